This design comes from an exercise in tuning for small area, a short achievable clock period and few clock cycles per item on the open sky130 flow, not from production work. At most, simulation tests tie the RTL to the original design; equivalence was not proved. Runs are listed by start time; runs that overlapped did not see each other's results, and the first one shown may already differ from the original design. Some runs may be left out. An edit can pass the tests and still lose a function that they never use. No functional check of the RTL was part of runs 2 to 5, 8 and 9. Power and IR drop assume default switching activity.

### flow/design.v
module CompDiv(
	input [31:0] Divisor_input,
	input [31:0] Dividend_input,
	input run,
	input rst,
	input clk,
	output ready,
	output [31:0] Quotient_output,
	output [31:0] Remainder_output
	);
	localparam IDLE = 2'd0, ALIGN = 2'd1, ITER = 2'd2, DONE = 2'd3;
	reg [1:0] state;
	reg rdy;
	reg [4:0] cnt;
	reg [31:0] R, Q, D;
	assign ready = rdy;
	assign Quotient_output = Q;
	assign Remainder_output = R;
	wire [5:0] za, zb;
	Clz32 clza(.x(R), .z(za));
	Clz32 clzb(.x(D), .z(zb));
	wire [6:0] dd = {1'b0, zb} - {1'b0, za};
	wire dneg = dd[6];
	wire bzero = zb[5];
	wire [4:0] sh = dd[4:0];
	wire [31:0] s0 = sh[0] ? {D[30:0], 1'b0} : D;
	wire [31:0] s1 = sh[1] ? {s0[29:0], 2'b0} : s0;
	wire [31:0] s2 = sh[2] ? {s1[27:0], 4'b0} : s1;
	wire [31:0] s3 = sh[3] ? {s2[23:0], 8'b0} : s2;
	wire [31:0] s4 = sh[4] ? {s3[15:0], 16'b0} : s3;
	wire [32:0] diff = {1'b0, R} - {1'b0, D};
	wire ge = ~diff[32];
	always @(posedge clk or posedge rst) begin
		if (rst) begin
			state <= IDLE;
			rdy <= 1'b0;
		end else begin
			case (state)
				IDLE: if (run) state <= ALIGN;
				ALIGN: if (bzero | dneg) begin
						state <= DONE;
						rdy <= 1'b1;
					end else state <= ITER;
				ITER: if (cnt == 5'd0) begin
						state <= DONE;
						rdy <= 1'b1;
					end
				default: ;
			endcase
		end
	end
	always @(posedge clk) begin
		case (state)
			IDLE: begin
				R <= Dividend_input;
				D <= Divisor_input;
			end
			ALIGN: begin
				D <= s4;
				cnt <= sh;
				Q <= {32{bzero}};
			end
			ITER: begin
				if (ge) R <= diff[31:0];
				Q <= {Q[30:0], ge};
				D <= {1'b0, D[31:1]};
				cnt <= cnt - 5'd1;
			end
			default: ;
		endcase
	end
endmodule
module Clz32(input [31:0] x, output [5:0] z);
	wire [4:0] zh, zl;
	Clz16 h(.x(x[31:16]), .z(zh));
	Clz16 l(.x(x[15:0]), .z(zl));
	assign z = zh[4] ? (zl[4] ? 6'd32 : {2'b01, zl[3:0]}) : {2'b00, zh[3:0]};
endmodule
module Clz16(input [15:0] x, output [4:0] z);
	wire [3:0] zh, zl;
	Clz8 h(.x(x[15:8]), .z(zh));
	Clz8 l(.x(x[7:0]), .z(zl));
	assign z = zh[3] ? (zl[3] ? 5'd16 : {2'b01, zl[2:0]}) : {2'b00, zh[2:0]};
endmodule
module Clz8(input [7:0] x, output [3:0] z);
	wire [2:0] zh, zl;
	Clz4 h(.x(x[7:4]), .z(zh));
	Clz4 l(.x(x[3:0]), .z(zl));
	assign z = zh[2] ? (zl[2] ? 4'd8 : {2'b01, zl[1:0]}) : {2'b00, zh[1:0]};
endmodule
module Clz4(input [3:0] x, output [2:0] z);
	assign z[2] = ~|x;
	assign z[1] = ~|x[3:2] & |x[1:0];
	assign z[0] = (~x[3] & x[2]) | (~x[3] & ~x[2] & ~x[1] & x[0]);
endmodule
### flow/run.sh
#!/bin/bash
# synth_recipe.tcl (not shown) runs the flow's synth.tcl, then flattens the netlist and writes it again
# the make line also repeats each setting of config.mk as NAME=value (left out here)
make -C /OpenROAD-flow-scripts/flow DESIGN_CONFIG=/design/flow/config.mk WORK_HOME=/design/flow/orfs CLKGATE_MAP_FILE= SYNTH_SCRIPT=/design/flow/synth_recipe.tcl finish
### flow/config.mk
export PLATFORM = sky130hd
export DESIGN_NAME = CompDiv
export DESIGN_NICKNAME = CompDiv
export VERILOG_FILES = /design/flow/design.v
export SDC_FILE = /design/flow/constraint.sdc
export NUM_CORES = 4
export LEC_CHECK = 0
export CAP_MARGIN = 20
export CORE_MARGIN = 2
export CORE_UTILIZATION = 40
export SLEW_MARGIN = 20
### flow/constraint.sdc
create_clock -name core_clock -period 10.0 [get_ports {clk}]
set_input_delay 2.0000 -clock core_clock [delete_from_list [all_inputs] [get_ports {clk}]]
set_output_delay 2.0000 -clock core_clock [all_outputs]
set_load 0.01 [all_outputs]
==> metrics.md, run 1 <==
| Metric | Value |
|---|---|
| Area Overhead vs Synth | 21.4% |
| Hold_sp | rdy |
| Drt wl/cell | 20.2 um |
| GR Overflow Total | 0 |
| Distinct cells, synth | 81 |
| Gr usage total | 0.234 |
| Status | no timing/DRC/antenna violations |
| Syn_nets | 1,083 |
| Setup TNS | 0 ns |
| Critical path class | flop to flop |
| Initial Util | 0.406 |
| Worst Path Required | 10.21 ns |
| Clock latency (worst-skew pair) | 0.36 ns |
| Hold path depth | 1 |
| Core ar. | 21,700 um2 |
| Final setup vio count | 0 |
| Mean Syn Cell Area | 9.08 um2 |
| Actual slew at the worst max-slew pin | 0.995 ns |
| Synth top cells by count | edfxtp_1, a21oi_1, nand2_1 |
| CP Launch Type | flop |
| Nets@finish | 1,191 |
| Syn Std Cell Area | 8810 um2 |
| Vias | 8,099 |
| Number of global-route vias before repair | 7,730 |
| Die width | 152 um |
| Critical path's largest stage delay | 0.72 ns |
| Asr flop ratio synth | 0.0288 |
| Setup WS pre-CTS | 5.06 ns |
| Synth top area cells | edfxtp_1, ha_1, a21oi_1 |
| Initial DRC Count | 667 |
| RePlAce Congestion | 0.938 |
| CP arrival | 5.31 ns |
| Post-synthesis compound-gate area fraction | 0.236 |
| Hold endpoint | rdy |
| Area leader, netlist | edfxtp_1 |
| Top cell by count, worst path | nor2_1 |
| Largest net degree at the start of global routing | 70 |
| # IOs | 132 |
| # port buffers | 131 |
| Ant. Diodes | 0 |
| Post-CTS Resized | 0 |
| Reg2reg path depth | 17 |
| Crit Path Max Fanout | 15 |
| Remaining DRCs | 0 |
| Total of max-cap violations | 0 |
| Met2 Routed Length | 13.3 mm |
| Antenna Nets Post-Route | 0 |
| Maximum clock path buffer count | 2 |
| Drt first pass iters | 7 |
| Post-synth top area share | 0.344 |
| Crit share post-route | 0.510 |
| Post-DP HPWL | 20.8 mm |
| Adder-cell share of the synthesized area | 0.0670 |
| Top Metal Used | met4 |
| F_max | 196 MHz |
| Global-route wire length before repair | 43.4 mm |
| Die Area | 23,200 um2 |
| Syn Inst Count | 970 |
| Die Span Y | 152 um |
| CP cell instances | nor4_1 > nand4_1 > nand2b_1 > o32a_1 > nor2_1 > a311oi_1 > ha_1 > inv_1 > fa_1 > a21o_1 > a21oi_1 > xnor2_1 > buf_4 > nor2_1 > nand2_1 > o22a_1 > a31oi_1 |
| FF+latch count, synth | 104 |
| Number of synthesized flops with an enable pin | 101 |
| CTS Buf Count | 9 |
| Wl on met1 | 12.2 mm |
| Clock sink count | 104 |
| Util after Layout | 0.493 |
| Ys flop type | edfxtp_1 |
| Worst path slowest cell | nor2_1 |
| Cts hold-fix bufs | 0 |
| Share of layout cells above drive strength 1 | 0.0794 |
| Initial antenna violation count | 0 |
| Slew headroom | 0.331 |
| Xor/xnor share of the synthesized area | 0.0330 |
| Final WL | 27.6 mm |
| Multiplexer area fraction after synthesis | 0.108 |
| Met3 WL | 1.65 mm |
| Hold Path Class | flop to flop |
| Worst setup slack after layout | 4.90 ns |
| Final hold vios | 0 |
| Yosys warns | 1 |
| Setup Skew | 0.0102 ns |
| Multi-input logic area | 5310 um2 |
| Row count | 54 |
| Non-filler cells, final | 1,363 |
| Worst r2r dst | D[21] |
| R2r startpoint | D[7] |
| DP Cell Count | 1,346 |
| CTS tree | built |
| Clk slew on worst S/H paths | 0.08 ns |
| CTS HTree Levels | 3 |
| Seq/Total Area, Yosys | 0.353 |
| Flop-to-flop setup slack | 4.90 ns |
| Reg area | 3110 um2 |
| RSZ-0062 raised after global routing | false |
| Root buf cell | clkbuf_16 |
| Vias/cell | 5.94 |
| Crit. End Element | flop |
| Post-Synth Simple-Gate Area | 0.152 |
| Postcts setup bufs | 0 |
| Fillcell total | 2,072 |
| Fin crit period | 5.10 ns |
| Most common cell in the netlist | edfxtp_1 |
| Largest family of logic cells by synthesized area | compound AO/OA/AOI/OAI gates |
| Max-slew violation count | 0 |
-- metal layers --
metal  GRT usage  up-vias
met5           0        -
li1            -     3876
met1       0.317     3879
met2       0.397      318
met3      0.0327       26
met4      0.0579        0
-- cells by family after synthesis --
family          Yosys count
compound gates          323
simple gates            286
buf+inv                 109
flops                   104
mux                      71
fa+ha+maj                46
xor+xnor                 31
-- critical path: cells and delay by family (launching register included) --
kind            cells  cell delay [ns]
flops               1             0.53
fa+ha+maj           2             0.69
xor+xnor            1             0.11
buf+inv             2             0.26
simple gates        6             1.96
compound gates      6             1.38
-- cell type report --
cell class	count	share of cell area
multi-input combinational	757	0.496
sequential	104	0.291
timing repair buffer	143	0.133
tap	280	0.0328
inverter	63	0.0221
clock buffer	10	0.0214
clock inverter	6	0.00409
-- registers in the layout, indices dropped and copies added, names as in the netlist --
name   count
D         32
Q         32
R         32
cnt        5
rdy        1
state      2
-- layout by cell type (no fill, tap or decap), types with 4 or more instances in the layout --
cell,count
a211o_1,5
a211oi_1,11
a21o_1,39
a21oi_1,96
a22oi_1,17
a31oi_1,12
and2_1,5
and3_1,4
buf_4,11
clkbuf_16,9
clkdlybuf4s50_1,131
edfxtp_1,101
ha_1,42
inv_1,63
mux2_2,24
mux2i_1,30
mux4_2,17
nand2_1,92
nand2b_1,7
nand3_1,15
nand4_1,11
nor2_1,87
nor2b_1,5
nor3_1,25
nor4_1,14
o211ai_1,9
o21a_1,8
o21ai_0,63
o21bai_1,8
o22a_1,5
o22ai_1,4
o31ai_1,5
xnor2_1,17
xor2_1,12
-- through the flow --
| stage | hold WS [ns] | instance area [um2] |
|---|---|---|
| 2_1_floorplan | 0.504 | 8810 |
| 3_3_place_gp | 0.501 | 10400 |
| 3_5_place_dp | 0.491 | 10400 |
| 4_1_cts | 0.508 | 10700 |
| 5_1_grt | 0.531 | 10700 |
| 6_report | 0.503 | 10700 |
-- worst max-delay path by stage --
stage                from  endpoint  slack [ns]  depth (start not counted)
floorplan           R[22]     D[23]        5.79                         16
global placement     D[6]     D[21]        5.15                         17
detailed placement   D[7]     D[21]        5.06                         17
CTS                  D[6]     D[21]        5.03                         17
global route         D[7]     D[22]        4.44                         17
finish               D[7]     D[21]        4.90                         17
Testbench counts, summed over its fixed seeds: cycles 18,514, items 2,400.
Power of run 1 is left out: the tool's default activity adds up to more than one toggle a clock period on the data nets, which glitch-free logic cannot reach.
==> inputs of run 2 (changes only) <==
--- a/flow/design.v
+++ b/flow/design.v
@@ -9,8 +9,9 @@
 	output [31:0] Remainder_output
 	);
-	localparam IDLE = 2'd0, ALIGN = 2'd1, ITER = 2'd2, DONE = 2'd3;
-	reg [1:0] state;
+	localparam IDLE = 3'd0, AL1 = 3'd1, AL2 = 3'd2, ITER = 3'd3, DONE = 3'd4;
+	reg [2:0] state;
 	reg rdy;
 	reg [4:0] cnt;
+	reg [4:0] sh;
 	reg [31:0] R, Q, D;
 	assign ready = rdy;
@@ -23,5 +24,4 @@
 	wire dneg = dd[6];
 	wire bzero = zb[5];
-	wire [4:0] sh = dd[4:0];
 	wire [31:0] s0 = sh[0] ? {D[30:0], 1'b0} : D;
 	wire [31:0] s1 = sh[1] ? {s0[29:0], 2'b0} : s0;
@@ -37,9 +37,10 @@
 		end else begin
 			case (state)
-				IDLE: if (run) state <= ALIGN;
-				ALIGN: if (bzero | dneg) begin
+				IDLE: if (run) state <= AL1;
+				AL1: if (bzero | dneg) begin
 						state <= DONE;
 						rdy <= 1'b1;
-					end else state <= ITER;
+					end else state <= AL2;
+				AL2: state <= ITER;
 				ITER: if (cnt == 5'd0) begin
 						state <= DONE;
@@ -51,12 +52,12 @@
 	end
 	always @(posedge clk) begin
+		sh <= (state == AL1) ? dd[4:0] : 5'd0;
+		if (state == IDLE) D <= Divisor_input;
+		else if (state == ITER) D <= {1'b0, D[31:1]};
+		else D <= s4;
 		case (state)
-			IDLE: begin
-				R <= Dividend_input;
-				D <= Divisor_input;
-			end
-			ALIGN: begin
-				D <= s4;
-				cnt <= sh;
+			IDLE: R <= Dividend_input;
+			AL1: begin
+				cnt <= dd[4:0];
 				Q <= {32{bzero}};
 			end
@@ -64,5 +65,4 @@
 				if (ge) R <= diff[31:0];
 				Q <= {Q[30:0], ge};
-				D <= {1'b0, D[31:1]};
 				cnt <= cnt - 5'd1;
 			end
==> metrics.md, run 2 <==
| Metric | Value |
|---|---|
| Crit Path Max Fanout | 9 (-6) |
| Post-DP HPWL | 20.0 mm (-4.2%) |
| Worst IR Drop VDD | 0.126 mV |
| Die Span Y | 151 um (-0.83%) |
| Yosys warns | 1 (unchanged) |
| Seq/Total Area, Yosys | 0.339 (-0.0141) |
| CP cell instances | nor4_1 > nand2_1 > a21o_1 > or3b_2 > a21oi_1 > a311oi_1 > ha_1 > fa_1 > nor2b_1 > o21ai_0 > nand2b_1 > a21o_1 > a21oi_1 > o31a_1 > or2_2 |
| Drt first pass iters | 12 (+5) |
| Number of synthesized flops with an enable pin | 71 (-30%) |
| Worst r2r dst | state[2] |
| Grt met3 use | 0.0392 (+0.00645) |
| Hold Path Class | flop to flop |
| Post-synthesis compound-gate area fraction | 0.254 (+0.0181) |
| Final hold vios | 0 (unchanged) |
| Distinct cells, synth | 79 (-2.5%) |
| Initial Util | 0.409 (+0.00316) |
| Post-synth top area share | 0.246 (-0.0981) |
| Initial antenna violation count | 0 (unchanged) |
| Xor/xnor share of the synthesized area | 0.0303 (-0.00261) |
| Flop-to-flop setup slack | 6.23 ns (+1.33 ns) |
| Critical path class | flop to flop |
| Clock sink count | 110 (+5.8%) |
| Multiplexer area fraction after synthesis | 0.0942 (-0.0140) |
| # port buffers | 131 (unchanged) |
| Final total power | 3.03 mW |
| Antenna Nets Post-Route | 0 (unchanged) |
| Setup Skew | 0.0119 ns (+0.00178 ns) |
| Seq pwr share | 0.285 |
| Initial DRC Count | 719 (+7.8%) |
| Row count | 53 (-1.9%) |
| Post-CTS Resized | 0 (unchanged) |
| Share of layout cells above drive strength 1 | 0.0719 (-0.00747) |
| Number of global-route vias before repair | 7,723 (-0.091%) |
| Hold path depth | 1 (unchanged) |
| CTS Buf Count | 9 (unchanged) |
| RSZ-0062 raised after global routing | false |
| Area leader, netlist | edfxtp_1 |
| Final setup vio count | 0 (unchanged) |
| Comb power frac | 0.591 |
| Total of max-cap violations | 0 (unchanged) |
| Psw | 1.43 mW |
| Crit share post-route | 0.377 (-0.133) |
| Vias | 8,120 (+0.26%) |
| Synth top area cells | edfxtp_1, dfxtp_1, ha_1 |
| GR Overflow Total | 0 (unchanged) |
| Met2 usage | 0.372 (-0.0250) |
| RePlAce Congestion | 0.934 (-0.44%) |
| Commonest non-fill, non-tap cells in the layout | clkdlybuf4s50_1, nor2_1, nand2_1, a21oi_1, o21ai_0 |
| Largest net degree at the start of global routing | 76 (+8.6%) |
| Critical path's largest stage delay | 0.50 ns (-0.22 ns) |
| Drt wl/cell | 19.5 um (-3.9%) |
| Ant. Diodes | 0 (unchanged) |
| CP Launch Type | flop |
| Ys flop type | edfxtp_1 |
| F_max | 265 MHz (+35%) |
| Pwr per Cell Area | 290 nW/um2 |
| Largest regs | D: 32 flops, Q: 32 flops, R: 32 flops |
| Area Overhead vs Synth | 20.6% |
| R2r startpoint | D[15] |
| Syn Std Cell Area | 8660 um2 (-1.7%) |
| Pint | 1.60 mW |
| Die width | 151 um (-0.83%) |
| Root buf cell | clkbuf_16 |
| Adder-cell share of the synthesized area | 0.0624 (-0.00462) |
| Actual slew at the worst max-slew pin | 0.948 ns (-0.0468 ns) |
| Clock latency (worst-skew pair) | 0.37 ns (about the same) |
| Vias/cell | 5.85 (-1.5%) |
| Most Used Layer, Global Route | met2 |
| Maximum clock path buffer count | 2 (unchanged) |
| Asr flop ratio synth | 0.0364 (+0.00752) |
| Hold endpoint | rdy |
| Mean Syn Cell Area | 8.52 um2 (-6.2%) |
| Sw frac | 0.471 |
| Status | no timing/DRC/antenna violations |
| Clk pwr share | 0.124 |
| Final WL | 27.0 mm (-2.2%) |
| Most common cell in the netlist | nor2_1 |
| CTS tree | built |
| Worst Path Required | 10.25 ns (+0.04 ns) |
| Postcts setup bufs | 0 (unchanged) |
| CP arrival | 4.03 ns (-1.28 ns) |
| Hold_sp | rdy |
| Static Leak | 4.28 nW |
| Die Area | 22,800 um2 (-1.7%) |
| FF+latch count, synth | 110 (+5.8%) |
| Slew headroom | 0.365 (+0.0340) |
| Syn_nets | 1,125 (+3.9%) |
| Worst path slowest cell | nor4_1 |
| Largest family of logic cells by synthesized area | compound AO/OA/AOI/OAI gates |
| Crit. End Element | flop |
| GR Util met1 | 0.333 (+0.0166) |
| Max-slew violation count | 0 (unchanged) |
| Fin crit period | 3.77 ns (-1.33 ns) |
| Commonest non-fill, non-tap cell in the layout | clkdlybuf4s50_1 |
| Post-Synth Simple-Gate Area | 0.164 (+0.0116) |
| # IOs | 132 (unchanged) |
| CTS HTree Levels | 3 (unchanged) |
| Synth top cells by count | nor2_1, nand2_1, a21oi_1 |
| CP delay by family, top | simple AND/OR/NAND/NOR gates |
| Clk slew on worst S/H paths | 0.09 ns (about the same) |
| Syn Inst Count | 1,016 (+4.7%) |
| Crit path buf inv count | 0 (-2) |
| Gr usage total | 0.236 (+0.00262) |
| Cts hold-fix bufs | 0 (unchanged) |
| Global-route wire length before repair | 41.8 mm (-3.6%) |
| Remaining DRCs | 0 (unchanged) |
| Reg2reg path depth | 15 (-2) |
| Setup TNS | 0 ns (unchanged) |
| Core ar. | 21,200 um2 (-2.5%) |
| Nets@finish | 1,216 (+2.1%) |
==> run 2: cell types whose count changed in the layout (fill, tap and decap cells not counted), sizes merged, moves of 15 or more <==
cell	before	now
a21oi	97	82
a22oi	17	2
dfxtp	0	35
edfxtp	101	71
nor2	87	127
o21ai	65	92
==> run 2: cell type report <==
cell class	instances	area, um2
timing repair buffer	143	1400
multi-input combinational	786	5260
clock inverter	7	63.8
fill	2057	10700
clock buffer	9	225
inverter	57	214
tap	275	344
sequential	110	2930
==> run 2: kinds of logic (layout without fill, tap and decap cells) <==
| group | Yosys count | in the layout |
|---|---|---|
| compound gates | 336 | 336 |
| xor+xnor | 30 | 30 |
| fa+ha+maj | 42 | 42 |
| buf+inv | 120 | 216 |
| flops | 110 | 110 |
| mux | 61 | 61 |
| simple gates | 317 | 317 |
==> run 2: how the worst max path moves through the flow <==
stage                     slack [ns]  depth (start not counted)      from        to
final                           6.23                         15     D[15]  state[2]
after floorplan                 5.96                          5  state[2]      R[0]
after global placement          6.38                         15     D[15]       rdy
after global routing            6.06                         15     D[15]  state[2]
after detailed placement        6.32                         15     D[15]       rdy
after CTS                       6.29                         15     D[15]  state[2]
==> run 2: metal layers <==
metal | vias to the layer above | wire, um
li1 | 3906 | -
met1 | 3843 | 12300
met2 | 318 | 12100
met3 | 53 | 1850
met4 | 0 | 711
met5 | - | 0
==> run 2: metrics by stage <==
stage	util	worst slack (ns)	instances	hold slack [ns]	area, um2
after floorplan	-	5.96	1016	0.496	8660
after global placement	0.480	6.38	1371	0.465	10200
after detailed placement	0.480	6.32	1371	0.467	10200
after CTS	0.494	6.29	1387	0.485	10400
after global routing	0.494	6.06	1387	0.515	10400
final	0.494	6.23	1387	0.484	10400
==> run 2: power groups by stage <==
stage / clock (mW) / combinational [mW] / sequential [mW]
6_report: 0.374 / 1.79 / 0.864
5_1_grt: 0.396 / 1.97 / 0.886
4_1_cts: 0.381 / 1.78 / 0.858
3_5_place_dp: 0 / 1.76 / 0.868
3_3_place_gp: 0 / 1.77 / 0.864
2_1_floorplan: 0 / 1.25 / 0.824
==> inputs of run 3 (changes only) <==
==> flow/flow/run.sh (new file) <==
#!/bin/bash
cp standard.sh standard.sh.txt 2>/dev/null
export SETUP_SLACK_MARGIN=7.5
bash standard.sh > standard.log 2>&1
==> flow/standard.sh (new file) <==
#!/bin/bash
# synth_recipe.tcl (not shown) runs the flow's synth.tcl, then flattens the netlist and writes it again
# the make line also repeats each setting of config.mk as NAME=value (left out here)
make -C /OpenROAD-flow-scripts/flow DESIGN_CONFIG=/design/flow/config.mk WORK_HOME=/design/flow/orfs CLKGATE_MAP_FILE= SYNTH_SCRIPT=/design/flow/synth_recipe.tcl "${@:-finish}"
removed: flow/run.sh
==> metrics.md, run 3 <==
| Metric | Value |
|---|---|
| CTS HTree Levels | 3 (unchanged) |
| Status | no timing/DRC/antenna violations |
| Drt wl/cell | 20.1 um (+3.5%) |
| Largest net degree at the start of global routing | 72 (-5.3%) |
| Yosys warns | 1 (unchanged) |
| DP Cell Count | 1,369 (-0.15%) |
| Initial antenna violation count | 0 (unchanged) |
| Area leader, netlist | edfxtp_1 |
| F_max | 312 MHz (+18%) |
| Ant. Diodes | 0 (unchanged) |
| Antenna Nets Post-Route | 0 (unchanged) |
| Maximum clock path buffer count | 2 (unchanged) |
| Die width | 151 um (unchanged) |
| CP cell instances | nor4_4 > nand2_1 > buf_4 > buf_6 > buf_6 > buf_6 > buf_6 > buf_6 > buf_6 > a31oi_4 > o31a_1 > inv_1 > ha_1 > a21o_1 > a21oi_2 > xor2_2 > o21ai_1 |
| Initial DRC Count | 792 (+10%) |
| Worst IR Drop VDD | 0.129 mV (+2.4%) |
| Cts hold-fix bufs | 0 (unchanged) |
| Worst path slowest cell | dfxtp_4 |
| Hold path depth | 1 (unchanged) |
| Asr flop ratio synth | 0.0364 (unchanged) |
| Number of synthesized flops with an enable pin | 71 (unchanged) |
| Worst Path Required | 10.11 ns (-0.14 ns) |
| Seq/Total Area, Yosys | 0.339 (unchanged) |
| Final hold vios | 0 (unchanged) |
| Gr usage total | 0.261 (+0.0241) |
| Final setup vio count | 0 (unchanged) |
| Synth top area cells | edfxtp_1, dfxtp_1, ha_1 |
| CTS tree | built |
| Static Leak | 5.12 nW (+20%) |
| Die Area | 22,800 um2 (unchanged) |
| Commonest non-fill, non-tap cells in the layout | nor2_1, buf_4, nand2_1, edfxtp_1, a21oi_1 |
| FF+latch count, synth | 110 (unchanged) |
| # IOs | 132 (unchanged) |
| Clk slew on worst S/H paths | 0.08 ns (about the same) |
| Distinct cells, synth | 79 (unchanged) |
| Post-synth top area share | 0.246 (unchanged) |
| Number of global-route vias before repair | 8,451 (+9.4%) |
| Syn Std Cell Area | 8660 um2 (unchanged) |
| Setup Skew | 0.0155 ns (+0.00352 ns) |
| CP Launch Type | flop |
| RePlAce Congestion | 0.896 (-4.1%) |
| Post-route cell area | 12,200 um2 (+17%) |
| Remaining DRCs | 0 (unchanged) |
| Clock sink count | 110 (unchanged) |
| Nets@finish | 1,342 (+10%) |
| Pwr per Cell Area | 293 nW/um2 (+1.1%) |
| Share of layout cells above drive strength 1 | 0.305 (+0.233) |
| Cell Area, Placed | 10,300 um2 (+1.3%) |
| Max-slew violation count | 0 (unchanged) |
| Vias/cell | 5.84 (-0.30%) |
| Ys flop type | edfxtp_1 |
| Non-filler cells, final | 1,513 (+9.1%) |
| CP Depth | 17 (+2) |
| Critical path's largest stage delay | 0.38 ns (-0.12 ns) |
| Crit path buf inv count | 8 (+8) |
| Crit Path Max Fanout | 5 (-4) |
| Flop-to-flop setup slack | 6.80 ns (+0.57 ns) |
| Mean Syn Cell Area | 8.52 um2 (unchanged) |
| Vias | 8,831 (+8.8%) |
| Largest regs | D: 32 flops, Q: 32 flops, R: 32 flops |
| Syn_nets | 1,125 (unchanged) |
| Util after Layout | 0.576 (+0.0827) |
| Root buf cell | clkbuf_16 |
| Commonest non-fill, non-tap cell in the layout | nor2_1 |
| Slew headroom | 0.322 (-0.0432) |
| Core ar. | 21,200 um2 (unchanged) |
| Fin crit period | 3.20 ns (-0.572 ns) |
| Post-DP HPWL | 19.8 mm (-0.86%) |
| Global-route wire length before repair | 46.0 mm (+10%) |
| Clock latency (worst-skew pair) | 0.37 ns (about the same) |
| Hold Path Class | flop to flop |
| RSZ-0062 raised after global routing | true |
| Setup TNS | 0 ns (unchanged) |
| CP arrival | 3.31 ns (-0.72 ns) |
| Most common cell in the netlist | nor2_1 |
| Critical path class | flop to flop |
| Row count | 53 (unchanged) |
| Actual slew at the worst max-slew pin | 1.01 ns (+0.0638 ns) |
| Area Overhead vs Synth | 40.8% |
| CP delay by family, top | buffers and inverters |
| Reg2reg path depth | 17 (+2) |
| Total of max-cap violations | 0 (unchanged) |
| Die Span Y | 151 um (unchanged) |
| Fillcell total | 1,893 (-8.0%) |
| Synth top cells by count | nor2_1, nand2_1, a21oi_1 |
| Final WL | 30.5 mm (+13%) |
| Crit share post-route | 0.320 (-0.0572) |
| Crit. End Element | flop |
| Drt first pass iters | 5 (-7) |
| Final total power | 3.58 mW (+18%) |
| Syn Inst Count | 1,016 (unchanged) |
| GR Overflow Total | 0 (unchanged) |
| Top cell by count, worst path | buf_6 |
| CTS Buf Count | 9 (unchanged) |
| Initial Util | 0.409 (unchanged) |
| # port buffers | 131 (unchanged) |
-- run 3: final cells by class --
type	instances	area, um2	area share
sequential	110	2990	0.245
clock inverter	6	63.8	0.00523
timing repair inverter	1	5.00	0.000411
inverter	57	224	0.0184
multi-input combinational	791	6100	0.500
clock buffer	10	229	0.0188
timing repair buffer	263	2240	0.184
tap	275	344	0.0282
-- run 3: per-layer routing --
metal	part of all wire	GRT usage	routed length [um]
met4	0.026	0.0818	804
met1	0.43	0.359	13200
met3	0.073	0.0410	2240
met2	0.47	0.422	14200
met5	0	0	0
-- run 3: path summary, 6_finish.rpt --
path / startpoint / endpoint
min reg2reg: Q[20] / Q[21]
min: Q[20] / Q[21]
min in group asynchronous: rst / state[1]
max in group asynchronous: rst / rdy
max: D[8] / cnt[3]
max reg2reg: D[8] / cnt[3]
-- run 3: what timing repair did --
item | CTS | global route
setup buffers | 88 | 32
cloned | 5 | 3
resized for setup | 398 | 57
setup endpoints to repair | 207 | 186
pin swaps | 51 | 30
-- run 3: metrics by stage --
stage / setup WS [ns] / hold WS [ns]
detailed placement: 6.56 / 0.481
global placement: 6.58 / 0.471
CTS: 6.81 / 0.523
floorplan: 6.95 / 0.504
global route: 6.71 / 0.575
finish: 6.80 / 0.553
-- run 3: kinds of logic (layout without fill, tap and decap cells) --
group	after synthesis	in the layout	synth area share
adders and majority gates	42	42	0.0624
xor gates and xnor gates	30	30	0.0303
DFF	110	110	0.339
and+or+nand+nor	317	322	0.164
AOI/OAI and AO/OA	336	336	0.254
muxes	61	61	0.0942
buffers and inverters	120	337	0.0564
-- run 3: report_power, final --
part / total (mW) / switching [mW] / internal [mW]
Combinational: 2.31 / 1.27 / 1.04
Sequential: 0.891 / 0.196 / 0.696
Clock: 0.371 / 0.193 / 0.177
-- run 3: worst reg2reg max path, delay by kind of cell, from the launching register on --
family	cells	cell delay [ns]
buffers and inverters	8	0.84
AOI/OAI and AO/OA	5	0.83
and+or+nand+nor	2	0.40
DFF	1	0.38
adders and majority gates	1	0.27
xor gates and xnor gates	1	0.23
==> inputs of run 4 (changes only) <==
==> flow/run.sh (new file) <==
#!/bin/bash
# synth_recipe.tcl (not shown) runs the flow's synth.tcl, then flattens the netlist and writes it again
# the make line also repeats each setting of config.mk as NAME=value (left out here)
make -C /OpenROAD-flow-scripts/flow DESIGN_CONFIG=/design/flow/config.mk WORK_HOME=/design/flow/orfs CLKGATE_MAP_FILE= SYNTH_SCRIPT=/design/flow/synth_recipe.tcl finish
--- a/flow/config.mk
+++ b/flow/config.mk
@@ -6,6 +6,8 @@
 export NUM_CORES = 4
 export LEC_CHECK = 0
+export ABC_CLOCK_PERIOD_IN_PS = 2000
 export CAP_MARGIN = 20
 export CORE_MARGIN = 2
 export CORE_UTILIZATION = 40
+export SETUP_SLACK_MARGIN = 5
 export SLEW_MARGIN = 20
removed: flow/flow/run.sh
removed: flow/standard.sh
==> metrics.md, run 4 <==
| Metric | Value |
|---|---|
| CP arrival | 4.03 ns (+0.72 ns) |
| Util after Layout | 0.494 (-0.0827) |
| Setup TNS | 0 ns (unchanged) |
| Setup WS pre-CTS | 6.32 ns (-0.232 ns) |
| Synth top cells by count | nor2_1, nand2_1, a21oi_1 |
| Vias | 8,120 (-8.1%) |
| CTS HTree Levels | 3 (unchanged) |
| FF+latch count, synth | 110 (unchanged) |
| Hold path depth | 1 (unchanged) |
| GR Overflow Total | 0 (unchanged) |
| Distinct cells, synth | 79 (unchanged) |
| Largest regs | D: 32 flops, Q: 32 flops, R: 32 flops |
| Drt first pass iters | 12 (+7) |
| Commonest non-fill, non-tap cells in the layout | clkdlybuf4s50_1, nor2_1, nand2_1, a21oi_1, o21ai_0 |
| Die Span Y | 151 um (unchanged) |
| RSZ-0062 raised after global routing | false |
| Post-synth top area share | 0.246 (unchanged) |
| Commonest non-fill, non-tap cell in the layout | clkdlybuf4s50_1 |
| Crit. End Element | flop |
| Area leader, netlist | edfxtp_1 |
| Die Area | 22,800 um2 (unchanged) |
| Worst Path Required | 10.25 ns (+0.14 ns) |
| Clock sink count | 110 (unchanged) |
| Area Overhead vs Synth | 20.6% |
| Worst r2r dst | state[2] |
| Row count | 53 (unchanged) |
| Final setup vio count | 0 (unchanged) |
| Root buf cell | clkbuf_16 |
| Clk slew on worst S/H paths | 0.09 ns (about the same) |
| CP delay by family, top | simple AND/OR/NAND/NOR gates |
| CP cell instances | nor4_1 > nand2_1 > a21o_1 > or3b_2 > a21oi_1 > a311oi_1 > ha_1 > fa_1 > nor2b_1 > o21ai_0 > nand2b_1 > a21o_1 > a21oi_1 > o31a_1 > or2_2 |
| CTS tree | built |
| # IOs | 132 (unchanged) |
| Fin crit period | 3.77 ns (+0.572 ns) |
| CTS Buf Count | 9 (unchanged) |
| Nets@finish | 1,216 (-9.4%) |
| Worst IR Drop VDD | 0.126 mV (-2.4%) |
| Ys flop type | edfxtp_1 |
| Cts hold-fix bufs | 0 (unchanged) |
| Syn Std Cell Area | 8660 um2 (unchanged) |
| Postcts setup bufs | 0 (-100%) |
| Crit. Startpoint | D[15] |
| Critical path class | flop to flop |
| Ant. Diodes | 0 (unchanged) |
| Hold endpoint | rdy |
| Max-slew violation count | 0 (unchanged) |
| Slew headroom | 0.365 (+0.0432) |
| Maximum clock path buffer count | 2 (unchanged) |
| Status | no timing/DRC/antenna violations |
| CP Launch Type | flop |
| Core ar. | 21,200 um2 (unchanged) |
| CP Depth | 15 (-2) |
| RePlAce Congestion | 0.934 (+4.3%) |
| Crit Path Max Fanout | 9 (+4) |
| Share of layout cells above drive strength 1 | 0.0719 (-0.233) |
| R2r startpoint | D[15] |
| Hold_sp | rdy |
| Synth top area cells | edfxtp_1, dfxtp_1, ha_1 |
| Actual slew at the worst max-slew pin | 0.948 ns (-0.0638 ns) |
| Syn_nets | 1,125 (unchanged) |
| Flop-to-flop setup slack | 6.23 ns (-0.57 ns) |
| Most common cell in the netlist | nor2_1 |
| Mean Syn Cell Area | 8.52 um2 (unchanged) |
| Final hold vios | 0 (unchanged) |
| Largest net degree at the start of global routing | 76 (+5.6%) |
| Drt wl/cell | 19.5 um (-3.4%) |
| Reg2reg path depth | 15 (-2) |
| Static Leak | 4.28 nW (-16%) |
| Gr usage total | 0.236 (-0.0241) |
| Antenna Nets Post-Route | 0 (unchanged) |
| F_max | 265 MHz (-15%) |
| Worst setup slack after layout | 6.23 ns (-0.572 ns) |
| Initial antenna violation count | 0 (unchanged) |
| Yosys warns | 1 (unchanged) |
| Seq/Total Area, Yosys | 0.339 (unchanged) |
| Post-CTS Resized | 0 (-100%) |
| Die width | 151 um (unchanged) |
| Asr flop ratio synth | 0.0364 (unchanged) |
| Final total power | 3.03 mW (-15%) |
| Total of max-cap violations | 0 (unchanged) |
| # port buffers | 131 (unchanged) |
| Final WL | 27.0 mm (-11%) |
| Number of global-route vias before repair | 7,723 (-8.6%) |
| Number of synthesized flops with an enable pin | 71 (unchanged) |
| Global-route wire length before repair | 41.8 mm (-9.1%) |
| Syn Inst Count | 1,016 (unchanged) |
| Pwr per Cell Area | 290 nW/um2 (-1.1%) |
| Hold Path Class | flop to flop |
| Crit share post-route | 0.377 (+0.0572) |
| Crit path buf inv count | 0 (-8) |
| Setup Skew | 0.0119 ns (-0.00352 ns) |
| Initial DRC Count | 719 (-9.2%) |
| Worst path slowest cell | nor4_1 |
| Clock latency (worst-skew pair) | 0.37 ns (about the same) |
| Initial Util | 0.409 (unchanged) |
| Critical path's largest stage delay | 0.50 ns (+0.12 ns) |
| Post-DP HPWL | 20.0 mm (+0.86%) |
| Vias/cell | 5.85 (+0.30%) |
| Remaining DRCs | 0 (unchanged) |
## run 4: report_power, final
part	total [mW]	switching, mW	internal, mW	leakage, nW
sequential	0.864	0.182	0.681	0.986
combinational	1.79	1.05	0.743	3.16
clock	0.374	0.198	0.177	0.142
total	3.03	1.43	1.60	4.28
## run 4: cells by family (layout without fill, tap and decap cells)
logic type,after synthesis,after routing,synth area share
fa+ha+maj,42,42,0.0624
flops,110,110,0.339
xor+xnor,30,30,0.0303
simple gates,317,317,0.164
compound gates,336,336,0.254
buf+inv,120,216,0.0564
mux,61,61,0.0942
## run 4: worst register-to-register path: cells and delay by family, from the launching register on
family	cells	cell delay [ns]
AND/OR/NAND/NOR	6	1.58
adder cells (fa/ha/maj)	2	0.65
flip-flops	1	0.40
AO/OA/AOI/OAI	7	1.03
## run 4: routing by layer
layer,GRT usage,vias to the layer above,wire length [um]
met2,0.372,318,12100
met5,0,-,0
li1,-,3906,-
met4,0.0738,0,711
met3,0.0392,53,1850
met1,0.333,3843,12300
## run 4: per-stage QoR
step / area [um2] / hold slack (ns) / instances
finish: 10400 / 0.484 / 1387
global route: 10400 / 0.515 / 1387
floorplan: 8660 / 0.496 / 1016
global placement: 10200 / 0.465 / 1371
detailed placement: 10200 / 0.467 / 1371
CTS: 10400 / 0.485 / 1387
## run 4: worst max path at each step
stage	end	slack (ns)
3_3_place_gp	rdy	6.38
3_5_place_dp	rdy	6.32
2_1_floorplan	R[0]	5.96
5_1_grt	state[2]	6.06
6_report	state[2]	6.23
4_1_cts	state[2]	6.29
## run 4: cell type report
cell class                 instances  area [um2]
inverter                          57         214
multi-input combinational        786        5260
sequential                       110        2930
fill                            2057       10700
timing repair buffer             143        1400
clock buffer                       9         225
clock inverter                     7        63.8
tap                              275         344
==> inputs of run 5 (changes only) <==
==> flow/design.v (replaced) <==
module CompDiv(
	input [31:0] Divisor_input,
	input [31:0] Dividend_input,
	input run,
	input rst,
	input clk,
	output ready,
	output [31:0] Quotient_output,
	output [31:0] Remainder_output
	);
	localparam IDLE = 2'd0, ALIGN = 2'd1, ITER = 2'd2, DONE = 2'd3;
	reg [1:0] state;
	reg rdy;
	reg [4:0] cnt;
	reg [31:0] R, Q, D;
	assign ready = rdy;
	assign Quotient_output = Q;
	assign Remainder_output = R;
	wire [2:0] ia, ib;
	wire [1:0] fa, fb;
	wire a0, b0;
	Lead32 la(.x(R), .i(ia), .f(fa), .z(a0));
	Lead32 lb(.x(D), .i(ib), .f(fb), .z(b0));
	wire [3:0] di = {1'b0, ib} - {1'b0, ia};	 
	wire [2:0] df = {1'b0, fb} - {1'b0, fa};	 
	wire [5:0] dd = {di[3], di, 2'b00} + {{3{df[2]}}, df};	 
	wire dneg = a0 | dd[5];
	wire [31:0] c0 = di[0] ? {D[27:0], 4'b0} : D;
	wire [31:0] c1 = di[1] ? {c0[23:0], 8'b0} : c0;
	wire [31:0] c2 = di[2] ? {c1[15:0], 16'b0} : c1;
	wire [2:0] fs = df + 3'd3;
	wire [34:0] t0 = {3'b000, c2};
	wire [34:0] t1 = fs[0] ? {t0[33:0], 1'b0} : t0;
	wire [34:0] t2 = fs[1] ? {t1[32:0], 2'b0} : t1;
	wire [34:0] t3 = fs[2] ? {t2[30:0], 4'b0} : t2;
	wire [31:0] aligned = t3[34:3];
	wire [32:0] diff = {1'b0, R} - {1'b0, D};
	wire ge = ~diff[32];
	always @(posedge clk or posedge rst) begin
		if (rst) begin
			state <= IDLE;
			rdy <= 1'b0;
		end else begin
			case (state)
				IDLE: if (run) state <= ALIGN;
				ALIGN: if (b0 | dneg) begin
						state <= DONE;
						rdy <= 1'b1;
					end else state <= ITER;
				ITER: if (cnt == 5'd0) begin
						state <= DONE;
						rdy <= 1'b1;
					end
				default: ;
			endcase
		end
	end
	always @(posedge clk) begin
		if (state == IDLE) D <= Divisor_input;
		else if (state == ALIGN) D <= aligned;
		else D <= {1'b0, D[31:1]};
		case (state)
			IDLE: R <= Dividend_input;
			ALIGN: begin
				cnt <= dd[4:0];
				Q <= {32{b0}};
			end
			ITER: begin
				if (ge) R <= diff[31:0];
				Q <= {Q[30:0], ge};
				cnt <= cnt - 5'd1;
			end
			default: ;
		endcase
	end
endmodule
module Lead32(input [31:0] x, output [2:0] i, output [1:0] f, output z);
	wire [7:0] nz;
	genvar k;
	generate for (k = 0; k < 8; k = k + 1) begin : g
		assign nz[k] = |x[4*k+3:4*k];
	end endgenerate
	assign z = ~|nz;
	assign i[2] = ~|nz[7:4];
	assign i[1] = i[2] ? ~|nz[3:2] : ~|nz[7:6];
	assign i[0] = i[2] ? (i[1] ? ~nz[1] : ~nz[3]) : (i[1] ? ~nz[5] : ~nz[7]);
	wire [3:0] lead = x[4*(7-i) +: 4];
	assign f[1] = ~|lead[3:2];
	assign f[0] = f[1] ? ~lead[1] : ~lead[3];
endmodule
==> flow/flow/run.sh (new file) <==
#!/bin/bash
# The standard layout (standard.sh, unchanged synthesis) with these optimisation knobs:
#  - port buffers are buf_1 cells (buffer_ports' own pick is a delay cell)
#  - after global routing, gates off the critical paths are sized down (RECOVER_POWER)
# Each tool's output goes to standard.log here; ORFS's own logs stay under orfs/logs.
export SETUP_SLACK_MARGIN=${MARGIN:-7.2}
export BUFFER_PORTS_ARGS="-buffer_cell sky130_fd_sc_hd__buf_1"
export RECOVER_POWER=${RECOVER:-100}
bash standard.sh > standard.log 2>&1
==> flow/standard.sh (new file) <==
#!/bin/bash
# synth_recipe.tcl (not shown) runs the flow's synth.tcl, then flattens the netlist and writes it again
# the make line also repeats each setting of config.mk as NAME=value (left out here)
make -C /OpenROAD-flow-scripts/flow DESIGN_CONFIG=/design/flow/config.mk WORK_HOME=/design/flow/orfs CLKGATE_MAP_FILE= SYNTH_SCRIPT=/design/flow/synth_recipe.tcl "${@:-finish}"
--- a/flow/config.mk
+++ b/flow/config.mk
@@ -6,8 +6,6 @@
 export NUM_CORES = 4
 export LEC_CHECK = 0
-export ABC_CLOCK_PERIOD_IN_PS = 2000
 export CAP_MARGIN = 20
 export CORE_MARGIN = 2
-export CORE_UTILIZATION = 40
-export SETUP_SLACK_MARGIN = 5
+export CORE_UTILIZATION = 60
 export SLEW_MARGIN = 20
removed: flow/run.sh
==> metrics.md, run 5 <==
| Metric | Value |
|---|---|
| Status | finished with violations |
| Failing Checks | max-capacitance violations, max-slew violations |
| FF+latch count, synth | 104 (-5.5%) |
| Initial Util | 0.610 (+0.201) |
| CTS Buf Count | 9 (unchanged) |
| CP arrival | 6.64 ns (+2.61 ns) |
| Vias | 9,409 (+16%) |
| Mean Syn Cell Area | 8.72 um2 (+2.3%) |
| Post-DP HPWL | 20.7 mm (+3.8%) |
| Asr flop ratio synth | 0.0288 (-0.00752) |
| Drt first pass iters | 9 (-3) |
| Maximum clock path buffer count | 2 (unchanged) |
| Largest net degree at the start of global routing | 73 (-3.9%) |
| Wl on met1 | 12.3 mm (+0.16%) |
| Actual slew at the worst max-slew pin | 3.38 ns (+2.43 ns) |
| Gr usage total | 0.393 (+0.157) |
| Hold path depth | 1 (unchanged) |
| GR Overflow Total | 0 (unchanged) |
| Initial DRC Count | 1,147 (+60%) |
| CTS HTree Levels | 3 (unchanged) |
| CTS tree | built |
| Syn Inst Count | 1,009 (-0.69%) |
| Crit share post-route | 0.634 (+0.257) |
| Cts hold-fix bufs | 0 (unchanged) |
| Core ar. | 14,400 um2 (-32%) |
| Util after Layout | 0.798 (+0.305) |
| Total of max-cap violations | 2 (+2) |
| Crit Path Max Fanout | 20 (+11) |
| Ys flop type | edfxtp_1 |
| Die Span Y | 125 um (-17%) |
| Die width | 125 um (-17%) |
| Max-slew violation count | 108 (+108) |
| Area Overhead vs Synth | 30.9% |
| Hold Path Class | flop to flop |
| Global-route wire length before repair | 48.0 mm (+15%) |
| DP Cell Count | 1,271 (-7.3%) |
| Synth top cells by count | nand2_1, nor2_1, a21oi_1 |
| CP Launch Type | flop |
| Die Area | 15,600 um2 (-31%) |
| Yosys warns | 1 (unchanged) |
| Post-synth top area share | 0.235 (-0.0107) |
| Setup Skew | 0.0132 ns (+0.00126 ns) |
| Setup TNS | 0 ns (unchanged) |
| Number of synthesized flops with an enable pin | 69 (-2.8%) |
| Drt wl/cell | 23.2 um (+19%) |
| Vias/cell | 6.69 (+14%) |
| # IOs | 132 (unchanged) |
| Met2 Routed Length | 14.9 mm (+23%) |
| Distinct cells, synth | 72 (-8.9%) |
| Non-filler cells, final | 1,407 (+1.4%) |
| Final WL | 32.7 mm (+21%) |
| Ant. Diodes | 0 (unchanged) |
| Syn_nets | 1,123 (-0.18%) |
| Fin crit period | 6.34 ns (+2.57 ns) |
| Worst Path Required | 10.30 ns (+0.05 ns) |
| Largest regs | D: 32 flops, Q: 32 flops, R: 32 flops |
| # port buffers | 131 (unchanged) |
| Root buf cell | clkbuf_16 |
| Slew headroom | -1.25 (-1.62) |
| Clk slew on worst S/H paths | 0.08 ns (about the same) |
| Antenna Nets Post-Route | 0 (unchanged) |
| Synth top area cells | edfxtp_1, mux2i_1, dfxtp_1 |
| Commonest non-fill, non-tap cells in the layout | buf_1, nand2_1, buf_4, edfxtp_1, nor2_1 |
| Seq/Total Area, Yosys | 0.317 (-0.0219) |
| Syn Std Cell Area | 8800 um2 (+1.6%) |
| Reg2reg path depth | 18 (+3) |
| Area leader, netlist | edfxtp_1 |
| Nets@finish | 1,332 (+9.5%) |
| Number of global-route vias before repair | 8,698 (+13%) |
| Crit. End Element | flop |
| Critical path class | flop to flop |
| Initial antenna violation count | 0 (unchanged) |
| Most common cell in the netlist | nand2_1 |
| RSZ-0062 raised after global routing | true |
| Commonest non-fill, non-tap cell in the layout | buf_1 |
| Met3 WL | 3.59 mm (+93%) |
| Final hold vios | 0 (unchanged) |
| Clock latency (worst-skew pair) | 0.37 ns (about the same) |
| Remaining DRCs | 0 (unchanged) |
| Clock sink count | 104 (-5.5%) |
| Row count | 44 (-17%) |
| RePlAce Congestion | 0.986 (+5.6%) |
| Top Metal Used | met4 |
| F_max | 158 MHz (-40%) |
| Share of layout cells above drive strength 1 | 0.262 (+0.191) |
| Final setup vio count | 0 (unchanged) |
run 5: cell types whose count changed after synthesis, sizes merged, moves of 11 or more:
cell,change
o211ai,+14
nor2,-53
inv,+11
a21oi,-11
o21ai,-28
a221oi,-15
buf,-12
mux2,+21
a211oi,+14
clkbuf,+13
mux2i,+34
run 5: worst paths after layout:
check	startpoint	to	slack, ns
worst min register to register	Q[21]	Q[22]	0.56
worst min-delay path	Q[21]	Q[22]	0.56
max in group asynchronous	rst	rdy	8.41
worst max register to register	D[16]	D[9]	3.66
worst max-delay path	D[16]	D[9]	3.66
min in group asynchronous	rst	state[0]	1.45
run 5: layout make-up:
cell class	instances	area (um2)
Multi-Input combinational cell	778	6290
Fill cell	993	2910
Sequential cell	104	2830
Timing Repair Buffer	257	1620
Inverter	68	268
Tap cell	184	230
Clock buffer	9	225
Clock inverter	7	62.6
run 5: critical path, cell delays in order (launching register included):
cell        delay, ns
dfxtp_1          0.37
or4_1            0.66
nand2b_1         0.12
a21boi_0         0.16
nor2_1           0.62
mux4_2           0.59
a221oi_1         0.39
o21bai_2         0.10
ha_1             0.20
inv_2            0.06
fa_1             0.44
inv_1            0.10
ha_1             0.28
clkinvlp_2       0.85
o21ai_0          0.87
nand2_1          0.12
o21ai_1          0.10
a211oi_1         0.08
a21oi_1          0.14
run 5: logic make-up after synthesis:
kind of cell	share of synthesized area
xor gates and xnor gates	0.0289
and+or+nand+nor	0.143
AOI/OAI and AO/OA	0.241
muxes	0.144
adders and majority gates	0.0694
buffers and inverters	0.0572
DFF	0.317
run 5: routing by layer:
layer	vias up	track usage
li1	4157	-
met1	4427	0.521
met2	673	0.627
met3	152	0.0792
met4	0	0.174
met5	-	0
run 5: repair_timing:
| action | 4_1_cts | 5_1_grt |
|---|---|---|
| resized for setup | 123 | 131 |
| cloned | 6 | 2 |
| pin swaps | 27 | 42 |
| buffers inserted | 80 | 32 |
| endpoints found under the setup margin | 166 | 157 |
run 5: stage by stage:
stage	setup slack, ns	hold slack (ns)	cell area [um2]
2_1_floorplan	5.67	0.489	9180
3_3_place_gp	4.44	0.453	9600
3_5_place_dp	4.37	0.456	9600
4_1_cts	5.45	0.554	11200
5_1_grt	3.37	0.578	11500
6_report	3.66	0.558	11500
Power of run 5 is not shown: the default activity estimate is doubtful for this run.
==> inputs of run 6 (changes only) <==
==> flow/design.v (replaced) <==
module CompDiv(
	input [31:0] Divisor_input,
	input [31:0] Dividend_input,
	input run,
	input rst,
	input clk,
	output ready,
	output [31:0] Quotient_output,
	output [31:0] Remainder_output
	);
	reg al1, al2, it, done;
	wire idle = ~(al1 | al2 | it | done);
	reg [4:0] cnt;
	reg [31:0] R, Q, D;
	assign ready = done;
	assign Quotient_output = Q;
	assign Remainder_output = R;
	wire [31:0] diff;
	wire ge;
	SubBK sub(.a(R), .b(D), .d(diff), .nb(ge));
	wire [5:0] za, zb;
	Clz32 clza(.x(R), .z(za));
	Clz32 clzb(.x(D), .z(zb));
	wire [4:0] d = zb[4:0] - za[4:0];
	wire b0 = ~|D;
	wire [31:0] s0 = cnt[0] ? {D[30:0], 1'b0} : D;
	wire [31:0] s1 = cnt[1] ? {s0[29:0], 2'b0} : s0;
	wire [31:0] s2 = cnt[2] ? {s1[27:0], 4'b0} : s1;
	wire [31:0] s3 = cnt[3] ? {s2[23:0], 8'b0} : s2;
	wire [31:0] s4 = cnt[4] ? {s3[15:0], 16'b0} : s3;
	always @(posedge clk or posedge rst) begin
		if (rst) begin
			al1 <= 1'b0;
			al2 <= 1'b0;
			it <= 1'b0;
			done <= 1'b0;
		end else begin
			al1 <= idle & run;
			al2 <= al1 & ge & ~b0;
			it <= al2 | (it & (cnt != 5'd0));
			done <= done | (al1 & (~ge | b0)) | (it & (cnt == 5'd0));
		end
	end
	always @(posedge clk) begin
		if (idle) D <= Divisor_input;
		else if (it) D <= {1'b0, D[31:1]};
		else D <= s4;
		if (idle) cnt <= 5'd0;
		else if (al1) cnt <= d;
		else if (it) cnt <= cnt - 5'd1;
		if (idle) R <= Dividend_input;
		else if (it & ge) R <= diff;
		if (al1) Q <= {32{b0}};
		else if (it) Q <= {Q[30:0], ge};
	end
endmodule
module Clz32(input [31:0] x, output [5:0] z);
	wire [4:0] zh, zl;
	Clz16 h(.x(x[31:16]), .z(zh));
	Clz16 l(.x(x[15:0]), .z(zl));
	assign z = zh[4] ? (zl[4] ? 6'd32 : {2'b01, zl[3:0]}) : {2'b00, zh[3:0]};
endmodule
module Clz16(input [15:0] x, output [4:0] z);
	wire [3:0] zh, zl;
	Clz8 h(.x(x[15:8]), .z(zh));
	Clz8 l(.x(x[7:0]), .z(zl));
	assign z = zh[3] ? (zl[3] ? 5'd16 : {2'b01, zl[2:0]}) : {2'b00, zh[2:0]};
endmodule
module Clz8(input [7:0] x, output [3:0] z);
	wire [2:0] zh, zl;
	Clz4 h(.x(x[7:4]), .z(zh));
	Clz4 l(.x(x[3:0]), .z(zl));
	assign z = zh[2] ? (zl[2] ? 4'd8 : {2'b01, zl[1:0]}) : {2'b00, zh[1:0]};
endmodule
module Clz4(input [3:0] x, output [2:0] z);
	assign z[2] = ~|x;
	assign z[1] = ~|x[3:2] & |x[1:0];
	assign z[0] = (~x[3] & x[2]) | (~x[3] & ~x[2] & ~x[1] & x[0]);
endmodule
module SubBK(input [31:0] a, input [31:0] b, output [31:0] d, output nb);
	wire [31:0] p = ~(a ^ b);
	wire [31:0] g0 = a & ~b;
	wire [31:0] gi = {g0[31:1], g0[0] | p[0]};
	wire [31:0] g [0:9];
	wire [31:0] q [0:9];
	assign g[0] = gi;
	assign q[0] = p;
	genvar l, i;
	generate
		for (l = 0; l < 5; l = l + 1) begin : up
			for (i = 0; i < 32; i = i + 1) begin : b
				if ((i + 1) % (2 << l) == 0) begin : n
					assign g[l+1][i] = g[l][i] | (q[l][i] & g[l][i - (1 << l)]);
					assign q[l+1][i] = q[l][i] & q[l][i - (1 << l)];
				end else begin : t
					assign g[l+1][i] = g[l][i];
					assign q[l+1][i] = q[l][i];
				end
			end
		end
		for (l = 3; l >= 0; l = l - 1) begin : dn
			for (i = 0; i < 32; i = i + 1) begin : b
				if ((i + 1) % (2 << l) == (1 << l) && i >= (2 << l)) begin : n
					assign g[9-l][i] = g[8-l][i] | (q[8-l][i] & g[8-l][i - (1 << l)]);
					assign q[9-l][i] = q[8-l][i] & q[8-l][i - (1 << l)];
				end else begin : t
					assign g[9-l][i] = g[8-l][i];
					assign q[9-l][i] = q[8-l][i];
				end
			end
		end
	endgenerate
	wire [31:0] c = {g[9][30:0], 1'b1};
	assign d = p ^ c;
	assign nb = g[9][31];
endmodule
==> flow/flow/run.sh (replaced) <==
#!/bin/bash
# The standard layout (standard.sh, unchanged synthesis) with two optimisation knobs:
#  - port buffers are buf_1 cells (buffer_ports' own pick is a larger delay cell)
# standard.sh's output goes to standard.log here; ORFS's own logs stay under orfs/logs.
export SETUP_SLACK_MARGIN=7
export BUFFER_PORTS_ARGS="-buffer_cell sky130_fd_sc_hd__buf_1"
bash standard.sh > standard.log 2>&1
==> metrics.md, run 6 <==
| Metric | Value |
|---|---|
| Status | no timing/DRC/antenna violations |
| Initial Util | 0.616 (+0.00631) |
| Multi-input logic area | 5050 um2 (-20%) |
| Clock latency (worst-skew pair) | 0.37 ns (about the same) |
| Reg area | 2820 um2 (about the same) |
| Post-route cell area | 9870 um2 (-14%) |
| Drt wl/cell | 20.2 um (-13%) |
| Setup Skew | 0.0101 ns (-0.00312 ns) |
| Max-slew violation count | 0 (-100%) |
| Hold endpoint | it |
| Slew headroom | 0.401 (+1.65) |
| Commonest non-fill, non-tap cell in the layout | nand2_1 |
| Initial antenna violation count | 0 (unchanged) |
| Remaining DRCs | 0 (unchanged) |
| Gr usage total | 0.351 (-0.0422) |
| Util after Layout | 0.745 (-0.0533) |
| Row count | 42 (-4.5%) |
| Critical path class | flop to output port |
| Clock sink count | 105 (+0.96%) |
| R2r startpoint | R[4] |
| Die Span Y | 121 um (-3.6%) |
| Hold_sp | al2 |
| Post-synthesis compound-gate area fraction | 0.213 (-0.0277) |
| Commonest non-fill, non-tap cells in the layout | nand2_1, buf_1, o21ai_0, inv_1, nor2_1 |
| Worst setup slack after layout | 6.87 ns (+3.21 ns) |
| Ys flop type | edfxtp_1 |
| CTS HTree Levels | 3 (unchanged) |
| Final setup vio count | 0 (unchanged) |
| Most common cell in the netlist | nand2_1 |
| Yosys warns | 2 (+1) |
| Crit Path Max Fanout | 5 (-75%) |
| Drt first pass iters | 6 (-3) |
| Hold path depth | 1 (unchanged) |
| # IOs | 132 (unchanged) |
| Fin crit period | 3.13 ns (-3.21 ns) |
| CP arrival | 1.13 ns (-5.51 ns) |
| Syn Inst Count | 956 (-5.3%) |
| Largest net degree at the start of global routing | 78 (+6.8%) |
| Actual slew at the worst max-slew pin | 0.895 ns (-2.48 ns) |
| Core ar. | 13,200 um2 (-8.2%) |
| FF+latch count, synth | 105 (+0.96%) |
| Setup WS pre-CTS | 6.67 ns (+2.30 ns) |
| Number of global-route vias before repair | 7,442 (-14%) |
| F_max | 319 MHz (+100%) |
| Worst r2r dst | cnt[4] |
| Final WL | 26.1 mm (-20%) |
| Die width | 121 um (-3.6%) |
| Asr flop ratio synth | 0.0381 (+0.00925) |
| Setup TNS | 0 ns (unchanged) |
| Maximum clock path buffer count | 2 (unchanged) |
| Synth top cells by count | nand2_1, o21ai_0, inv_1 |
| Crit. End Element | output port |
| Vias/cell | 6.35 (-5.0%) |
| Syn_nets | 1,077 (-4.1%) |
| Worst Path Required | 8.00 ns (-2.30 ns) |
| Flop-to-flop setup slack | 6.93 ns (+3.27 ns) |
| Initial DRC Count | 931 (-19%) |
| CTS Buf Count | 9 (unchanged) |
| Multiplexer area fraction after synthesis | 0.0874 (-0.0568) |
| Hold Path Class | flop to flop |
| Area leader, netlist | edfxtp_1 |
| Antenna Nets Post-Route | 0 (unchanged) |
| CTS tree | built |
| Post-synth top area share | 0.243 (+0.00734) |
| Largest regs | D: 32 flops, Q: 32 flops, R: 32 flops |
| Post-DP HPWL | 17.5 mm (-16%) |
| Distinct cells, synth | 68 (-5.6%) |
| Fillcell total | 1,038 (+4.5%) |
| Ant. Diodes | 0 (unchanged) |
| Synth top area cells | edfxtp_1, dfxtp_1, nand2_1 |
| Cell Area, Placed | 8700 um2 (-9.3%) |
| GR Overflow Total | 0 (unchanged) |
| Area Overhead vs Synth | 20.9% |
| # port buffers | 131 (unchanged) |
| RePlAce Congestion | 0.963 (-2.4%) |
| Mean Syn Cell Area | 8.54 um2 (-2.1%) |
| Seq/Total Area, Yosys | 0.341 (+0.0241) |
| Post-Synth Simple-Gate Area | 0.161 (+0.0182) |
| Clk slew on worst S/H paths | 0.08 ns (about the same) |
| Crit share post-route | 0.313 (-0.321) |
| Reg2reg path depth | 12 (-6) |
| Largest family of logic cells by synthesized area | compound AO/OA/AOI/OAI gates |
| CP Launch Type | flop |
| Vias | 8,211 (-13%) |
| Nets@finish | 1,233 (-7.4%) |
| RSZ-0062 raised after global routing | true |
| Share of layout cells above drive strength 1 | 0.178 (-0.0843) |
| Xor/xnor share of the synthesized area | 0.0253 (-0.00357) |
| Syn Std Cell Area | 8160 um2 (-7.2%) |
| Number of synthesized flops with an enable pin | 66 (-4.3%) |
| Adder-cell share of the synthesized area | 0.0984 (+0.0290) |
| Final hold vios | 0 (unchanged) |
| Root buf cell | clkbuf_16 |
| Die Area | 14,600 um2 (-7.0%) |
| Global-route wire length before repair | 39.6 mm (-17%) |
| Total of max-cap violations | 0 (-2) |
[run 6: critical path: stages (launching register included)]
cell and delay, ns:
edfxtp_1 0.49, buf_6 0.17, buf_6 0.11
[run 6: how the worst max path moves through the flow]
stage,from,endpoint,slack (ns)
6_report,R[20],Remainder_output[20],6.87
5_1_grt,R[4],cnt[4],6.71
4_1_cts,R[20],Remainder_output[20],6.85
3_5_place_dp,D[0],R[2],6.67
3_3_place_gp,D[0],R[1],6.74
2_1_floorplan,R[17],cnt[4],7.00
[run 6: final cells by class]
class	instances	area share
Multi-Input combinational cell	709	0.512
Clock inverter	7	0.00938
Timing Repair Buffer	202	0.115
Sequential cell	105	0.286
Inverter	85	0.0325
Clock buffer	9	0.0228
Tap cell	176	0.0223
[run 6: what timing repair did]
item / in CTS / in global routing
pin swaps: 4 / 19
hold buffers: 0 / 0
cloned: 1 / 0
resized for setup: 28 / 89
setup endpoints to repair: 75 / 81
buffers inserted: 31 / 30
[run 6: per-stage QoR]
step           hold slack [ns]  instances
2_1_floorplan            0.462        956
3_3_place_gp             0.515       1215
3_5_place_dp             0.520       1215
4_1_cts                  0.535       1263
5_1_grt                  0.573       1293
6_report                 0.544       1293
[run 6: routing by layer]
layer,vias to the layer above,routed length [um],track usage,part of all wire
met1,3871,11000,0.509,0.42
met5,-,0,0,0
met3,83,2520,0.0750,0.097
met2,488,11700,0.509,0.45
met4,0,979,0.147,0.037
li1,3769,-,-,-
[run 6: kinds of logic after synthesis]
logic type / count (synthesis)
AND/OR/NAND/NOR: 298
multiplexers: 52
XOR/XNOR: 22
flip-flops: 105
adder cells (fa/ha/maj): 54
AO/OA/AOI/OAI: 282
buffers and inverters: 143
Testbench counts for the RTL of run 6, summed over its fixed seeds: cycles 19,557, items 2,400.
Power of run 6 is not shown: the default activity estimate is doubtful for this run.
==> inputs of run 7 (changes only) <==
--- a/flow/config.mk
+++ b/flow/config.mk
@@ -8,4 +8,4 @@
 export CAP_MARGIN = 20
 export CORE_MARGIN = 2
-export CORE_UTILIZATION = 60
+export CORE_UTILIZATION = 40
 export SLEW_MARGIN = 20
==> metrics.md, run 7 <==
| Metric | Value |
|---|---|
| Ant. Diodes | 0 (unchanged) |
| Fin crit period | 3.15 ns (+0.0146 ns) |
| RePlAce Congestion | 0.944 (-2.0%) |
| Status | no timing/DRC/antenna violations |
| Syn Std Cell Area | 8160 um2 (unchanged) |
| Crit Path Max Fanout | 2 (-3) |
| Hold Path Class | flop to flop |
| Antenna Nets Post-Route | 0 (unchanged) |
| Slew headroom | 0.416 (+0.0155) |
| Vias/cell | 5.67 (-11%) |
| Most common cell in the netlist | nand2_1 |
| Gr usage total | 0.248 (-0.103) |
| Share of layout cells above drive strength 1 | 0.182 (+0.00399) |
| Setup Skew | 0.0128 ns (+0.00273 ns) |
| Maximum clock path buffer count | 2 (unchanged) |
| Setup TNS | 0 ns (unchanged) |
| Largest net degree at the start of global routing | 78 (unchanged) |
| Syn Inst Count | 956 (unchanged) |
| Critical path class | flop to output port |
| Area leader, netlist | edfxtp_1 |
| Total of max-cap violations | 0 (unchanged) |
| Crit. End Element | output port |
| CP cell instances | buf_4 > buf_6 > buf_6 |
| Commonest non-fill, non-tap cell in the layout | nand2_1 |
| CP arrival | 1.15 ns (+0.02 ns) |
| Row count | 52 (+24%) |
| Commonest non-fill, non-tap cells in the layout | nand2_1, buf_1, o21ai_0, inv_1, nor2_1 |
| Fillcell total | 1,946 (+87%) |
| # port buffers | 131 (unchanged) |
| Clock sink count | 105 (unchanged) |
| Area Overhead vs Synth | 22.9% |
| Number of global-route vias before repair | 7,536 (+1.3%) |
| Seq/Total Area, Yosys | 0.341 (unchanged) |
| Wl on met1 | 11.6 mm (+6.1%) |
| Die Area | 21,600 um2 (+48%) |
| Ys flop type | edfxtp_1 |
| Clk slew on worst S/H paths | 0.09 ns (about the same) |
| CTS tree | built |
| Largest regs | D: 32 flops, Q: 32 flops, R: 32 flops |
| Actual slew at the worst max-slew pin | 0.874 ns (-0.0212 ns) |
| Met3 WL | 2.32 mm (-8.1%) |
| Met2 Routed Length | 12.4 mm (+6.7%) |
| Die width | 147 um (+22%) |
| GR Overflow Total | 0 (unchanged) |
| Final hold slack | 0.537 ns (-0.00663 ns) |
| Core ar. | 20,100 um2 (+52%) |
| Worst Path Required | 8.00 ns (about the same) |
| Hold path depth | 1 (unchanged) |
| Max-slew violation count | 0 (unchanged) |
| Post-synth top area share | 0.243 (unchanged) |
| F_max | 318 MHz (-0.46%) |
| Drt first pass iters | 5 (-1) |
| Drt wl/cell | 19.4 um (-4.0%) |
| Clock latency (worst-skew pair) | 0.38 ns (about the same) |
| Remaining DRCs | 0 (unchanged) |
| Vias | 7,881 (-4.0%) |
| Synth top area cells | edfxtp_1, dfxtp_1, nand2_1 |
| Synth top cells by count | nand2_1, o21ai_0, inv_1 |
| Initial antenna violation count | 0 (unchanged) |
| Root buf cell | clkbuf_16 |
| Syn_nets | 1,077 (unchanged) |
| # IOs | 132 (unchanged) |
| Asr flop ratio synth | 0.0381 (unchanged) |
| Reg2reg path depth | 13 (+1) |
| Top cell by count, worst path | buf_6 |
| Distinct cells, synth | 68 (unchanged) |
| Die Span Y | 147 um (+22%) |
| CTS HTree Levels | 3 (unchanged) |
| Final WL | 26.9 mm (+3.2%) |
| Crit share post-route | 0.315 (+0.00146) |
| Yosys warns | 2 (unchanged) |
| Initial Util | 0.406 (-0.210) |
| Number of synthesized flops with an enable pin | 66 (unchanged) |
| Post-DP HPWL | 18.5 mm (+5.9%) |
| Nets@finish | 1,236 (+0.24%) |
| Final setup vio count | 0 (unchanged) |
| Mean Syn Cell Area | 8.54 um2 (unchanged) |
| Worst path slowest cell | edfxtp_1 |
| RSZ-0062 raised after global routing | true |
| Critical path's largest stage delay | 0.41 ns (-0.08 ns) |
| CP Launch Type | flop |
| CTS Buf Count | 9 (unchanged) |
| Initial DRC Count | 675 (-27%) |
| Global-route wire length before repair | 42.0 mm (+6.0%) |
| Final hold vios | 0 (unchanged) |
| Top Metal Used | met4 |
| FF+latch count, synth | 105 (unchanged) |
-- run 7: critical path, delay by kind of cell, from the launching register on --
kind	cells	cell delay [ns]
buffers and inverters	3	0.37
DFF	1	0.41
-- run 7: path summary, 6_finish.rpt --
path | startpoint | end | slack [ns]
worst max-delay path | R[23] | Remainder_output[23] | 6.85
worst min-delay path | al2 | it | 0.54
worst max register to register | R[23] | cnt[4] | 6.87
worst min register to register | al2 | it | 0.54
max in group asynchronous | rst | done | 8.35
min in group asynchronous | rst | it | 1.48
-- run 7: per-layer routing --
layer,up-vias,global-route usage
met1,3682,0.341
met3,45,0.0500
met4,0,0.0655
li1,3765,-
met2,389,0.401
met5,-,0
-- run 7: timing repair --
item / in CTS / in global routing
gates cloned: 1 / 0
resized for setup: 57 / 50
pin swaps: 13 / 9
endpoints found under the setup margin: 71 / 70
hold buffers: 0 / 0
buffers inserted: 55 / 10
-- run 7: cell families (layout without fill, tap and decap cells) --
family          Yosys count  in the layout  share of synthesized area
mux                      52             52                     0.0874
flops                   105            105                      0.341
simple gates            298            298                      0.161
xor+xnor                 22             22                     0.0253
compound gates          282            283                      0.213
buf+inv                 143            306                     0.0739
fa+ha+maj                54             54                     0.0984
-- run 7: final cells by class --
cell class | count | area, um2 | area share
clock buffers | 9 | 225 | 0.0224
clock inverters | 7 | 88.8 | 0.00885
inverters | 85 | 323 | 0.0322
multi-input cells | 709 | 5100 | 0.508
flip-flops and latches | 105 | 2820 | 0.281
well taps | 270 | 338 | 0.0337
repair buffers | 205 | 1140 | 0.113
-- run 7: per-stage QoR --
step                utilization  instances  setup WS (ns)  cell area [um2]
floorplan                     -        956           7.00             8190
global placement          0.438       1308           6.69             8810
detailed placement        0.438       1308           6.61             8810
CTS                       0.485       1380           6.92             9750
global route              0.499       1390           6.79            10000
finish                    0.499       1390           6.85            10000
Power of run 7 is not shown: the default activity estimate is doubtful for this run.
==> inputs of run 8 (changes only) <==
--- a/flow/design.v
+++ b/flow/design.v
@@ -23,10 +23,12 @@
 	Clz32 clzb(.x(D), .z(zb));
 	wire [4:0] d = zb[4:0] - za[4:0];
+	wire d0 = zb[4:0] == za[4:0];
 	wire b0 = ~|D;
-	wire [31:0] s0 = cnt[0] ? {D[30:0], 1'b0} : D;
-	wire [31:0] s1 = cnt[1] ? {s0[29:0], 2'b0} : s0;
-	wire [31:0] s2 = cnt[2] ? {s1[27:0], 4'b0} : s1;
-	wire [31:0] s3 = cnt[3] ? {s2[23:0], 8'b0} : s2;
-	wire [31:0] s4 = cnt[4] ? {s3[15:0], 16'b0} : s3;
+	wire [4:0] amt = it ? 5'd31 : cnt;
+	wire [31:0] s0 = amt[0] ? {D[30:0], D[31]} : D;
+	wire [31:0] s1 = amt[1] ? {s0[29:0], s0[31:30]} : s0;
+	wire [31:0] s2 = amt[2] ? {s1[27:0], s1[31:28]} : s1;
+	wire [31:0] s3 = amt[3] ? {s2[23:0], s2[31:24]} : s2;
+	wire [31:0] s4 = amt[4] ? {s3[15:0], s3[31:16]} : s3;
 	always @(posedge clk or posedge rst) begin
 		if (rst) begin
@@ -37,6 +39,6 @@
 		end else begin
 			al1 <= idle & run;
-			al2 <= al1 & ge & ~b0;
-			it <= al2 | (it & (cnt != 5'd0));
+			al2 <= al1 & ge & ~b0 & ~d0;
+			it <= (al1 & ge & ~b0 & d0) | al2 | (it & (cnt != 5'd0));
 			done <= done | (al1 & (~ge | b0)) | (it & (cnt == 5'd0));
 		end
@@ -44,5 +46,4 @@
 	always @(posedge clk) begin
 		if (idle) D <= Divisor_input;
-		else if (it) D <= {1'b0, D[31:1]};
 		else D <= s4;
 		if (idle) cnt <= 5'd0;
==> flow/flow/run.sh (replaced) <==
#!/bin/bash
# The standard layout (standard.sh, unchanged synthesis) with these optimisation knobs:
#  - port buffers are buf_1 cells (buffer_ports' own pick is a larger delay cell)
#  - optional: sizing may change a cell's footprint (FOOTPRINT=0)
# standard.sh's output goes to standard.log here; ORFS's own logs stay under orfs/logs.
export SETUP_SLACK_MARGIN=7
export BUFFER_PORTS_ARGS="-buffer_cell sky130_fd_sc_hd__buf_1"
bash standard.sh MATCH_CELL_FOOTPRINT=0 finish > standard.log 2>&1
--- a/flow/config.mk
+++ b/flow/config.mk
@@ -8,4 +8,4 @@
 export CAP_MARGIN = 20
 export CORE_MARGIN = 2
-export CORE_UTILIZATION = 40
+export CORE_UTILIZATION = 60
 export SLEW_MARGIN = 20
==> metrics.md, run 8 <==
| Metric | Value |
|---|---|
| Status | no timing/DRC/antenna violations |
| Global-route wire length before repair | 37.8 mm (-10%) |
| CTS Buf Count | 9 (unchanged) |
| Gr usage total | 0.317 (+0.0688) |
| CP Launch Type | flop |
| Final WL | 24.9 mm (-7.5%) |
| Clock sink count | 105 (unchanged) |
| Crit share post-route | 0.302 (-0.0124) |
| Nets@finish | 1,283 (+3.8%) |
| Hold Path Class | flop to flop |
| Crit path buf inv count | 1 (-2) |
| Post-DP HPWL | 16.7 mm (-9.9%) |
| Worst setup slack after layout | 6.98 ns (+0.124 ns) |
| Remaining DRCs | 0 (unchanged) |
| Maximum clock path buffer count | 2 (unchanged) |
| Final hold vios | 0 (unchanged) |
| Worst path slowest cell | edfxtp_1 |
| Hold path depth | 2 (+1) |
| Crit Path Max Fanout | 4 (+2) |
| Syn_nets | 1,148 (+6.6%) |
| Die Area | 15,300 um2 (-29%) |
| Number of synthesized flops with an enable pin | 64 (-3.0%) |
| Vias/cell | 6.18 (+9.0%) |
| Ant. Diodes | 0 (unchanged) |
| Worst Path Required | 8.00 ns (about the same) |
| Setup Skew | 0.0141 ns (+0.00131 ns) |
| Commonest non-fill, non-tap cells in the layout | buf_1, nand2_1, o21ai_0, mux2i_1, inv_1 |
| FF+latch count, synth | 105 (unchanged) |
| CTS HTree Levels | 3 (unchanged) |
| Synth top area cells | edfxtp_1, mux2i_1, dfxtp_1 |
| Largest net degree at the start of global routing | 101 (+29%) |
| Max-slew violation count | 0 (unchanged) |
| Initial Util | 0.618 (+0.212) |
| Syn Std Cell Area | 8610 um2 (+5.5%) |
| Synth top cells by count | nand2_1, o21ai_0, mux2i_1 |
| Total of max-cap violations | 0 (unchanged) |
| Drt first pass iters | 6 (+1) |
| GR Overflow Total | 0 (unchanged) |
| Distinct cells, synth | 58 (-15%) |
| Crit. End Element | output port |
| Ys flop type | edfxtp_1 |
| Core ar. | 13,900 um2 (-31%) |
| CP cell instances | buf_6 |
| Critical path's largest stage delay | 0.49 ns (+0.08 ns) |
| F_max | 331 MHz (+4.1%) |
| Vias | 8,324 (+5.6%) |
| CP Depth | 1 (-2) |
| Final setup vio count | 0 (unchanged) |
| # port buffers | 131 (unchanged) |
| Slew headroom | 0.241 (-0.176) |
| Area leader, netlist | edfxtp_1 |
| Root buf cell | clkbuf_16 |
| Largest regs | D: 32 flops, Q: 32 flops, R: 32 flops |
| Fin crit period | 3.02 ns (-0.124 ns) |
| CP delay by family, top | flip-flops |
| Area Overhead vs Synth | 19.8% |
| Mean Syn Cell Area | 8.38 um2 (-1.8%) |
| RSZ-0062 raised after global routing | true |
| CTS tree | built |
| Syn Inst Count | 1,027 (+7.4%) |
| Share of layout cells above drive strength 1 | 0.151 (-0.0313) |
| Clock latency (worst-skew pair) | 0.37 ns (about the same) |
| Actual slew at the worst max-slew pin | 1.14 ns (+0.265 ns) |
| Commonest non-fill, non-tap cell in the layout | buf_1 |
| Drt wl/cell | 18.5 um (-4.5%) |
| Number of global-route vias before repair | 7,233 (-4.0%) |
| Row count | 43 (-17%) |
| Most common cell in the netlist | nand2_1 |
| Seq/Total Area, Yosys | 0.321 (-0.0201) |
| Antenna Nets Post-Route | 0 (unchanged) |
| CP arrival | 1.02 ns (-0.13 ns) |
| Initial DRC Count | 1,026 (+52%) |
| Initial antenna violation count | 0 (unchanged) |
| Die width | 124 um (-16%) |
| Post-synth top area share | 0.223 (-0.0196) |
| Reg2reg path depth | 13 (unchanged) |
| Critical path class | flop to output port |
| Setup WS pre-CTS | 6.36 ns (-0.250 ns) |
| Setup TNS | 0 ns (unchanged) |
| Clk slew on worst S/H paths | 0.08 ns (about the same) |
| # IOs | 132 (unchanged) |
| Yosys warns | 2 (unchanged) |
| Asr flop ratio synth | 0.0381 (unchanged) |
| RePlAce Congestion | 0.909 (-3.7%) |
| Die Span Y | 124 um (-16%) |
## run 8: cell types whose count changed after synthesis, moves of 13 or more
cell | before | now
nand2_1 | 139 | 123
o22ai_1 | 13 | 0
nor2b_1 | 5 | 38
mux2i_1 | 30 | 96
nor3_1 | 13 | 40
o2111ai_1 | 0 | 34
clkbuf_1 | 30 | 61
a22oi_1 | 9 | 32
## run 8: cell type report
type | instances | area [um2]
Multi-Input combinational cell | 762 | 5570
Fill cell | 1087 | 3620
Sequential cell | 105 | 2820
Timing Repair Buffer | 204 | 1120
Inverter | 80 | 300
Clock buffer | 10 | 229
Tap cell | 180 | 225
Clock inverter | 6 | 61.3
## run 8: layer usage
layer,GRT usage,up-vias,wire (um)
met5,0,-,0
li1,-,3966,-
met3,0.0517,49,1820
met4,0.0952,0,586
met1,0.448,3894,10700
met2,0.500,415,11800
## run 8: repair_timing
item                                    4_1_cts  5_1_grt
pin swaps                                     7       16
hold buffers                                  0        0
endpoints found under the setup margin       74       61
gates resized for setup                      27       69
buffers inserted                             46       16
gates cloned                                  1        0
## run 8: logic make-up (layout without fill, tap and decap cells)
kind of cell / count (synthesis) / count (layout) / synth area share
and+or+nand+nor: 311 / 311 / 0.177
AOI/OAI and AO/OA: 280 / 281 / 0.202
buffers and inverters: 161 / 300 / 0.0738
DFF: 105 / 105 / 0.321
muxes: 96 / 96 / 0.112
adders and majority gates: 54 / 54 / 0.0933
xor gates and xnor gates: 20 / 20 / 0.0212
## run 8: final timing paths
kind                       slack [ns]  start             endpoint
hold reg to reg                  0.54    al2                   it
min in group asynchronous        1.49    rst                  al2
setup / recovery                 6.98   R[9]  Remainder_output[9]
hold / removal                   0.54    al2                   it
max in group asynchronous        8.36    rst                  al1
setup reg to reg                 7.04   R[0]                R[30]
## run 8: per-stage QoR
step,utilization,hold slack [ns],instances,cell area [um2]
final,0.740,0.537,1347,10300
after global routing,0.740,0.591,1347,10300
after CTS,0.709,0.539,1329,9880
after detailed placement,0.657,0.522,1266,9150
after global placement,0.657,0.526,1266,9150
after floorplan,-,0.476,1027,8660
Power of run 8 is not shown: the default activity estimate is doubtful for this run.
==> inputs of run 9 (changes only) <==
==> flow/design.v (replaced) <==
module CompDiv(
	input [31:0] Divisor_input,
	input [31:0] Dividend_input,
	input run,
	input rst,
	input clk,
	output ready,
	output [31:0] Quotient_output,
	output [31:0] Remainder_output
	);
	reg al, it, done;
	wire idle = ~(al | it | done);
	reg [4:0] cnt;
	reg [2:0] ia, ib;
	reg [31:0] R, Q, D;
	assign ready = done;
	assign Quotient_output = Q;
	assign Remainder_output = R;
	wire [2:0] ia_in, ib_in;
	Lead8 la(.x(Dividend_input), .i(ia_in));
	Lead8 lb(.x(Divisor_input), .i(ib_in));
	wire [31:0] diff;
	wire ge;
	SubBK sub(.a(R), .b(D), .d(diff), .nb(ge));
	wire b0 = ~|D;
	wire [3:0] na = R[4*(7-ia) +: 4];
	wire [3:0] nb = D[4*(7-ib) +: 4];
	wire [1:0] fa, fb;
	Clz4 ca(.x(na), .z(fa));
	Clz4 cb(.x(nb), .z(fb));
	wire [2:0] di = ib - ia;			 
	wire [2:0] df = {1'b0, fb} - {1'b0, fa};	 
	wire [4:0] d = {di, 2'b00} + {{2{df[2]}}, df};
	wire [2:0] ci = di;
	reg [2:0] fs;	 
	always @(*) begin
		case ({fb, fa})
			4'b00_00, 4'b01_01, 4'b10_10, 4'b11_11: fs = 3'd3;
			4'b00_01, 4'b01_10, 4'b10_11: fs = 3'd2;
			4'b00_10, 4'b01_11: fs = 3'd1;
			4'b00_11: fs = 3'd0;
			4'b01_00, 4'b10_01, 4'b11_10: fs = 3'd4;
			4'b10_00, 4'b11_01: fs = 3'd5;
			default: fs = 3'd6;
		endcase
	end
	wire [31:0] c0 = ci[0] ? {D[27:0], 4'b0} : D;
	wire [31:0] c1 = ci[1] ? {c0[23:0], 8'b0} : c0;
	wire [31:0] c2 = ci[2] ? {c1[15:0], 16'b0} : c1;
	wire [34:0] t0 = {3'b000, c2};
	wire [34:0] t1 = fs[0] ? {t0[33:0], 1'b0} : t0;
	wire [34:0] t2 = fs[1] ? {t1[32:0], 2'b0} : t1;
	wire [34:0] t3 = fs[2] ? {t2[30:0], 4'b0} : t2;
	always @(posedge clk or posedge rst) begin
		if (rst) begin
			al <= 1'b0;
			it <= 1'b0;
			done <= 1'b0;
		end else begin
			al <= idle & run;
			it <= (al & ge & ~b0) | (it & (cnt != 5'd0));
			done <= done | (al & (~ge | b0)) | (it & (cnt == 5'd0));
		end
	end
	always @(posedge clk) begin
		ia <= ia_in;	 
		ib <= ib_in;
		if (idle) D <= Divisor_input;
		else if (al) D <= t3[34:3];
		else D <= {1'b0, D[31:1]};
		if (al) cnt <= d;
		else cnt <= cnt - 5'd1;
		if (idle) R <= Dividend_input;
		else if (it & ge) R <= diff;
		if (al) Q <= {32{b0}};
		else if (it) Q <= {Q[30:0], ge};
	end
endmodule
module Lead8(input [31:0] x, output [2:0] i);
	wire [7:0] nz;
	genvar k;
	generate for (k = 0; k < 8; k = k + 1) begin : g
		assign nz[k] = |x[4*k+3:4*k];
	end endgenerate
	assign i[2] = ~|nz[7:4];
	assign i[1] = i[2] ? ~|nz[3:2] : ~|nz[7:6];
	assign i[0] = i[2] ? (i[1] ? ~nz[1] : ~nz[3]) : (i[1] ? ~nz[5] : ~nz[7]);
endmodule
module Clz4(input [3:0] x, output [1:0] z);
	assign z[1] = ~|x[3:2];
	assign z[0] = z[1] ? ~x[1] : ~x[3];
endmodule
module SubBK(input [31:0] a, input [31:0] b, output [31:0] d, output nb);
	wire [31:0] p = ~(a ^ b);
	wire [31:0] g0 = a & ~b;
	wire [31:0] gi = {g0[31:1], g0[0] | p[0]};
	wire [31:0] g [0:9];
	wire [31:0] q [0:9];
	assign g[0] = gi;
	assign q[0] = p;
	genvar l, i;
	generate
		for (l = 0; l < 5; l = l + 1) begin : up
			for (i = 0; i < 32; i = i + 1) begin : b
				if ((i + 1) % (2 << l) == 0) begin : n
					assign g[l+1][i] = g[l][i] | (q[l][i] & g[l][i - (1 << l)]);
					assign q[l+1][i] = q[l][i] & q[l][i - (1 << l)];
				end else begin : t
					assign g[l+1][i] = g[l][i];
					assign q[l+1][i] = q[l][i];
				end
			end
		end
		for (l = 3; l >= 0; l = l - 1) begin : dn
			for (i = 0; i < 32; i = i + 1) begin : b
				if ((i + 1) % (2 << l) == (1 << l) && i >= (2 << l)) begin : n
					assign g[9-l][i] = g[8-l][i] | (q[8-l][i] & g[8-l][i - (1 << l)]);
					assign q[9-l][i] = q[8-l][i] & q[8-l][i - (1 << l)];
				end else begin : t
					assign g[9-l][i] = g[8-l][i];
					assign q[9-l][i] = q[8-l][i];
				end
			end
		end
	endgenerate
	wire [31:0] c = {g[9][30:0], 1'b1};
	assign d = p ^ c;
	assign nb = g[9][31];
endmodule
==> metrics.md, run 9 <==
| Metric | Value |
|---|---|
| Syn Inst Count | 887 (-14%) |
| Post-DP HPWL | 18.4 mm (+11%) |
| Synth top area cells | edfxtp_1, dfxtp_1, mux2i_1 |
| CP delay by family, top | multiplexers |
| Setup TNS | 0 ns (unchanged) |
| Core ar. | 13,900 um2 (-0.39%) |
| Initial antenna violation count | 0 (unchanged) |
| CTS HTree Levels | 3 (unchanged) |
| Row count | 43 (unchanged) |
| Ys flop type | edfxtp_1 |
| Critical path's largest stage delay | 0.52 ns (+0.03 ns) |
| Final hold vios | 0 (unchanged) |
| Die width | 123 um (-0.54%) |
| Setup Skew | 0.00985 ns (-0.00427 ns) |
| Nets@finish | 1,203 (-6.2%) |
| Seq/Total Area, Yosys | 0.336 (+0.0148) |
| Worst path slowest cell | mux4_2 |
| Gr usage total | 0.391 (+0.0747) |
| Critical path class | flop to flop |
| Maximum clock path buffer count | 2 (unchanged) |
| Actual slew at the worst max-slew pin | 1.03 ns (-0.111 ns) |
| Largest regs | D: 32 flops, Q: 32 flops, R: 32 flops |
| Final setup vio count | 0 (unchanged) |
| RePlAce Congestion | 1.04 (+14%) |
| Clk slew on worst S/H paths | 0.08 ns (about the same) |
| Root buf cell | clkbuf_16 |
| Syn_nets | 1,011 (-12%) |
| Asr flop ratio synth | 0.0273 (-0.0108) |
| Die Span Y | 123 um (-0.54%) |
| Total of max-cap violations | 0 (unchanged) |
| Number of global-route vias before repair | 8,048 (+11%) |
| Number of synthesized flops with an enable pin | 64 (unchanged) |
| Status | no timing/DRC/antenna violations |
| Most common cell in the netlist | nand2_1 |
| GR Overflow Total | 0 (unchanged) |
| Area Overhead vs Synth | 30.4% |
| Distinct cells, synth | 77 (+33%) |
| # port buffers | 131 (unchanged) |
| Crit. Startpoint | R[5] |
| F_max | 293 MHz (-12%) |
| Clock latency (worst-skew pair) | 0.38 ns (about the same) |
| Synth top cells by count | nand2_1, inv_1, o21ai_0 |
| FF+latch count, synth | 110 (+4.8%) |
| Die Area | 15,200 um2 (-1.1%) |
| Crit path buf inv count | 2 (+1) |
| CP arrival | 3.65 ns (+2.63 ns) |
| Remaining DRCs | 0 (unchanged) |
| Max-slew violation count | 0 (unchanged) |
| Clock sink count | 110 (+4.8%) |
| Mean Syn Cell Area | 9.60 um2 (+14%) |
| Drt first pass iters | 5 (-1) |
| Hold Path Class | flop to flop |
| Final WL | 30.7 mm (+23%) |
| Vias/cell | 6.73 (+8.9%) |
| Area leader, netlist | edfxtp_1 |
| Fillcell total | 885 (-19%) |
| Final hold slack | 0.491 ns (-0.0461 ns) |
| Slew headroom | 0.315 (+0.0743) |
| RSZ-0062 raised after global routing | true |
| Fin crit period | 3.42 ns (+0.396 ns) |
| Vias | 8,510 (+2.2%) |
| # IOs | 132 (unchanged) |
| Drt wl/cell | 24.2 um (+31%) |
| Hold_sp | cnt[0] |
| CP cell instances | mux4_2 > mux2i_4 > or2b_1 > nand3_1 > o21ai_1 > o21a_2 > inv_2 > ha_4 > inv_2 > o2bb2ai_4 > or3_4 > mux2i_1 > mux2_2 > o21ai_1 |
| R2r startpoint | R[5] |
| CP Launch Type | flop |
| Largest net degree at the start of global routing | 57 (-44%) |
| Antenna Nets Post-Route | 0 (unchanged) |
| Commonest non-fill, non-tap cells in the layout | buf_1, nand2_1, inv_1, buf_4, edfxtp_1 |
| Crit. End Element | flop |
| Initial Util | 0.613 (-0.00455) |
| Commonest non-fill, non-tap cell in the layout | buf_1 |
| Global-route wire length before repair | 44.4 mm (+18%) |
| Initial DRC Count | 991 (-3.4%) |
| Crit Path Max Fanout | 6 (+2) |
| Yosys warns | 2 (unchanged) |
| CTS Buf Count | 9 (unchanged) |
| Share of layout cells above drive strength 1 | 0.297 (+0.146) |
| Crit share post-route | 0.342 (+0.0396) |
| Syn Std Cell Area | 8510 um2 (-1.1%) |
| Worst Path Required | 10.23 ns (+2.23 ns) |
| CTS tree | built |
| Post-synth top area share | 0.226 (+0.00253) |
==> run 9: cell type report <==
cell class                      count  area, um2  area share
Sequential cell                   110       2920       0.263
Clock inverter                      7       75.1     0.00676
Tap cell                          180        225      0.0203
Inverter                           85        338      0.0304
Antenna cell                        1       2.50    0.000225
Clock buffer                        9        225      0.0203
Multi-Input combinational cell    650       5870       0.529
Timing Repair Buffer              223       1440       0.130
==> run 9: worst register-to-register path, cell delays in order (launching register included) <==
cell and delay, ns:
edfxtp_1 0.46, mux4_2 0.52, mux2i_4 0.17, or2b_1 0.12
nand3_1 0.07, o21ai_1 0.10, o21a_2 0.19, inv_2 0.06
ha_4 0.26, inv_2 0.04, o2bb2ai_4 0.18, or3_4 0.47
mux2i_1 0.35, mux2_2 0.24, o21ai_1 0.06
==> run 9: cells by family (layout without fill, tap and decap cells) <==
kind of cell    after synthesis  count (layout)  synth area share
buf+inv                     137             324            0.0674
compound gates              224             227             0.168
other cells                   0               1                 0
mux                         120             120             0.185
fa+ha+maj                    57              57             0.101
simple gates                217             224             0.118
flops                       110             110             0.336
xor+xnor                     22              22            0.0260
==> run 9: path summary, 6_finish.rpt <==
path | endpoint | slack (ns) | cells after the start
setup / recovery | D[17] | 6.58 | 14
min in group asynchronous | it | 1.46 | 2
hold / removal | cnt[0] | 0.49 | 1
setup reg to reg | D[17] | 6.58 | 14
max in group asynchronous | done | 8.40 | 2
hold reg to reg | cnt[0] | 0.49 | 1
==> run 9: stage by stage <==
step | cells | worst slack [ns] | cell area [um2] | util
floorplan | 887 | 6.70 | 8550 | -
global placement | 1152 | 6.20 | 9050 | 0.652
detailed placement | 1152 | 6.13 | 9050 | 0.652
CTS | 1234 | 6.68 | 10500 | 0.753
global route | 1264 | 6.49 | 11100 | 0.800
finish | 1265 | 6.58 | 11100 | 0.800
==> run 9: what timing repair did <==
item,CTS,global route
hold buffers,0,0
gates resized for setup,166,82
pin swaps,38,25
gates cloned,11,2
buffers inserted,55,27
setup endpoints to repair,106,118
==> run 9: per-layer routing <==
layer / wire length [um] / vias up / track usage
met2: 13900 / 624 / 0.591
li1: - / 3669 / -
met4: 1640 / 0 / 0.217
met1: 11500 / 4088 / 0.514
met3: 3560 / 129 / 0.0987
met5: 0 / - / 0
Power of run 9 is not shown: the default activity estimate is doubtful for this run.
==> inputs of run 10 (changes only) <==
==> flow/design.v: back to that of run 6 <==
==> metrics.md, run 10 <==
| Metric | Value |
|---|---|
| Seq/Total Area, Yosys | 0.341 (+0.00531) |
| Remaining DRCs | 0 (unchanged) |
| Final setup vio count | 0 (unchanged) |
| Syn Inst Count | 956 (+7.8%) |
| Number of synthesized flops with an enable pin | 66 (+3.1%) |
| Syn Std Cell Area | 8160 um2 (-4.1%) |
| Area Overhead vs Synth | 20.9% |
| Commonest non-fill, non-tap cell in the layout | nand2_1 |
| Worst path slowest cell | edfxtp_1 |
| Core ar. | 13,200 um2 (-4.6%) |
| Post-synth top area share | 0.243 (+0.0171) |
| Largest regs | D: 32 flops, Q: 32 flops, R: 32 flops |
| GR Overflow Total | 0 (unchanged) |
| Status | no timing/DRC/antenna violations |
| Crit path buf inv count | 2 (unchanged) |
| Worst Path Required | 8.00 ns (-2.23 ns) |
| Commonest non-fill, non-tap cells in the layout | nand2_1, buf_1, o21ai_0, inv_1, nor2_1 |
| Most common cell in the netlist | nand2_1 |
| Antenna Nets Post-Route | 0 (unchanged) |
| Cts hold-fix bufs | 0 (unchanged) |
| CTS HTree Levels | 3 (unchanged) |
| RSZ-0062 raised after global routing | true |
| Die Span Y | 121 um (-2.0%) |
| Area leader, netlist | edfxtp_1 |
| Initial DRC Count | 896 (-9.6%) |
| Slew headroom | 0.416 (+0.101) |
| Syn_nets | 1,077 (+6.5%) |
| Final hold vios | 0 (unchanged) |
| Critical path's largest stage delay | 0.49 ns (-0.03 ns) |
| Yosys warns | 2 (unchanged) |
| CP delay by family, top | flip-flops |
| Initial Util | 0.616 (+0.00291) |
| Fillcell total | 1,037 (+17%) |
| Crit share post-route | 0.313 (-0.0285) |
| Hold Path Class | flop to flop |
| Mean Syn Cell Area | 8.54 um2 (-11%) |
| CP Launch Type | flop |
| CP cell instances | buf_6 > buf_6 |
| Actual slew at the worst max-slew pin | 0.875 ns (-0.152 ns) |
| Drt first pass iters | 8 (+3) |
| Final hold slack | 0.543 ns (+0.0519 ns) |
| Crit. End Element | output port |
| Largest net degree at the start of global routing | 78 (+37%) |
| CTS Buf Count | 9 (unchanged) |
| DP Cell Count | 1,215 (+5.5%) |
| Setup Skew | 0.00977 ns (-0.0000764 ns) |
| Clock latency (worst-skew pair) | 0.37 ns (about the same) |
| Global-route wire length before repair | 39.6 mm (-11%) |
| Top cell by count, worst path | buf_6 |
| Synth top area cells | edfxtp_1, dfxtp_1, nand2_1 |
| Ys flop type | edfxtp_1 |
| # IOs | 132 (unchanged) |
| Fin crit period | 3.13 ns (-0.285 ns) |
| Die width | 121 um (-2.0%) |
| # port buffers | 131 (unchanged) |
| Crit Path Max Fanout | 5 (-1) |
| Post-DP HPWL | 17.5 mm (-5.2%) |
| Final WL | 26.1 mm (-15%) |
| Distinct cells, synth | 68 (-12%) |
| Non-filler cells, final | 1,293 (+2.2%) |
| Row count | 42 (-2.3%) |
| Initial antenna violation count | 0 (unchanged) |
| Clk slew on worst S/H paths | 0.08 ns (about the same) |
| Setup TNS | 0 ns (unchanged) |
| Synth top cells by count | nand2_1, o21ai_0, inv_1 |
| Total of max-cap violations | 0 (unchanged) |
| Root buf cell | clkbuf_16 |
| Drt wl/cell | 20.2 um (-17%) |
| CTS tree | built |
| CP arrival | 1.13 ns (-2.52 ns) |
| Nets@finish | 1,233 (+2.5%) |
| Critical path class | flop to output port |
| Vias | 8,202 (-3.6%) |
| Max-slew violation count | 0 (unchanged) |
| RePlAce Congestion | 0.963 (-7.4%) |
| Vias/cell | 6.34 (-5.7%) |
| Asr flop ratio synth | 0.0381 (+0.0108) |
| Die Area | 14,600 um2 (-4.0%) |
| Clock sink count | 105 (-4.5%) |
| FF+latch count, synth | 105 (-4.5%) |
| Number of global-route vias before repair | 7,440 (-7.6%) |
| F_max | 319 MHz (+9.1%) |
| Share of layout cells above drive strength 1 | 0.178 (-0.119) |
| Ant. Diodes | 0 (-1) |
| Maximum clock path buffer count | 2 (unchanged) |
| Gr usage total | 0.351 (-0.0403) |
run 10: worst register-to-register path, cell delays in order, from the launching register on:
cell and delay [ns]:
edfxtp_1 0.46, nor4_1 0.60, inv_1 0.10, o21ai_0 0.30
a21oi_1 0.13, o21ai_0 0.20, nand2_1 0.09, ha_1 0.32
a21o_1 0.20, a21oi_2 0.12, xnor3_1 0.23, a21oi_2 0.13
nor2_1 0.04
run 10: stage by stage:
stage	area (um2)	util	setup slack [ns]
floorplan	8190	-	7.00
global placement	8700	0.657	6.74
detailed placement	8700	0.657	6.67
CTS	9380	0.708	6.85
global route	9870	0.745	6.71
finish	9870	0.745	6.87
run 10: layer usage:
metal  wire length, um  vias up  track usage
met2             11700      481        0.509
met1             11000     3877        0.510
met4               929        0        0.147
li1                  -     3770            -
met3              2540       74       0.0750
met5                 0        -            0
run 10: worst paths after layout:
path,startpoint,end,slack [ns],cells after the start
setup / recovery,R[20],Remainder_output[20],6.87,2
hold / removal,al2,it,0.54,1
setup reg to reg,R[4],cnt[4],6.96,12
hold reg to reg,al2,it,0.54,1
max in group asynchronous,rst,done,8.36,2
min in group asynchronous,rst,al1,1.48,2
run 10: what timing repair did:
item,4_1_cts,5_1_grt
endpoints found under the setup margin,75,83
setup buffers,31,30
cloned,1,0
pin swaps,4,19
gates resized for setup,30,89
run 10: logic make-up (layout without fill, tap and decap cells):
logic type | count (synthesis) | count (layout) | synth area share
buffers and inverters | 143 | 303 | 0.0739
adder cells (fa/ha/maj) | 54 | 54 | 0.0984
AO/OA/AOI/OAI | 282 | 283 | 0.213
XOR/XNOR | 22 | 22 | 0.0253
flip-flops | 105 | 105 | 0.341
AND/OR/NAND/NOR | 298 | 298 | 0.161
multiplexers | 52 | 52 | 0.0874
run 10: final cells by class:
type | instances | area [um2] | area share
well taps | 176 | 220 | 0.0223
clock inverters | 7 | 92.6 | 0.00938
flip-flops and latches | 105 | 2820 | 0.286
inverters | 85 | 323 | 0.0327
multi-input cells | 709 | 5050 | 0.511
repair buffers | 202 | 1140 | 0.115
clock buffers | 9 | 225 | 0.0228
Testbench counts for the RTL of run 10, summed over its fixed seeds: cycles 19,557, items 2,400.
Power of run 10 is not shown: the default activity estimate is doubtful for this run.
==> inputs of run 11 (changes only) <==
--- a/flow/design.v
+++ b/flow/design.v
@@ -23,4 +23,5 @@
 	Clz32 clzb(.x(D), .z(zb));
 	wire [4:0] d = zb[4:0] - za[4:0];
+	wire d0 = zb[4:0] == za[4:0];
 	wire b0 = ~|D;
 	wire [31:0] s0 = cnt[0] ? {D[30:0], 1'b0} : D;
@@ -29,4 +30,10 @@
 	wire [31:0] s3 = cnt[3] ? {s2[23:0], 8'b0} : s2;
 	wire [31:0] s4 = cnt[4] ? {s3[15:0], 16'b0} : s3;
+	wire r_ld = idle;
+	wire r_sub = it & ge;
+	wire r_keep = ~(r_ld | r_sub);
+	wire [31:0] R_next = ({32{r_ld}} & Dividend_input) | ({32{r_sub}} & diff) | ({32{r_keep}} & R);
+	wire q_keep = ~(al1 | it);
+	wire [31:0] Q_next = ({32{al1 & b0}}) | ({32{it}} & {Q[30:0], ge}) | ({32{q_keep}} & Q);
 	always @(posedge clk or posedge rst) begin
 		if (rst) begin
@@ -37,6 +44,6 @@
 		end else begin
 			al1 <= idle & run;
-			al2 <= al1 & ge & ~b0;
-			it <= al2 | (it & (cnt != 5'd0));
+			al2 <= al1 & ge & ~b0 & ~d0;
+			it <= (al1 & ge & ~b0 & d0) | al2 | (it & (cnt != 5'd0));
 			done <= done | (al1 & (~ge | b0)) | (it & (cnt == 5'd0));
 		end
@@ -49,8 +56,6 @@
 		else if (al1) cnt <= d;
 		else if (it) cnt <= cnt - 5'd1;
-		if (idle) R <= Dividend_input;
-		else if (it & ge) R <= diff;
-		if (al1) Q <= {32{b0}};
-		else if (it) Q <= {Q[30:0], ge};
+		R <= R_next;
+		Q <= Q_next;
 	end
 endmodule
--- a/flow/flow/run.sh
+++ b/flow/flow/run.sh
@@ -4,5 +4,5 @@
 #  - optional: sizing may change a cell's footprint (FOOTPRINT=0)
 # standard.sh's output goes to standard.log here; ORFS's own logs stay under orfs/logs.
-export SETUP_SLACK_MARGIN=7
+export SETUP_SLACK_MARGIN=7.2
 export BUFFER_PORTS_ARGS="-buffer_cell sky130_fd_sc_hd__buf_1"
 bash standard.sh MATCH_CELL_FOOTPRINT=0 finish > standard.log 2>&1
==> metrics.md, run 11 <==
| Metric | Value |
|---|---|
| Status | no timing/DRC/antenna violations |
| Gr usage total | 0.422 (+0.0705) |
| Vias/cell | 7.30 (+15%) |
| RSZ-0062 raised after global routing | true |
| Critical path's largest stage delay | 0.57 ns (+0.08 ns) |
| Clock latency (worst-skew pair) | 0.38 ns (about the same) |
| Util after Layout | 0.874 (+0.128) |
| Crit path buf inv count | 3 (+1) |
| Synth top area cells | dfxtp_1, mux4_2, ha_1 |
| Grt met3 use | 0.0898 (+0.0148) |
| Setup TNS | 0 ns (unchanged) |
| Crit. Startpoint | D[21] |
| Hold_sp | R[13] |
| Crit Path Max Fanout | 7 (+2) |
| CP delay by family, top | compound AO/OA/AOI/OAI gates |
| Remaining DRCs | 0 (unchanged) |
| Final WL | 34.1 mm (+31%) |
| Commonest non-fill, non-tap cells in the layout | buf_4, nor2_1, buf_6, nand2_1, buf_1 |
| Slew headroom | 0.394 (-0.0221) |
| Distinct cells, synth | 74 (+8.8%) |
| Initial DRC Count | 1,647 (+84%) |
| Setup WS pre-CTS | 6.27 ns (-0.399 ns) |
| Yosys warns | 2 (unchanged) |
| Die Span Y | 118 um (-1.9%) |
| CTS tree | built |
| Global-route wire length before repair | 47.0 mm (+19%) |
| Fin crit period | 3.56 ns (+0.430 ns) |
| Cts hold-fix bufs | 0 (unchanged) |
| Drt wl/cell | 26.4 um (+31%) |
| Asr flop ratio synth | 0.0381 (unchanged) |
| Crit. End Element | flop |
| GR Util met1 | 0.534 (+0.0247) |
| CTS Buf Count | 9 (unchanged) |
| Final hold vios | 0 (unchanged) |
| Worst Path Required | 10.21 ns (+2.21 ns) |
| Final setup vio count | 0 (unchanged) |
| Largest regs | D: 32 flops, Q: 32 flops, R: 32 flops |
| Max-slew violation count | 0 (unchanged) |
| Area leader, netlist | dfxtp_1 |
| CP Launch Type | flop |
| Clock sink count | 105 (unchanged) |
| Worst path slowest cell | fa_2 |
| FF+latch count, synth | 105 (unchanged) |
| Post-synth top area share | 0.253 (+0.00972) |
| Setup Skew | 0.0124 ns (+0.00258 ns) |
| Fillcell total | 585 (-44%) |
| R2r startpoint | D[21] |
| Nets@finish | 1,237 (+0.32%) |
| Commonest non-fill, non-tap cell in the layout | buf_4 |
| Antenna Nets Post-Route | 0 (unchanged) |
| F_max | 281 MHz (-12%) |
| Worst setup slack after layout | 6.44 ns (-0.430 ns) |
| Largest family of logic cells by synthesized area | compound AO/OA/AOI/OAI gates |
| Die width | 118 um (-1.9%) |
| Root buf cell | clkbuf_16 |
| Clk slew on worst S/H paths | 0.09 ns (about the same) |
| Post-Synth Simple-Gate Area | 0.141 (-0.0197) |
| Adder-cell share of the synthesized area | 0.102 (+0.00394) |
| Met2 usage | 0.674 (+0.165) |
| Initial Util | 0.619 (+0.00303) |
| Actual slew at the worst max-slew pin | 0.908 ns (+0.0330 ns) |
| Row count | 41 (-2.4%) |
| Largest net degree at the start of global routing | 65 (-17%) |
| Die Area | 14,000 um2 (-3.7%) |
| Core ar. | 12,700 um2 (-4.3%) |
| Xor/xnor share of the synthesized area | 0.0222 (-0.00313) |
| Number of global-route vias before repair | 8,713 (+17%) |
| Mean Syn Cell Area | 8.70 um2 (+1.9%) |
| Share of layout cells above drive strength 1 | 0.413 (+0.235) |
| Most Used Layer, Global Route | met2 |
| Vias | 9,435 (+15%) |
| Hold Path Class | flop to flop |
| Maximum clock path buffer count | 2 (unchanged) |
| Syn Std Cell Area | 7850 um2 (-3.8%) |
| Multiplexer area fraction after synthesis | 0.120 (+0.0327) |
| Ys flop type | dfxtp_1 |
| CP cell instances | inv_1 > ha_1 > a21oi_1 > o21ai_2 > nor2_2 > a31oi_4 > buf_6 > a21o_1 > fa_2 > inv_1 > o311ai_2 |
| Ant. Diodes | 0 (unchanged) |
| Initial antenna violation count | 0 (unchanged) |
| Drt first pass iters | 7 (-1) |
| Top cell by count, worst path | inv_1 |
| Syn_nets | 1,023 (-5.0%) |
| Critical path class | flop to flop |
| # port buffers | 131 (unchanged) |
| CTS HTree Levels | 3 (unchanged) |
| Post-synthesis compound-gate area fraction | 0.272 (+0.0587) |
| Number of synthesized flops with an enable pin | 2 (-97%) |
| Most common cell in the netlist | dfxtp_1 |
| Total of max-cap violations | 0 (unchanged) |
| GR Overflow Total | 0 (unchanged) |
| CP arrival | 3.77 ns (+2.64 ns) |
| Synth top cells by count | dfxtp_1, nor2_1, nand2_1 |
| # IOs | 132 (unchanged) |
| RePlAce Congestion | 0.971 (+0.90%) |
| Syn Inst Count | 902 (-5.6%) |
| Post-DP HPWL | 16.8 mm (-3.5%) |
| Crit share post-route | 0.356 (+0.0430) |
| Area Overhead vs Synth | 41.1% |
| Seq/Total Area, Yosys | 0.273 (-0.0680) |
## run 11: changes by cell type after synthesis, moves of 18 or more
cell	before	now
nand2_1	139	73
dfxtp_1	35	99
edfxtp_1	66	2
o21ai_0	99	39
a221o_1	1	32
clkbuf_1	30	53
o311ai_0	1	21
mux4_2	9	28
mux2i_1	30	12
## run 11: cells by family after synthesis
logic type / after synthesis
AO/OA/AOI/OAI: 292
AND/OR/NAND/NOR: 236
buffers and inverters: 139
flip-flops: 105
multiplexers: 57
adder cells (fa/ha/maj): 54
XOR/XNOR: 19
## run 11: area by class of cell
type	instances	area, um2	area share
Clock buffer	9	225	0.0203
Timing Repair Buffer	269	2090	0.189
Multi-Input combinational cell	661	5800	0.524
Clock inverter	7	88.8	0.00803
Inverter	70	267	0.0241
Tap cell	172	215	0.0194
Sequential cell	105	2380	0.215
## run 11: path summary, 6_finish.rpt
path	to	cells after the start	slack, ns
worst max-delay path	R[28]	11	6.44
worst min-delay path	R[13]	2	0.55
worst max register to register	R[28]	11	6.44
worst min register to register	R[13]	2	0.55
max in group asynchronous	it	2	8.33
min in group asynchronous	it	2	1.48
## run 11: per-layer routing
layer	vias up	share of wire
li1	3855	-
met1	4369	0.34
met2	926	0.46
met3	285	0.12
met4	0	0.078
met5	-	0
## run 11: worst min-delay path, cell delays in order, from the launching register on
cell and delay (ns):
dfxtp_4 0.38, a32oi_1 0.09, o31ai_1 0.05
## run 11: per-stage QoR
stage | instances | instance area (um2) | hold slack (ns)
3_3_place_gp | 1146 | 8420 | 0.463
3_5_place_dp | 1146 | 8420 | 0.473
6_report | 1293 | 11100 | 0.551
5_1_grt | 1293 | 11100 | 0.570
2_1_floorplan | 902 | 7910 | 0.464
4_1_cts | 1258 | 10400 | 0.532
## run 11: what timing repair did
action,4_1_cts,5_1_grt
setup endpoints to repair,112,109
gates resized for setup,367,90
buffers inserted,94,34
cloned,2,1
pin swaps,30,40
Testbench counts for the RTL of run 11, summed over its fixed seeds: cycles 19,444, items 2,400.
Power of run 11 is not shown: the default activity estimate is doubtful for this run.
==> inputs of run 12 (changes only) <==
--- a/flow/flow/run.sh
+++ b/flow/flow/run.sh
@@ -4,5 +4,5 @@
 #  - optional: sizing may change a cell's footprint (FOOTPRINT=0)
 # standard.sh's output goes to standard.log here; ORFS's own logs stay under orfs/logs.
-export SETUP_SLACK_MARGIN=7.2
+export SETUP_SLACK_MARGIN=7
 export BUFFER_PORTS_ARGS="-buffer_cell sky130_fd_sc_hd__buf_1"
 bash standard.sh MATCH_CELL_FOOTPRINT=0 finish > standard.log 2>&1
==> metrics.md, run 12 <==
| Metric | Value |
|---|---|
| Antenna Nets Post-Route | 0 (unchanged) |
| Mean Syn Cell Area | 8.70 um2 (unchanged) |
| Status | no timing/DRC/antenna violations |
| Drt first pass iters | 7 (unchanged) |
| # port buffers | 131 (unchanged) |
| Area leader, netlist | dfxtp_1 |
| Number of global-route vias before repair | 7,360 (-16%) |
| Total of max-cap violations | 0 (unchanged) |
| Setup Skew | 0.0150 ns (+0.00260 ns) |
| Worst Path Required | 10.27 ns (+0.06 ns) |
| Final setup vio count | 0 (unchanged) |
| Vias/cell | 6.84 (-6.3%) |
| Ys flop type | dfxtp_1 |
| # IOs | 132 (unchanged) |
| RePlAce Congestion | 0.987 (+1.6%) |
| GR Overflow Total | 0 (unchanged) |
| Distinct cells, synth | 74 (unchanged) |
| Seq/Total Area, Yosys | 0.273 (unchanged) |
| Clock sink count | 105 (unchanged) |
| Most common cell in the netlist | dfxtp_1 |
| CTS HTree Levels | 3 (unchanged) |
| Crit. Startpoint | D[21] |
| Final hold vios | 0 (unchanged) |
| Nets@finish | 1,127 (-8.9%) |
| Yosys warns | 2 (unchanged) |
| R2r startpoint | D[21] |
| Largest regs | D: 32 flops, Q: 32 flops, R: 32 flops |
| Die Span Y | 118 um (unchanged) |
| Ant. Diodes | 0 (unchanged) |
| Max-slew violation count | 0 (unchanged) |
| Asr flop ratio synth | 0.0381 (unchanged) |
| Post-DP HPWL | 16.5 mm (-2.0%) |
| Hold Path Class | flop to flop |
| Initial Util | 0.619 (unchanged) |
| Fin crit period | 3.13 ns (-0.435 ns) |
| Row count | 41 (unchanged) |
| Global-route wire length before repair | 38.2 mm (-19%) |
| Setup WS pre-CTS | 6.33 ns (+0.0569 ns) |
| CTS Buf Count | 9 (unchanged) |
| Slew headroom | 0.377 (-0.0171) |
| Number of synthesized flops with an enable pin | 2 (unchanged) |
| Syn Inst Count | 902 (unchanged) |
| Post-synth top area share | 0.253 (unchanged) |
| Largest net degree at the start of global routing | 64 (-1.5%) |
| Drt wl/cell | 20.8 um (-21%) |
| CP arrival | 3.40 ns (-0.37 ns) |
| Syn Std Cell Area | 7850 um2 (unchanged) |
| Share of layout cells above drive strength 1 | 0.203 (-0.210) |
| Commonest non-fill, non-tap cells in the layout | buf_1, nor2_1, nand2_1, inv_1, a21oi_1 |
| Flop-to-flop setup slack | 6.87 ns (+0.43 ns) |
| Root buf cell | clkbuf_16 |
| FF+latch count, synth | 105 (unchanged) |
| Critical path class | flop to flop |
| RSZ-0062 raised after global routing | true |
| CP Launch Type | flop |
| Clock latency (worst-skew pair) | 0.37 ns (about the same) |
| Die width | 118 um (unchanged) |
| Clk slew on worst S/H paths | 0.08 ns (about the same) |
| Area Overhead vs Synth | 17.6% |
| Hold_sp | Q[31] |
| Reg2reg path depth | 11 (unchanged) |
| Commonest non-fill, non-tap cell in the layout | buf_1 |
| Crit Path Max Fanout | 7 (unchanged) |
| Synth top cells by count | dfxtp_1, nor2_1, nand2_1 |
| Crit share post-route | 0.313 (-0.0435) |
| Syn_nets | 1,023 (unchanged) |
| Synth top area cells | dfxtp_1, mux4_2, ha_1 |
| Crit. End Element | flop |
| Hold endpoint | Q[31] |
| Gr usage total | 0.334 (-0.0875) |
| Worst r2r dst | R[30] |
| Final WL | 24.6 mm (-28%) |
| Remaining DRCs | 0 (unchanged) |
| F_max | 320 MHz (+14%) |
| Setup TNS | 0 ns (unchanged) |
| Vias | 8,086 (-14%) |
| Initial antenna violation count | 0 (unchanged) |
| Util after Layout | 0.729 (-0.145) |
| Fillcell total | 1,012 (+73%) |
| Reg area | 2240 um2 (-5.7%) |
| Maximum clock path buffer count | 2 (unchanged) |
| Core ar. | 12,700 um2 (unchanged) |
| Die Area | 14,000 um2 (unchanged) |
| Multi-input logic area | 5450 um2 (-6.1%) |
| Initial DRC Count | 892 (-46%) |
| CTS tree | built |
| Actual slew at the worst max-slew pin | 0.934 ns (+0.0256 ns) |
| Worst setup slack after layout | 6.87 ns (+0.435 ns) |
| Hold path depth | 1 (-1) |
[run 12: worst max path at each step]
stage / slack (ns) / to
floorplan: 7.01 / R[30]
global placement: 6.44 / R[31]
detailed placement: 6.33 / R[23]
CTS: 6.93 / R[30]
global route: 6.67 / R[30]
finish: 6.87 / R[30]
[run 12: layout make-up]
class,instances,area share
clock buffer,9,0.0244
clock inverter,7,0.00962
multi-input combinational,659,0.590
tap,172,0.0233
sequential,105,0.243
inverter,70,0.0287
timing repair buffer,161,0.0809
[run 12: logic make-up (layout without fill, tap and decap cells)]
group | after synthesis | after routing | share of synthesized area
and+or+nand+nor | 236 | 236 | 0.141
DFF | 105 | 105 | 0.273
muxes | 57 | 57 | 0.120
adders and majority gates | 54 | 54 | 0.102
buffers and inverters | 139 | 247 | 0.0694
xor gates and xnor gates | 19 | 19 | 0.0222
AOI/OAI and AO/OA | 292 | 293 | 0.272
[run 12: worst max-delay path, cell delays in order (launching register included)]
cell	delay [ns]
dfxtp_2	0.45
inv_1	0.11
ha_1	0.37
a21oi_1	0.23
o21ai_0	0.20
nor2_1	0.26
a31oi_4	0.18
a2111oi_4	0.41
a21oi_2	0.06
fa_1	0.48
inv_1	0.05
o311ai_2	0.22
[run 12: timing repair]
item,4_1_cts,5_1_grt
gates cloned,0,1
hold buffers,0,0
endpoints found under the setup margin,63,49
hold endpoints to repair,0,0
resized for setup,47,78
setup buffers,6,15
pin swaps,4,21
[run 12: layer usage]
layer | routed length (um) | global-route usage | up-vias
li1 | - | - | 3630
met1 | 10200 | 0.463 | 3868
met2 | 11400 | 0.522 | 501
met3 | 2210 | 0.0473 | 87
met4 | 845 | 0.143 | 0
met5 | 0 | 0 | -
[run 12: metrics by stage]
stage | instances | area [um2] | hold slack, ns
after detailed placement | 1145 | 8380 | 0.470
after floorplan | 902 | 7870 | 0.464
after CTS | 1167 | 8820 | 0.495
after global routing | 1183 | 9230 | 0.525
final | 1183 | 9230 | 0.500
after global placement | 1145 | 8380 | 0.464
Power of run 12 is not shown: the default activity estimate is doubtful for this run.
==> inputs of run 13 (changes only) <==
--- a/flow/design.v
+++ b/flow/design.v
@@ -18,5 +18,5 @@
 	wire [31:0] diff;
 	wire ge;
-	SubBK sub(.a(R), .b(D), .d(diff), .nb(ge));
+	SubSK sub(.a(R), .b(D), .d(diff), .nb(ge));
 	wire [5:0] za, zb;
 	Clz32 clza(.x(R), .z(za));
@@ -83,19 +83,19 @@
 	assign z[0] = (~x[3] & x[2]) | (~x[3] & ~x[2] & ~x[1] & x[0]);
 endmodule
-module SubBK(input [31:0] a, input [31:0] b, output [31:0] d, output nb);
+module SubSK(input [31:0] a, input [31:0] b, output [31:0] d, output nb);
 	wire [31:0] p = ~(a ^ b);
 	wire [31:0] g0 = a & ~b;
 	wire [31:0] gi = {g0[31:1], g0[0] | p[0]};
-	wire [31:0] g [0:9];
-	wire [31:0] q [0:9];
+	wire [31:0] g [0:5];
+	wire [31:0] q [0:5];
 	assign g[0] = gi;
 	assign q[0] = p;
 	genvar l, i;
 	generate
-		for (l = 0; l < 5; l = l + 1) begin : up
+		for (l = 0; l < 5; l = l + 1) begin : lv
 			for (i = 0; i < 32; i = i + 1) begin : b
-				if ((i + 1) % (2 << l) == 0) begin : n
-					assign g[l+1][i] = g[l][i] | (q[l][i] & g[l][i - (1 << l)]);
-					assign q[l+1][i] = q[l][i] & q[l][i - (1 << l)];
+				if ((i >> l) & 1) begin : n
+					assign g[l+1][i] = g[l][i] | (q[l][i] & g[l][((i >> l) << l) - 1]);
+					assign q[l+1][i] = q[l][i] & q[l][((i >> l) << l) - 1];
 				end else begin : t
 					assign g[l+1][i] = g[l][i];
@@ -104,18 +104,7 @@
 			end
 		end
-		for (l = 3; l >= 0; l = l - 1) begin : dn
-			for (i = 0; i < 32; i = i + 1) begin : b
-				if ((i + 1) % (2 << l) == (1 << l) && i >= (2 << l)) begin : n
-					assign g[9-l][i] = g[8-l][i] | (q[8-l][i] & g[8-l][i - (1 << l)]);
-					assign q[9-l][i] = q[8-l][i] & q[8-l][i - (1 << l)];
-				end else begin : t
-					assign g[9-l][i] = g[8-l][i];
-					assign q[9-l][i] = q[8-l][i];
-				end
-			end
-		end
 	endgenerate
-	wire [31:0] c = {g[9][30:0], 1'b1};
+	wire [31:0] c = {g[5][30:0], 1'b1};
 	assign d = p ^ c;
-	assign nb = g[9][31];
+	assign nb = g[5][31];
 endmodule
==> metrics.md, run 13 <==
| Metric | Value |
|---|---|
| Status | no timing/DRC/antenna violations |
| CP arrival | 0.98 ns (-2.42 ns) |
| Crit Path Max Fanout | 4 (-3) |
| Drt wl/cell | 20.0 um (-3.9%) |
| Commonest non-fill, non-tap cell in the layout | buf_1 |
| Asr flop ratio synth | 0.0381 (unchanged) |
| Yosys warns | 2 (unchanged) |
| Syn_nets | 1,005 (-1.8%) |
| Number of global-route vias before repair | 7,020 (-4.6%) |
| CP Launch Type | flop |
| CTS HTree Levels | 3 (unchanged) |
| Final setup vio count | 0 (unchanged) |
| CP delay by family, top | flip-flops |
| Worst path slowest cell | dfrtp_1 |
| Die Span Y | 116 um (-1.9%) |
| Fin crit period | 2.98 ns (-0.147 ns) |
| Nets@finish | 1,110 (-1.5%) |
| Critical path class | flop to output port |
| Synth top area cells | dfxtp_1, a221o_1, mux4_2 |
| # port buffers | 131 (unchanged) |
| Final hold slack | 0.490 ns (-0.00939 ns) |
| Ys flop type | dfxtp_1 |
| Vias/cell | 6.58 (-3.8%) |
| Top Metal Used | met4 |
| Die width | 116 um (-1.9%) |
| Syn Inst Count | 895 (-0.78%) |
| Antenna Nets Post-Route | 0 (unchanged) |
| Crit. End Element | output port |
| Hold Path Class | flop to flop |
| Largest net degree at the start of global routing | 68 (+6.3%) |
| Initial Util | 0.621 (+0.00145) |
| Crit share post-route | 0.298 (-0.0147) |
| Met3 WL | 1.84 mm (-17%) |
| Fillcell total | 992 (-2.0%) |
| Commonest non-fill, non-tap cells in the layout | buf_1, nor2_1, nand2_1, o21ai_0, a21oi_1 |
| Setup TNS | 0 ns (unchanged) |
| CTS Buf Count | 9 (unchanged) |
| F_max | 336 MHz (+4.9%) |
| Slew headroom | 0.523 (+0.147) |
| Distinct cells, synth | 62 (-16%) |
| Synth top cells by count | nor2_1, dfxtp_1, nand2_1 |
| Actual slew at the worst max-slew pin | 0.715 ns (-0.219 ns) |
| Met2 Routed Length | 11.2 mm (-1.5%) |
| FF+latch count, synth | 105 (unchanged) |
| Share of layout cells above drive strength 1 | 0.141 (-0.0615) |
| Drt first pass iters | 5 (-2) |
| Core ar. | 12,200 um2 (-4.0%) |
| Final WL | 23.5 mm (-4.7%) |
| Root buf cell | clkbuf_16 |
| Seq/Total Area, Yosys | 0.284 (+0.0108) |
| Remaining DRCs | 0 (unchanged) |
| GR Overflow Total | 0 (unchanged) |
| Gr usage total | 0.342 (+0.00767) |
| Util after Layout | 0.713 (-0.0158) |
| Wl on met1 | 9.83 mm (-3.7%) |
| Most common cell in the netlist | nor2_1 |
| Clock sink count | 105 (unchanged) |
| Mean Syn Cell Area | 8.44 um2 (-3.0%) |
| Post-DP HPWL | 16.2 mm (-1.9%) |
| Cts hold-fix bufs | 0 (unchanged) |
| Clock latency (worst-skew pair) | 0.37 ns (about the same) |
| Critical path's largest stage delay | 0.41 ns (-0.07 ns) |
| Largest regs | D: 32 flops, Q: 32 flops, R: 32 flops |
| Setup Skew | 0.0134 ns (-0.00155 ns) |
| Total of max-cap violations | 0 (unchanged) |
| Maximum clock path buffer count | 2 (unchanged) |
| Max-slew violation count | 0 (unchanged) |
| Crit path buf inv count | 1 (-1) |
| RSZ-0062 raised after global routing | true |
| Area Overhead vs Synth | 14.8% |
| CTS tree | built |
| # IOs | 132 (unchanged) |
| RePlAce Congestion | 0.930 (-5.8%) |
| Ant. Diodes | 0 (unchanged) |
| Clk slew on worst S/H paths | 0.07 ns (about the same) |
| CP cell instances | buf_1 |
| Initial DRC Count | 875 (-1.9%) |
| Post-synth top area share | 0.263 (+0.00996) |
| Final hold vios | 0 (unchanged) |
| Area leader, netlist | dfxtp_1 |
| Vias | 7,714 (-4.6%) |
| Number of synthesized flops with an enable pin | 2 (unchanged) |
| Initial antenna violation count | 0 (unchanged) |
| Syn Std Cell Area | 7550 um2 (-3.8%) |
| Row count | 40 (-2.4%) |
| Die Area | 13,500 um2 (-3.7%) |
| Global-route wire length before repair | 35.9 mm (-6.2%) |
| Worst Path Required | 8.00 ns (-2.27 ns) |
==> run 13: kinds of logic (layout without fill, tap and decap cells) <==
logic type,count (synthesis),count (layout),synth area share
and+or+nand+nor,248,251,0.148
buffers and inverters,115,222,0.0630
xor gates and xnor gates,32,32,0.0371
AOI/OAI and AO/OA,280,280,0.257
muxes,72,72,0.134
DFF,105,105,0.284
adders and majority gates,43,43,0.0772
==> run 13: final cells by class <==
class	instances	area (um2)	area share
flip-flops and latches	105	2200	0.254
well taps	168	210	0.0242
multi-input cells	678	5080	0.586
clock inverters	5	48.8	0.00563
repair buffers	149	661	0.0762
clock buffers	11	254	0.0293
inverters	57	214	0.0247
==> run 13: worst paths after layout <==
kind / startpoint / to / slack (ns) / depth (start not counted)
setup / recovery: done / ready / 7.02 / 1
hold / removal: Q[31] / Q[31] / 0.49 / 1
setup reg to reg: R[15] / cnt[4] / 7.07 / 13
hold reg to reg: Q[31] / Q[31] / 0.49 / 1
max in group asynchronous: rst / it / 8.36 / 2
min in group asynchronous: rst / done / 1.48 / 2
==> run 13: through the flow <==
| step | setup WS (ns) | instance area [um2] | cells |
|---|---|---|---|
| floorplan | 7.28 | 7550 | 895 |
| global placement | 6.48 | 8080 | 1146 |
| detailed placement | 6.33 | 8080 | 1146 |
| CTS | 6.99 | 8440 | 1164 |
| global route | 6.96 | 8670 | 1173 |
| finish | 7.02 | 8670 | 1173 |
==> run 13: metal layers <==
layer / vias to the layer above / GRT usage
met3: 50 / 0.0550
met2: 403 / 0.563
met1: 3694 / 0.458
li1: 3567 / -
met4: 0 / 0.123
met5: - / 0
==> run 13: timing repair <==
action,CTS,global route
setup buffers,1,5
resized for setup,20,54
hold endpoints to repair,0,0
pin swaps,2,10
endpoints found under the setup margin,41,53
gates cloned,1,3
Testbench counts for the RTL of run 13, summed over its fixed seeds: cycles 19,444, items 2,400.
Power of run 13 is not shown: the default activity estimate is doubtful for this run.
==> inputs of run 14 (changes only) <==
--- a/flow/config.mk
+++ b/flow/config.mk
@@ -8,4 +8,4 @@
 export CAP_MARGIN = 20
 export CORE_MARGIN = 2
-export CORE_UTILIZATION = 60
+export CORE_UTILIZATION = 70
 export SLEW_MARGIN = 20
==> metrics.md, run 14 <==
| Metric | Value |
|---|---|
| Crit. End Element | output port |
| Mean Syn Cell Area | 8.44 um2 (unchanged) |
| Critical path class | flop to output port |
| Nets@finish | 1,109 (-0.090%) |
| RSZ-0062 raised after global routing | true |
| Synth top area cells | dfxtp_1, a221o_1, mux4_2 |
| Setup TNS | 0 ns (unchanged) |
| Final setup vio count | 0 (unchanged) |
| Final WL | 23.9 mm (+1.8%) |
| F_max | 333 MHz (-0.68%) |
| Synth top cells by count | nor2_1, dfxtp_1, nand2_1 |
| Yosys warns | 2 (unchanged) |
| CP delay by family, top | flip-flops |
| Number of synthesized flops with an enable pin | 2 (unchanged) |
| CTS Buf Count | 9 (unchanged) |
| Vias | 8,017 (+3.9%) |
| Vias/cell | 7.03 (+6.9%) |
| Worst r2r dst | cnt[4] |
| Fillcell total | 671 (-32%) |
| Drt first pass iters | 6 (+1) |
| Multi-input logic area | 5040 um2 (-0.76%) |
| Cts hold-fix bufs | 0 (unchanged) |
| Post-DP HPWL | 15.9 mm (-1.7%) |
| Initial Util | 0.725 (+0.104) |
| Reg2reg path depth | 13 (unchanged) |
| Reg area | 2260 um2 (+2.6%) |
| Slew headroom | 0.272 (-0.252) |
| Post-synth top area share | 0.263 (unchanged) |
| Die Span Y | 108 um (-7.2%) |
| # IOs | 132 (unchanged) |
| Area leader, netlist | dfxtp_1 |
| Syn Std Cell Area | 7550 um2 (unchanged) |
| Commonest non-fill, non-tap cells in the layout | buf_1, nor2_1, nand2_1, a21oi_1, o21ai_0 |
| Hold endpoint | Q[31] |
| DP Cell Count | 1,113 (-2.9%) |
| Actual slew at the worst max-slew pin | 1.09 ns (+0.374 ns) |
| Total of max-cap violations | 0 (unchanged) |
| Ant. Diodes | 0 (unchanged) |
| Maximum clock path buffer count | 2 (unchanged) |
| Clock sink count | 105 (unchanged) |
| Setup Skew | 0.0149 ns (+0.00144 ns) |
| Wl on met1 | 9.11 mm (-7.3%) |
| Remaining DRCs | 0 (unchanged) |
| Util after Layout | 0.823 (+0.110) |
| Distinct cells, synth | 62 (unchanged) |
| CTS tree | built |
| Flop-to-flop setup slack | 7.04 ns (-0.03 ns) |
| Row count | 37 (-7.5%) |
| Ys flop type | dfxtp_1 |
| CTS HTree Levels | 3 (unchanged) |
| Clk slew on worst S/H paths | 0.12 ns (+0.05 ns) |
| CP arrival | 1.00 ns (+0.02 ns) |
| Crit Path Max Fanout | 6 (+2) |
| Fin crit period | 3.00 ns (+0.0205 ns) |
| Drt wl/cell | 21.0 um (+4.7%) |
| Crit share post-route | 0.300 (+0.00205) |
| Hold Path Class | flop to flop |
| Global-route wire length before repair | 36.4 mm (+1.4%) |
| Non-filler cells, final | 1,140 (-2.8%) |
| Top Metal Used | met4 |
| Clock latency (worst-skew pair) | 0.42 ns (+0.05 ns) |
| Area Overhead vs Synth | 13.6% |
| Syn Inst Count | 895 (unchanged) |
| Crit path buf inv count | 1 (unchanged) |
| Hold path depth | 1 (unchanged) |
| R2r startpoint | R[10] |
| Status | no timing/DRC/antenna violations |
| Initial DRC Count | 1,139 (+30%) |
| # port buffers | 131 (unchanged) |
| Commonest non-fill, non-tap cell in the layout | buf_1 |
| Initial antenna violation count | 0 (unchanged) |
| FF+latch count, synth | 105 (unchanged) |
| Most common cell in the netlist | nor2_1 |
| Crit. Startpoint | R[31] |
| Root buf cell | clkbuf_8 |
| Gr usage total | 0.398 (+0.0558) |
| Met2 Routed Length | 11.1 mm (-0.58%) |
| Core ar. | 10,400 um2 (-14%) |
| Worst path slowest cell | dfxtp_2 |
| Die width | 108 um (-7.2%) |
| Final hold vios | 0 (unchanged) |
| Die Area | 11,600 um2 (-14%) |
| Largest net degree at the start of global routing | 68 (unchanged) |
| Syn_nets | 1,005 (unchanged) |
| CP cell instances | buf_1 |
| Number of global-route vias before repair | 7,369 (+5.0%) |
| RePlAce Congestion | 0.959 (+3.1%) |
| Largest regs | D: 32 flops, Q: 32 flops, R: 32 flops |
| Met3 WL | 2.61 mm (+42%) |
| Seq/Total Area, Yosys | 0.284 (unchanged) |
| CP Launch Type | flop |
| GR Overflow Total | 0 (unchanged) |
| Asr flop ratio synth | 0.0381 (unchanged) |
| Share of layout cells above drive strength 1 | 0.163 (+0.0221) |
| Max-slew violation count | 0 (unchanged) |
| Critical path's largest stage delay | 0.41 ns (about the same) |
| Worst Path Required | 8.00 ns (about the same) |
| Antenna Nets Post-Route | 0 (unchanged) |
| Hold_sp | Q[31] |
## run 14: cell counts after synthesis
Identical to the previous run, type by type.
## run 14: cell type report
cell class              count  area share
clock buffers              11      0.0178
clock inverters             5     0.00598
inverters                  57      0.0250
multi-input cells         677       0.588
flip-flops and latches    105       0.263
well taps                 136      0.0198
repair buffers            149      0.0798
## run 14: worst max path at each step
stage	end	slack (ns)	cells after the start
floorplan	cnt[4]	7.28	13
global placement	R[20]	6.49	11
detailed placement	R[19]	6.17	12
CTS	Remainder_output[9]	6.98	1
global route	cnt[4]	6.87	13
finish	Remainder_output[31]	7.00	1
## run 14: routing by layer
| metal | vias up | global-route usage |
|---|---|---|
| met3 | 120 | 0.0914 |
| li1 | 3563 | - |
| met4 | 0 | 0.168 |
| met2 | 590 | 0.644 |
| met5 | - | 0 |
| met1 | 3744 | 0.510 |
## run 14: repair_timing
item,CTS,global route
endpoints found under the setup margin,66,80
endpoints found under the hold margin,0,0
resized for setup,45,73
setup buffers,3,5
pin swaps,4,5
gates cloned,2,1
## run 14: cells by family (layout without fill, tap and decap cells)
family	after synthesis	after routing	share of synthesized area
AOI/OAI and AO/OA	280	280	0.257
and+or+nand+nor	248	250	0.148
buffers and inverters	115	222	0.0630
DFF	105	105	0.284
muxes	72	72	0.134
adders and majority gates	43	43	0.0772
xor gates and xnor gates	32	32	0.0371
## run 14: per-stage QoR
step | worst slack, ns | hold slack [ns] | cell area (um2)
floorplan | 7.28 | 0.460 | 7550
global placement | 6.49 | 0.466 | 8030
detailed placement | 6.17 | 0.481 | 8030
CTS | 6.98 | 0.505 | 8360
global route | 6.87 | 0.527 | 8570
finish | 7.00 | 0.502 | 8570
Power of run 14 is not shown: the default activity estimate is doubtful for this run.
==> inputs of run 15 (changes only) <==
--- a/flow/flow/run.sh
+++ b/flow/flow/run.sh
@@ -4,5 +4,5 @@
 #  - optional: sizing may change a cell's footprint (FOOTPRINT=0)
 # standard.sh's output goes to standard.log here; ORFS's own logs stay under orfs/logs.
-export SETUP_SLACK_MARGIN=7
+export SETUP_SLACK_MARGIN=7.15
 export BUFFER_PORTS_ARGS="-buffer_cell sky130_fd_sc_hd__buf_1"
 bash standard.sh MATCH_CELL_FOOTPRINT=0 finish > standard.log 2>&1
--- a/flow/config.mk
+++ b/flow/config.mk
@@ -8,4 +8,4 @@
 export CAP_MARGIN = 20
 export CORE_MARGIN = 2
-export CORE_UTILIZATION = 70
+export CORE_UTILIZATION = 60
 export SLEW_MARGIN = 20
==> metrics.md, run 15 <==
| Metric | Value |
|---|---|
| Status | no timing/DRC/antenna violations |
| Worst path slowest cell | dfxtp_4 |
| CP arrival | 3.20 ns (+2.20 ns) |
| Crit. End Element | flop |
| Global-route wire length before repair | 39.0 mm (+7.1%) |
| # IOs | 132 (unchanged) |
| Synth top cells by count | nor2_1, dfxtp_1, nand2_1 |
| Critical path class | flop to flop |
| # port buffers | 131 (unchanged) |
| Syn_nets | 1,005 (unchanged) |
| Clk slew on worst S/H paths | 0.09 ns (-0.03 ns) |
| Yosys warns | 2 (unchanged) |
| Max-slew violation count | 0 (unchanged) |
| Die width | 116 um (+7.7%) |
| Clock sink count | 105 (unchanged) |
| RSZ-0062 raised after global routing | true |
| Die Span Y | 116 um (+7.7%) |
| Cell Area, Placed | 8080 um2 (+0.59%) |
| Seq/Total Area, Yosys | 0.284 (unchanged) |
| Root buf cell | clkbuf_16 |
| Antenna Nets Post-Route | 0 (unchanged) |
| CP delay by family, top | compound AO/OA/AOI/OAI gates |
| Remaining DRCs | 0 (unchanged) |
| Vias/cell | 6.94 (-1.4%) |
| Drt wl/cell | 23.1 um (+10%) |
| Critical path's largest stage delay | 0.44 ns (+0.03 ns) |
| Number of synthesized flops with an enable pin | 2 (unchanged) |
| Area Overhead vs Synth | 32.9% |
| Util after Layout | 0.825 (+0.00173) |
| Initial DRC Count | 1,186 (+4.1%) |
| Largest regs | D: 32 flops, Q: 32 flops, R: 32 flops |
| Post-route cell area | 10,000 um2 (+17%) |
| Setup Skew | 0.0119 ns (-0.00296 ns) |
| Share of layout cells above drive strength 1 | 0.341 (+0.178) |
| Worst Path Required | 10.25 ns (+2.25 ns) |
| Actual slew at the worst max-slew pin | 0.740 ns (-0.349 ns) |
| Final WL | 29.0 mm (+21%) |
| Slew headroom | 0.507 (+0.235) |
| F_max | 339 MHz (+1.6%) |
| Setup TNS | 0 ns (unchanged) |
| Hold path depth | 1 (unchanged) |
| DP Cell Count | 1,146 (+3.0%) |
| Final setup vio count | 0 (unchanged) |
| Initial Util | 0.621 (-0.104) |
| Area leader, netlist | dfxtp_1 |
| Row count | 40 (+8.1%) |
| Crit Path Max Fanout | 9 (+3) |
| Hold endpoint | Q[31] |
| Flop-to-flop setup slack | 7.05 ns (about the same) |
| Crit path buf inv count | 2 (+1) |
| Syn Inst Count | 895 (unchanged) |
| Most common cell in the netlist | nor2_1 |
| CP Launch Type | flop |
| Largest net degree at the start of global routing | 68 (unchanged) |
| Cts hold-fix bufs | 0 (unchanged) |
| Vias | 8,683 (+8.3%) |
| FF+latch count, synth | 105 (unchanged) |
| RePlAce Congestion | 0.930 (-3.0%) |
| Die Area | 13,500 um2 (+16%) |
| Mean Syn Cell Area | 8.44 um2 (unchanged) |
| Commonest non-fill, non-tap cell in the layout | nor2_1 |
| Worst r2r dst | R[3] |
| Crit share post-route | 0.295 (-0.00486) |
| Clock latency (worst-skew pair) | 0.38 ns (-0.04 ns) |
| Core ar. | 12,200 um2 (+17%) |
| R2r startpoint | D[6] |
| Nets@finish | 1,189 (+7.2%) |
| Fin crit period | 2.95 ns (-0.0486 ns) |
| Synth top area cells | dfxtp_1, a221o_1, mux4_2 |
| CP cell instances | inv_1 > ha_1 > nand4_1 > o22ai_2 > o2111a_2 > o211ai_1 > a21o_2 > buf_12 > and2_4 > a221o_1 |
| Syn Std Cell Area | 7550 um2 (unchanged) |
| Gr usage total | 0.371 (-0.0265) |
| Hold Path Class | flop to flop |
| Reg2reg path depth | 10 (-3) |
| Total of max-cap violations | 0 (unchanged) |
| Maximum clock path buffer count | 2 (unchanged) |
| Number of global-route vias before repair | 7,603 (+3.2%) |
| Asr flop ratio synth | 0.0381 (unchanged) |
| Post-synth top area share | 0.263 (unchanged) |
| CTS tree | built |
| Drt first pass iters | 8 (+2) |
| Hold_sp | Q[31] |
| Initial antenna violation count | 0 (unchanged) |
| Distinct cells, synth | 62 (unchanged) |
| Non-filler cells, final | 1,252 (+9.8%) |
| CTS HTree Levels | 3 (unchanged) |
| Commonest non-fill, non-tap cells in the layout | nor2_1, buf_4, nand2_1, buf_1, a21oi_1 |
| Ant. Diodes | 0 (unchanged) |
| Post-DP HPWL | 16.2 mm (+1.7%) |
| GR Overflow Total | 0 (unchanged) |
| Final hold vios | 0 (unchanged) |
| Ys flop type | dfxtp_1 |
| CTS Buf Count | 9 (unchanged) |
| Fillcell total | 707 (+5.4%) |
run 15: cells by family (layout without fill, tap and decap cells):
kind of cell	Yosys count	count (layout)	synth area share
AOI/OAI and AO/OA	280	280	0.257
xor gates and xnor gates	32	32	0.0371
adders and majority gates	43	43	0.0772
buffers and inverters	115	301	0.0630
DFF	105	105	0.284
muxes	72	72	0.134
and+or+nand+nor	248	251	0.148
run 15: repair_timing:
action / CTS / global route
setup buffers: 48 / 35
pin swaps: 9 / 22
cloned: 3 / 3
endpoints found under the setup margin: 102 / 99
gates resized for setup: 213 / 159
run 15: worst max path at each step:
stage,startpoint,endpoint,slack [ns],cells after the start
2_1_floorplan,R[13],cnt[4],7.28,13
3_3_place_gp,D[0],R[20],6.48,11
3_5_place_dp,D[0],R[30],6.33,12
4_1_cts,done,ready,7.12,1
5_1_grt,R[9],cnt[4],6.95,14
6_report,D[6],R[3],7.05,10
run 15: layout make-up:
cell class	instances	area, um2	share of cell area
Inverter	57	218	0.0217
Tap cell	168	210	0.0210
Clock inverter	5	48.8	0.00486
Sequential cell	105	2350	0.235
Clock buffer	11	254	0.0253
Multi-Input combinational cell	678	5280	0.526
Timing Repair Buffer	228	1670	0.166
run 15: stage by stage:
stage | hold slack (ns) | setup slack (ns)
6_report | 0.490 | 7.05
5_1_grt | 0.492 | 6.95
4_1_cts | 0.492 | 7.12
3_5_place_dp | 0.473 | 6.33
3_3_place_gp | 0.466 | 6.48
2_1_floorplan | 0.460 | 7.28
run 15: layer usage:
layer  vias up  global-route usage  wire [um]  part of all wire
met3       160              0.0711       3070              0.11
li1       3724                   -          -                 -
met1      4106               0.474      10400              0.36
met5         -                   0          0                 0
met4         0               0.158       1650             0.057
met2       693               0.618      13800              0.48
Power of run 15 is not shown: the default activity estimate is doubtful for this run.
==> inputs of run 16 (changes only) <==
--- a/flow/flow/run.sh
+++ b/flow/flow/run.sh
@@ -4,5 +4,5 @@
 #  - optional: sizing may change a cell's footprint (FOOTPRINT=0)
 # standard.sh's output goes to standard.log here; ORFS's own logs stay under orfs/logs.
-export SETUP_SLACK_MARGIN=7.15
+export SETUP_SLACK_MARGIN=7
 export BUFFER_PORTS_ARGS="-buffer_cell sky130_fd_sc_hd__buf_1"
 bash standard.sh MATCH_CELL_FOOTPRINT=0 finish > standard.log 2>&1
--- a/flow/config.mk
+++ b/flow/config.mk
@@ -9,3 +9,5 @@
 export CORE_MARGIN = 2
 export CORE_UTILIZATION = 60
+export CTS_BUF_LIST = sky130_fd_sc_hd__clkbuf_8 sky130_fd_sc_hd__clkbuf_16
+export CTS_CLUSTER_SIZE = 40
 export SLEW_MARGIN = 20
==> metrics.md, run 16 <==
| Metric | Value |
|---|---|
| Total of max-cap violations | 0 (unchanged) |
| Setup Skew | 0.0132 ns (+0.00129 ns) |
| Hold_sp | Q[31] |
| Number of synthesized flops with an enable pin | 2 (unchanged) |
| Status | no timing/DRC/antenna violations |
| Post-DP HPWL | 16.2 mm (unchanged) |
| Share of layout cells above drive strength 1 | 0.141 (-0.200) |
| Root buf cell | clkbuf_16 |
| CP cell instances | buf_1 |
| Crit share post-route | 0.298 (+0.00236) |
| Clock latency (worst-skew pair) | 0.37 ns (about the same) |
| Worst path slowest cell | dfxtp_1 |
| Crit. End Element | output port |
| Initial DRC Count | 875 (-26%) |
| Fin crit period | 2.98 ns (+0.0236 ns) |
| Non-filler cells, final | 1,173 (-6.3%) |
| Global-route wire length before repair | 35.9 mm (-7.9%) |
| Setup WS pre-CTS | 6.33 ns (unchanged) |
| Asr flop ratio synth | 0.0381 (unchanged) |
| Worst setup slack after layout | 7.02 ns (-0.0236 ns) |
| Critical path's largest stage delay | 0.44 ns (about the same) |
| Seq/Total Area, Yosys | 0.284 (unchanged) |
| Ant. Diodes | 0 (unchanged) |
| FF+latch count, synth | 105 (unchanged) |
| GR Overflow Total | 0 (unchanged) |
| F_max | 336 MHz (-0.79%) |
| Drt first pass iters | 7 (-1) |
| Post-route cell area | 8670 um2 (-14%) |
| Syn Std Cell Area | 7550 um2 (unchanged) |
| Vias/cell | 6.58 (-5.1%) |
| CP delay by family, top | flip-flops |
| Initial Util | 0.621 (unchanged) |
| Syn Inst Count | 895 (unchanged) |
| Commonest non-fill, non-tap cell in the layout | buf_1 |
| CP arrival | 0.98 ns (-2.22 ns) |
| Die Span Y | 116 um (unchanged) |
| CTS tree | built |
| Setup TNS | 0 ns (unchanged) |
| CP Launch Type | flop |
| DP Cell Count | 1,146 (unchanged) |
| CTS Buf Count | 9 (unchanged) |
| Number of global-route vias before repair | 7,020 (-7.7%) |
| RePlAce Congestion | 0.930 (unchanged) |
| Synth top area cells | dfxtp_1, a221o_1, mux4_2 |
| Crit Path Max Fanout | 6 (-3) |
| Critical path class | flop to output port |
| Largest net degree at the start of global routing | 68 (unchanged) |
| Mean Syn Cell Area | 8.44 um2 (unchanged) |
| Drt wl/cell | 20.1 um (-13%) |
| Gr usage total | 0.342 (-0.0293) |
| Commonest non-fill, non-tap cells in the layout | buf_1, nor2_1, nand2_1, o21ai_0, a21oi_1 |
| Fillcell total | 992 (+40%) |
| Row count | 40 (unchanged) |
| Slew headroom | 0.508 (+0.000919) |
| Initial antenna violation count | 0 (unchanged) |
| Cell Area, Placed | 8080 um2 (unchanged) |
| Ys flop type | dfxtp_1 |
| Clock sink count | 105 (unchanged) |
| Area Overhead vs Synth | 14.8% |
| Final WL | 23.5 mm (-19%) |
| # IOs | 132 (unchanged) |
| Yosys warns | 2 (unchanged) |
| Nets@finish | 1,110 (-6.6%) |
| Final setup vio count | 0 (unchanged) |
| R2r startpoint | D[10] |
| Die Area | 13,500 um2 (unchanged) |
| Synth top cells by count | nor2_1, dfxtp_1, nand2_1 |
| Crit. Startpoint | R[18] |
| Worst Path Required | 8.00 ns (-2.25 ns) |
| Maximum clock path buffer count | 2 (unchanged) |
| Max-slew violation count | 0 (unchanged) |
| Clk slew on worst S/H paths | 0.07 ns (-0.02 ns) |
| Area leader, netlist | dfxtp_1 |
| Vias | 7,719 (-11%) |
| Die width | 116 um (unchanged) |
| RSZ-0062 raised after global routing | true |
| Most common cell in the netlist | nor2_1 |
| Largest regs | D: 32 flops, Q: 32 flops, R: 32 flops |
| Actual slew at the worst max-slew pin | 0.736 ns (-0.00366 ns) |
| Post-synth top area share | 0.263 (unchanged) |
| Hold Path Class | flop to flop |
| Final hold vios | 0 (unchanged) |
| # port buffers | 131 (unchanged) |
| Distinct cells, synth | 62 (unchanged) |
| Syn_nets | 1,005 (unchanged) |
| Crit path buf inv count | 1 (-1) |
| Remaining DRCs | 0 (unchanged) |
| CTS HTree Levels | 3 (unchanged) |
| Antenna Nets Post-Route | 0 (unchanged) |
| Core ar. | 12,200 um2 (unchanged) |
## run 16: cell counts after synthesis
No cell type changed its count.
## run 16: final timing paths
check | endpoint | slack [ns] | cells after the start
min in group asynchronous | done | 1.48 | 2
worst min register to register | Q[31] | 0.49 | 1
worst min-delay path | Q[31] | 0.49 | 1
max in group asynchronous | it | 8.37 | 2
worst max register to register | cnt[4] | 7.07 | 13
worst max-delay path | Remainder_output[18] | 7.02 | 1
## run 16: stage by stage
stage	hold WS, ns	utilization
2_1_floorplan	0.460	-
5_1_grt	0.503	0.713
4_1_cts	0.491	0.694
3_5_place_dp	0.473	0.665
6_report	0.492	0.713
3_3_place_gp	0.466	0.665
## run 16: cells by family after synthesis
kind of cell               Yosys count  share of synthesized area
AOI/OAI and AO/OA                  280                      0.257
xor gates and xnor gates            32                     0.0371
adders and majority gates           43                     0.0772
buffers and inverters              115                     0.0630
DFF                                105                      0.284
muxes                               72                      0.134
and+or+nand+nor                    248                      0.148
## run 16: layout make-up
class / instances / area, um2 / area share
Multi-Input combinational cell: 678 / 5080 / 0.586
Sequential cell: 105 / 2200 / 0.254
Timing Repair Buffer: 149 / 661 / 0.0762
Clock buffer: 10 / 250 / 0.0289
Inverter: 57 / 214 / 0.0247
Tap cell: 168 / 210 / 0.0242
Clock inverter: 6 / 52.6 / 0.00606
## run 16: per-layer routing
layer	global-route usage	vias up	wire length (um)
li1	-	3565	-
met1	0.458	3679	9760
met2	0.563	423	11200
met3	0.0550	52	1990
met4	0.123	0	602
met5	0	-	0
## run 16: repair_timing
item	CTS	global route
pin swaps	2	10
resized for setup	20	54
endpoints found under the setup margin	41	53
hold buffers	0	0
setup buffers	1	5
cloned	1	3
Power of run 16 is not shown: the default activity estimate is doubtful for this run.
==> inputs of run 17 (changes only) <==
==> flow/flow/run.sh (replaced) <==
#!/bin/bash
# The standard layout (standard.sh, unchanged synthesis) with these optimisation knobs:
#  - port buffers are buf_1 cells (buffer_ports' own pick is a larger delay cell)
#  - sizing may change a cell's footprint
#  - after global routing, gates on the least critical 30% of paths are sized down (RECOVER_POWER)
# standard.sh's output goes to standard.log here; ORFS's own logs stay under orfs/logs.
export SETUP_SLACK_MARGIN=7
export RECOVER_POWER=30
export BUFFER_PORTS_ARGS="-buffer_cell sky130_fd_sc_hd__buf_1"
bash standard.sh MATCH_CELL_FOOTPRINT=0 finish > standard.log 2>&1
--- a/flow/config.mk
+++ b/flow/config.mk
@@ -9,5 +9,3 @@
 export CORE_MARGIN = 2
 export CORE_UTILIZATION = 60
-export CTS_BUF_LIST = sky130_fd_sc_hd__clkbuf_8 sky130_fd_sc_hd__clkbuf_16
-export CTS_CLUSTER_SIZE = 40
 export SLEW_MARGIN = 20
==> metrics.md, run 17 <==
| Metric | Value |
|---|---|
| Ant. Diodes | 0 (unchanged) |
| Drt wl/cell | 19.9 um (-0.77%) |
| Mean Syn Cell Area | 8.44 um2 (unchanged) |
| Critical path class | flop to flop |
| Die Span Y | 116 um (unchanged) |
| Row count | 40 (unchanged) |
| Synth top cells by count | nor2_1, dfxtp_1, nand2_1 |
| RePlAce Congestion | 0.930 (unchanged) |
| Max-slew violation count | 166 (+166) |
| Non-filler cells, final | 1,173 (unchanged) |
| Root buf cell | clkbuf_16 |
| Initial Util | 0.621 (unchanged) |
| Worst Path Required | 10.12 ns (+2.12 ns) |
| Share of layout cells above drive strength 1 | 0.135 (-0.00597) |
| Synth top area cells | dfxtp_1, a221o_1, mux4_2 |
| Post-synth top area share | 0.263 (unchanged) |
| RSZ-0062 raised after global routing | true |
| Commonest non-fill, non-tap cells in the layout | buf_1, nor2_1, nand2_1, o21ai_0, a21oi_1 |
| Remaining DRCs | 0 (unchanged) |
| Hold_sp | Q[31] |
| # IOs | 132 (unchanged) |
| Final WL | 23.4 mm (-0.77%) |
| Hold path depth | 1 (unchanged) |
| Cts hold-fix bufs | 0 (unchanged) |
| Vias/cell | 6.61 (+0.43%) |
| Worst r2r dst | D[31] |
| Reg2reg path depth | 5 (-8) |
| Maximum clock path buffer count | 2 (unchanged) |
| Distinct cells, synth | 62 (unchanged) |
| Clock sink count | 105 (unchanged) |
| DP Cell Count | 1,146 (unchanged) |
| Fillcell total | 1,001 (+0.91%) |
| CTS HTree Levels | 3 (unchanged) |
| Syn_nets | 1,005 (unchanged) |
| Number of synthesized flops with an enable pin | 2 (unchanged) |
| Core ar. | 12,200 um2 (unchanged) |
| Slew headroom | -0.995 (-1.50) |
| Hold endpoint | Q[31] |
| Crit. End Element | flop |
| Crit Path Max Fanout | 67 (+61) |
| Clock latency (worst-skew pair) | 0.37 ns (about the same) |
| Asr flop ratio synth | 0.0381 (unchanged) |
| GR Overflow Total | 0 (unchanged) |
| Setup Skew | 0.0115 ns (-0.00167 ns) |
| FF+latch count, synth | 105 (unchanged) |
| Global-route wire length before repair | 35.9 mm (unchanged) |
| Die Area | 13,500 um2 (unchanged) |
| Area Overhead vs Synth | 14.5% |
| Nets@finish | 1,110 (unchanged) |
| Vias | 7,752 (+0.43%) |
| Largest regs | D: 32 flops, Q: 32 flops, R: 32 flops |
| Most common cell in the netlist | nor2_1 |
| CTS Buf Count | 9 (unchanged) |
| CP arrival | 5.06 ns (+4.08 ns) |
| Gr usage total | 0.342 (unchanged) |
| R2r startpoint | it |
| CP Launch Type | flop |
| Area leader, netlist | dfxtp_1 |
| Clk slew on worst S/H paths | 0.07 ns (about the same) |
| Total of max-cap violations | 3 (+3) |
| Hold Path Class | flop to flop |
| Syn Std Cell Area | 7550 um2 (unchanged) |
| Drt first pass iters | 5 (-2) |
| Seq/Total Area, Yosys | 0.284 (unchanged) |
| Initial DRC Count | 860 (-1.7%) |
| Crit. Startpoint | it |
| Post-DP HPWL | 16.2 mm (unchanged) |
| Yosys warns | 2 (unchanged) |
| Syn Inst Count | 895 (unchanged) |
| Post-route cell area | 8640 um2 (-0.29%) |
| Status | finished with violations |
| Final hold slack | 0.492 ns (-0.000379 ns) |
| CTS tree | built |
| Fin crit period | 4.94 ns (+1.96 ns) |
| Largest net degree at the start of global routing | 68 (unchanged) |
| Commonest non-fill, non-tap cell in the layout | buf_1 |
| Ys flop type | dfxtp_1 |
| Flop-to-flop setup slack | 5.06 ns (-2.01 ns) |
| F_max | 202 MHz (-40%) |
| Final hold vios | 0 (unchanged) |
| Die width | 116 um (unchanged) |
| Number of global-route vias before repair | 7,020 (unchanged) |
| Setup TNS | 0 ns (unchanged) |
| Failing Checks | max-capacitance violations, max-slew violations |
| # port buffers | 131 (unchanged) |
| Actual slew at the worst max-slew pin | 2.99 ns (+2.26 ns) |
| Crit share post-route | 0.494 (+0.196) |
| Cell Area, Placed | 8080 um2 (unchanged) |
| Antenna Nets Post-Route | 0 (unchanged) |
| Initial antenna violation count | 0 (unchanged) |
| Final setup vio count | 0 (unchanged) |
-- run 17: cell counts after synthesis --
No cell type changed its count.
-- run 17: area by class of cell --
class,count,area [um2],area share
multi-input cells,678,5070,0.586
well taps,168,210,0.0243
flip-flops and latches,105,2200,0.254
inverters,57,214,0.0248
clock inverters,5,48.8,0.00564
clock buffers,11,254,0.0294
repair buffers,149,649,0.0751
-- run 17: routing by layer --
metal / wire length [um] / global-route usage / up-vias / part of all wire
met4: 755 / 0.123 / 0 / 0.032
met3: 1990 / 0.0550 / 68 / 0.085
met5: 0 / 0 / - / 0
li1: - / - / 3567 / -
met1: 9630 / 0.458 / 3687 / 0.41
met2: 11000 / 0.563 / 430 / 0.47
-- run 17: metrics by stage --
step                      utilization  setup WS (ns)
after floorplan                     -           7.28
after global placement          0.665           6.48
after detailed placement        0.665           6.33
after CTS                       0.694           6.99
after global routing            0.711           4.64
final                           0.711           5.06
-- run 17: cells by family after synthesis --
group                      Yosys count  synth area share
and+or+nand+nor                    248             0.148
xor gates and xnor gates            32            0.0371
muxes                               72             0.134
buffers and inverters              115            0.0630
DFF                                105             0.284
AOI/OAI and AO/OA                  280             0.257
adders and majority gates           43            0.0772
-- run 17: critical path: stages (launching register included) --
cell,delay (ns)
dfrtp_2,0.40
clkbuf_1,1.09
nor4_1,0.73
clkbuf_1,1.88
nor2_1,0.23
a22o_1,0.32
-- run 17: timing repair --
item | 4_1_cts | 5_1_grt
setup buffers | 1 | 5
setup endpoints to repair | 41 | 53
gates resized for setup | 20 | 54
pin swaps | 2 | 10
gates cloned | 1 | 3
-- run 17: worst max-delay path by stage --
stage,end
floorplan,cnt[4]
global placement,R[20]
detailed placement,R[30]
CTS,Remainder_output[14]
global route,D[31]
finish,D[31]
Power of run 17 is not shown: the default activity estimate is doubtful for this run.
==> inputs of run 18 (changes only) <==
==> flow/flow/run.sh (replaced) <==
#!/bin/bash
# The standard layout (standard.sh, unchanged synthesis) with these optimisation knobs:
#  - port buffers are buf_1 cells (buffer_ports' own pick is a larger delay cell)
#  - optional: sizing may change a cell's footprint (FOOTPRINT=0)
# standard.sh's output goes to standard.log here; ORFS's own logs stay under orfs/logs.
export SETUP_SLACK_MARGIN=7
export BUFFER_PORTS_ARGS="-buffer_cell sky130_fd_sc_hd__buf_1"
bash standard.sh MATCH_CELL_FOOTPRINT=0 finish > standard.log 2>&1
--- a/flow/config.mk
+++ b/flow/config.mk
@@ -8,4 +8,4 @@
 export CAP_MARGIN = 20
 export CORE_MARGIN = 2
-export CORE_UTILIZATION = 60
+export CORE_UTILIZATION = 65
 export SLEW_MARGIN = 20
==> metrics.md, run 18 <==
| Metric | Value |
|---|---|
| Status | no timing/DRC/antenna violations |
| Final hold vios | 0 (unchanged) |
| Mean Syn Cell Area | 8.44 um2 (unchanged) |
| Die Span Y | 112 um (-3.8%) |
| Met2 Routed Length | 11.0 mm (about the same) |
| CP Depth | 1 (-4) |
| CP Launch Type | flop |
| Drt wl/cell | 20.4 um (+2.6%) |
| Setup TNS | 0 ns (unchanged) |
| Post-synth top area share | 0.263 (unchanged) |
| Post-route cell area | 8620 um2 (-0.25%) |
| Actual slew at the worst max-slew pin | 0.742 ns (-2.25 ns) |
| Commonest non-fill, non-tap cell in the layout | buf_1 |
| CP delay by family, top | flip-flops |
| Cell Area, Placed | 8050 um2 (-0.39%) |
| Nets@finish | 1,107 (-0.27%) |
| Crit Path Max Fanout | 6 (-91%) |
| Reg2reg path depth | 10 (+5) |
| GR Overflow Total | 0 (unchanged) |
| Global-route wire length before repair | 35.9 mm (about the same) |
| Final WL | 23.4 mm (+0.11%) |
| Area leader, netlist | dfxtp_1 |
| Core ar. | 11,400 um2 (-6.5%) |
| Syn Std Cell Area | 7550 um2 (unchanged) |
| Post-DP HPWL | 15.7 mm (-2.9%) |
| # port buffers | 131 (unchanged) |
| Die Area | 12,500 um2 (-7.4%) |
| Row count | 39 (-2.5%) |
| Worst Path Required | 8.00 ns (-2.12 ns) |
| Crit share post-route | 0.299 (-0.195) |
| Critical path class | flop to output port |
| Total of max-cap violations | 0 (-3) |
| Yosys warns | 2 (unchanged) |
| Clock latency (worst-skew pair) | 0.38 ns (about the same) |
| Clk slew on worst S/H paths | 0.08 ns (about the same) |
| # IOs | 132 (unchanged) |
| Asr flop ratio synth | 0.0381 (unchanged) |
| Flop-to-flop setup slack | 7.03 ns (+1.97 ns) |
| Seq/Total Area, Yosys | 0.284 (unchanged) |
| Largest regs | D: 32 flops, Q: 32 flops, R: 32 flops |
| Root buf cell | clkbuf_16 |
| Fillcell total | 876 (-12%) |
| CTS HTree Levels | 3 (unchanged) |
| Syn Inst Count | 895 (unchanged) |
| Hold Path Class | flop to flop |
| Util after Layout | 0.758 (+0.0476) |
| CP arrival | 0.99 ns (-4.07 ns) |
| Most common cell in the netlist | nor2_1 |
| Initial Util | 0.664 (+0.0432) |
| RSZ-0062 raised after global routing | true |
| Hold path depth | 2 (+1) |
| Maximum clock path buffer count | 2 (unchanged) |
| RePlAce Congestion | 0.987 (+6.2%) |
| Slew headroom | 0.504 (+1.50) |
| Synth top cells by count | nor2_1, dfxtp_1, nand2_1 |
| Antenna Nets Post-Route | 0 (unchanged) |
| Setup Skew | 0.0111 ns (-0.000436 ns) |
| Initial antenna violation count | 0 (unchanged) |
| Synth top area cells | dfxtp_1, a221o_1, mux4_2 |
| Ant. Diodes | 0 (unchanged) |
| Met3 WL | 2.25 mm (+13%) |
| Die width | 112 um (-3.8%) |
| Number of synthesized flops with an enable pin | 2 (unchanged) |
| Number of global-route vias before repair | 7,168 (+2.1%) |
| CTS Buf Count | 9 (unchanged) |
| F_max | 335 MHz (+65%) |
| Area Overhead vs Synth | 14.2% |
| CP cell instances | buf_1 |
| Syn_nets | 1,005 (unchanged) |
| Worst path slowest cell | dfxtp_1 |
| Cts hold-fix bufs | 0 (unchanged) |
| Distinct cells, synth | 62 (unchanged) |
| Remaining DRCs | 0 (unchanged) |
| Top Metal Used | met4 |
| Gr usage total | 0.354 (+0.0122) |
| Share of layout cells above drive strength 1 | 0.138 (+0.00240) |
| Final setup vio count | 0 (unchanged) |
| Crit path buf inv count | 1 (-1) |
| Clock sink count | 105 (unchanged) |
| Crit. End Element | output port |
| Ys flop type | dfxtp_1 |
| Fin crit period | 2.99 ns (-1.95 ns) |
| Initial DRC Count | 929 (+8.0%) |
| Drt first pass iters | 5 (unchanged) |
| Max-slew violation count | 0 (-100%) |
| CTS tree | built |
| Critical path's largest stage delay | 0.44 ns (-1.44 ns) |
| FF+latch count, synth | 105 (unchanged) |
| Commonest non-fill, non-tap cells in the layout | buf_1, nor2_1, nand2_1, a21oi_1, o21ai_0 |
| Largest net degree at the start of global routing | 68 (unchanged) |
| Vias/cell | 6.83 (+3.3%) |
| Vias | 7,820 (+0.88%) |
| Wl on met1 | 9.11 mm (-5.4%) |
==> run 18: cell counts after synthesis <==
Identical to the previous run, type by type.
==> run 18: path summary, 6_finish.rpt <==
path / from / end
worst max register to register: D[8] / R[9]
min in group asynchronous: rst / al1
max in group asynchronous: rst / it
worst min register to register: R[18] / R[18]
worst min-delay path: R[18] / R[18]
worst max-delay path: R[19] / Remainder_output[19]
==> run 18: cell type report <==
cell class	count	area [um2]	share of cell area
Multi-Input combinational cell	678	5070	0.588
Sequential cell	105	2200	0.255
Timing Repair Buffer	146	661	0.0766
Clock buffer	9	225	0.0261
Inverter	57	214	0.0248
Tap cell	143	179	0.0207
Clock inverter	7	76.3	0.00885
==> run 18: stage by stage <==
step	std cells	setup slack, ns	hold slack (ns)
floorplan	895	7.28	0.460
global placement	1121	6.50	0.466
finish	1145	7.01	0.520
global route	1145	6.88	0.542
CTS	1139	6.99	0.521
detailed placement	1121	6.29	0.497
==> run 18: layer usage <==
metal | up-vias | GRT usage
met5 | - | 0
met4 | 0 | 0.168
met3 | 85 | 0.0768
met2 | 485 | 0.559
met1 | 3701 | 0.464
li1 | 3549 | -
==> run 18: cells by family after synthesis <==
family | Yosys count | share of synthesized area
xor+xnor | 32 | 0.0371
flops | 105 | 0.284
fa+ha+maj | 43 | 0.0772
mux | 72 | 0.134
simple gates | 248 | 0.148
compound gates | 280 | 0.257
buf+inv | 115 | 0.0630
==> run 18: timing repair <==
item                                    4_1_cts  5_1_grt
pin swaps                                     2       12
endpoints found under the setup margin       42       56
buffers inserted                              1        1
gates resized for setup                      20       52
cloned                                        1        4
==> run 18: tightest hold or removal path: stages (launching register included) <==
cell,delay (ns)
dfxtp_2,0.36
nand2_1,0.07
nand3_1,0.06
Power of run 18 is not shown: the default activity estimate is doubtful for this run.

## static timing again, ports no longer ideal
No port has a modelled driver above. Below, the same layouts with a new extraction and two added sets of constraints. Step 1 (the two cells are an assumption about what drives the block):
set clk [get_ports {clk}]
set_driving_cell -lib_cell sky130_fd_sc_hd__clkbuf_16 $clk
set_driving_cell -lib_cell sky130_fd_sc_hd__buf_2 [delete_from_list [all_inputs] $clk]
Step 2 moves the port delays by t, midway between the first and last clock arrival at a register: inputs arrive t later, outputs are due t later. That takes back most of the time a late clock gives input paths. a / b / c = no drivers / after step 1 / after step 2; a / b = the first two.
| run | t (ns) | setup WS [ns] | hold WS [ns] |
|---|---|---|---|
| run 1 | 0.402 | 4.897 / 4.897 / 4.897 | 0.503 / 0.503 / 0.503 |
| run 2 | 0.409 | 6.227 / 6.227 / 6.227 | 0.484 / 0.484 / 0.484 |
| run 3 | 0.410 | 6.799 / 6.756 / 6.799 | 0.553 / 0.553 / 0.553 |
| run 4 | 0.409 | 6.227 / 6.227 / 6.227 | 0.484 / 0.484 / 0.484 |
| run 5 | 0.415 | 3.661 / 3.661 / 3.661 | 0.558 / 0.558 / 0.558 |
| run 6 | 0.405 | 6.869 / 6.826 / 6.933 | 0.544 / 0.544 / 0.544 |
| run 7 | 0.416 | 6.855 / 6.808 / 6.871 | 0.537 / 0.537 / 0.537 |
| run 8 | 0.400 | 6.979 / 6.937 / 7.044 | 0.537 / 0.537 / 0.537 |
| run 9 | 0.417 | 6.583 / 6.583 / 6.583 | 0.491 / 0.491 / 0.491 |
| run 10 | 0.407 | 6.868 / 6.824 / 6.958 | 0.543 / 0.543 / 0.543 |
| run 11 | 0.418 | 6.438 / 6.438 / 6.438 | 0.551 / 0.551 / 0.551 |
| run 12 | 0.408 | 6.873 / 6.873 / 6.873 | 0.500 / 0.500 / 0.500 |
| run 13 | 0.409 | 7.020 / 6.979 / 7.068 | 0.490 / 0.490 / 0.490 |
| run 14 | 0.449 | 7.000 / 6.961 / 7.038 | 0.502 / 0.502 / 0.502 |
| run 15 | 0.415 | 7.048 / 7.048 / 7.048 | 0.490 / 0.490 / 0.490 |
| run 16 | 0.408 | 7.025 / 6.983 / 7.068 | 0.492 / 0.492 / 0.492 |
| run 17 | 0.407 | 5.061 / 5.061 / 5.061 | 0.492 / 0.492 / 0.492 |
| run 18 | 0.418 | 7.015 / 6.971 / 7.029 | 0.520 / 0.520 / 0.520 |
